Background: an optimization exercise with open tools, aiming at small area. Do not read the settings as production practice. Where RTL was checked, it was by simulation tests only, not by an equivalence proof against the original. Runs are listed by start time; runs that overlapped did not see each other's results, and the first one shown may already differ from the original design. Not every run is shown, and edits may drop behaviour that the tests do not exercise. No functional check of the RTL was part of runs 1 and 9. The flow treats the clock pin as an ideal source, which a real chip does not have. Power figures rest on the tool's default switching activity, not on a simulated workload.

## flow/run.sh

```bash
#!/bin/bash
# synth_recipe.tcl (not shown) runs the flow's synth.tcl, then flattens the netlist and writes it again
# the make line also repeats each setting of config.mk as NAME=value (left out here)
make -C /OpenROAD-flow-scripts/flow DESIGN_CONFIG=/design/flow/config.mk WORK_HOME=/design/flow/orfs CLKGATE_MAP_FILE= SYNTH_SCRIPT=/design/flow/synth_recipe.tcl finish
```

## flow/config.mk

```make
export PLATFORM = sky130hd
export DESIGN_NAME = keyscan
export DESIGN_NICKNAME = keyscan
export VERILOG_FILES = /design/flow/design.v
export SDC_FILE = /design/flow/constraint.sdc
export NUM_CORES = 4
export LEC_CHECK = 0
export CAP_MARGIN = 20
export CORE_MARGIN = 2
export CORE_UTILIZATION = 40
export SLEW_MARGIN = 20
```

## flow/constraint.sdc

```tcl
create_clock -name core_clock -period 10.0 [get_ports {clk}]
set_input_delay 2.0000 -clock core_clock [delete_from_list [all_inputs] [get_ports {clk}]]
set_output_delay 2.0000 -clock core_clock [all_outputs]
set_load 0.01 [all_outputs]
```

## flow/design.v

```verilog
module Hssync(
  input        io_global_pclk,
  input        io_global_presetn,
  input        io_global_sclk,
  input        io_global_sresetn,
  input  [7:0] io_master_key_curinfo,
  input        io_master_key_vld,
  output       io_master_key_ack,
  output [7:0] io_slave_key_curinfo,
  output       io_slave_key_vld,
  input        io_slave_key_ack
);
  reg  _T;  
  reg  _T_1;  
  wire  _T_2;  
  reg [1:0] _T_3;  
  wire  _T_4;  
  wire  _T_5;  
  wire  _T_7;  
  wire  _T_8;  
  wire  _T_10;  
  wire  _T_11;  
  wire  _T_13;  
  wire  _T_14;  
  wire  _T_16;  
  reg [1:0] _T_21;  
  reg  _T_22;  
  reg  _T_23;  
  wire  _T_24;  
  wire  _T_25;  
  wire  _T_27;  
  wire  _T_29;  
  wire  _T_30;  
  wire  _T_31;  
  wire  _T_32;  
  wire  _T_34;  
  wire  _T_36;  
  assign _T_2 = _T_1 == 1'h0;  
  assign _T_4 = 2'h0 == _T_3;  
  assign _T_5 = 2'h1 == _T_3;  
  assign _T_7 = 2'h2 == _T_3;  
  assign _T_8 = io_master_key_vld == 1'h0;  
  assign _T_10 = 2'h3 == _T_3;  
  assign _T_11 = _T_3 == 2'h1;  
  assign _T_13 = _T_11 & io_master_key_vld;  
  assign _T_14 = _T_3 == 2'h2;  
  assign _T_16 = _T_14 & _T_2;  
  assign _T_24 = 2'h0 == _T_21;  
  assign _T_25 = 2'h1 == _T_21;  
  assign _T_27 = 2'h2 == _T_21;  
  assign _T_29 = 2'h3 == _T_21;  
  assign _T_30 = _T_23 == 1'h0;  
  assign _T_31 = _T_21 == 2'h2;  
  assign _T_32 = _T_21 == 2'h1;  
  assign _T_34 = _T_32 & _T_23;  
  assign _T_36 = _T_21 == 2'h3;  
  assign io_master_key_ack = _T_14 & _T_1;  
  assign io_slave_key_curinfo = io_master_key_curinfo;  
  assign io_slave_key_vld = _T_31 | _T_34;  
  always @(posedge io_global_sclk) begin
    _T <= _T_36 & _T_23;
    _T_1 <= _T;
  end
  always @(posedge io_global_pclk) begin
    _T_22 <= _T_13 | _T_16;
    _T_23 <= _T_22;
  end
  always @(posedge io_global_sclk or posedge io_global_sresetn) begin
    if (io_global_sresetn) begin
      _T_3 <= 2'h0;
    end else if (_T_4) begin
      _T_3 <= 2'h1;
    end else if (_T_5) begin
      if (io_master_key_vld) begin
        _T_3 <= 2'h2;
      end
    end else if (_T_7) begin
      if (_T_8) begin
        _T_3 <= 2'h1;
      end else if (_T_1) begin
        _T_3 <= 2'h3;
      end
    end else if (_T_10) begin
      if (_T_2) begin
        _T_3 <= 2'h1;
      end
    end
  end
  always @(posedge io_global_pclk or posedge io_global_presetn) begin
    if (io_global_presetn) begin
      _T_21 <= 2'h0;
    end else if (_T_24) begin
      _T_21 <= 2'h1;
    end else if (_T_25) begin
      if (_T_23) begin
        _T_21 <= 2'h2;
      end
    end else if (_T_27) begin
      if (io_slave_key_ack) begin
        _T_21 <= 2'h3;
      end
    end else if (_T_29) begin
      if (_T_30) begin
        _T_21 <= 2'h1;
      end
    end
  end
endmodule
module Regfile(
  input         clock,
  input         reset,
  input         io_apb_psel,
  input         io_apb_pwrite,
  input         io_apb_penable,
  input  [5:0]  io_apb_paddr,
  input  [31:0] io_apb_pwdata,
  output [31:0] io_apb_prdata,
  output        io_apb_irq,
  input  [7:0]  io_hs_key_curinfo,
  input         io_hs_key_vld,
  output        io_hs_key_ack,
  output        io_ctl_ksen,
  output        io_ctl_wken,
  output [7:0]  io_ctl_key_preinfo,
  output [25:0] io_ctl_ioen,
  output        io_ctl_pol,
  output [3:0]  io_ctl_deb_value,
  output [3:0]  io_ctl_rintval_value,
  output [3:0]  io_ctl_sintval_value,
  input  [4:0]  io_ctl_cyc_value,
  input         io_ctl_ctl_int
);
  reg  key_vld_d;  
  reg  key_vld_dd;  
  reg  key_ack;  
  wire  _T;  
  wire  key_vld_r;  
  reg  ctl_int_d;  
  reg  ctl_int_dd;  
  reg  ctl_int_ddd;  
  reg  ctl_int_r;  
  wire  _T_2;  
  wire  _T_5;  
  wire  wr_en;  
  wire  _T_6;  
  wire  _T_7;  
  wire  _T_8;  
  wire  rd_en;  
  wire  _T_9;  
  wire  ks_en_wr;  
  reg  ks_en;  
  reg  wk_en;  
  wire  _T_11;  
  wire  _T_12;  
  wire  _T_14;  
  wire  _T_15;  
  wire [31:0] ks_en_bus;  
  wire  _T_17;  
  wire  io_cfg_wr;  
  reg [17:0] ksoe;  
  reg [7:0] ksie;  
  wire [17:0] _T_19;  
  wire [7:0] _T_20;  
  wire [31:0] io_cfg_bus;  
  wire  _T_22;  
  wire  int_cfg_wr;  
  reg  int_en;  
  reg  ksf;  
  reg  ksif;  
  wire  _T_27;  
  wire  _T_29;  
  wire  _GEN_7;  
  wire  _T_32;  
  wire  _T_33;  
  wire  _T_35;  
  wire [31:0] int_cfg_bus;  
  wire  _T_39;  
  wire  ks_cfg_wr;  
  reg  pol;  
  reg  clr_key;  
  reg [3:0] sintval_value;  
  reg [3:0] rintval_value;  
  reg [3:0] deb_value;  
  wire  _T_41;  
  wire  _T_42;  
  wire [3:0] _T_43;  
  wire [3:0] _T_44;  
  wire [3:0] _T_45;  
  wire [31:0] ks_cfg_bus;  
  reg [7:0] rows_0;  
  wire  _T_51;  
  wire  _T_53;  
  reg [7:0] rows_1;  
  wire  _T_55;  
  wire  _T_57;  
  reg [7:0] rows_2;  
  wire  _T_59;  
  wire  _T_61;  
  reg [7:0] rows_3;  
  wire  _T_63;  
  wire  _T_65;  
  reg [7:0] rows_4;  
  wire  _T_67;  
  wire  _T_69;  
  reg [7:0] rows_5;  
  wire  _T_71;  
  wire  _T_73;  
  reg [7:0] rows_6;  
  wire  _T_75;  
  wire  _T_77;  
  reg [7:0] rows_7;  
  wire  _T_79;  
  wire  _T_81;  
  reg [7:0] rows_8;  
  wire  _T_83;  
  wire  _T_85;  
  reg [7:0] rows_9;  
  wire  _T_87;  
  wire  _T_89;  
  reg [7:0] rows_10;  
  wire  _T_91;  
  wire  _T_93;  
  reg [7:0] rows_11;  
  wire  _T_95;  
  wire  _T_97;  
  reg [7:0] rows_12;  
  wire  _T_99;  
  wire  _T_101;  
  reg [7:0] rows_13;  
  wire  _T_103;  
  wire  _T_105;  
  reg [7:0] rows_14;  
  wire  _T_107;  
  wire  _T_109;  
  reg [7:0] rows_15;  
  wire  _T_111;  
  wire  _T_113;  
  reg [7:0] rows_16;  
  wire  _T_115;  
  wire  _T_117;  
  reg [7:0] rows_17;  
  wire  _T_119;  
  wire  _T_121;  
  wire [31:0] ks_info0_bus;  
  wire [31:0] ks_info1_bus;  
  wire [31:0] ks_info2_bus;  
  wire [31:0] ks_info3_bus;  
  wire [31:0] ks_info4_bus;  
  wire  _T_135;  
  wire  _T_136;  
  wire  _T_137;  
  wire  _T_138;  
  wire  _T_139;  
  reg [31:0] prdata_d;  
  wire  _T_149;  
  wire [7:0] sel_rows_0;  
  wire  _T_150;  
  wire [7:0] sel_rows_1;  
  wire  _T_151;  
  wire [7:0] sel_rows_2;  
  wire  _T_152;  
  wire [7:0] sel_rows_3;  
  wire  _T_153;  
  wire [7:0] sel_rows_4;  
  wire  _T_154;  
  wire [7:0] sel_rows_5;  
  wire  _T_155;  
  wire [7:0] sel_rows_6;  
  wire  _T_156;  
  wire [7:0] sel_rows_7;  
  wire  _T_157;  
  wire [7:0] sel_rows_8;  
  wire  _T_158;  
  wire [7:0] sel_rows_9;  
  wire  _T_159;  
  wire [7:0] sel_rows_10;  
  wire  _T_160;  
  wire [7:0] sel_rows_11;  
  wire  _T_161;  
  wire [7:0] sel_rows_12;  
  wire  _T_162;  
  wire [7:0] sel_rows_13;  
  wire  _T_163;  
  wire [7:0] sel_rows_14;  
  wire  _T_164;  
  wire [7:0] sel_rows_15;  
  wire  _T_165;  
  wire [7:0] sel_rows_16;  
  wire  _T_166;  
  wire [7:0] sel_rows_17;  
  wire [7:0] _T_167;  
  wire [7:0] _T_168;  
  wire [7:0] _T_169;  
  wire [7:0] _T_170;  
  wire [7:0] _T_171;  
  wire [7:0] _T_172;  
  wire [7:0] _T_173;  
  wire [7:0] _T_174;  
  wire [7:0] _T_175;  
  wire [7:0] _T_176;  
  wire [7:0] _T_177;  
  wire [7:0] _T_178;  
  wire [7:0] _T_179;  
  wire [7:0] _T_180;  
  wire [7:0] _T_181;  
  wire [7:0] _T_182;  
  wire [7:0] _T_183;  
  wire [7:0] key_info;  
  assign _T = key_vld_dd == 1'h0;  
  assign key_vld_r = _T & key_vld_d;  
  assign _T_2 = ctl_int_ddd == 1'h0;  
  assign _T_5 = io_apb_psel & io_apb_penable;  
  assign wr_en = _T_5 & io_apb_pwrite;  
  assign _T_6 = io_apb_penable == 1'h0;  
  assign _T_7 = io_apb_psel & _T_6;  
  assign _T_8 = io_apb_pwrite == 1'h0;  
  assign rd_en = _T_7 & _T_8;  
  assign _T_9 = io_apb_paddr == 6'h0;  
  assign ks_en_wr = _T_9 & wr_en;  
  assign _T_11 = io_apb_pwdata[0];  
  assign _T_12 = io_apb_pwdata[1];  
  assign _T_14 = wk_en == 1'h0;  
  assign _T_15 = ctl_int_r & _T_14;  
  assign ks_en_bus = {30'h0,wk_en,ks_en};  
  assign _T_17 = io_apb_paddr == 6'h1;  
  assign io_cfg_wr = _T_17 & wr_en;  
  assign _T_19 = io_apb_pwdata[25:8];  
  assign _T_20 = io_apb_pwdata[7:0];  
  assign io_cfg_bus = {6'h0,ksoe,ksie};  
  assign _T_22 = io_apb_paddr == 6'h2;  
  assign int_cfg_wr = _T_22 & wr_en;  
  assign _T_27 = int_cfg_wr & _T_12;  
  assign _T_29 = ~ _T_12;  
  assign _GEN_7 = ctl_int_r | ksf;  
  assign _T_32 = io_apb_pwdata[2];  
  assign _T_33 = int_cfg_wr & _T_32;  
  assign _T_35 = ~ _T_32;  
  assign int_cfg_bus = {29'h0,ksif,ksf,int_en};  
  assign _T_39 = io_apb_paddr == 6'h3;  
  assign ks_cfg_wr = _T_39 & wr_en;  
  assign _T_41 = io_apb_pwdata[13];  
  assign _T_42 = io_apb_pwdata[12];  
  assign _T_43 = io_apb_pwdata[11:8];  
  assign _T_44 = io_apb_pwdata[7:4];  
  assign _T_45 = io_apb_pwdata[3:0];  
  assign ks_cfg_bus = {18'h0,pol,clr_key,sintval_value,rintval_value,deb_value};  
  assign _T_51 = io_ctl_cyc_value == 5'h0;  
  assign _T_53 = _T_51 & key_vld_r;  
  assign _T_55 = io_ctl_cyc_value == 5'h1;  
  assign _T_57 = _T_55 & key_vld_r;  
  assign _T_59 = io_ctl_cyc_value == 5'h2;  
  assign _T_61 = _T_59 & key_vld_r;  
  assign _T_63 = io_ctl_cyc_value == 5'h3;  
  assign _T_65 = _T_63 & key_vld_r;  
  assign _T_67 = io_ctl_cyc_value == 5'h4;  
  assign _T_69 = _T_67 & key_vld_r;  
  assign _T_71 = io_ctl_cyc_value == 5'h5;  
  assign _T_73 = _T_71 & key_vld_r;  
  assign _T_75 = io_ctl_cyc_value == 5'h6;  
  assign _T_77 = _T_75 & key_vld_r;  
  assign _T_79 = io_ctl_cyc_value == 5'h7;  
  assign _T_81 = _T_79 & key_vld_r;  
  assign _T_83 = io_ctl_cyc_value == 5'h8;  
  assign _T_85 = _T_83 & key_vld_r;  
  assign _T_87 = io_ctl_cyc_value == 5'h9;  
  assign _T_89 = _T_87 & key_vld_r;  
  assign _T_91 = io_ctl_cyc_value == 5'ha;  
  assign _T_93 = _T_91 & key_vld_r;  
  assign _T_95 = io_ctl_cyc_value == 5'hb;  
  assign _T_97 = _T_95 & key_vld_r;  
  assign _T_99 = io_ctl_cyc_value == 5'hc;  
  assign _T_101 = _T_99 & key_vld_r;  
  assign _T_103 = io_ctl_cyc_value == 5'hd;  
  assign _T_105 = _T_103 & key_vld_r;  
  assign _T_107 = io_ctl_cyc_value == 5'he;  
  assign _T_109 = _T_107 & key_vld_r;  
  assign _T_111 = io_ctl_cyc_value == 5'hf;  
  assign _T_113 = _T_111 & key_vld_r;  
  assign _T_115 = io_ctl_cyc_value == 5'h10;  
  assign _T_117 = _T_115 & key_vld_r;  
  assign _T_119 = io_ctl_cyc_value == 5'h11;  
  assign _T_121 = _T_119 & key_vld_r;  
  assign ks_info0_bus = {rows_3,rows_2,rows_1,rows_0};  
  assign ks_info1_bus = {rows_7,rows_6,rows_5,rows_4};  
  assign ks_info2_bus = {rows_11,rows_10,rows_9,rows_8};  
  assign ks_info3_bus = {rows_15,rows_14,rows_13,rows_12};  
  assign ks_info4_bus = {16'h0,rows_17,rows_16};  
  assign _T_135 = io_apb_paddr == 6'h4;  
  assign _T_136 = io_apb_paddr == 6'h5;  
  assign _T_137 = io_apb_paddr == 6'h6;  
  assign _T_138 = io_apb_paddr == 6'h7;  
  assign _T_139 = io_apb_paddr == 6'h8;  
  assign _T_149 = ksoe[0];  
  assign sel_rows_0 = _T_149 ? rows_0 : 8'h0;  
  assign _T_150 = ksoe[1];  
  assign sel_rows_1 = _T_150 ? rows_1 : 8'h0;  
  assign _T_151 = ksoe[2];  
  assign sel_rows_2 = _T_151 ? rows_2 : 8'h0;  
  assign _T_152 = ksoe[3];  
  assign sel_rows_3 = _T_152 ? rows_3 : 8'h0;  
  assign _T_153 = ksoe[4];  
  assign sel_rows_4 = _T_153 ? rows_4 : 8'h0;  
  assign _T_154 = ksoe[5];  
  assign sel_rows_5 = _T_154 ? rows_5 : 8'h0;  
  assign _T_155 = ksoe[6];  
  assign sel_rows_6 = _T_155 ? rows_6 : 8'h0;  
  assign _T_156 = ksoe[7];  
  assign sel_rows_7 = _T_156 ? rows_7 : 8'h0;  
  assign _T_157 = ksoe[8];  
  assign sel_rows_8 = _T_157 ? rows_8 : 8'h0;  
  assign _T_158 = ksoe[9];  
  assign sel_rows_9 = _T_158 ? rows_9 : 8'h0;  
  assign _T_159 = ksoe[10];  
  assign sel_rows_10 = _T_159 ? rows_10 : 8'h0;  
  assign _T_160 = ksoe[11];  
  assign sel_rows_11 = _T_160 ? rows_11 : 8'h0;  
  assign _T_161 = ksoe[12];  
  assign sel_rows_12 = _T_161 ? rows_12 : 8'h0;  
  assign _T_162 = ksoe[13];  
  assign sel_rows_13 = _T_162 ? rows_13 : 8'h0;  
  assign _T_163 = ksoe[14];  
  assign sel_rows_14 = _T_163 ? rows_14 : 8'h0;  
  assign _T_164 = ksoe[15];  
  assign sel_rows_15 = _T_164 ? rows_15 : 8'h0;  
  assign _T_165 = ksoe[16];  
  assign sel_rows_16 = _T_165 ? rows_16 : 8'h0;  
  assign _T_166 = ksoe[17];  
  assign sel_rows_17 = _T_166 ? rows_17 : 8'h0;  
  assign _T_167 = _T_119 ? sel_rows_17 : 8'h0;  
  assign _T_168 = _T_115 ? sel_rows_16 : _T_167;  
  assign _T_169 = _T_111 ? sel_rows_15 : _T_168;  
  assign _T_170 = _T_107 ? sel_rows_14 : _T_169;  
  assign _T_171 = _T_103 ? sel_rows_13 : _T_170;  
  assign _T_172 = _T_99 ? sel_rows_12 : _T_171;  
  assign _T_173 = _T_95 ? sel_rows_11 : _T_172;  
  assign _T_174 = _T_91 ? sel_rows_10 : _T_173;  
  assign _T_175 = _T_87 ? sel_rows_9 : _T_174;  
  assign _T_176 = _T_83 ? sel_rows_8 : _T_175;  
  assign _T_177 = _T_79 ? sel_rows_7 : _T_176;  
  assign _T_178 = _T_75 ? sel_rows_6 : _T_177;  
  assign _T_179 = _T_71 ? sel_rows_5 : _T_178;  
  assign _T_180 = _T_67 ? sel_rows_4 : _T_179;  
  assign _T_181 = _T_63 ? sel_rows_3 : _T_180;  
  assign _T_182 = _T_59 ? sel_rows_2 : _T_181;  
  assign _T_183 = _T_55 ? sel_rows_1 : _T_182;  
  assign key_info = _T_51 ? sel_rows_0 : _T_183;  
  assign io_apb_prdata = prdata_d;  
  assign io_apb_irq = ctl_int_r;  
  assign io_hs_key_ack = key_ack;  
  assign io_ctl_ksen = ks_en;  
  assign io_ctl_wken = wk_en;  
  assign io_ctl_key_preinfo = key_info & ksie;  
  assign io_ctl_ioen = {ksoe,ksie};  
  assign io_ctl_pol = pol;  
  assign io_ctl_deb_value = deb_value;  
  assign io_ctl_rintval_value = rintval_value;  
  assign io_ctl_sintval_value = sintval_value;  
  always @(posedge clock) begin
    key_vld_d <= io_hs_key_vld;
    key_vld_dd <= key_vld_d;
    ctl_int_d <= io_ctl_ctl_int;
    ctl_int_dd <= ctl_int_d;
    ctl_int_ddd <= ctl_int_dd;
  end
  always @(posedge clock or posedge reset) begin
    if (reset) begin
      key_ack <= 1'h0;
    end else begin
      key_ack <= _T & key_vld_d;
    end
  end
  always @(posedge clock or posedge reset) begin
    if (reset) begin
      ctl_int_r <= 1'h0;
    end else begin
      ctl_int_r <= _T_2 & ctl_int_dd;
    end
  end
  always @(posedge clock or posedge reset) begin
    if (reset) begin
      ks_en <= 1'h0;
    end else if (ks_en_wr) begin
      ks_en <= _T_11;
    end else if (_T_15) begin
      ks_en <= 1'h0;
    end
  end
  always @(posedge clock or posedge reset) begin
    if (reset) begin
      wk_en <= 1'h0;
    end else if (ks_en_wr) begin
      wk_en <= _T_12;
    end
  end
  always @(posedge clock or posedge reset) begin
    if (reset) begin
      ksoe <= 18'h0;
    end else if (io_cfg_wr) begin
      ksoe <= _T_19;
    end
  end
  always @(posedge clock or posedge reset) begin
    if (reset) begin
      ksie <= 8'h0;
    end else if (io_cfg_wr) begin
      ksie <= _T_20;
    end
  end
  always @(posedge clock or posedge reset) begin
    if (reset) begin
      int_en <= 1'h0;
    end else if (int_cfg_wr) begin
      int_en <= _T_11;
    end
  end
  always @(posedge clock or posedge reset) begin
    if (reset) begin
      ksf <= 1'h0;
    end else if (_T_27) begin
      ksf <= _T_29;
    end else begin
      ksf <= _GEN_7;
    end
  end
  always @(posedge clock or posedge reset) begin
    if (reset) begin
      ksif <= 1'h0;
    end else if (_T_33) begin
      ksif <= _T_35;
    end else if (ctl_int_r) begin
      ksif <= int_en;
    end
  end
  always @(posedge clock or posedge reset) begin
    if (reset) begin
      pol <= 1'h0;
    end else if (ks_cfg_wr) begin
      pol <= _T_41;
    end
  end
  always @(posedge clock or posedge reset) begin
    if (reset) begin
      clr_key <= 1'h0;
    end else begin
      clr_key <= ks_cfg_wr & _T_42;
    end
  end
  always @(posedge clock or posedge reset) begin
    if (reset) begin
      sintval_value <= 4'h8;
    end else if (ks_cfg_wr) begin
      sintval_value <= _T_43;
    end
  end
  always @(posedge clock or posedge reset) begin
    if (reset) begin
      rintval_value <= 4'h0;
    end else if (ks_cfg_wr) begin
      rintval_value <= _T_44;
    end
  end
  always @(posedge clock or posedge reset) begin
    if (reset) begin
      deb_value <= 4'h4;
    end else if (ks_cfg_wr) begin
      deb_value <= _T_45;
    end
  end
  always @(posedge clock or posedge reset) begin
    if (reset) begin
      rows_0 <= 8'h0;
    end else if (clr_key) begin
      rows_0 <= 8'h0;
    end else if (_T_53) begin
      rows_0 <= io_hs_key_curinfo;
    end
  end
  always @(posedge clock or posedge reset) begin
    if (reset) begin
      rows_1 <= 8'h0;
    end else if (clr_key) begin
      rows_1 <= 8'h0;
    end else if (_T_57) begin
      rows_1 <= io_hs_key_curinfo;
    end
  end
  always @(posedge clock or posedge reset) begin
    if (reset) begin
      rows_2 <= 8'h0;
    end else if (clr_key) begin
      rows_2 <= 8'h0;
    end else if (_T_61) begin
      rows_2 <= io_hs_key_curinfo;
    end
  end
  always @(posedge clock or posedge reset) begin
    if (reset) begin
      rows_3 <= 8'h0;
    end else if (clr_key) begin
      rows_3 <= 8'h0;
    end else if (_T_65) begin
      rows_3 <= io_hs_key_curinfo;
    end
  end
  always @(posedge clock or posedge reset) begin
    if (reset) begin
      rows_4 <= 8'h0;
    end else if (clr_key) begin
      rows_4 <= 8'h0;
    end else if (_T_69) begin
      rows_4 <= io_hs_key_curinfo;
    end
  end
  always @(posedge clock or posedge reset) begin
    if (reset) begin
      rows_5 <= 8'h0;
    end else if (clr_key) begin
      rows_5 <= 8'h0;
    end else if (_T_73) begin
      rows_5 <= io_hs_key_curinfo;
    end
  end
  always @(posedge clock or posedge reset) begin
    if (reset) begin
      rows_6 <= 8'h0;
    end else if (clr_key) begin
      rows_6 <= 8'h0;
    end else if (_T_77) begin
      rows_6 <= io_hs_key_curinfo;
    end
  end
  always @(posedge clock or posedge reset) begin
    if (reset) begin
      rows_7 <= 8'h0;
    end else if (clr_key) begin
      rows_7 <= 8'h0;
    end else if (_T_81) begin
      rows_7 <= io_hs_key_curinfo;
    end
  end
  always @(posedge clock or posedge reset) begin
    if (reset) begin
      rows_8 <= 8'h0;
    end else if (clr_key) begin
      rows_8 <= 8'h0;
    end else if (_T_85) begin
      rows_8 <= io_hs_key_curinfo;
    end
  end
  always @(posedge clock or posedge reset) begin
    if (reset) begin
      rows_9 <= 8'h0;
    end else if (clr_key) begin
      rows_9 <= 8'h0;
    end else if (_T_89) begin
      rows_9 <= io_hs_key_curinfo;
    end
  end
  always @(posedge clock or posedge reset) begin
    if (reset) begin
      rows_10 <= 8'h0;
    end else if (clr_key) begin
      rows_10 <= 8'h0;
    end else if (_T_93) begin
      rows_10 <= io_hs_key_curinfo;
    end
  end
  always @(posedge clock or posedge reset) begin
    if (reset) begin
      rows_11 <= 8'h0;
    end else if (clr_key) begin
      rows_11 <= 8'h0;
    end else if (_T_97) begin
      rows_11 <= io_hs_key_curinfo;
    end
  end
  always @(posedge clock or posedge reset) begin
    if (reset) begin
      rows_12 <= 8'h0;
    end else if (clr_key) begin
      rows_12 <= 8'h0;
    end else if (_T_101) begin
      rows_12 <= io_hs_key_curinfo;
    end
  end
  always @(posedge clock or posedge reset) begin
    if (reset) begin
      rows_13 <= 8'h0;
    end else if (clr_key) begin
      rows_13 <= 8'h0;
    end else if (_T_105) begin
      rows_13 <= io_hs_key_curinfo;
    end
  end
  always @(posedge clock or posedge reset) begin
    if (reset) begin
      rows_14 <= 8'h0;
    end else if (clr_key) begin
      rows_14 <= 8'h0;
    end else if (_T_109) begin
      rows_14 <= io_hs_key_curinfo;
    end
  end
  always @(posedge clock or posedge reset) begin
    if (reset) begin
      rows_15 <= 8'h0;
    end else if (clr_key) begin
      rows_15 <= 8'h0;
    end else if (_T_113) begin
      rows_15 <= io_hs_key_curinfo;
    end
  end
  always @(posedge clock or posedge reset) begin
    if (reset) begin
      rows_16 <= 8'h0;
    end else if (clr_key) begin
      rows_16 <= 8'h0;
    end else if (_T_117) begin
      rows_16 <= io_hs_key_curinfo;
    end
  end
  always @(posedge clock or posedge reset) begin
    if (reset) begin
      rows_17 <= 8'h0;
    end else if (clr_key) begin
      rows_17 <= 8'h0;
    end else if (_T_121) begin
      rows_17 <= io_hs_key_curinfo;
    end
  end
  always @(posedge clock or posedge reset) begin
    if (reset) begin
      prdata_d <= 32'h0;
    end else if (rd_en) begin
      if (_T_9) begin
        prdata_d <= ks_en_bus;
      end else if (_T_17) begin
        prdata_d <= io_cfg_bus;
      end else if (_T_22) begin
        prdata_d <= int_cfg_bus;
      end else if (_T_39) begin
        prdata_d <= ks_cfg_bus;
      end else if (_T_135) begin
        prdata_d <= ks_info0_bus;
      end else if (_T_136) begin
        prdata_d <= ks_info1_bus;
      end else if (_T_137) begin
        prdata_d <= ks_info2_bus;
      end else if (_T_138) begin
        prdata_d <= ks_info3_bus;
      end else if (_T_139) begin
        prdata_d <= ks_info4_bus;
      end else begin
        prdata_d <= 32'h0;
      end
    end
  end
endmodule
module Ctl(
  input         clock,
  input         reset,
  output [7:0]  io_hs_key_curinfo,
  output        io_hs_key_vld,
  input         io_hs_key_ack,
  input         io_regfile_ksen,
  input         io_regfile_wken,
  input  [7:0]  io_regfile_key_preinfo,
  input  [25:0] io_regfile_ioen,
  input         io_regfile_pol,
  input  [3:0]  io_regfile_deb_value,
  input  [3:0]  io_regfile_rintval_value,
  input  [3:0]  io_regfile_sintval_value,
  output [4:0]  io_regfile_cyc_value,
  output        io_regfile_ctl_int,
  input  [7:0]  io_gpio_ks_in,
  output [17:0] io_gpio_ks_out,
  output [17:0] io_gpio_ks_oe
);
  reg [2:0] ks_state;  
  reg  key_vld;  
  reg [7:0] ks_in_d;  
  reg [7:0] ks_in_dd;  
  wire [17:0] out_en;  
  wire [7:0] in_en;  
  wire [7:0] _T;  
  wire [7:0] _T_1;  
  wire [7:0] ks_in_mask;  
  reg [17:0] cyc_cnt;  
  wire  _T_264;  
  wire [1:0] _T_265;  
  wire  _T_267;  
  wire [15:0] _T_266;  
  wire [15:0] _GEN_42;  
  wire [15:0] _T_268;  
  wire [7:0] _T_269;  
  wire  _T_271;  
  wire [7:0] _T_270;  
  wire [7:0] _T_272;  
  wire [3:0] _T_273;  
  wire  _T_275;  
  wire [3:0] _T_274;  
  wire [3:0] _T_276;  
  wire [1:0] _T_277;  
  wire  _T_279;  
  wire [1:0] _T_278;  
  wire [1:0] _T_280;  
  wire  _T_281;  
  wire [4:0] _T_285;  
  wire [4:0] cyc_value;  
  wire  sel_cyc_value_0;  
  wire  sel_cyc_value_1;  
  wire  sel_cyc_value_2;  
  wire  sel_cyc_value_3;  
  wire  sel_cyc_value_4;  
  wire  sel_cyc_value_5;  
  wire  sel_cyc_value_6;  
  wire  sel_cyc_value_7;  
  wire  sel_cyc_value_8;  
  wire  sel_cyc_value_9;  
  wire  sel_cyc_value_10;  
  wire  sel_cyc_value_11;  
  wire  sel_cyc_value_12;  
  wire  sel_cyc_value_13;  
  wire  sel_cyc_value_14;  
  wire  sel_cyc_value_15;  
  wire  sel_cyc_value_16;  
  wire  sel_cyc_value_17;  
  wire  _T_2;  
  wire [7:0] sel_ks_in_mask_0;  
  wire  _T_3;  
  wire [7:0] sel_ks_in_mask_1;  
  wire  _T_4;  
  wire [7:0] sel_ks_in_mask_2;  
  wire  _T_5;  
  wire [7:0] sel_ks_in_mask_3;  
  wire  _T_6;  
  wire [7:0] sel_ks_in_mask_4;  
  wire  _T_7;  
  wire [7:0] sel_ks_in_mask_5;  
  wire  _T_8;  
  wire [7:0] sel_ks_in_mask_6;  
  wire  _T_9;  
  wire [7:0] sel_ks_in_mask_7;  
  wire  _T_10;  
  wire [7:0] sel_ks_in_mask_8;  
  wire  _T_11;  
  wire [7:0] sel_ks_in_mask_9;  
  wire  _T_12;  
  wire [7:0] sel_ks_in_mask_10;  
  wire  _T_13;  
  wire [7:0] sel_ks_in_mask_11;  
  wire  _T_14;  
  wire [7:0] sel_ks_in_mask_12;  
  wire  _T_15;  
  wire [7:0] sel_ks_in_mask_13;  
  wire  _T_16;  
  wire [7:0] sel_ks_in_mask_14;  
  wire  _T_17;  
  wire [7:0] sel_ks_in_mask_15;  
  wire  _T_18;  
  wire [7:0] sel_ks_in_mask_16;  
  wire  _T_19;  
  wire [7:0] sel_ks_in_mask_17;  
  wire [7:0] _T_20;  
  wire [7:0] _T_21;  
  wire [7:0] _T_22;  
  wire [7:0] _T_23;  
  wire [7:0] _T_24;  
  wire [7:0] _T_25;  
  wire [7:0] _T_26;  
  wire [7:0] _T_27;  
  wire [7:0] _T_28;  
  wire [7:0] _T_29;  
  wire [7:0] _T_30;  
  wire [7:0] _T_31;  
  wire [7:0] _T_32;  
  wire [7:0] _T_33;  
  wire [7:0] _T_34;  
  wire [7:0] _T_35;  
  wire [7:0] _T_36;  
  wire [7:0] key_cur_st;  
  wire  _T_37;  
  reg [1:0] step_cnt;  
  wire  step_cnt_max;  
  wire  _T_38;  
  wire  _T_39;  
  wire  _T_40;  
  wire  key_change;  
  reg [7:0] key_cur_st_d;  
  wire  _T_41;  
  wire  _T_42;  
  wire  _T_43;  
  wire  key_pulse;  
  reg [17:0] f_ks_oe;  
  wire [16:0] _T_253;  
  wire  _T_254;  
  wire [17:0] cyc_cnt_shift;  
  wire [17:0] m_ks_oe;  
  wire  _T_44;  
  wire  _T_45;  
  wire  _T_46;  
  wire  _T_236;  
  wire [2:0] _GEN_11;  
  wire  _T_238;  
  wire  _T_239;  
  reg [15:0] sintval_cnt;  
  wire [15:0] sintval_cnt_max;  
  wire  sintval_finish;  
  wire [2:0] _GEN_12;  
  wire [2:0] _GEN_13;  
  wire  _T_240;  
  wire [2:0] _GEN_14;  
  wire [2:0] _GEN_15;  
  wire [2:0] _GEN_16;  
  wire  _T_243;  
  reg [15:0] deb_cnt;  
  wire [15:0] deb_cnt_max;  
  wire  _T_212;  
  wire  _T_213;  
  wire  _T_214;  
  wire  _T_215;  
  wire  _T_216;  
  wire  valid_change;  
  wire  _T_245;  
  wire [2:0] _GEN_17;  
  wire [2:0] _GEN_18;  
  wire  _T_247;  
  wire  cnt_complt;  
  wire  _T_249;  
  wire  _T_250;  
  reg [3:0] rintval_cnt;  
  wire  rintval_finish;  
  wire  _T_252;  
  wire [2:0] _GEN_19;  
  wire [2:0] _GEN_20;  
  wire [2:0] _GEN_21;  
  wire [2:0] _GEN_22;  
  wire [2:0] _GEN_23;  
  wire [2:0] _GEN_24;  
  wire [2:0] _GEN_25;  
  wire [2:0] n_ks_state;  
  wire  _T_47;  
  wire  _T_48;  
  wire  _T_49;  
  wire  _T_50;  
  wire  _T_51;  
  wire  _T_52;  
  wire  _T_53;  
  reg [17:0] f_ks_out;  
  wire  _T_55;  
  wire  _T_57;  
  wire  _T_58;  
  wire  _T_59;  
  wire  m_ks_out_0;  
  wire  _T_62;  
  wire  _T_64;  
  wire  _T_65;  
  wire  m_ks_out_1;  
  wire  _T_69;  
  wire  _T_71;  
  wire  _T_72;  
  wire  m_ks_out_2;  
  wire  _T_76;  
  wire  _T_78;  
  wire  _T_79;  
  wire  m_ks_out_3;  
  wire  _T_83;  
  wire  _T_85;  
  wire  _T_86;  
  wire  m_ks_out_4;  
  wire  _T_90;  
  wire  _T_92;  
  wire  _T_93;  
  wire  m_ks_out_5;  
  wire  _T_97;  
  wire  _T_99;  
  wire  _T_100;  
  wire  m_ks_out_6;  
  wire  _T_104;  
  wire  _T_106;  
  wire  _T_107;  
  wire  m_ks_out_7;  
  wire  _T_111;  
  wire  _T_113;  
  wire  _T_114;  
  wire  m_ks_out_8;  
  wire  _T_118;  
  wire  _T_120;  
  wire  _T_121;  
  wire  m_ks_out_9;  
  wire  _T_125;  
  wire  _T_127;  
  wire  _T_128;  
  wire  m_ks_out_10;  
  wire  _T_132;  
  wire  _T_134;  
  wire  _T_135;  
  wire  m_ks_out_11;  
  wire  _T_139;  
  wire  _T_141;  
  wire  _T_142;  
  wire  m_ks_out_12;  
  wire  _T_146;  
  wire  _T_148;  
  wire  _T_149;  
  wire  m_ks_out_13;  
  wire  _T_153;  
  wire  _T_155;  
  wire  _T_156;  
  wire  m_ks_out_14;  
  wire  _T_160;  
  wire  _T_162;  
  wire  _T_163;  
  wire  m_ks_out_15;  
  wire  _T_167;  
  wire  _T_169;  
  wire  _T_170;  
  wire  m_ks_out_16;  
  wire  _T_174;  
  wire  _T_176;  
  wire  _T_177;  
  wire  m_ks_out_17;  
  wire [8:0] _T_192;  
  wire [17:0] _T_201;  
  wire  _T_208;  
  wire  _T_209;  
  wire [15:0] _T_211;  
  wire  _T_220;  
  wire  _T_221;  
  wire [15:0] _T_223;  
  wire  _T_227;  
  wire  _T_228;  
  wire [3:0] _T_230;  
  wire [1:0] _T_234;  
  wire  _T_286;  
  wire  _T_287;  
  wire  _GEN_35;  
  reg [7:0] key_curinfo;  
  reg  int_trig;  
  wire  _T_291;  
  wire  _T_292;  
  wire  _T_294;  
  wire  _GEN_39;  
  reg  ctl_int;  
  assign out_en = io_regfile_ioen[25:8];  
  assign in_en = io_regfile_ioen[7:0];  
  assign _T = ~ ks_in_dd;  
  assign _T_1 = io_regfile_pol ? ks_in_dd : _T;  
  assign ks_in_mask = in_en & _T_1;  
  assign _T_264 = cyc_cnt == 18'h0;  
  assign _T_265 = cyc_cnt[17:16];  
  assign _T_267 = _T_265 != 2'h0;  
  assign _T_266 = cyc_cnt[15:0];  
  assign _GEN_42 = {{14'd0}, _T_265};  
  assign _T_268 = _GEN_42 | _T_266;  
  assign _T_269 = _T_268[15:8];  
  assign _T_271 = _T_269 != 8'h0;  
  assign _T_270 = _T_268[7:0];  
  assign _T_272 = _T_269 | _T_270;  
  assign _T_273 = _T_272[7:4];  
  assign _T_275 = _T_273 != 4'h0;  
  assign _T_274 = _T_272[3:0];  
  assign _T_276 = _T_273 | _T_274;  
  assign _T_277 = _T_276[3:2];  
  assign _T_279 = _T_277 != 2'h0;  
  assign _T_278 = _T_276[1:0];  
  assign _T_280 = _T_277 | _T_278;  
  assign _T_281 = _T_280[1];  
  assign _T_285 = {_T_267,_T_271,_T_275,_T_279,_T_281};  
  assign cyc_value = _T_264 ? 5'h0 : _T_285;  
  assign sel_cyc_value_0 = cyc_value == 5'h0;  
  assign sel_cyc_value_1 = cyc_value == 5'h1;  
  assign sel_cyc_value_2 = cyc_value == 5'h2;  
  assign sel_cyc_value_3 = cyc_value == 5'h3;  
  assign sel_cyc_value_4 = cyc_value == 5'h4;  
  assign sel_cyc_value_5 = cyc_value == 5'h5;  
  assign sel_cyc_value_6 = cyc_value == 5'h6;  
  assign sel_cyc_value_7 = cyc_value == 5'h7;  
  assign sel_cyc_value_8 = cyc_value == 5'h8;  
  assign sel_cyc_value_9 = cyc_value == 5'h9;  
  assign sel_cyc_value_10 = cyc_value == 5'ha;  
  assign sel_cyc_value_11 = cyc_value == 5'hb;  
  assign sel_cyc_value_12 = cyc_value == 5'hc;  
  assign sel_cyc_value_13 = cyc_value == 5'hd;  
  assign sel_cyc_value_14 = cyc_value == 5'he;  
  assign sel_cyc_value_15 = cyc_value == 5'hf;  
  assign sel_cyc_value_16 = cyc_value == 5'h10;  
  assign sel_cyc_value_17 = cyc_value == 5'h11;  
  assign _T_2 = out_en[0];  
  assign sel_ks_in_mask_0 = _T_2 ? ks_in_mask : 8'h0;  
  assign _T_3 = out_en[1];  
  assign sel_ks_in_mask_1 = _T_3 ? ks_in_mask : 8'h0;  
  assign _T_4 = out_en[2];  
  assign sel_ks_in_mask_2 = _T_4 ? ks_in_mask : 8'h0;  
  assign _T_5 = out_en[3];  
  assign sel_ks_in_mask_3 = _T_5 ? ks_in_mask : 8'h0;  
  assign _T_6 = out_en[4];  
  assign sel_ks_in_mask_4 = _T_6 ? ks_in_mask : 8'h0;  
  assign _T_7 = out_en[5];  
  assign sel_ks_in_mask_5 = _T_7 ? ks_in_mask : 8'h0;  
  assign _T_8 = out_en[6];  
  assign sel_ks_in_mask_6 = _T_8 ? ks_in_mask : 8'h0;  
  assign _T_9 = out_en[7];  
  assign sel_ks_in_mask_7 = _T_9 ? ks_in_mask : 8'h0;  
  assign _T_10 = out_en[8];  
  assign sel_ks_in_mask_8 = _T_10 ? ks_in_mask : 8'h0;  
  assign _T_11 = out_en[9];  
  assign sel_ks_in_mask_9 = _T_11 ? ks_in_mask : 8'h0;  
  assign _T_12 = out_en[10];  
  assign sel_ks_in_mask_10 = _T_12 ? ks_in_mask : 8'h0;  
  assign _T_13 = out_en[11];  
  assign sel_ks_in_mask_11 = _T_13 ? ks_in_mask : 8'h0;  
  assign _T_14 = out_en[12];  
  assign sel_ks_in_mask_12 = _T_14 ? ks_in_mask : 8'h0;  
  assign _T_15 = out_en[13];  
  assign sel_ks_in_mask_13 = _T_15 ? ks_in_mask : 8'h0;  
  assign _T_16 = out_en[14];  
  assign sel_ks_in_mask_14 = _T_16 ? ks_in_mask : 8'h0;  
  assign _T_17 = out_en[15];  
  assign sel_ks_in_mask_15 = _T_17 ? ks_in_mask : 8'h0;  
  assign _T_18 = out_en[16];  
  assign sel_ks_in_mask_16 = _T_18 ? ks_in_mask : 8'h0;  
  assign _T_19 = out_en[17];  
  assign sel_ks_in_mask_17 = _T_19 ? ks_in_mask : 8'h0;  
  assign _T_20 = sel_cyc_value_17 ? sel_ks_in_mask_17 : 8'h0;  
  assign _T_21 = sel_cyc_value_16 ? sel_ks_in_mask_16 : _T_20;  
  assign _T_22 = sel_cyc_value_15 ? sel_ks_in_mask_15 : _T_21;  
  assign _T_23 = sel_cyc_value_14 ? sel_ks_in_mask_14 : _T_22;  
  assign _T_24 = sel_cyc_value_13 ? sel_ks_in_mask_13 : _T_23;  
  assign _T_25 = sel_cyc_value_12 ? sel_ks_in_mask_12 : _T_24;  
  assign _T_26 = sel_cyc_value_11 ? sel_ks_in_mask_11 : _T_25;  
  assign _T_27 = sel_cyc_value_10 ? sel_ks_in_mask_10 : _T_26;  
  assign _T_28 = sel_cyc_value_9 ? sel_ks_in_mask_9 : _T_27;  
  assign _T_29 = sel_cyc_value_8 ? sel_ks_in_mask_8 : _T_28;  
  assign _T_30 = sel_cyc_value_7 ? sel_ks_in_mask_7 : _T_29;  
  assign _T_31 = sel_cyc_value_6 ? sel_ks_in_mask_6 : _T_30;  
  assign _T_32 = sel_cyc_value_5 ? sel_ks_in_mask_5 : _T_31;  
  assign _T_33 = sel_cyc_value_4 ? sel_ks_in_mask_4 : _T_32;  
  assign _T_34 = sel_cyc_value_3 ? sel_ks_in_mask_3 : _T_33;  
  assign _T_35 = sel_cyc_value_2 ? sel_ks_in_mask_2 : _T_34;  
  assign _T_36 = sel_cyc_value_1 ? sel_ks_in_mask_1 : _T_35;  
  assign key_cur_st = sel_cyc_value_0 ? sel_ks_in_mask_0 : _T_36;  
  assign _T_37 = ks_state == 3'h2;  
  assign step_cnt_max = step_cnt == 2'h3;  
  assign _T_38 = _T_37 & step_cnt_max;  
  assign _T_39 = io_regfile_key_preinfo == key_cur_st;  
  assign _T_40 = _T_39 == 1'h0;  
  assign key_change = _T_38 & _T_40;  
  assign _T_41 = ks_state == 3'h3;  
  assign _T_42 = key_cur_st == key_cur_st_d;  
  assign _T_43 = _T_42 == 1'h0;  
  assign key_pulse = _T_41 & _T_43;  
  assign _T_253 = cyc_cnt[16:0];  
  assign _T_254 = cyc_cnt[17];  
  assign cyc_cnt_shift = {_T_253,_T_254};  
  assign m_ks_oe = cyc_cnt_shift & out_en;  
  assign _T_44 = ks_state == 3'h1;  
  assign _T_45 = ks_state == 3'h4;  
  assign _T_46 = _T_44 | _T_45;  
  assign _T_236 = 3'h0 == ks_state;  
  assign _GEN_11 = io_regfile_ksen ? 3'h1 : ks_state;  
  assign _T_238 = 3'h1 == ks_state;  
  assign _T_239 = io_regfile_ksen == 1'h0;  
  assign sintval_cnt_max = 16'h1 << io_regfile_sintval_value;  
  assign sintval_finish = sintval_cnt == sintval_cnt_max;  
  assign _GEN_12 = sintval_finish ? 3'h2 : ks_state;  
  assign _GEN_13 = _T_239 ? 3'h0 : _GEN_12;  
  assign _T_240 = 3'h2 == ks_state;  
  assign _GEN_14 = key_change ? 3'h3 : 3'h4;  
  assign _GEN_15 = step_cnt_max ? _GEN_14 : ks_state;  
  assign _GEN_16 = _T_239 ? 3'h0 : _GEN_15;  
  assign _T_243 = 3'h3 == ks_state;  
  assign deb_cnt_max = 16'h1 << io_regfile_deb_value;  
  assign _T_212 = deb_cnt == deb_cnt_max;  
  assign _T_213 = key_pulse == 1'h0;  
  assign _T_214 = _T_212 & _T_213;  
  assign _T_215 = key_cur_st == io_regfile_key_preinfo;  
  assign _T_216 = _T_215 == 1'h0;  
  assign valid_change = _T_214 & _T_216;  
  assign _T_245 = key_pulse | valid_change;  
  assign _GEN_17 = _T_245 ? 3'h4 : ks_state;  
  assign _GEN_18 = _T_239 ? 3'h0 : _GEN_17;  
  assign _T_247 = 3'h4 == ks_state;  
  assign cnt_complt = cyc_cnt == 18'h20000;  
  assign _T_249 = key_vld == 1'h0;  
  assign _T_250 = cnt_complt & _T_249;  
  assign rintval_finish = rintval_cnt == io_regfile_rintval_value;  
  assign _T_252 = rintval_finish & _T_249;  
  assign _GEN_19 = _T_252 ? 3'h2 : ks_state;  
  assign _GEN_20 = _T_250 ? 3'h1 : _GEN_19;  
  assign _GEN_21 = _T_239 ? 3'h0 : _GEN_20;  
  assign _GEN_22 = _T_247 ? _GEN_21 : 3'h0;  
  assign _GEN_23 = _T_243 ? _GEN_18 : _GEN_22;  
  assign _GEN_24 = _T_240 ? _GEN_16 : _GEN_23;  
  assign _GEN_25 = _T_238 ? _GEN_13 : _GEN_24;  
  assign n_ks_state = _T_236 ? _GEN_11 : _GEN_25;  
  assign _T_47 = n_ks_state == 3'h2;  
  assign _T_48 = _T_46 & _T_47;  
  assign _T_49 = n_ks_state == 3'h1;  
  assign _T_50 = n_ks_state == 3'h0;  
  assign _T_51 = _T_49 | _T_50;  
  assign _T_52 = n_ks_state == 3'h4;  
  assign _T_53 = _T_51 | _T_52;  
  assign _T_55 = cyc_cnt_shift[0];  
  assign _T_57 = ~ _T_55;  
  assign _T_58 = io_regfile_pol ? _T_55 : _T_57;  
  assign _T_59 = ~ io_regfile_pol;  
  assign m_ks_out_0 = _T_2 ? _T_58 : _T_59;  
  assign _T_62 = cyc_cnt_shift[1];  
  assign _T_64 = ~ _T_62;  
  assign _T_65 = io_regfile_pol ? _T_62 : _T_64;  
  assign m_ks_out_1 = _T_3 ? _T_65 : _T_59;  
  assign _T_69 = cyc_cnt_shift[2];  
  assign _T_71 = ~ _T_69;  
  assign _T_72 = io_regfile_pol ? _T_69 : _T_71;  
  assign m_ks_out_2 = _T_4 ? _T_72 : _T_59;  
  assign _T_76 = cyc_cnt_shift[3];  
  assign _T_78 = ~ _T_76;  
  assign _T_79 = io_regfile_pol ? _T_76 : _T_78;  
  assign m_ks_out_3 = _T_5 ? _T_79 : _T_59;  
  assign _T_83 = cyc_cnt_shift[4];  
  assign _T_85 = ~ _T_83;  
  assign _T_86 = io_regfile_pol ? _T_83 : _T_85;  
  assign m_ks_out_4 = _T_6 ? _T_86 : _T_59;  
  assign _T_90 = cyc_cnt_shift[5];  
  assign _T_92 = ~ _T_90;  
  assign _T_93 = io_regfile_pol ? _T_90 : _T_92;  
  assign m_ks_out_5 = _T_7 ? _T_93 : _T_59;  
  assign _T_97 = cyc_cnt_shift[6];  
  assign _T_99 = ~ _T_97;  
  assign _T_100 = io_regfile_pol ? _T_97 : _T_99;  
  assign m_ks_out_6 = _T_8 ? _T_100 : _T_59;  
  assign _T_104 = cyc_cnt_shift[7];  
  assign _T_106 = ~ _T_104;  
  assign _T_107 = io_regfile_pol ? _T_104 : _T_106;  
  assign m_ks_out_7 = _T_9 ? _T_107 : _T_59;  
  assign _T_111 = cyc_cnt_shift[8];  
  assign _T_113 = ~ _T_111;  
  assign _T_114 = io_regfile_pol ? _T_111 : _T_113;  
  assign m_ks_out_8 = _T_10 ? _T_114 : _T_59;  
  assign _T_118 = cyc_cnt_shift[9];  
  assign _T_120 = ~ _T_118;  
  assign _T_121 = io_regfile_pol ? _T_118 : _T_120;  
  assign m_ks_out_9 = _T_11 ? _T_121 : _T_59;  
  assign _T_125 = cyc_cnt_shift[10];  
  assign _T_127 = ~ _T_125;  
  assign _T_128 = io_regfile_pol ? _T_125 : _T_127;  
  assign m_ks_out_10 = _T_12 ? _T_128 : _T_59;  
  assign _T_132 = cyc_cnt_shift[11];  
  assign _T_134 = ~ _T_132;  
  assign _T_135 = io_regfile_pol ? _T_132 : _T_134;  
  assign m_ks_out_11 = _T_13 ? _T_135 : _T_59;  
  assign _T_139 = cyc_cnt_shift[12];  
  assign _T_141 = ~ _T_139;  
  assign _T_142 = io_regfile_pol ? _T_139 : _T_141;  
  assign m_ks_out_12 = _T_14 ? _T_142 : _T_59;  
  assign _T_146 = cyc_cnt_shift[13];  
  assign _T_148 = ~ _T_146;  
  assign _T_149 = io_regfile_pol ? _T_146 : _T_148;  
  assign m_ks_out_13 = _T_15 ? _T_149 : _T_59;  
  assign _T_153 = cyc_cnt_shift[14];  
  assign _T_155 = ~ _T_153;  
  assign _T_156 = io_regfile_pol ? _T_153 : _T_155;  
  assign m_ks_out_14 = _T_16 ? _T_156 : _T_59;  
  assign _T_160 = cyc_cnt_shift[15];  
  assign _T_162 = ~ _T_160;  
  assign _T_163 = io_regfile_pol ? _T_160 : _T_162;  
  assign m_ks_out_15 = _T_17 ? _T_163 : _T_59;  
  assign _T_167 = cyc_cnt_shift[16];  
  assign _T_169 = ~ _T_167;  
  assign _T_170 = io_regfile_pol ? _T_167 : _T_169;  
  assign m_ks_out_16 = _T_18 ? _T_170 : _T_59;  
  assign _T_174 = cyc_cnt_shift[17];  
  assign _T_176 = ~ _T_174;  
  assign _T_177 = io_regfile_pol ? _T_174 : _T_176;  
  assign m_ks_out_17 = _T_19 ? _T_177 : _T_59;  
  assign _T_192 = {m_ks_out_8,m_ks_out_7,m_ks_out_6,m_ks_out_5,m_ks_out_4,m_ks_out_3,m_ks_out_2,m_ks_out_1,m_ks_out_0};  
  assign _T_201 = {m_ks_out_17,m_ks_out_16,m_ks_out_15,m_ks_out_14,m_ks_out_13,m_ks_out_12,m_ks_out_11,m_ks_out_10,m_ks_out_9,_T_192};  
  assign _T_208 = valid_change == 1'h0;  
  assign _T_209 = _T_41 & _T_208;  
  assign _T_211 = deb_cnt + 16'h1;  
  assign _T_220 = sintval_finish == 1'h0;  
  assign _T_221 = _T_44 & _T_220;  
  assign _T_223 = sintval_cnt + 16'h1;  
  assign _T_227 = rintval_finish == 1'h0;  
  assign _T_228 = _T_45 & _T_227;  
  assign _T_230 = rintval_cnt + 4'h1;  
  assign _T_234 = step_cnt + 2'h1;  
  assign _T_286 = io_regfile_wken == 1'h0;  
  assign _T_287 = valid_change & _T_286;  
  assign _GEN_35 = io_hs_key_ack ? 1'h0 : key_vld;  
  assign _T_291 = _T_41 & valid_change;  
  assign _T_292 = ks_state == 3'h0;  
  assign _T_294 = _T_292 | _T_44;  
  assign _GEN_39 = _T_294 ? 1'h0 : int_trig;  
  assign io_hs_key_curinfo = key_curinfo;  
  assign io_hs_key_vld = key_vld;  
  assign io_regfile_cyc_value = _T_264 ? 5'h0 : _T_285;  
  assign io_regfile_ctl_int = ctl_int;  
  assign io_gpio_ks_out = f_ks_out;  
  assign io_gpio_ks_oe = f_ks_oe;  
  always @(posedge clock) begin
    if (_T_236) begin
      if (io_regfile_ksen) begin
        ks_state <= 3'h1;
      end
    end else if (_T_238) begin
      if (_T_239) begin
        ks_state <= 3'h0;
      end else if (sintval_finish) begin
        ks_state <= 3'h2;
      end
    end else if (_T_240) begin
      if (_T_239) begin
        ks_state <= 3'h0;
      end else if (step_cnt_max) begin
        if (key_change) begin
          ks_state <= 3'h3;
        end else begin
          ks_state <= 3'h4;
        end
      end
    end else if (_T_243) begin
      if (_T_239) begin
        ks_state <= 3'h0;
      end else if (_T_245) begin
        ks_state <= 3'h4;
      end
    end else if (_T_247) begin
      if (_T_239) begin
        ks_state <= 3'h0;
      end else if (_T_250) begin
        ks_state <= 3'h1;
      end else if (_T_252) begin
        ks_state <= 3'h2;
      end
    end else begin
      ks_state <= 3'h0;
    end
    ks_in_d <= io_gpio_ks_in;
    ks_in_dd <= ks_in_d;
    if (sel_cyc_value_0) begin
      if (_T_2) begin
        key_cur_st_d <= ks_in_mask;
      end else begin
        key_cur_st_d <= 8'h0;
      end
    end else if (sel_cyc_value_1) begin
      if (_T_3) begin
        key_cur_st_d <= ks_in_mask;
      end else begin
        key_cur_st_d <= 8'h0;
      end
    end else if (sel_cyc_value_2) begin
      if (_T_4) begin
        key_cur_st_d <= ks_in_mask;
      end else begin
        key_cur_st_d <= 8'h0;
      end
    end else if (sel_cyc_value_3) begin
      if (_T_5) begin
        key_cur_st_d <= ks_in_mask;
      end else begin
        key_cur_st_d <= 8'h0;
      end
    end else if (sel_cyc_value_4) begin
      if (_T_6) begin
        key_cur_st_d <= ks_in_mask;
      end else begin
        key_cur_st_d <= 8'h0;
      end
    end else if (sel_cyc_value_5) begin
      if (_T_7) begin
        key_cur_st_d <= ks_in_mask;
      end else begin
        key_cur_st_d <= 8'h0;
      end
    end else if (sel_cyc_value_6) begin
      if (_T_8) begin
        key_cur_st_d <= ks_in_mask;
      end else begin
        key_cur_st_d <= 8'h0;
      end
    end else if (sel_cyc_value_7) begin
      if (_T_9) begin
        key_cur_st_d <= ks_in_mask;
      end else begin
        key_cur_st_d <= 8'h0;
      end
    end else if (sel_cyc_value_8) begin
      if (_T_10) begin
        key_cur_st_d <= ks_in_mask;
      end else begin
        key_cur_st_d <= 8'h0;
      end
    end else if (sel_cyc_value_9) begin
      if (_T_11) begin
        key_cur_st_d <= ks_in_mask;
      end else begin
        key_cur_st_d <= 8'h0;
      end
    end else if (sel_cyc_value_10) begin
      if (_T_12) begin
        key_cur_st_d <= ks_in_mask;
      end else begin
        key_cur_st_d <= 8'h0;
      end
    end else if (sel_cyc_value_11) begin
      if (_T_13) begin
        key_cur_st_d <= ks_in_mask;
      end else begin
        key_cur_st_d <= 8'h0;
      end
    end else if (sel_cyc_value_12) begin
      if (_T_14) begin
        key_cur_st_d <= ks_in_mask;
      end else begin
        key_cur_st_d <= 8'h0;
      end
    end else if (sel_cyc_value_13) begin
      if (_T_15) begin
        key_cur_st_d <= ks_in_mask;
      end else begin
        key_cur_st_d <= 8'h0;
      end
    end else if (sel_cyc_value_14) begin
      if (_T_16) begin
        key_cur_st_d <= ks_in_mask;
      end else begin
        key_cur_st_d <= 8'h0;
      end
    end else if (sel_cyc_value_15) begin
      if (_T_17) begin
        key_cur_st_d <= ks_in_mask;
      end else begin
        key_cur_st_d <= 8'h0;
      end
    end else if (sel_cyc_value_16) begin
      if (_T_18) begin
        key_cur_st_d <= ks_in_mask;
      end else begin
        key_cur_st_d <= 8'h0;
      end
    end else if (sel_cyc_value_17) begin
      if (_T_19) begin
        key_cur_st_d <= ks_in_mask;
      end else begin
        key_cur_st_d <= 8'h0;
      end
    end else begin
      key_cur_st_d <= 8'h0;
    end
  end
  always @(posedge clock or posedge reset) begin
    if (reset) begin
      key_vld <= 1'h0;
    end else begin
      key_vld <= _T_287 | _GEN_35;
    end
  end
  always @(posedge clock or posedge reset) begin
    if (reset) begin
      cyc_cnt <= 18'h0;
    end else if (_T_236) begin
      cyc_cnt <= 18'h0;
    end else if (_T_238) begin
      if (_T_50) begin
        cyc_cnt <= 18'h0;
      end else if (_T_47) begin
        cyc_cnt <= cyc_cnt_shift;
      end else begin
        cyc_cnt <= 18'h20000;
      end
    end else if (_T_247) begin
      if (_T_47) begin
        cyc_cnt <= cyc_cnt_shift;
      end else if (_T_49) begin
        cyc_cnt <= 18'h20000;
      end
    end
  end
  always @(posedge clock or posedge reset) begin
    if (reset) begin
      step_cnt <= 2'h0;
    end else if (_T_47) begin
      step_cnt <= _T_234;
    end else begin
      step_cnt <= 2'h0;
    end
  end
  always @(posedge clock or posedge reset) begin
    if (reset) begin
      f_ks_oe <= 18'h0;
    end else if (_T_48) begin
      f_ks_oe <= m_ks_oe;
    end else if (_T_53) begin
      f_ks_oe <= 18'h0;
    end
  end
  always @(posedge clock or posedge reset) begin
    if (reset) begin
      sintval_cnt <= 16'h0;
    end else if (_T_239) begin
      sintval_cnt <= 16'h0;
    end else if (_T_221) begin
      sintval_cnt <= _T_223;
    end else begin
      sintval_cnt <= 16'h0;
    end
  end
  always @(posedge clock or posedge reset) begin
    if (reset) begin
      deb_cnt <= 16'h0;
    end else if (_T_239) begin
      deb_cnt <= 16'h0;
    end else if (_T_209) begin
      deb_cnt <= _T_211;
    end else begin
      deb_cnt <= 16'h0;
    end
  end
  always @(posedge clock or posedge reset) begin
    if (reset) begin
      rintval_cnt <= 4'h0;
    end else if (_T_239) begin
      rintval_cnt <= 4'h0;
    end else if (_T_228) begin
      rintval_cnt <= _T_230;
    end else begin
      rintval_cnt <= 4'h0;
    end
  end
  always @(posedge clock or posedge reset) begin
    if (reset) begin
      f_ks_out <= 18'h0;
    end else if (_T_48) begin
      f_ks_out <= _T_201;
    end else if (_T_51) begin
      if (io_regfile_pol) begin
        f_ks_out <= 18'h0;
      end else begin
        f_ks_out <= 18'h3ffff;
      end
    end
  end
  always @(posedge clock or posedge reset) begin
    if (reset) begin
      key_curinfo <= 8'h0;
    end else if (valid_change) begin
      if (sel_cyc_value_0) begin
        if (_T_2) begin
          key_curinfo <= ks_in_mask;
        end else begin
          key_curinfo <= 8'h0;
        end
      end else if (sel_cyc_value_1) begin
        if (_T_3) begin
          key_curinfo <= ks_in_mask;
        end else begin
          key_curinfo <= 8'h0;
        end
      end else if (sel_cyc_value_2) begin
        if (_T_4) begin
          key_curinfo <= ks_in_mask;
        end else begin
          key_curinfo <= 8'h0;
        end
      end else if (sel_cyc_value_3) begin
        if (_T_5) begin
          key_curinfo <= ks_in_mask;
        end else begin
          key_curinfo <= 8'h0;
        end
      end else if (sel_cyc_value_4) begin
        if (_T_6) begin
          key_curinfo <= ks_in_mask;
        end else begin
          key_curinfo <= 8'h0;
        end
      end else if (sel_cyc_value_5) begin
        if (_T_7) begin
          key_curinfo <= ks_in_mask;
        end else begin
          key_curinfo <= 8'h0;
        end
      end else if (sel_cyc_value_6) begin
        if (_T_8) begin
          key_curinfo <= ks_in_mask;
        end else begin
          key_curinfo <= 8'h0;
        end
      end else if (sel_cyc_value_7) begin
        if (_T_9) begin
          key_curinfo <= ks_in_mask;
        end else begin
          key_curinfo <= 8'h0;
        end
      end else if (sel_cyc_value_8) begin
        if (_T_10) begin
          key_curinfo <= ks_in_mask;
        end else begin
          key_curinfo <= 8'h0;
        end
      end else if (sel_cyc_value_9) begin
        if (_T_11) begin
          key_curinfo <= ks_in_mask;
        end else begin
          key_curinfo <= 8'h0;
        end
      end else if (sel_cyc_value_10) begin
        if (_T_12) begin
          key_curinfo <= ks_in_mask;
        end else begin
          key_curinfo <= 8'h0;
        end
      end else if (sel_cyc_value_11) begin
        if (_T_13) begin
          key_curinfo <= ks_in_mask;
        end else begin
          key_curinfo <= 8'h0;
        end
      end else if (sel_cyc_value_12) begin
        if (_T_14) begin
          key_curinfo <= ks_in_mask;
        end else begin
          key_curinfo <= 8'h0;
        end
      end else if (sel_cyc_value_13) begin
        if (_T_15) begin
          key_curinfo <= ks_in_mask;
        end else begin
          key_curinfo <= 8'h0;
        end
      end else if (sel_cyc_value_14) begin
        if (_T_16) begin
          key_curinfo <= ks_in_mask;
        end else begin
          key_curinfo <= 8'h0;
        end
      end else if (sel_cyc_value_15) begin
        if (_T_17) begin
          key_curinfo <= ks_in_mask;
        end else begin
          key_curinfo <= 8'h0;
        end
      end else if (sel_cyc_value_16) begin
        if (_T_18) begin
          key_curinfo <= ks_in_mask;
        end else begin
          key_curinfo <= 8'h0;
        end
      end else if (sel_cyc_value_17) begin
        if (_T_19) begin
          key_curinfo <= ks_in_mask;
        end else begin
          key_curinfo <= 8'h0;
        end
      end else begin
        key_curinfo <= 8'h0;
      end
    end else if (io_hs_key_ack) begin
      key_curinfo <= 8'h0;
    end
  end
  always @(posedge clock or posedge reset) begin
    if (reset) begin
      int_trig <= 1'h0;
    end else begin
      int_trig <= _T_291 | _GEN_39;
    end
  end
  always @(posedge clock or posedge reset) begin
    if (reset) begin
      ctl_int <= 1'h0;
    end else begin
      ctl_int <= _T_44 & int_trig;
    end
  end
endmodule
module KeyscanTop(
  input         io_global_pclk,
  input         io_global_presetn,
  input         io_global_sclk,
  input         io_global_sresetn,
  input         io_apb_psel,
  input         io_apb_pwrite,
  input         io_apb_penable,
  input  [5:0]  io_apb_paddr,
  input  [31:0] io_apb_pwdata,
  output [31:0] io_apb_prdata,
  output        io_apb_irq,
  input  [7:0]  io_gpio_ks_in,
  output [17:0] io_gpio_ks_out,
  output [17:0] io_gpio_ks_oe
);
  wire  hssync_io_global_pclk;  
  wire  hssync_io_global_presetn;  
  wire  hssync_io_global_sclk;  
  wire  hssync_io_global_sresetn;  
  wire [7:0] hssync_io_master_key_curinfo;  
  wire  hssync_io_master_key_vld;  
  wire  hssync_io_master_key_ack;  
  wire [7:0] hssync_io_slave_key_curinfo;  
  wire  hssync_io_slave_key_vld;  
  wire  hssync_io_slave_key_ack;  
  wire  regfile_clock;  
  wire  regfile_reset;  
  wire  regfile_io_apb_psel;  
  wire  regfile_io_apb_pwrite;  
  wire  regfile_io_apb_penable;  
  wire [5:0] regfile_io_apb_paddr;  
  wire [31:0] regfile_io_apb_pwdata;  
  wire [31:0] regfile_io_apb_prdata;  
  wire  regfile_io_apb_irq;  
  wire [7:0] regfile_io_hs_key_curinfo;  
  wire  regfile_io_hs_key_vld;  
  wire  regfile_io_hs_key_ack;  
  wire  regfile_io_ctl_ksen;  
  wire  regfile_io_ctl_wken;  
  wire [7:0] regfile_io_ctl_key_preinfo;  
  wire [25:0] regfile_io_ctl_ioen;  
  wire  regfile_io_ctl_pol;  
  wire [3:0] regfile_io_ctl_deb_value;  
  wire [3:0] regfile_io_ctl_rintval_value;  
  wire [3:0] regfile_io_ctl_sintval_value;  
  wire [4:0] regfile_io_ctl_cyc_value;  
  wire  regfile_io_ctl_ctl_int;  
  wire  ctl_clock;  
  wire  ctl_reset;  
  wire [7:0] ctl_io_hs_key_curinfo;  
  wire  ctl_io_hs_key_vld;  
  wire  ctl_io_hs_key_ack;  
  wire  ctl_io_regfile_ksen;  
  wire  ctl_io_regfile_wken;  
  wire [7:0] ctl_io_regfile_key_preinfo;  
  wire [25:0] ctl_io_regfile_ioen;  
  wire  ctl_io_regfile_pol;  
  wire [3:0] ctl_io_regfile_deb_value;  
  wire [3:0] ctl_io_regfile_rintval_value;  
  wire [3:0] ctl_io_regfile_sintval_value;  
  wire [4:0] ctl_io_regfile_cyc_value;  
  wire  ctl_io_regfile_ctl_int;  
  wire [7:0] ctl_io_gpio_ks_in;  
  wire [17:0] ctl_io_gpio_ks_out;  
  wire [17:0] ctl_io_gpio_ks_oe;  
  Hssync hssync (  
    .io_global_pclk(hssync_io_global_pclk),
    .io_global_presetn(hssync_io_global_presetn),
    .io_global_sclk(hssync_io_global_sclk),
    .io_global_sresetn(hssync_io_global_sresetn),
    .io_master_key_curinfo(hssync_io_master_key_curinfo),
    .io_master_key_vld(hssync_io_master_key_vld),
    .io_master_key_ack(hssync_io_master_key_ack),
    .io_slave_key_curinfo(hssync_io_slave_key_curinfo),
    .io_slave_key_vld(hssync_io_slave_key_vld),
    .io_slave_key_ack(hssync_io_slave_key_ack)
  );
  Regfile regfile (  
    .clock(regfile_clock),
    .reset(regfile_reset),
    .io_apb_psel(regfile_io_apb_psel),
    .io_apb_pwrite(regfile_io_apb_pwrite),
    .io_apb_penable(regfile_io_apb_penable),
    .io_apb_paddr(regfile_io_apb_paddr),
    .io_apb_pwdata(regfile_io_apb_pwdata),
    .io_apb_prdata(regfile_io_apb_prdata),
    .io_apb_irq(regfile_io_apb_irq),
    .io_hs_key_curinfo(regfile_io_hs_key_curinfo),
    .io_hs_key_vld(regfile_io_hs_key_vld),
    .io_hs_key_ack(regfile_io_hs_key_ack),
    .io_ctl_ksen(regfile_io_ctl_ksen),
    .io_ctl_wken(regfile_io_ctl_wken),
    .io_ctl_key_preinfo(regfile_io_ctl_key_preinfo),
    .io_ctl_ioen(regfile_io_ctl_ioen),
    .io_ctl_pol(regfile_io_ctl_pol),
    .io_ctl_deb_value(regfile_io_ctl_deb_value),
    .io_ctl_rintval_value(regfile_io_ctl_rintval_value),
    .io_ctl_sintval_value(regfile_io_ctl_sintval_value),
    .io_ctl_cyc_value(regfile_io_ctl_cyc_value),
    .io_ctl_ctl_int(regfile_io_ctl_ctl_int)
  );
  Ctl ctl (  
    .clock(ctl_clock),
    .reset(ctl_reset),
    .io_hs_key_curinfo(ctl_io_hs_key_curinfo),
    .io_hs_key_vld(ctl_io_hs_key_vld),
    .io_hs_key_ack(ctl_io_hs_key_ack),
    .io_regfile_ksen(ctl_io_regfile_ksen),
    .io_regfile_wken(ctl_io_regfile_wken),
    .io_regfile_key_preinfo(ctl_io_regfile_key_preinfo),
    .io_regfile_ioen(ctl_io_regfile_ioen),
    .io_regfile_pol(ctl_io_regfile_pol),
    .io_regfile_deb_value(ctl_io_regfile_deb_value),
    .io_regfile_rintval_value(ctl_io_regfile_rintval_value),
    .io_regfile_sintval_value(ctl_io_regfile_sintval_value),
    .io_regfile_cyc_value(ctl_io_regfile_cyc_value),
    .io_regfile_ctl_int(ctl_io_regfile_ctl_int),
    .io_gpio_ks_in(ctl_io_gpio_ks_in),
    .io_gpio_ks_out(ctl_io_gpio_ks_out),
    .io_gpio_ks_oe(ctl_io_gpio_ks_oe)
  );
  assign io_apb_prdata = regfile_io_apb_prdata;  
  assign io_apb_irq = regfile_io_apb_irq;  
  assign io_gpio_ks_out = ctl_io_gpio_ks_out;  
  assign io_gpio_ks_oe = ctl_io_gpio_ks_oe;  
  assign hssync_io_global_pclk = io_global_pclk;  
  assign hssync_io_global_presetn = io_global_presetn;  
  assign hssync_io_global_sclk = io_global_sclk;  
  assign hssync_io_global_sresetn = io_global_sresetn;  
  assign hssync_io_master_key_curinfo = ctl_io_hs_key_curinfo;  
  assign hssync_io_master_key_vld = ctl_io_hs_key_vld;  
  assign hssync_io_slave_key_ack = regfile_io_hs_key_ack;  
  assign regfile_clock = io_global_pclk;
  assign regfile_reset = io_global_presetn;
  assign regfile_io_apb_psel = io_apb_psel;  
  assign regfile_io_apb_pwrite = io_apb_pwrite;  
  assign regfile_io_apb_penable = io_apb_penable;  
  assign regfile_io_apb_paddr = io_apb_paddr;  
  assign regfile_io_apb_pwdata = io_apb_pwdata;  
  assign regfile_io_hs_key_curinfo = hssync_io_slave_key_curinfo;  
  assign regfile_io_hs_key_vld = hssync_io_slave_key_vld;  
  assign regfile_io_ctl_cyc_value = ctl_io_regfile_cyc_value;  
  assign regfile_io_ctl_ctl_int = ctl_io_regfile_ctl_int;  
  assign ctl_clock = io_global_sclk;
  assign ctl_reset = io_global_sresetn;
  assign ctl_io_hs_key_ack = hssync_io_master_key_ack;  
  assign ctl_io_regfile_ksen = regfile_io_ctl_ksen;  
  assign ctl_io_regfile_wken = regfile_io_ctl_wken;  
  assign ctl_io_regfile_key_preinfo = regfile_io_ctl_key_preinfo;  
  assign ctl_io_regfile_ioen = regfile_io_ctl_ioen;  
  assign ctl_io_regfile_pol = regfile_io_ctl_pol;  
  assign ctl_io_regfile_deb_value = regfile_io_ctl_deb_value;  
  assign ctl_io_regfile_rintval_value = regfile_io_ctl_rintval_value;  
  assign ctl_io_regfile_sintval_value = regfile_io_ctl_sintval_value;  
  assign ctl_io_gpio_ks_in = io_gpio_ks_in;  
endmodule
module keyscan(
  input         clk,
  input         rst,
  input         psel,
  input         pwrite,
  input         penable,
  input  [5:0]  paddr,
  input  [31:0] pwdata,
  output [31:0] prdata,
  output        irq,
  input  [7:0]  ks_in,
  output [17:0] ks_out,
  output [17:0] ks_oe
);
  KeyscanTop u_keyscan (
    .io_global_pclk(clk),
    .io_global_presetn(rst),
    .io_global_sclk(clk),
    .io_global_sresetn(rst),
    .io_apb_psel(psel),
    .io_apb_pwrite(pwrite),
    .io_apb_penable(penable),
    .io_apb_paddr(paddr),
    .io_apb_pwdata(pwdata),
    .io_apb_prdata(prdata),
    .io_apb_irq(irq),
    .io_gpio_ks_in(ks_in),
    .io_gpio_ks_out(ks_out),
    .io_gpio_ks_oe(ks_oe)
  );
endmodule
```

==> results.cfg, run 1 <==
[yosys]
post_synth_instance_area_mm2 = 0.0212
yosys.area_share.xor_xnor_pct = 2.89
synth.largest_area_cell = sky130_fd_sc_hd__dfrtp_1
dominant_combinational_cell_family_by_area_after_synthesis = simple AND/OR/NAND/NOR gates
avgSynthCellArea_um2 = 8.65
synth-seq-area-share_pct = 42.4
ys_seq_elements = 366
mappedNetlistNets = 2517
synth_enable_flop_cells = 0
synth.yosys.warnings = 3
most_used_flip_flop_cell_after_synthesis = sky130_fd_sc_hd__dfrtp_1
synth-async-reset-ratio_pct = 90.2
post_synth_inst_count = 2451
ys_top_cells_by_area = sky130_fd_sc_hd__dfrtp_1 (39%), sky130_fd_sc_hd__nand2_1 (7.9%), sky130_fd_sc_hd__a21oi_1 (5.6%)
synth_mux_area_share_pct = 7.06
synth_adder_area_share_pct = 0.885
ys_types = 99
synth_compound_gate_area_share_pct = 19.9
synth_top_cell_area_share_pct = 38.7
synth_simple_gate_area_share_pct = 22.8

[final_layout]
drive_gt1_share_pct = 10.7
fin_area_mm2 = 0.0244
final_cell_mix = sky130_fd_sc_hd__nand2_1 (444), sky130_fd_sc_hd__dfrtp_1 (326), sky130_fd_sc_hd__a21oi_1 (236), sky130_fd_sc_hd__nor2_1 (209), sky130_fd_sc_hd__clkdlybuf4s50_1 (111)
final_common_cell = sky130_fd_sc_hd__nand2_1
final_net_count = 2546
syn_to_final_growth_pct = 15.1
number_of_antenna_cells_inserted = 0

[cts]
cts-htree-levels = 2
cts_resized = 0
clkLatencyLatePin_ns = 0.58
tritoncts.num_buffers = 42
post_cts.repair.setup_buffers = 0
clk_transition_reported_paths_ns = 0.06
tritoncts_clock_tree = done
clockBufferDepth = 3
clock_root_cell = sky130_fd_sc_hd__clkbuf_16
cts_sinks = 366
cts_hold_buf = 0

[die]
full_die_area_mm2 = 0.0549
io-pin-count = 120
chipHeight_um = 234
floorplan.rows = 84
die_width_um = 234
area_of_the_core_mm2 = 0.0524
floorplan.initialDensity_pct = 40.4

[sta]
drv_slew = 0
timing.setup.tns_ns = 0
worst_pin_slew_ns = 1.21
setup_repair_after_global_routing_missed_its_margin = no
final-setup-viol-count = 0
max_slew_headroom_pct = 19.0
period_share_pct = 63.1
clock_period_minus_worst_slack_ns = 6.31
max_freq_mhz = 159
timing.clock.skew_ns = 0.0319
finalHoldViolCount = 0

[worst_setup_path]
worst-endpoint-arrival_ns = 6.80
worstPathMaxFanout = 35
crit_slowest_cell = sky130_fd_sc_hd__a2111oi_2
critPathCaptureType = register
worst-endpoint-required_ns = 10.49
r2r_setup_slack_ns = 3.69
critPathBufInv = 1
critPathTopFamily = compound AO/OA/AOI/OAI gates
crit_chain = nor4_4 > buf_4 > nand2_1 > a2111oi_2 > a2111oi_0 > a211oi_1 > o211ai_1 > nand3_1 > nor4b_4 > nand3_2 > nor3_2 > o41a_4 > nand2_1 > o21ai_2
critPathMostFrequentCell = sky130_fd_sc_hd__nand2_1
slowest_delay_ns = 1.17
timing.critical_path.from_type = register
type_of_the_worst_setup_path = reg -> reg

[drt]
drc = 0
num_vias = 20400
wirelength_mm = 92.1
initialDrtViolationCount = 2195
drt-vias-per-instance = 6.36
post_drt_wl_per_cell_um = 28.8
first_drt_pass_iteration_count = 6
number_of_nets_still_failing_antenna_checks_after_routing = 0

[status]
status = timing/DRC/antenna clean

[min_path]
hold_path.class = reg -> reg

[placement]
io_buffers = 113
place_congestion = 1.05
hpwl_mm = 67.7
postPlaceCellArea_mm2 = 0.0229

[power]
power.static_leakage_nw = 10.2
max-vdd-ir-drop_mv = 0.110
power.density_mw_per_mm2 = 186

[global_route]
vias_in_the_first_global_route = 19500
maximum_number_of_pins_on_one_net_before_global_route_repair = 152
grt_antenna_before_repair = 1
global_router_s_overall_resource_usage_pct = 33.4
grt_pass1_wl_mm = 134
grt_remaining_overflow = 0

[run]
max_cap_viol_count = 0
==> cell families after synthesis <==
group / after synthesis
DFF: 366
muxes: 131
adders and majority gates: 15
buffers and inverters: 202
xor gates and xnor gates: 70
AOI/OAI and AO/OA: 648
and+or+nand+nor: 1019
==> final timing paths <==
path | from | end | depth (start not counted)
worst max register to register | u_keyscan.ctl.cyc_cnt[5] | u_keyscan.ctl.cyc_cnt[10] | 14
max in group asynchronous | rst | u_keyscan.ctl.key_curinfo[1] | 3
worst max-delay path | u_keyscan.ctl.cyc_cnt[5] | u_keyscan.ctl.cyc_cnt[10] | 14
min in group asynchronous | rst | u_keyscan.regfile.pol | 2
worst min-delay path | u_keyscan.ctl.ks_in_d[7] | u_keyscan.ctl.ks_in_dd[7] | 0
worst min register to register | u_keyscan.ctl.ks_in_d[7] | u_keyscan.ctl.ks_in_dd[7] | 0
==> layer usage <==
metal	track usage, %	share of wire, %	up-vias
met5	0	0	-
met4	16.7	5.5	0
met3	7.09	8.8	261
met2	51.3	45	1056
met1	44.6	41	10100
li1	-	-	8911
==> area by class of cell <==
type | count | area (µm²)
Sequential cell | 366 | 8990
Tap cell | 688 | 861
Inverter | 28 | 109
Fill cell | 5066 | 28000
Clock inverter | 15 | 260
Multi-Input combinational cell | 1883 | 11500
Clock buffer | 61 | 1220
Timing Repair Buffer | 159 | 1490
==> Yosys cell counts (8+ instances only) <==
library cell               number
sky130_fd_sc_hd__nand2_1      444
sky130_fd_sc_hd__dfrtp_1      328
sky130_fd_sc_hd__a21oi_1      236
sky130_fd_sc_hd__nor2_1       210
sky130_fd_sc_hd__clkbuf_1     122
sky130_fd_sc_hd__nand3_1      110
sky130_fd_sc_hd__o21ai_0       85
sky130_fd_sc_hd__mux2i_1       63
sky130_fd_sc_hd__nor3_1        60
sky130_fd_sc_hd__mux2_2        58
sky130_fd_sc_hd__o21ai_1       39
sky130_fd_sc_hd__xor2_1        39
sky130_fd_sc_hd__dfxtp_1       36
sky130_fd_sc_hd__xnor2_1       31
sky130_fd_sc_hd__a31oi_1       27
sky130_fd_sc_hd__a21o_1        26
sky130_fd_sc_hd__buf_2         26
sky130_fd_sc_hd__inv_1         26
sky130_fd_sc_hd__a221oi_1      25
sky130_fd_sc_hd__nand4_1       25
sky130_fd_sc_hd__nor4_1        25
sky130_fd_sc_hd__and3_1        24
sky130_fd_sc_hd__a22oi_1       21
sky130_fd_sc_hd__o211ai_1      19
sky130_fd_sc_hd__ha_1          15
sky130_fd_sc_hd__nand2b_1      15
sky130_fd_sc_hd__a22o_1        12
sky130_fd_sc_hd__buf_1         12
sky130_fd_sc_hd__o22ai_1       12
sky130_fd_sc_hd__o21ai_2       11
sky130_fd_sc_hd__or4_1         11
sky130_fd_sc_hd__a211o_1       10
sky130_fd_sc_hd__a211oi_1      10
sky130_fd_sc_hd__a222oi_1      10
sky130_fd_sc_hd__nor2b_1       10
sky130_fd_sc_hd__and2_1         9
sky130_fd_sc_hd__mux4_2         9
sky130_fd_sc_hd__nor3b_1        9
sky130_fd_sc_hd__buf_4          8
sky130_fd_sc_hd__o21a_1         8
==> state kept, by name, summed over array words and instances, names as in the netlist, 16 cells and up <==
signal and cells:
u_keyscan.ctl.cyc_cnt 18, u_keyscan.ctl.deb_cnt 16, u_keyscan.ctl.sintval_cnt 16, u_keyscan.regfile.prdata_d 32
u_keyscan.ctl.f_ks_out 18, u_keyscan.regfile.ksoe 18, u_keyscan.ctl.f_ks_oe 18
==> power breakdown <==
group / internal (mW) / switching [mW]
Clock: 1.03 / 0.639
Combinational: 0.379 / 0.803
Sequential: 1.57 / 0.113
==> through the flow <==
step | instances | hold WS (ns) | power (mW) | utilization (%) | worst slack, ns
after floorplan | 2451 | 0.310 | 2.45 | - | 3.59
after global placement | 3124 | 0.311 | 2.85 | 43.7 | 3.84
after detailed placement | 3124 | 0.312 | 2.88 | 43.7 | 3.98
after CTS | 3200 | 0.319 | 4.55 | 46.5 | 3.93
after global routing | 3200 | 0.325 | 4.74 | 46.5 | 3.54
final | 3200 | 0.322 | 4.54 | 46.5 | 3.69
==> worst register-to-register path: stages, from the launching register on <==
cell and delay [ns]:
sky130_fd_sc_hd__dfrtp_1 0.51, sky130_fd_sc_hd__nor4_4 0.29, sky130_fd_sc_hd__buf_4 0.46, sky130_fd_sc_hd__nand2_1 0.70, sky130_fd_sc_hd__a2111oi_2 1.17, sky130_fd_sc_hd__a2111oi_0 0.34
sky130_fd_sc_hd__a211oi_1 0.62, sky130_fd_sc_hd__o211ai_1 0.31, sky130_fd_sc_hd__nand3_1 0.15, sky130_fd_sc_hd__nor4b_4 0.24, sky130_fd_sc_hd__nand3_2 0.21, sky130_fd_sc_hd__nor3_2 0.51
sky130_fd_sc_hd__o41a_4 0.47, sky130_fd_sc_hd__nand2_1 0.16, sky130_fd_sc_hd__o21ai_2 0.09
==> inputs of run 2 (changes only) <==
==> flow/design.v (replaced) <==
module keyscan(
  input         clk,
  input         rst,
  input         psel,
  input         pwrite,
  input         penable,
  input  [5:0]  paddr,
  input  [31:0] pwdata,
  output [31:0] prdata,
  output        irq,
  input  [7:0]  ks_in,
  output [17:0] ks_out,
  output [17:0] ks_oe
);
  localparam [2:0] S_IDLE = 3'd0, S_SINT = 3'd1, S_ROW = 3'd2, S_DEB = 3'd3, S_WAIT = 3'd4;
  wire wr_en = psel & penable & pwrite;
  wire rd_en = psel & ~penable & ~pwrite;
  wire a0 = paddr == 6'd0;
  wire a1 = paddr == 6'd1;
  wire a2 = paddr == 6'd2;
  wire a3 = paddr == 6'd3;
  wire a4 = paddr == 6'd4;
  wire a5 = paddr == 6'd5;
  wire a6 = paddr == 6'd6;
  wire a7 = paddr == 6'd7;
  wire a8 = paddr == 6'd8;
  wire wr0 = wr_en & a0;
  wire wr1 = wr_en & a1;
  wire wr2 = wr_en & a2;
  wire wr3 = wr_en & a3;
  reg        ks_en, wk_en, int_en, ksf, ksif, pol, clr_key;
  reg [17:0] ksoe;
  reg [7:0]  ksie;
  reg [3:0]  sint_v, rint_v, deb_v;
  reg        irq_r;
  always @(posedge clk) begin
    if (rst) begin
      ks_en <= 1'b0;
      wk_en <= 1'b0;
      ksoe <= 18'h0;
      ksie <= 8'h0;
      int_en <= 1'b0;
      ksf <= 1'b0;
      ksif <= 1'b0;
      pol <= 1'b0;
      clr_key <= 1'b0;
      sint_v <= 4'h8;
      rint_v <= 4'h0;
      deb_v <= 4'h4;
    end else begin
      if (wr0) begin
        ks_en <= pwdata[0];
        wk_en <= pwdata[1];
      end else if (irq_r & ~wk_en)
        ks_en <= 1'b0;
      if (wr1) begin
        ksoe <= pwdata[25:8];
        ksie <= pwdata[7:0];
      end
      if (wr2) int_en <= pwdata[0];
      if (wr2 & pwdata[1]) ksf <= 1'b0;
      else ksf <= ksf | irq_r;
      if (wr2 & pwdata[2]) ksif <= 1'b0;
      else if (irq_r) ksif <= int_en;
      if (wr3) begin
        pol <= pwdata[13];
        sint_v <= pwdata[11:8];
        rint_v <= pwdata[7:4];
        deb_v <= pwdata[3:0];
      end
      clr_key <= wr3 & pwdata[12];
    end
  end
  reg  [2:0]  st;
  reg  [4:0]  idx;         
  reg  [15:0] cnt;         
  reg         from_deb;    
  reg  [7:0]  ks_in_d, ks_in_dd;
  reg  [7:0]  cur_d;
  reg  [7:0]  key_curinfo;
  reg         key_vld;
  reg         int_trig;
  reg  [1:0]  int_dly;
  reg         oe_hot, out_hot, out_bg;
  reg  [143:0] rows;      
  reg [1:0] m_st, s_st;
  reg       m_ack_s, m_ack_ss, req_s, req_ss;
  reg       vld_d, vld_dd, key_ack;
  wire      m_ack = (m_st == 2'd2) & m_ack_ss;
  wire      s_vld = (s_st == 2'd2) | ((s_st == 2'd1) & req_ss);
  wire      kvr = vld_d & ~vld_dd;
  wire s0 = st == S_IDLE;
  wire s1 = st == S_SINT;
  wire s2 = st == S_ROW;
  wire s3 = st == S_DEB;
  wire s4 = st == S_WAIT;
  wire [7:0] inp = pol ? ks_in_dd : ~ks_in_dd;
  wire [17:0] hit;
  genvar gi;
  generate
    for (gi = 0; gi < 16; gi = gi + 1) begin : g_hit
      assign hit[gi] = ~idx[4] & (idx[3:0] == gi);
    end
  endgenerate
  assign hit[16] = idx[4] & ~idx[0];
  assign hit[17] = idx[4] & idx[0];
  wire       oe_sel = idx[4] ? (idx[0] ? ksoe[17] : ksoe[16]) : ksoe[idx[3:0]];
  wire [7:0] key_cur_st = oe_sel ? (ksie & inp) : 8'h0;
  wire [7:0] row_sel = idx[4] ? (idx[0] ? rows[143:136] : rows[135:128]) : rows[idx[3:0]*8 +: 8];
  wire       neq_pre = oe_sel & |((row_sel ^ inp) & ksie);
  wire [15:0] smax = 16'h1 << sint_v;
  wire [15:0] dmax = 16'h1 << deb_v;
  wire        s_fin = cnt == smax;
  wire        step_max = cnt[1];
  wire        deb_act = s3 | (s4 & from_deb);
  wire        key_pulse = s3 & (key_cur_st != cur_d);
  wire        valid_change = deb_act & (cnt == dmax) & ~key_pulse & neq_pre;
  wire [3:0]  rcnt = (s4 & from_deb) ? 4'h0 : cnt[3:0];
  wire        r_fin = rcnt == rint_v;
  wire        cnt_complt = idx == 5'd17;
  reg [2:0] n;
  always @(*) begin
    n = S_IDLE;
    if (ks_en) begin
      case (st)
        S_IDLE: n = S_SINT;
        S_SINT: n = s_fin ? S_ROW : S_SINT;
        S_ROW:  n = step_max ? (neq_pre ? S_DEB : S_WAIT) : S_ROW;
        S_DEB:  n = (key_pulse | valid_change) ? S_WAIT : S_DEB;
        S_WAIT: n = key_vld ? S_WAIT : cnt_complt ? S_SINT : r_fin ? S_ROW : S_WAIT;
        default: n = S_IDLE;
      endcase
    end
  end
  wire go_sint = n == S_SINT;
  wire go_row = n == S_ROW;
  wire load = (s1 | s4) & go_row;
  wire cnt_run = ks_en & ((s1 & ~s_fin) | (s2 & ~step_max) | (s3 & ~valid_change) |
                          (s4 & ~r_fin & ~go_sint));
  wire [15:0] cnt_in = {cnt[15:4], rcnt};
  always @(posedge clk) begin
    if (rst) begin
      st <= S_IDLE;
      idx <= 5'd0;
      cnt <= 16'h0;
      from_deb <= 1'b0;
      key_vld <= 1'b0;
      int_trig <= 1'b0;
      int_dly <= 2'd0;
    end else begin
      st <= n;
      if (s0 | (s1 & ~go_sint)) idx <= 5'd0;
      else if (s1) idx <= 5'd17;
      else if (s4 & go_row) idx <= idx + 5'd1;
      cnt <= cnt_run ? cnt_in + 16'h1 : 16'h0;
      from_deb <= s3;
      key_vld <= (valid_change & ~wk_en) | (key_vld & ~m_ack);
      int_trig <= (s3 & valid_change) | (int_trig & ~(s0 | s1));
      if (s1 & int_trig) int_dly <= 2'd1;
      else if (int_dly != 2'd0) int_dly <= int_dly + 2'd1;
    end
  end
  always @(posedge clk) begin
    ks_in_d <= ks_in;
    ks_in_dd <= ks_in_d;
    cur_d <= key_cur_st;
    if (valid_change) key_curinfo <= key_cur_st;
  end
  wire [17:0] ksoe_next = {ksoe[0], ksoe[17:1]};
  wire        oe_new = s1 ? ksoe[0] :
                          idx[4] ? (idx[0] ? ksoe_next[17] : ksoe_next[16]) : ksoe_next[idx[3:0]];
  always @(posedge clk or posedge rst) begin
    if (rst) begin
      oe_hot <= 1'b0;
      out_hot <= 1'b0;
      out_bg <= 1'b0;
      irq_r <= 1'b0;
    end else begin
      irq_r <= int_dly == 2'd3;
      if (load) begin
        oe_hot <= oe_new;
        out_hot <= oe_new;
        out_bg <= ~pol;
      end else if (go_sint | n == S_IDLE) begin
        oe_hot <= 1'b0;
        out_hot <= 1'b0;
        out_bg <= ~pol;
      end else if (n == S_WAIT)
        oe_hot <= 1'b0;
    end
  end
  assign ks_oe = {18{oe_hot}} & hit;
  assign ks_out = {18{out_bg}} ^ ({18{out_hot}} & hit);
  always @(posedge clk) begin
    m_ack_s <= (s_st == 2'd3) & req_ss;
    m_ack_ss <= m_ack_s;
    req_s <= ((m_st == 2'd1) & key_vld) | ((m_st == 2'd2) & ~m_ack_ss);
    req_ss <= req_s;
    vld_d <= s_vld;
    vld_dd <= vld_d;
  end
  always @(posedge clk) begin
    if (rst) begin
      m_st <= 2'd0;
      s_st <= 2'd0;
      key_ack <= 1'b0;
    end else begin
      case (m_st)
        2'd0: m_st <= 2'd1;
        2'd1: if (key_vld) m_st <= 2'd2;
        2'd2: if (~key_vld) m_st <= 2'd1; else if (m_ack_ss) m_st <= 2'd3;
        default: if (~m_ack_ss) m_st <= 2'd1;
      endcase
      case (s_st)
        2'd0: s_st <= 2'd1;
        2'd1: if (req_ss) s_st <= 2'd2;
        2'd2: if (key_ack) s_st <= 2'd3;
        default: if (~req_ss) s_st <= 2'd1;
      endcase
      key_ack <= kvr;
    end
  end
  wire       clr = clr_key | rst;
  wire [7:0] wdat = clr ? 8'h0 : key_curinfo;
  integer ri;
  always @(posedge clk) begin
    for (ri = 0; ri < 18; ri = ri + 1)
      if (clr | (kvr & hit[ri])) rows[ri*8 +: 8] <= wdat;
  end
  reg [31:0] rsel;
  always @(*) begin
    rsel = 32'h0;
    if (a0) rsel = {30'h0, wk_en, ks_en};
    if (a1) rsel = {6'h0, ksoe, ksie};
    if (a2) rsel = {29'h0, ksif, ksf, int_en};
    if (a3) rsel = {18'h0, pol, clr_key, sint_v, rint_v, deb_v};
    if (a4) rsel = {rows[31:24], rows[23:16], rows[15:8], rows[7:0]};
    if (a5) rsel = {rows[63:56], rows[55:48], rows[47:40], rows[39:32]};
    if (a6) rsel = {rows[95:88], rows[87:80], rows[79:72], rows[71:64]};
    if (a7) rsel = {rows[127:120], rows[119:112], rows[111:104], rows[103:96]};
    if (a8) rsel = {16'h0, rows[143:136], rows[135:128]};
  end
  reg [31:0] prdata_r;
  always @(posedge clk or posedge rst) begin
    if (rst) prdata_r <= 32'h0;
    else if (rd_en) prdata_r <= rsel;
  end
  assign prdata = prdata_r;
  assign irq = irq_r;
endmodule
==> results.cfg, run 2 <==
[placement]
preCtsSetupSlack_ns = 4.27
hpwl_mm = 32.6
io_buffers = 113
place_congestion = 0.892

[final_layout]
final_common_cell = sky130_fd_sc_hd__nand2_1
final_cell_mix = sky130_fd_sc_hd__nand2_1 (206), sky130_fd_sc_hd__edfxtp_1 (152), sky130_fd_sc_hd__clkdlybuf4s50_1 (111), sky130_fd_sc_hd__dfxtp_1 (108), sky130_fd_sc_hd__a21oi_1 (94)
largest_register_ff_count = 144
syn_to_final_growth_pct = 16.6
sequential_cell_area_mm2 = 0.00765
number_of_antenna_cells_inserted = 0
fillers = 3439
drive_gt1_share_pct = 10.5
final_net_count = 1550
largest_registers = rows: 144 flops, prdata_r: 32 flops, ksoe: 18 flops
final_core_util_pct = 47.1
largest_register = rows
area_of_combinational_cells_with_multiple_inputs_mm2 = 0.00689

[die]
chipHeight_um = 198
io-pin-count = 120
die_width_um = 198
floorplan.initialDensity_pct = 40.4
floorplan.rows = 71
area_of_the_core_mm2 = 0.0374
full_die_area_mm2 = 0.0393

[yosys]
yosys.cell_count.top_type = sky130_fd_sc_hd__nand2_1
post_synth_instance_area_mm2 = 0.0151
synth_enable_flop_cells = 152
synth_top_cell_area_share_pct = 30.2
synth-seq-area-share_pct = 50.7
yosys-top-cells-count = sky130_fd_sc_hd__nand2_1 (206), sky130_fd_sc_hd__edfxtp_1 (152), sky130_fd_sc_hd__dfxtp_1 (109), sky130_fd_sc_hd__nor2_1 (95), sky130_fd_sc_hd__a21oi_1 (94)
ys_top_cells_by_area = sky130_fd_sc_hd__edfxtp_1 (30%), sky130_fd_sc_hd__dfxtp_1 (14%), sky130_fd_sc_hd__dfrtp_1 (6.0%)
synth-async-reset-ratio_pct = 12.1
most_used_flip_flop_cell_after_synthesis = sky130_fd_sc_hd__edfxtp_1
post_synth_inst_count = 1423
synth.largest_area_cell = sky130_fd_sc_hd__edfxtp_1
ys_seq_elements = 297
synth.yosys.warnings = 1
avgSynthCellArea_um2 = 10.6
ys_types = 85
mappedNetlistNets = 1491

[sta]
clock_period_minus_worst_slack_ns = 5.94
timing.setup.tns_ns = 0
period_share_pct = 59.4
setup_repair_after_global_routing_missed_its_margin = no
timing.clock.skew_ns = 0.0193
drv_slew = 0
finalHoldViolCount = 0
max_slew_headroom_pct = 21.3
final-setup-viol-count = 0
worst_pin_slew_ns = 1.17
final.setup.worst_slack_ns = 4.06
hold_slack_ns = 0.325
max_freq_mhz = 168

[cts]
cts_resized = 0
cts_sinks = 297
cts-htree-levels = 2
cts_hold_buf = 0
clock_root_cell = sky130_fd_sc_hd__clkbuf_16
clkLatencyLatePin_ns = 0.55
tritoncts_clock_tree = done
clockBufferDepth = 3
post_cts.repair.setup_buffers = 0
tritoncts.num_buffers = 35
clk_transition_reported_paths_ns = 0.06

[global_route]
met3_usage_pct = 3.32
grt_pass1_wl_mm = 69.0
grt.busiest_layer = met2
vias_in_the_first_global_route = 11000
grt_util_met2_pct = 37.5
global_router_s_overall_resource_usage_pct = 23.5
maximum_number_of_pins_on_one_net_before_global_route_repair = 57
use_met1_pct = 32.6
grt_antenna_before_repair = 0
grt_remaining_overflow = 0

[power]
finalPower_mw = 2.79
power.combinational.fraction_pct = 7.9
power.density_mw_per_mm2 = 158
net-switching-power_mw = 0.676
power.static_leakage_nw = 6.10
netSwitchingFraction_pct = 24.3
power_frac_seq_pct = 48.8
max-vdd-ir-drop_mv = 0.0935
clkPwrFrac_pct = 43.2
internal-power_mw = 2.11

[worst_setup_path]
type_of_the_worst_setup_path = reg -> out
worst-endpoint-arrival_ns = 3.94
worst-endpoint-required_ns = 8.00
worstPathMaxFanout = 41
timing.critical_path.from_type = register
critPathCaptureType = primary output
r2r_setup_slack_ns = 4.57

[min_path]
hold_path.class = reg -> reg

[drt]
wirelength_mm = 46.2
num_vias = 11700
drc = 0
post_drt_wl_per_cell_um = 22.9
initialDrtViolationCount = 1162
number_of_nets_still_failing_antenna_checks_after_routing = 0
first_drt_pass_iteration_count = 5
drt-vias-per-instance = 5.81

[run]
max_cap_viol_count = 0

[status]
status = timing/DRC/antenna clean
[run 2: cell count changes after synthesis, moves of 40 or more]
cell,before,now
sky130_fd_sc_hd__nor2_1,210,95
sky130_fd_sc_hd__clkbuf_1,122,82
sky130_fd_sc_hd__nor3_1,60,14
sky130_fd_sc_hd__nand3_1,110,29
sky130_fd_sc_hd__edfxtp_1,0,152
sky130_fd_sc_hd__a21oi_1,236,94
sky130_fd_sc_hd__dfrtp_1,328,36
sky130_fd_sc_hd__nand2_1,444,206
sky130_fd_sc_hd__dfxtp_1,36,109
[run 2: path summary, 6_finish.rpt]
| kind | end | cells after the start | start |
|---|---|---|---|
| min reg2reg | ks_in_dd[1] | 0 | ks_in_d[1] |
| max in group asynchronous | prdata_r[27] | 4 | rst |
| max | ks_out[15] | 7 | idx[0] |
| max reg2reg | key_curinfo[5] | 9 | idx[0] |
| min | ks_in_dd[1] | 0 | ks_in_d[1] |
| min in group asynchronous | out_bg | 4 | rst |
[run 2: layout make-up]
type                       count  share of cell area [%]
clock inverter                16                   0.618
sequential                   297                    43.5
inverter                      32                   0.682
tap                          511                    3.63
multi-input combinational    988                    39.1
timing repair buffer         128                    7.01
clock buffer                  48                    5.48
[run 2: routing by layer]
| metal | vias up | part of all wire [%] |
|---|---|---|
| met3 | 77 | 6.6 |
| li1 | 5341 | - |
| met5 | - | 0 |
| met1 | 5849 | 43 |
| met2 | 466 | 47 |
| met4 | 0 | 3.3 |
[run 2: critical path, cell delays in order, from the launching register on]
cell                              delay (ns)
sky130_fd_sc_hd__dfxtp_4                0.75
sky130_fd_sc_hd__buf_4                  0.71
sky130_fd_sc_hd__ha_1                   0.62
sky130_fd_sc_hd__and3_1                 0.23
sky130_fd_sc_hd__ha_1                   0.25
sky130_fd_sc_hd__nand2_1                0.09
sky130_fd_sc_hd__xnor2_1                0.14
sky130_fd_sc_hd__clkdlybuf4s50_1        0.58
[run 2: logic make-up after synthesis]
group,after synthesis,share of synthesized area (%)
adders and majority gates,17,1.41
xor gates and xnor gates,54,3.13
muxes,116,11.3
buffers and inverters,138,3.94
and+or+nand+nor,500,16.3
AOI/OAI and AO/OA,301,13.3
DFF,297,50.7
[run 2: power by group through the flow]
stage	sequential (mW)	clock [mW]	combinational (mW)
finish	1.36	1.20	0.220
global route	1.36	1.27	0.239
CTS	1.36	1.22	0.219
detailed placement	1.39	0	0.218
global placement	1.38	0	0.214
floorplan	1.38	0	0.117
[run 2: stage by stage]
stage / std cells / cell area [µm²]
floorplan: 1423 / 15100
global placement: 1955 / 16500
detailed placement: 1955 / 16500
CTS: 2019 / 17600
global route: 2020 / 17600
finish: 2020 / 17600
==> inputs of run 3 (changes only) <==
--- a/flow/config.mk
+++ b/flow/config.mk
@@ -5,7 +5,9 @@
 export SDC_FILE = /design/flow/constraint.sdc
 export NUM_CORES = 4
 export LEC_CHECK = 0
+export ABC_AREA = 1
 export CAP_MARGIN = 20
 export CORE_MARGIN = 2
-export CORE_UTILIZATION = 40
+export CORE_UTILIZATION = 60
+export CTS_BUF_LIST = sky130_fd_sc_hd__clkbuf_4
 export SLEW_MARGIN = 20
==> results.cfg, run 3 <==
[power]
finalPower_mw = 2.72
power.combinational.fraction_pct = 9.5
net-switching-power_mw = 0.718
power.density_mw_per_mm2 = 156
power_frac_seq_pct = 50.5
internal-power_mw = 2.01
max-vdd-ir-drop_mv = 0.125
netSwitchingFraction_pct = 26.3
clkPwrFrac_pct = 40.0
power.static_leakage_nw = 7.46

[yosys]
avgSynthCellArea_um2 = 8.12
synth_top_cell_area_share_pct = 30.3
yosys.cell_count.top_type = sky130_fd_sc_hd__nand2_1
synth_enable_flop_cells = 152
synth-seq-area-share_pct = 50.8
most_used_flip_flop_cell_after_synthesis = sky130_fd_sc_hd__edfxtp_1
post_synth_instance_area_mm2 = 0.0150
synth.yosys.warnings = 1
ys_top_cells_by_area = sky130_fd_sc_hd__edfxtp_1 (30%), sky130_fd_sc_hd__dfxtp_1 (15%), sky130_fd_sc_hd__nand2_1 (10%)
post_synth_inst_count = 1852
ys_seq_elements = 297
synth.largest_area_cell = sky130_fd_sc_hd__edfxtp_1
yosys-top-cells-count = sky130_fd_sc_hd__nand2_1 (417), sky130_fd_sc_hd__inv_1 (265), sky130_fd_sc_hd__nor2_1 (191), sky130_fd_sc_hd__edfxtp_1 (152), sky130_fd_sc_hd__o21ai_0 (143)
mappedNetlistNets = 1920
ys_types = 47
synth-async-reset-ratio_pct = 12.1

[sta]
timing.setup.tns_ns = 0
max_freq_mhz = 181
final-setup-viol-count = 0
setup_repair_after_global_routing_missed_its_margin = no
hold_slack_ns = 0.326
clock_period_minus_worst_slack_ns = 5.52
finalHoldViolCount = 0
period_share_pct = 55.2
max_slew_headroom_pct = 22.9
timing.clock.skew_ns = 0.0457
final.setup.worst_slack_ns = 4.48
worst_pin_slew_ns = 1.15
drv_slew = 0

[final_layout]
fin_area_mm2 = 0.0175
stdcell_count = 2389
largest_register = rows
largest_registers = rows: 144 flops, prdata_r: 32 flops, ksoe: 18 flops
drive_gt1_share_pct = 9.11
final_core_util_pct = 71.5
final_common_cell = sky130_fd_sc_hd__nand2_1
final_cell_mix = sky130_fd_sc_hd__nand2_1 (417), sky130_fd_sc_hd__inv_1 (264), sky130_fd_sc_hd__nor2_1 (189), sky130_fd_sc_hd__edfxtp_1 (152), sky130_fd_sc_hd__o21ai_0 (135)
largest_register_ff_count = 144
syn_to_final_growth_pct = 16.2
final_net_count = 2067

[drt]
drt-vias-per-instance = 5.69
drc = 0
num_vias = 13600
wirelength_mm = 46.3
post_drt_wl_per_cell_um = 19.4
number_of_nets_still_failing_antenna_checks_after_routing = 0
initialDrtViolationCount = 1718
first_drt_pass_iteration_count = 9

[cts]
clock_root_cell = sky130_fd_sc_hd__clkbuf_4
post_cts.repair.setup_buffers = 0
tritoncts.num_buffers = 79
cts_sinks = 297
clkLatencyLatePin_ns = 0.70
cts-htree-levels = 3
cts_hold_buf = 0
clk_transition_reported_paths_ns = 0.06
clockBufferDepth = 3
tritoncts_clock_tree = done
cts_resized = 0

[min_path]
hold_path.class = reg -> reg
min_from = m_ack_s
hold-path-cell-count = 0

[worst_setup_path]
worst-endpoint-arrival_ns = 3.52
timing.critical_path.from_type = register
slowest_delay_ns = 0.80
type_of_the_worst_setup_path = reg -> out
reg2reg_depth = 24
worstPathMaxFanout = 96
critical_path.reg2reg.startpoint = idx[0]
critical_path.startpoint = idx[0]
worst-endpoint-required_ns = 8.00
crit_slowest_cell = sky130_fd_sc_hd__buf_4
crit_chain = buf_4 > ha_1 > inv_1 > nor2_1 > inv_1 > nor2_1 > nand2_1 > xor2_1 > clkdlybuf4s50_1
critPathCaptureType = primary output

[global_route]
grt_pass1_wl_mm = 71.1
maximum_number_of_pins_on_one_net_before_global_route_repair = 97
grt_antenna_before_repair = 4
grt_remaining_overflow = 0
vias_in_the_first_global_route = 13200
global_router_s_overall_resource_usage_pct = 35.5

[die]
chipHeight_um = 162
floorplan.initialDensity_pct = 61.5
full_die_area_mm2 = 0.0264
io-pin-count = 120
die_width_um = 162
floorplan.rows = 57
area_of_the_core_mm2 = 0.0245

[placement]
postPlaceCellArea_mm2 = 0.0164
preCtsSetupSlack_ns = 4.17
io_buffers = 113
hpwl_mm = 33.0
place_congestion = 0.952
dpl.cell_count = 2242

[status]
status = timing/DRC/antenna clean

[run]
max_cap_viol_count = 0
==> run 3: changes by cell type after synthesis, moves of 28 or more <==
cell and change:
sky130_fd_sc_hd__and2_1 -28, sky130_fd_sc_hd__clkbuf_1 -40, sky130_fd_sc_hd__inv_1 +235, sky130_fd_sc_hd__mux2i_1 -56, sky130_fd_sc_hd__mux4_2 -39, sky130_fd_sc_hd__nand2_1 +211, sky130_fd_sc_hd__nand3_1 +82, sky130_fd_sc_hd__nor2_1 +96
sky130_fd_sc_hd__o21ai_0 +90, sky130_fd_sc_hd__xnor2_1 -36, sky130_fd_sc_hd__xor2_1 +52
==> run 3: kinds of logic (layout without fill, tap and decap cells) <==
group | count (synthesis) | count (layout) | share of synthesized area [%]
and+or+nand+nor | 792 | 792 | 21.8
buffers and inverters | 355 | 566 | 9.42
AOI/OAI and AO/OA | 321 | 321 | 12.4
DFF | 297 | 297 | 50.8
xor gates and xnor gates | 70 | 70 | 4.08
adders and majority gates | 17 | 17 | 1.41
other | 0 | 2 | 0
==> run 3: cell type report <==
cell class,count,area (µm²)
clock buffers,109,818
inverters,280,1050
clock inverters,36,215
fillers,1969,6980
repair buffers,141,1340
multi-input cells,1200,6000
flip-flops and latches,297,7650
diodes,2,5.00
well taps,324,405
==> run 3: power groups by stage <==
stage	sequential [mW]	combinational [mW]	clock, mW
2_1_floorplan	1.40	0.134	0
3_3_place_gp	1.40	0.243	0
3_5_place_dp	1.40	0.254	0
4_1_cts	1.38	0.255	1.10
5_1_grt	1.38	0.284	1.17
6_report	1.38	0.258	1.09
==> run 3: worst paths after layout <==
| path | end | slack, ns |
|---|---|---|
| hold / removal | m_ack_ss | 0.33 |
| min in group asynchronous | irq_r | 2.46 |
| setup / recovery | ks_out[11] | 4.48 |
| hold reg to reg | m_ack_ss | 0.33 |
| setup reg to reg | out_bg | 5.53 |
| max in group asynchronous | prdata_r[26] | 6.95 |
==> run 3: worst max-delay path, delay by kind of cell, from the launching register on <==
family / cells / cell delay [ns]
adders and majority gates: 1 / 0.33
buffers and inverters: 4 / 1.53
xor gates and xnor gates: 1 / 0.18
and+or+nand+nor: 3 / 0.40
DFF: 1 / 0.39
==> run 3: layer usage <==
layer | GRT usage (%) | wire length (µm)
met1 | 47.2 | 18600
met4 | 19.2 | 2510
met5 | 0 | 14
met2 | 52.4 | 19600
met3 | 10.8 | 5570
==> inputs of run 4 (changes only) <==
--- a/flow/design.v
+++ b/flow/design.v
@@ -83,12 +83,9 @@
   reg  [1:0]  int_dly;
   reg         oe_hot, out_hot, out_bg;
   reg  [143:0] rows;      
-  reg [1:0] m_st, s_st;
-  reg       m_ack_s, m_ack_ss, req_s, req_ss;
-  reg       vld_d, vld_dd, key_ack;
-  wire      m_ack = (m_st == 2'd2) & m_ack_ss;
-  wire      s_vld = (s_st == 2'd2) | ((s_st == 2'd1) & req_ss);
-  wire      kvr = vld_d & ~vld_dd;
+  reg  [3:0]  hs_ph;
+  wire        m_ack = hs_ph == 4'd8;
+  wire        kvr = hs_ph == 4'd4;
   wire s0 = st == S_IDLE;
   wire s1 = st == S_SINT;
   wire s2 = st == S_ROW;
@@ -104,17 +101,23 @@
   endgenerate
   assign hit[16] = idx[4] & ~idx[0];
   assign hit[17] = idx[4] & idx[0];
-  wire       oe_sel = idx[4] ? (idx[0] ? ksoe[17] : ksoe[16]) : ksoe[idx[3:0]];
+  wire       oe_sel = |(hit & ksoe);
   wire [7:0] key_cur_st = oe_sel ? (ksie & inp) : 8'h0;
-  wire [7:0] row_sel = idx[4] ? (idx[0] ? rows[143:136] : rows[135:128]) : rows[idx[3:0]*8 +: 8];
+  reg  [7:0] row_sel;
+  integer si;
+  always @(*) begin
+    row_sel = 8'h0;
+    for (si = 0; si < 18; si = si + 1)
+      row_sel = row_sel | ({8{hit[si]}} & rows[si*8 +: 8]);
+  end
   wire       neq_pre = oe_sel & |((row_sel ^ inp) & ksie);
-  wire [15:0] smax = 16'h1 << sint_v;
-  wire [15:0] dmax = 16'h1 << deb_v;
-  wire        s_fin = cnt == smax;
+  wire [3:0]  lim_v = s1 ? sint_v : deb_v;
+  wire        at_lim = cnt == (16'h1 << lim_v);
+  wire        s_fin = at_lim;
   wire        step_max = cnt[1];
   wire        deb_act = s3 | (s4 & from_deb);
   wire        key_pulse = s3 & (key_cur_st != cur_d);
-  wire        valid_change = deb_act & (cnt == dmax) & ~key_pulse & neq_pre;
+  wire        valid_change = deb_act & at_lim & ~key_pulse & neq_pre;
   wire [3:0]  rcnt = (s4 & from_deb) ? 4'h0 : cnt[3:0];
   wire        r_fin = rcnt == rint_v;
   wire        cnt_complt = idx == 5'd17;
@@ -154,7 +157,7 @@
       else if (s4 & go_row) idx <= idx + 5'd1;
       cnt <= cnt_run ? cnt_in + 16'h1 : 16'h0;
       from_deb <= s3;
-      key_vld <= (valid_change & ~wk_en) | (key_vld & ~m_ack);
+      key_vld <= key_vld_nx;
       int_trig <= (s3 & valid_change) | (int_trig & ~(s0 | s1));
       if (s1 & int_trig) int_dly <= 2'd1;
       else if (int_dly != 2'd0) int_dly <= int_dly + 2'd1;
@@ -167,8 +170,7 @@
     if (valid_change) key_curinfo <= key_cur_st;
   end
   wire [17:0] ksoe_next = {ksoe[0], ksoe[17:1]};
-  wire        oe_new = s1 ? ksoe[0] :
-                          idx[4] ? (idx[0] ? ksoe_next[17] : ksoe_next[16]) : ksoe_next[idx[3:0]];
+  wire        oe_new = s1 ? ksoe[0] : |(hit & ksoe_next);
   always @(posedge clk or posedge rst) begin
     if (rst) begin
       oe_hot <= 1'b0;
@@ -191,34 +193,13 @@
   end
   assign ks_oe = {18{oe_hot}} & hit;
   assign ks_out = {18{out_bg}} ^ ({18{out_hot}} & hit);
-  always @(posedge clk) begin
-    m_ack_s <= (s_st == 2'd3) & req_ss;
-    m_ack_ss <= m_ack_s;
-    req_s <= ((m_st == 2'd1) & key_vld) | ((m_st == 2'd2) & ~m_ack_ss);
-    req_ss <= req_s;
-    vld_d <= s_vld;
-    vld_dd <= vld_d;
-  end
-  always @(posedge clk) begin
-    if (rst) begin
-      m_st <= 2'd0;
-      s_st <= 2'd0;
-      key_ack <= 1'b0;
-    end else begin
-      case (m_st)
-        2'd0: m_st <= 2'd1;
-        2'd1: if (key_vld) m_st <= 2'd2;
-        2'd2: if (~key_vld) m_st <= 2'd1; else if (m_ack_ss) m_st <= 2'd3;
-        default: if (~m_ack_ss) m_st <= 2'd1;
-      endcase
-      case (s_st)
-        2'd0: s_st <= 2'd1;
-        2'd1: if (req_ss) s_st <= 2'd2;
-        2'd2: if (key_ack) s_st <= 2'd3;
-        default: if (~req_ss) s_st <= 2'd1;
-      endcase
-      key_ack <= kvr;
-    end
+  wire key_vld_nx = (valid_change & ~wk_en) | (key_vld & ~m_ack);
+  always @(posedge clk) begin
+    if (rst) hs_ph <= 4'd0;
+    else if (hs_ph == 4'd0) hs_ph <= {3'd0, key_vld_nx};
+    else if (hs_ph == 4'd11) hs_ph <= key_vld_nx ? 4'd12 : 4'd0;
+    else if (hs_ph == 4'd12) hs_ph <= 4'd1;
+    else hs_ph <= hs_ph + 4'd1;
   end
   wire       clr = clr_key | rst;
   wire [7:0] wdat = clr ? 8'h0 : key_curinfo;
@@ -227,19 +208,16 @@
     for (ri = 0; ri < 18; ri = ri + 1)
       if (clr | (kvr & hit[ri])) rows[ri*8 +: 8] <= wdat;
   end
-  reg [31:0] rsel;
-  always @(*) begin
-    rsel = 32'h0;
-    if (a0) rsel = {30'h0, wk_en, ks_en};
-    if (a1) rsel = {6'h0, ksoe, ksie};
-    if (a2) rsel = {29'h0, ksif, ksf, int_en};
-    if (a3) rsel = {18'h0, pol, clr_key, sint_v, rint_v, deb_v};
-    if (a4) rsel = {rows[31:24], rows[23:16], rows[15:8], rows[7:0]};
-    if (a5) rsel = {rows[63:56], rows[55:48], rows[47:40], rows[39:32]};
-    if (a6) rsel = {rows[95:88], rows[87:80], rows[79:72], rows[71:64]};
-    if (a7) rsel = {rows[127:120], rows[119:112], rows[111:104], rows[103:96]};
-    if (a8) rsel = {16'h0, rows[143:136], rows[135:128]};
-  end
+  wire [31:0] rsel =
+    ({32{a0}} & {30'h0, wk_en, ks_en}) |
+    ({32{a1}} & {6'h0, ksoe, ksie}) |
+    ({32{a2}} & {29'h0, ksif, ksf, int_en}) |
+    ({32{a3}} & {18'h0, pol, clr_key, sint_v, rint_v, deb_v}) |
+    ({32{a4}} & rows[31:0]) |
+    ({32{a5}} & rows[63:32]) |
+    ({32{a6}} & rows[95:64]) |
+    ({32{a7}} & rows[127:96]) |
+    ({32{a8}} & {16'h0, rows[143:128]});
   reg [31:0] prdata_r;
   always @(posedge clk or posedge rst) begin
     if (rst) prdata_r <= 32'h0;
==> flow/flow/run.sh (new file) <==
#!/bin/bash
# The standard layout (standard.sh) with three changes:
#  - synthesis maps the logic with an area-oriented ABC script,
#  - the port buffers use the smallest buffer cell,
#  - the clock tree uses clkbuf_8 buffers on clusters of at most 16 sinks.
set -euo pipefail
W=$PWD
export AREA_ABC_SCRIPT=$W/flow/area.abc
export BUFFER_PORTS_ARGS="-buffer_cell sky130_fd_sc_hd__buf_1"
export CTS_ARGS="-sink_clustering_enable -repair_clock_nets -sink_clustering_size 16 -sink_clustering_max_diameter 60 -buf_list sky130_fd_sc_hd__clkbuf_8 -root_buf sky130_fd_sc_hd__clkbuf_8 -dont_use_dummy_load"
sed "s#SYNTH_SCRIPT=[^ ]*#SYNTH_SCRIPT=$W/flow/synth.tcl#" standard.sh > flow_standard.sh
grep -q "SYNTH_SCRIPT=$W/flow/synth.tcl" flow_standard.sh
bash flow_standard.sh > standard.log 2>&1
==> flow/flow/area.abc (new file) <==
strash
balance
rewrite
refactor
balance
rewrite
rewrite -z
balance
refactor -z
rewrite -z
balance
balance
rewrite
refactor
balance
rewrite
rewrite -z
balance
refactor -z
rewrite -z
balance
dch -f
map -a
strash
dch -f
map -a
topo
dnsize -c
==> flow/flow/synth.tcl (new file) <==
# synth_recipe.tcl with one change: Yosys's abc pass maps the logic with an
# area-oriented ABC script (flow/area.abc) instead of ORFS's own script.
proc synth {args} { yosys synth -nofsm -noshare {*}$args }
proc abc {args} {
  set i [lsearch -exact $args -script]
  if { $i >= 0 } { lset args [expr {$i + 1}] $::env(AREA_ABC_SCRIPT) }
  yosys abc {*}$args
}
source $::env(SCRIPTS_DIR)/synth.tcl
# left out here: clear keep_hierarchy, flatten, clean up, hide names made inside functions, write 1_2_yosys.v
==> flow/standard.sh (new file) <==
#!/bin/bash
# synth_recipe.tcl (not shown) runs the flow's synth.tcl, then flattens the netlist and writes it again
# the make line also repeats each setting of config.mk as NAME=value (left out here)
make -C /OpenROAD-flow-scripts/flow DESIGN_CONFIG=/design/flow/config.mk WORK_HOME=/design/flow/orfs CLKGATE_MAP_FILE= SYNTH_SCRIPT=/design/flow/synth_recipe.tcl "${@:-finish}"
==> flow/config.mk (replaced) <==
export PLATFORM = sky130hd
export DESIGN_NAME = keyscan
export DESIGN_NICKNAME = keyscan
export VERILOG_FILES = /design/flow/design.v
export SDC_FILE = /design/flow/constraint.sdc
export NUM_CORES = 4
export LEC_CHECK = 0
export CAP_MARGIN = 20
export CORE_MARGIN = 2
export CORE_UTILIZATION = 60
export SLEW_MARGIN = 20
removed: flow/run.sh
==> results.cfg, run 4 <==
[yosys]
synth_enable_flop_cells = 152
ys_types = 37
post_synth_instance_area_mm2 = 0.0127
synth-seq-area-share_pct = 59.1
synth-async-reset-ratio_pct = 12.4
synth_top_cell_area_share_pct = 35.9
most_used_flip_flop_cell_after_synthesis = sky130_fd_sc_hd__edfxtp_1
post_synth_inst_count = 1269
avgSynthCellArea_um2 = 10.0
synth.yosys.warnings = 1
yosys.cell_count.top_type = sky130_fd_sc_hd__nor2_1
synth.largest_area_cell = sky130_fd_sc_hd__edfxtp_1
ys_seq_elements = 290
yosys-top-cells-count = sky130_fd_sc_hd__nor2_1 (175), sky130_fd_sc_hd__clkinv_1 (158), sky130_fd_sc_hd__edfxtp_1 (152), sky130_fd_sc_hd__nand2_1 (115), sky130_fd_sc_hd__a22oi_1 (106)
ys_top_cells_by_area = sky130_fd_sc_hd__edfxtp_1 (36%), sky130_fd_sc_hd__dfxtp_1 (16%), sky130_fd_sc_hd__dfrtp_1 (7.1%)
mappedNetlistNets = 1330

[drt]
wirelength_mm = 42.3
num_vias = 11100
drc = 0
post_drt_wl_per_cell_um = 24.6
first_drt_pass_iteration_count = 6
initialDrtViolationCount = 1345
number_of_nets_still_failing_antenna_checks_after_routing = 0
drt-vias-per-instance = 6.46

[final_layout]
final_common_cell = sky130_fd_sc_hd__nor2_1
final_cell_mix = sky130_fd_sc_hd__nor2_1 (169), sky130_fd_sc_hd__clkinv_1 (157), sky130_fd_sc_hd__edfxtp_1 (152), sky130_fd_sc_hd__nand2_1 (115), sky130_fd_sc_hd__buf_1 (113)
syn_to_final_growth_pct = 11.4
final_net_count = 1508
drive_gt1_share_pct = 5.67
largest_register = rows
largest_registers = rows: 144 flops, prdata_r: 32 flops, ksoe: 18 flops
number_of_antenna_cells_inserted = 0
fin_area_mm2 = 0.0142
final_core_util_pct = 67.8
largest_register_ff_count = 144

[cts]
clk_transition_reported_paths_ns = 0.09
tritoncts.num_buffers = 23
cts-htree-levels = 1
cts_hold_buf = 0
clockBufferDepth = 3
post_cts.repair.setup_buffers = 0
tritoncts_clock_tree = done
cts_sinks = 290
clkLatencyLatePin_ns = 0.57
cts_resized = 0
clock_root_cell = sky130_fd_sc_hd__clkbuf_8

[worst_setup_path]
timing.critical_path.from_type = register
worst-endpoint-arrival_ns = 6.66
type_of_the_worst_setup_path = reg -> reg
critical_path.reg2reg.startpoint = idx[3]
critical_path.startpoint = idx[3]
worstPathMaxFanout = 16
worst-endpoint-required_ns = 10.40
critPathCaptureType = register

[die]
floorplan.initialDensity_pct = 60.9
die_width_um = 150
full_die_area_mm2 = 0.0224
area_of_the_core_mm2 = 0.0209
chipHeight_um = 150
io-pin-count = 120
floorplan.rows = 53

[sta]
worst_pin_slew_ns = 1.18
timing.clock.skew_ns = 0.0420
clock_period_minus_worst_slack_ns = 6.26
drv_slew = 0
max_freq_mhz = 160
timing.setup.tns_ns = 0
period_share_pct = 62.6
max_slew_headroom_pct = 20.7
final-setup-viol-count = 0
hold_slack_ns = 0.335
finalHoldViolCount = 0
setup_repair_after_global_routing_missed_its_margin = no

[global_route]
grt_antenna_before_repair = 0
grt_remaining_overflow = 0
vias_in_the_first_global_route = 10300
maximum_number_of_pins_on_one_net_before_global_route_repair = 79
global_router_s_overall_resource_usage_pct = 37.7
grt_pass1_wl_mm = 61.7

[placement]
postPlaceCellArea_mm2 = 0.0138
place_congestion = 0.985
io_buffers = 113
hpwl_mm = 29.3

[min_path]
hold_path.class = reg -> reg
min_from = ks_in_d[6]

[status]
status = timing/DRC/antenna clean

[power]
max-vdd-ir-drop_mv = 0.163
power.density_mw_per_mm2 = 148
power.static_leakage_nw = 4.71

[run]
max_cap_viol_count = 0
==> run 4: changes by cell type in the layout (fill, tap and decap cells not counted), sizes merged, moves of 29 or more <==
cell	change
nand2	-306
clkinv	+119
buf	+125
clkdlybuf4s50	-113
nand3	-75
clkbuf	-86
inv	-273
a22oi	+96
nor2	-29
o21ai	-78
==> run 4: power by group <==
group          switching, mW  internal, mW  total (mW)
combinational          0.105        0.0490       0.154
clock                  0.363         0.206       0.569
sequential            0.0430          1.33        1.37
total                  0.511          1.58        2.09
==> run 4: cell type report <==
cell class	instances	area, µm²
Inverter	158	593
Clock buffer	23	317
Tap cell	275	344
Sequential cell	290	7510
Fill cell	1753	6720
Timing Repair Buffer	153	724
Multi-Input combinational cell	821	4680
==> run 4: per-stage QoR <==
stage          std cells  worst slack (ns)  power [mW]
2_1_floorplan       1269              4.13        1.46
3_3_place_gp        1695              3.87        1.54
3_5_place_dp        1695              3.81        1.54
4_1_cts             1718              3.77        2.09
5_1_grt             1720              3.32        2.16
6_report            1720              3.74        2.09
==> run 4: cell families after synthesis <==
family | synth area share (%)
AND/OR/NAND/NOR | 12.7
AO/OA/AOI/OAI | 18.9
flip-flops | 59.1
adder cells (fa/ha/maj) | 0.984
XOR/XNOR | 3.72
buffers and inverters | 4.67
==> run 4: final timing paths <==
path                       slack, ns           end  cells past startpoint
max                             3.74       cnt[11]                     18
min                             0.33   ks_in_dd[6]                      0
max reg2reg                     3.74       cnt[11]                     18
min reg2reg                     0.33   ks_in_dd[6]                      0
max in group asynchronous       7.42   prdata_r[3]                      4
min in group asynchronous       1.95  prdata_r[23]                      4
==> run 4: per-layer routing <==
metal | share of wire (%) | track usage (%)
met1 | 37 | 51.2
met2 | 44 | 56.6
met3 | 13 | 9.24
met4 | 5.9 | 19.4
met5 | 0 | 0
==> run 4: critical path: stages (launching register included) <==
cell	delay, ns
sky130_fd_sc_hd__dfxtp_1	0.43
sky130_fd_sc_hd__clkinv_1	0.11
sky130_fd_sc_hd__nor2_1	0.14
sky130_fd_sc_hd__clkinv_1	0.12
sky130_fd_sc_hd__nor2_1	0.87
sky130_fd_sc_hd__clkinv_1	0.55
sky130_fd_sc_hd__o22ai_1	0.29
sky130_fd_sc_hd__a221oi_1	0.07
sky130_fd_sc_hd__nand3_1	0.39
sky130_fd_sc_hd__clkinv_1	0.16
sky130_fd_sc_hd__nor3_1	0.36
sky130_fd_sc_hd__xnor2_1	0.17
sky130_fd_sc_hd__nand3_1	0.08
sky130_fd_sc_hd__nor3_1	0.47
sky130_fd_sc_hd__nor2_1	0.08
sky130_fd_sc_hd__nor2_1	0.84
sky130_fd_sc_hd__nor2_1	0.19
sky130_fd_sc_hd__o311ai_4	0.70
sky130_fd_sc_hd__nor3_1	0.10
==> inputs of run 5 (changes only) <==
==> flow/flow/run.sh (replaced) <==
#!/bin/bash
# The standard layout (standard.sh) with three changes:
#  - synthesis maps the logic with an area-oriented ABC script,
#  - the port buffers use the smallest buffer cell,
#  - the clock tree uses clkbuf_8 buffers on clusters of at most 20 sinks.
set -euo pipefail
W=$PWD
export AREA_ABC_SCRIPT=$W/flow/area.abc
export BUFFER_PORTS_ARGS="-buffer_cell sky130_fd_sc_hd__buf_1"
export CTS_ARGS="-sink_clustering_enable -repair_clock_nets -sink_clustering_size 20 -sink_clustering_max_diameter 60 -buf_list sky130_fd_sc_hd__clkbuf_8 -root_buf sky130_fd_sc_hd__clkbuf_8 -dont_use_dummy_load"
sed "s#SYNTH_SCRIPT=[^ ]*#SYNTH_SCRIPT=$W/flow/synth.tcl#" standard.sh > flow_standard.sh
grep -q "SYNTH_SCRIPT=$W/flow/synth.tcl" flow_standard.sh
bash flow_standard.sh > standard.log 2>&1
--- a/flow/config.mk
+++ b/flow/config.mk
@@ -7,5 +7,5 @@
 export LEC_CHECK = 0
 export CAP_MARGIN = 20
 export CORE_MARGIN = 2
-export CORE_UTILIZATION = 60
+export CORE_UTILIZATION = 80
 export SLEW_MARGIN = 20
==> results.cfg, run 5 <==
[drt]
first_drt_pass_iteration_count = 11
met2_length_mm = 18.4
wirelength_mm = 43.0
highest_layer = met4
num_vias = 12000
drt-vias-per-instance = 7.28
route.layer.met1.wl_mm = 13.1
met3RoutedLength_mm = 7.84
initialDrtViolationCount = 2359
drc = 0
number_of_nets_still_failing_antenna_checks_after_routing = 0
post_drt_wl_per_cell_um = 26.2

[final_layout]
largest_register = rows
drive_gt1_share_pct = 4.91
final_core_util_pct = 88.7
largest_registers = rows: 144 flops, prdata_r: 32 flops, ksoe: 18 flops
number_of_antenna_cells_inserted = 0
final_common_cell = sky130_fd_sc_hd__nor2_1
final_net_count = 1489
final_cell_mix = sky130_fd_sc_hd__nor2_1 (167), sky130_fd_sc_hd__clkinv_1 (157), sky130_fd_sc_hd__edfxtp_1 (152), sky130_fd_sc_hd__nand2_1 (115), sky130_fd_sc_hd__buf_1 (113)
largest_register_ff_count = 144
fin_area_mm2 = 0.0139
syn_to_final_growth_pct = 9.66

[die]
io-pin-count = 120
floorplan.initialDensity_pct = 80.9
area_of_the_core_mm2 = 0.0157
floorplan.rows = 46
die_width_um = 130
full_die_area_mm2 = 0.0169
chipHeight_um = 130

[power]
power.static_leakage_nw = 4.62
power.density_mw_per_mm2 = 147
finalPower_mw = 2.05
max-vdd-ir-drop_mv = 0.199

[yosys]
ys_seq_elements = 290
mappedNetlistNets = 1330
yosys-top-cells-count = sky130_fd_sc_hd__nor2_1 (175), sky130_fd_sc_hd__clkinv_1 (158), sky130_fd_sc_hd__edfxtp_1 (152), sky130_fd_sc_hd__nand2_1 (115), sky130_fd_sc_hd__a22oi_1 (106)
synth-async-reset-ratio_pct = 12.4
synth-seq-area-share_pct = 59.1
avgSynthCellArea_um2 = 10.0
ys_top_cells_by_area = sky130_fd_sc_hd__edfxtp_1 (36%), sky130_fd_sc_hd__dfxtp_1 (16%), sky130_fd_sc_hd__dfrtp_1 (7.1%)
synth.yosys.warnings = 1
synth_enable_flop_cells = 152
ys_types = 37
post_synth_instance_area_mm2 = 0.0127
post_synth_inst_count = 1269
most_used_flip_flop_cell_after_synthesis = sky130_fd_sc_hd__edfxtp_1
yosys.cell_count.top_type = sky130_fd_sc_hd__nor2_1
synth_top_cell_area_share_pct = 35.9
synth.largest_area_cell = sky130_fd_sc_hd__edfxtp_1

[cts]
clk_transition_reported_paths_ns = 0.11
clockBufferDepth = 3
cts_resized = 0
cts_sinks = 290
post_cts.repair.setup_buffers = 0
clock_root_cell = sky130_fd_sc_hd__clkbuf_8
cts_hold_buf = 0
cts-htree-levels = 1
tritoncts_clock_tree = done
clkLatencyLatePin_ns = 0.57
tritoncts.num_buffers = 19

[sta]
timing.setup.tns_ns = 0
finalHoldViolCount = 0
timing.clock.skew_ns = 0.0681
setup_repair_after_global_routing_missed_its_margin = no
final.setup.worst_slack_ns = 3.65
max_slew_headroom_pct = 13.4
final-setup-viol-count = 0
clock_period_minus_worst_slack_ns = 6.35
max_freq_mhz = 158
worst_pin_slew_ns = 1.29
period_share_pct = 63.5
drv_slew = 0

[placement]
preCtsSetupSlack_ns = 4.12
io_buffers = 113
place_congestion = 1.05
postPlaceCellArea_mm2 = 0.0136
hpwl_mm = 28.5

[min_path]
hold-path-cell-count = 0
hold_path.class = reg -> reg
worstHoldEndpoint = ks_in_dd[5]
min_from = ks_in_d[5]

[global_route]
grt_pass1_wl_mm = 61.9
global_router_s_overall_resource_usage_pct = 50.5
vias_in_the_first_global_route = 11100
grt_antenna_before_repair = 0
grt_remaining_overflow = 0
maximum_number_of_pins_on_one_net_before_global_route_repair = 79

[worst_setup_path]
critical_path.reg2reg.startpoint = idx[2]
critPathCaptureType = register
r2r_setup_slack_ns = 3.65
worstPathMaxFanout = 10
worst-endpoint-arrival_ns = 6.79
timing.critical_path.from_type = register
worst-endpoint-required_ns = 10.44
type_of_the_worst_setup_path = reg -> reg
regToRegEndpoint = idx[3]
reg2reg_depth = 25

[run]
max_cap_viol_count = 0

[status]
status = timing/DRC/antenna clean
run 5: worst max-delay path: stages, from the launching register on:
cell and delay (ns):
sky130_fd_sc_hd__dfxtp_1 0.41, sky130_fd_sc_hd__clkinv_1 0.17, sky130_fd_sc_hd__nor2_1 0.22, sky130_fd_sc_hd__clkinv_1 0.18, sky130_fd_sc_hd__nor2_1 0.96, sky130_fd_sc_hd__clkinv_1 0.44, sky130_fd_sc_hd__o22ai_1 0.22, sky130_fd_sc_hd__a2111oi_0 0.10
sky130_fd_sc_hd__nand3_1 0.37, sky130_fd_sc_hd__clkinv_1 0.16, sky130_fd_sc_hd__nor3_1 0.36, sky130_fd_sc_hd__xnor2_1 0.18, sky130_fd_sc_hd__nand3_1 0.09, sky130_fd_sc_hd__nor3_1 0.45, sky130_fd_sc_hd__nand2_1 0.11, sky130_fd_sc_hd__nand2_1 0.08
sky130_fd_sc_hd__o2111ai_1 0.17, sky130_fd_sc_hd__nor2_1 0.19, sky130_fd_sc_hd__a21oi_1 0.09, sky130_fd_sc_hd__a21oi_1 0.24, sky130_fd_sc_hd__nand2_1 0.11, sky130_fd_sc_hd__nor2_1 0.21, sky130_fd_sc_hd__clkinv_1 0.21, sky130_fd_sc_hd__nor4_1 0.29
sky130_fd_sc_hd__o21ai_0 0.13, sky130_fd_sc_hd__a21oi_1 0.12
run 5: layout make-up:
| class | count | area [µm²] |
|---|---|---|
| well taps | 216 | 270 |
| fillers | 751 | 1770 |
| repair buffers | 138 | 612 |
| multi-input cells | 821 | 4690 |
| clock buffers | 19 | 262 |
| inverters | 158 | 593 |
| flip-flops and latches | 290 | 7510 |
run 5: kinds of logic after synthesis:
kind of cell | after synthesis | synth area share [%]
adders and majority gates | 10 | 0.984
buffers and inverters | 158 | 4.67
and+or+nand+nor | 386 | 12.7
DFF | 290 | 59.1
AOI/OAI and AO/OA | 371 | 18.9
xor gates and xnor gates | 54 | 3.72
run 5: how the worst max path moves through the flow:
stage / from / end
detailed placement: idx[0] / idx[3]
CTS: idx[1] / idx[3]
global route: idx[2] / idx[3]
finish: idx[2] / idx[3]
global placement: idx[2] / idx[3]
floorplan: pwrite / prdata_r[2]
run 5: layer usage:
metal  track usage (%)  up-vias
met5                 0        -
met4              33.8        0
met3              19.2      353
met2              73.7     1322
met1              63.1     5362
li1                  -     4924
run 5: through the flow:
step           hold WS, ns  cells
3_3_place_gp         0.310   1622
5_1_grt              0.342   1642
6_report             0.342   1642
2_1_floorplan        0.310   1269
3_5_place_dp         0.315   1623
4_1_cts              0.342   1642
run 5: where the power goes:
group | leakage [nW] | total, mW | internal (mW) | switching [mW]
clock network | 0.137 | 0.522 | 0.173 | 0.349
logic | 1.75 | 0.156 | 0.0463 | 0.110
registers | 2.73 | 1.38 | 1.33 | 0.0485
total | 4.62 | 2.05 | 1.55 | 0.507
==> inputs of run 6 (changes only) <==
==> flow/flow/run.sh (replaced) <==
#!/bin/bash
# The standard layout (standard.sh) with three changes:
#  - synthesis maps the logic with an area-oriented ABC script,
#  - the port buffers use the smallest buffer cell,
#  - the clock tree uses clkbuf_8 buffers on clusters of at most 16 sinks.
set -euo pipefail
W=$PWD
export AREA_ABC_SCRIPT=$W/flow/area.abc
export BUFFER_PORTS_ARGS="-buffer_cell sky130_fd_sc_hd__buf_1"
export CTS_ARGS="-sink_clustering_enable -repair_clock_nets -sink_clustering_size 16 -sink_clustering_max_diameter 60 -buf_list sky130_fd_sc_hd__clkbuf_8 -root_buf sky130_fd_sc_hd__clkbuf_8 -dont_use_dummy_load"
sed "s#SYNTH_SCRIPT=[^ ]*#SYNTH_SCRIPT=$W/flow/synth.tcl#" standard.sh > flow_standard.sh
grep -q "SYNTH_SCRIPT=$W/flow/synth.tcl" flow_standard.sh
bash flow_standard.sh > standard.log 2>&1
--- a/flow/flow/area.abc
+++ b/flow/flow/area.abc
@@ -19,10 +19,10 @@
 refactor -z
 rewrite -z
 balance
-dch -f
-map -a
-strash
-dch -f
-map -a
+&get -n
+&st
+&dch -f
+&nf -a
+&put
 topo
 dnsize -c
--- a/flow/config.mk
+++ b/flow/config.mk
@@ -7,5 +7,5 @@
 export LEC_CHECK = 0
 export CAP_MARGIN = 20
 export CORE_MARGIN = 2
-export CORE_UTILIZATION = 80
+export CORE_UTILIZATION = 70
 export SLEW_MARGIN = 20
==> results.cfg, run 6 <==
[status]
status = timing/DRC/antenna clean

[yosys]
synth.largest_area_cell = sky130_fd_sc_hd__edfxtp_1
ys_seq_elements = 290
synth_top_cell_area_share_pct = 35.6
ys_top_cells_by_area = sky130_fd_sc_hd__edfxtp_1 (36%), sky130_fd_sc_hd__dfxtp_1 (16%), sky130_fd_sc_hd__dfrtp_1 (7.0%)
yosys-top-cells-count = sky130_fd_sc_hd__edfxtp_1 (152), sky130_fd_sc_hd__nand2_1 (148), sky130_fd_sc_hd__dfxtp_1 (102), sky130_fd_sc_hd__a21oi_1 (89), sky130_fd_sc_hd__a22oi_1 (82)
yosys.cell_count.top_type = sky130_fd_sc_hd__edfxtp_1
synth_enable_flop_cells = 152
avgSynthCellArea_um2 = 11.2
ys_types = 56
synth-async-reset-ratio_pct = 12.4
post_synth_instance_area_mm2 = 0.0128
synth.yosys.warnings = 1
mappedNetlistNets = 1209
post_synth_inst_count = 1148
synth-seq-area-share_pct = 58.6
most_used_flip_flop_cell_after_synthesis = sky130_fd_sc_hd__edfxtp_1

[die]
floorplan.initialDensity_pct = 71.3
floorplan.rows = 49
io-pin-count = 120
die_width_um = 139
area_of_the_core_mm2 = 0.0180
full_die_area_mm2 = 0.0194
chipHeight_um = 139

[sta]
max_freq_mhz = 164
finalHoldViolCount = 0
timing.clock.skew_ns = 0.0613
worst_pin_slew_ns = 1.19
period_share_pct = 61.0
setup_repair_after_global_routing_missed_its_margin = no
drv_slew = 0
final-setup-viol-count = 0
final.setup.worst_slack_ns = 3.90
clock_period_minus_worst_slack_ns = 6.10
timing.setup.tns_ns = 0
hold_slack_ns = 0.330
max_slew_headroom_pct = 19.9

[run]
max_cap_viol_count = 0

[drt]
num_vias = 11300
first_drt_pass_iteration_count = 9
post_drt_wl_per_cell_um = 26.8
initialDrtViolationCount = 2233
wirelength_mm = 41.4
number_of_nets_still_failing_antenna_checks_after_routing = 0
drt-vias-per-instance = 7.34
drc = 0

[cts]
cts-htree-levels = 1
tritoncts.num_buffers = 23
clkLatencyLatePin_ns = 0.58
clk_transition_reported_paths_ns = 0.10
clockBufferDepth = 3
tritoncts_clock_tree = done
cts_resized = 0
post_cts.repair.setup_buffers = 0
clock_root_cell = sky130_fd_sc_hd__clkbuf_8
cts_hold_buf = 0
cts_sinks = 290

[worst_setup_path]
timing.critical_path.from_type = register
r2r_setup_slack_ns = 3.90
critical_path.reg2reg.startpoint = idx[4]
critical_path.startpoint = idx[4]
critPathCaptureType = register
regToRegEndpoint = cnt[7]
worstPathMaxFanout = 20
worst-endpoint-arrival_ns = 6.49
type_of_the_worst_setup_path = reg -> reg
setup.worst_path.end = cnt[7]
worst-endpoint-required_ns = 10.39
reg2reg_depth = 13

[global_route]
grt_remaining_overflow = 0
grt_antenna_before_repair = 0
vias_in_the_first_global_route = 10600
grt_pass1_wl_mm = 62.2
maximum_number_of_pins_on_one_net_before_global_route_repair = 56
global_router_s_overall_resource_usage_pct = 42.0

[power]
power.combinational.fraction_pct = 6.0
clkPwrFrac_pct = 28.0
net-switching-power_mw = 0.466
netSwitchingFraction_pct = 23.3
power.density_mw_per_mm2 = 141
internal-power_mw = 1.54
finalPower_mw = 2.00
max-vdd-ir-drop_mv = 0.160
power_frac_seq_pct = 66.0
power.static_leakage_nw = 4.96

[min_path]
hold_path.class = reg -> reg

[final_layout]
syn_to_final_growth_pct = 11.0
final_net_count = 1380
fillers = 1121
final_cell_mix = sky130_fd_sc_hd__edfxtp_1 (152), sky130_fd_sc_hd__nand2_1 (148), sky130_fd_sc_hd__buf_1 (112), sky130_fd_sc_hd__dfxtp_1 (102), sky130_fd_sc_hd__a21oi_1 (89)
area_of_combinational_cells_with_multiple_inputs_mm2 = 0.00531
largest_register_ff_count = 144
largest_registers = rows: 144 flops, prdata_r: 32 flops, ksoe: 18 flops
drive_gt1_share_pct = 6.07
final_common_cell = sky130_fd_sc_hd__edfxtp_1
number_of_antenna_cells_inserted = 0
final_core_util_pct = 79.2
largest_register = rows
sequential_cell_area_mm2 = 0.00751

[placement]
hpwl_mm = 28.6
place_congestion = 1.01
io_buffers = 113
preCtsSetupSlack_ns = 4.04
run 6: worst max-delay path, stage by stage, from the launching register on:
cell and delay (ns):
sky130_fd_sc_hd__dfxtp_1 0.88, sky130_fd_sc_hd__clkinv_1 0.44, sky130_fd_sc_hd__ha_1 0.65, sky130_fd_sc_hd__a222oi_1 0.46
sky130_fd_sc_hd__nand3_1 0.15, sky130_fd_sc_hd__or3_1 0.62, sky130_fd_sc_hd__and3_1 0.34, sky130_fd_sc_hd__xor2_1 0.17
sky130_fd_sc_hd__nor4_1 0.54, sky130_fd_sc_hd__nor3b_1 0.44, sky130_fd_sc_hd__a21boi_0 0.26, sky130_fd_sc_hd__o31ai_1 0.27
sky130_fd_sc_hd__a41o_1 0.59, sky130_fd_sc_hd__nor3_1 0.12
run 6: final cells by class:
cell class / count / share of cell area (%)
flip-flops and latches: 290 / 52.8
well taps: 229 / 2.01
clock buffers: 23 / 2.23
inverters: 36 / 0.950
repair buffers: 146 / 4.73
multi-input cells: 822 / 37.3
run 6: power groups by stage:
stage	Sequential (mW)	Combinational (mW)	Clock, mW
floorplan	1.34	0.0562	0
global placement	1.34	0.113	0
detailed placement	1.35	0.117	0
CTS	1.32	0.118	0.558
global route	1.33	0.131	0.587
finish	1.32	0.120	0.561
run 6: worst min path at each step:
stage	to	cells past startpoint	slack [ns]	start
finish	ks_in_dd[7]	0	0.33	ks_in_d[7]
global placement	ks_in_dd[6]	0	0.31	ks_in_d[6]
CTS	ks_in_dd[7]	0	0.33	ks_in_d[7]
floorplan	ks_in_dd[0]	0	0.31	ks_in_d[0]
global route	ks_in_dd[7]	0	0.33	ks_in_d[7]
detailed placement	ks_in_dd[2]	0	0.31	ks_in_d[2]
run 6: per-stage QoR:
stage	cells	cell area, µm²
5_1_grt	1546	14200
6_report	1546	14200
2_1_floorplan	1148	12800
4_1_cts	1546	14200
3_5_place_dp	1523	13900
3_3_place_gp	1523	13900
run 6: logic make-up (layout without fill, tap and decap cells):
family	Yosys count	after routing	synth area share, %
buf+inv	36	205	1.05
fa+ha+maj	10	10	0.976
flops	290	290	58.6
compound gates	347	347	19.1
xor+xnor	58	58	3.96
simple gates	395	395	15.3
mux	12	12	0.986
run 6: layer usage:
layer,share of wire [%],global-route usage [%],up-vias
met4,6.5,18.9,0
met1,34,57.1,5266
met3,15,9.46,198
met2,45,65.5,1043
met5,0,0,-
li1,-,-,4835
==> inputs of run 7 (changes only) <==
==> flow/flow/run.sh (replaced) <==
#!/bin/bash
# The standard layout (standard.sh) with three changes:
#  - synthesis maps the logic with an area-oriented ABC script,
#  - the port buffers use the smallest buffer cell,
#  - the clock tree uses clkbuf_8 buffers on clusters of at most 16 sinks.
set -euo pipefail
W=$PWD
export AREA_ABC_SCRIPT=$W/flow/area.abc
export BUFFER_PORTS_ARGS="-buffer_cell sky130_fd_sc_hd__buf_1"
export CTS_ARGS="-sink_clustering_enable -repair_clock_nets -buf_list {sky130_fd_sc_hd__clkbuf_4 sky130_fd_sc_hd__clkbuf_8 sky130_fd_sc_hd__clkbuf_16} -dont_use_dummy_load"
sed "s#SYNTH_SCRIPT=[^ ]*#SYNTH_SCRIPT=$W/flow/synth.tcl#" standard.sh > flow_standard.sh
grep -q "SYNTH_SCRIPT=$W/flow/synth.tcl" flow_standard.sh
bash flow_standard.sh > standard.log 2>&1
--- a/flow/flow/area.abc
+++ b/flow/flow/area.abc
@@ -19,10 +19,10 @@
 refactor -z
 rewrite -z
 balance
-&get -n
-&st
-&dch -f
-&nf -a
-&put
+dch -f
+map -a
+strash
+dch -f
+map -a
 topo
 dnsize -c
==> results.cfg, run 7 <==
[status]
status = timing/DRC/antenna clean

[final_layout]
largest_registers = rows: 144 flops, prdata_r: 32 flops, ksoe: 18 flops
final_net_count = 1501
final_cell_mix = sky130_fd_sc_hd__nor2_1 (169), sky130_fd_sc_hd__clkinv_1 (157), sky130_fd_sc_hd__edfxtp_1 (152), sky130_fd_sc_hd__nand2_1 (115), sky130_fd_sc_hd__buf_1 (113)
fillers = 1157
syn_to_final_growth_pct = 13.7
largest_register_ff_count = 144
number_of_antenna_cells_inserted = 0
largest_register = rows
final_common_cell = sky130_fd_sc_hd__nor2_1
drive_gt1_share_pct = 5.56

[die]
floorplan.rows = 49
io-pin-count = 120
floorplan.initialDensity_pct = 71.0
die_width_um = 139
full_die_area_mm2 = 0.0193
chipHeight_um = 139
area_of_the_core_mm2 = 0.0179

[sta]
timing.setup.tns_ns = 0
drv_slew = 0
worst_pin_slew_ns = 1.28
final.setup.worst_slack_ns = 3.80
clock_period_minus_worst_slack_ns = 6.20
finalHoldViolCount = 0
timing.clock.skew_ns = 0.0692
max_freq_mhz = 161
period_share_pct = 62.0
final-setup-viol-count = 0
setup_repair_after_global_routing_missed_its_margin = no
max_slew_headroom_pct = 13.8

[global_route]
global_router_s_overall_resource_usage_pct = 43.6
maximum_number_of_pins_on_one_net_before_global_route_repair = 79
grt_remaining_overflow = 0
grt_antenna_before_repair = 0
vias_in_the_first_global_route = 11200
grt_pass1_wl_mm = 63.6

[placement]
hpwl_mm = 28.9
preCtsSetupSlack_ns = 4.13
place_congestion = 1.03
io_buffers = 113

[cts]
clk_transition_reported_paths_ns = 0.06
cts_resized = 0
post_cts.repair.setup_buffers = 0
clockBufferDepth = 3
clock_root_cell = sky130_fd_sc_hd__clkbuf_16
cts-htree-levels = 1
cts_hold_buf = 0
tritoncts.num_buffers = 30
clkLatencyLatePin_ns = 0.58
cts_sinks = 290
tritoncts_clock_tree = done

[yosys]
synth-seq-area-share_pct = 59.1
post_synth_inst_count = 1269
synth_enable_flop_cells = 152
yosys.cell_count.top_type = sky130_fd_sc_hd__nor2_1
synth_top_cell_area_share_pct = 35.9
synth.yosys.warnings = 1
synth.largest_area_cell = sky130_fd_sc_hd__edfxtp_1
synth-async-reset-ratio_pct = 12.4
avgSynthCellArea_um2 = 10.0
most_used_flip_flop_cell_after_synthesis = sky130_fd_sc_hd__edfxtp_1
post_synth_instance_area_mm2 = 0.0127
ys_seq_elements = 290
mappedNetlistNets = 1330
ys_top_cells_by_area = sky130_fd_sc_hd__edfxtp_1 (36%), sky130_fd_sc_hd__dfxtp_1 (16%), sky130_fd_sc_hd__dfrtp_1 (7.1%)
yosys-top-cells-count = sky130_fd_sc_hd__nor2_1 (175), sky130_fd_sc_hd__clkinv_1 (158), sky130_fd_sc_hd__edfxtp_1 (152), sky130_fd_sc_hd__nand2_1 (115), sky130_fd_sc_hd__a22oi_1 (106)
ys_types = 37

[power]
power.combinational.fraction_pct = 6.3
clkPwrFrac_pct = 37.9
net-switching-power_mw = 0.566
power.static_leakage_nw = 4.85
power.density_mw_per_mm2 = 170
internal-power_mw = 1.90
max-vdd-ir-drop_mv = 0.187
netSwitchingFraction_pct = 23.0
power_frac_seq_pct = 55.8

[drt]
wirelength_mm = 42.9
initialDrtViolationCount = 1738
number_of_nets_still_failing_antenna_checks_after_routing = 0
drt-vias-per-instance = 6.98
drc = 0
num_vias = 11600
first_drt_pass_iteration_count = 7
post_drt_wl_per_cell_um = 25.7

[worst_setup_path]
type_of_the_worst_setup_path = reg -> reg
worst-endpoint-arrival_ns = 6.60
critPathCaptureType = register
timing.critical_path.from_type = register
worst-endpoint-required_ns = 10.40
worstPathMaxFanout = 12

[run]
max_cap_viol_count = 0

[min_path]
hold_path.class = reg -> reg
run 7: cell types whose count changed in the layout (fill, tap and decap cells not counted), sizes merged, moves of 17 or more:
cell | previous run | this run
a222oi | 51 | 0
xnor2 | 42 | 4
a22oi | 82 | 106
nor2 | 65 | 175
and2 | 33 | 1
a221oi | 6 | 23
xor2 | 16 | 50
nand2 | 148 | 115
o21ai | 28 | 82
and3 | 23 | 1
clkinv | 35 | 157
run 7: cell type report:
type / instances / area [µm²] / area share (%)
repair buffers: 139 / 619 / 4.29
inverters: 158 / 593 / 4.10
flip-flops and latches: 290 / 7510 / 52.0
clock buffers: 30 / 751 / 5.20
multi-input cells: 821 / 4690 / 32.5
well taps: 229 / 287 / 1.98
run 7: worst paths after layout:
path                            start      endpoint  slack [ns]  cells after the start
hold / removal             ks_in_d[4]   ks_in_dd[4]        0.33                      0
min in group asynchronous         rst   prdata_r[9]        1.90                      4
hold reg to reg            ks_in_d[4]   ks_in_dd[4]        0.33                      0
max in group asynchronous         rst  prdata_r[16]        7.42                      4
setup / recovery               idx[0]        cnt[6]        3.80                     18
setup reg to reg               idx[0]        cnt[6]        3.80                     18
run 7: logic make-up (layout without fill, tap and decap cells):
| family | after synthesis | in the layout | synth area share (%) |
|---|---|---|---|
| flops | 290 | 290 | 59.1 |
| fa+ha+maj | 10 | 10 | 0.984 |
| simple gates | 386 | 386 | 12.7 |
| buf+inv | 158 | 327 | 4.67 |
| xor+xnor | 54 | 54 | 3.72 |
| compound gates | 371 | 371 | 18.9 |
run 7: power groups by stage:
stage	sequential [mW]	combinational (mW)	clock, mW
floorplan	1.39	0.0719	0
global placement	1.39	0.142	0
detailed placement	1.39	0.147	0
CTS	1.37	0.149	0.931
global route	1.38	0.165	0.973
finish	1.37	0.154	0.934
run 7: through the flow:
step / area, µm² / power (mW) / std cells / utilization (%) / hold slack [ns]
4_1_cts: 14400 / 2.45 / 1666 / 80.5 / 0.330
6_report: 14500 / 2.46 / 1667 / 80.7 / 0.328
3_3_place_gp: 13600 / 1.53 / 1635 / 76.2 / 0.310
5_1_grt: 14500 / 2.52 / 1667 / 80.7 / 0.331
3_5_place_dp: 13700 / 1.54 / 1636 / 76.3 / 0.314
2_1_floorplan: 12700 / 1.46 / 1269 / - / 0.310
run 7: worst max-delay path, cell delays in order (launching register included):
cell                        delay (ns)
sky130_fd_sc_hd__dfxtp_1          0.36
sky130_fd_sc_hd__clkinv_1         0.13
sky130_fd_sc_hd__ha_1             0.16
sky130_fd_sc_hd__nand2_1          0.11
sky130_fd_sc_hd__nor2_1           0.89
sky130_fd_sc_hd__clkinv_1         0.47
sky130_fd_sc_hd__o22ai_1          0.31
sky130_fd_sc_hd__a2111oi_0        0.10
sky130_fd_sc_hd__nand3_1          0.37
sky130_fd_sc_hd__nand3_1          0.29
sky130_fd_sc_hd__xor2_1           0.23
sky130_fd_sc_hd__nand4_1          0.19
sky130_fd_sc_hd__nor3_1           0.53
sky130_fd_sc_hd__nor2_1           0.08
sky130_fd_sc_hd__nor2_1           0.84
sky130_fd_sc_hd__nor2_1           0.11
sky130_fd_sc_hd__o311ai_2         0.52
sky130_fd_sc_hd__buf_4            0.28
sky130_fd_sc_hd__nor3b_1          0.07
run 7: metal layers:
metal / vias up / GRT usage [%] / part of all wire, %
met4: 0 / 25.0 / 7.5
met2: 1017 / 66.1 / 43
met1: 5395 / 57.2 / 34
li1: 4962 / - / -
met5: - / 0 / 0
met3: 255 / 12.1 / 15
==> inputs of run 8 (changes only) <==
--- a/flow/flow/run.sh
+++ b/flow/flow/run.sh
@@ -7,7 +7,7 @@
 W=$PWD
 export AREA_ABC_SCRIPT=$W/flow/area.abc
 export BUFFER_PORTS_ARGS="-buffer_cell sky130_fd_sc_hd__buf_1"
-export CTS_ARGS="-sink_clustering_enable -repair_clock_nets -buf_list {sky130_fd_sc_hd__clkbuf_4 sky130_fd_sc_hd__clkbuf_8 sky130_fd_sc_hd__clkbuf_16} -dont_use_dummy_load"
+export CTS_ARGS="-sink_clustering_enable -repair_clock_nets -sink_clustering_size 26 -sink_clustering_max_diameter 60 -buf_list sky130_fd_sc_hd__clkbuf_16 -root_buf sky130_fd_sc_hd__clkbuf_16 -dont_use_dummy_load"
 sed "s#SYNTH_SCRIPT=[^ ]*#SYNTH_SCRIPT=$W/flow/synth.tcl#" standard.sh > flow_standard.sh
 grep -q "SYNTH_SCRIPT=$W/flow/synth.tcl" flow_standard.sh
 bash flow_standard.sh > standard.log 2>&1
==> results.cfg, run 8 <==
[status]
status = timing/DRC/antenna clean

[yosys]
avgSynthCellArea_um2 = 10.0
synth_enable_flop_cells = 152
synth-seq-area-share_pct = 59.1
post_synth_inst_count = 1269
ys_types = 37
mappedNetlistNets = 1330
synth-async-reset-ratio_pct = 12.4
yosys-top-cells-count = sky130_fd_sc_hd__nor2_1 (175), sky130_fd_sc_hd__clkinv_1 (158), sky130_fd_sc_hd__edfxtp_1 (152), sky130_fd_sc_hd__nand2_1 (115), sky130_fd_sc_hd__a22oi_1 (106)
synth_top_cell_area_share_pct = 35.9
most_used_flip_flop_cell_after_synthesis = sky130_fd_sc_hd__edfxtp_1
yosys.cell_count.top_type = sky130_fd_sc_hd__nor2_1
post_synth_instance_area_mm2 = 0.0127
ys_seq_elements = 290
ys_top_cells_by_area = sky130_fd_sc_hd__edfxtp_1 (36%), sky130_fd_sc_hd__dfxtp_1 (16%), sky130_fd_sc_hd__dfrtp_1 (7.1%)
synth.yosys.warnings = 1
synth.largest_area_cell = sky130_fd_sc_hd__edfxtp_1

[worst_setup_path]
setup.worst_path.end = cnt[2]
r2r_setup_slack_ns = 3.75
reg2reg_depth = 19
type_of_the_worst_setup_path = reg -> reg
critical_path.reg2reg.startpoint = idx[0]
worst-endpoint-arrival_ns = 6.62
timing.critical_path.from_type = register
critical_path.startpoint = idx[0]
regToRegEndpoint = cnt[2]
worstPathMaxFanout = 12
worst-endpoint-required_ns = 10.37
critPathCaptureType = register

[global_route]
use_met1_pct = 57.6
maximum_number_of_pins_on_one_net_before_global_route_repair = 79
vias_in_the_first_global_route = 11000
grt_antenna_before_repair = 0
grt_util_met2_pct = 65.5
global_router_s_overall_resource_usage_pct = 43.2
met3_usage_pct = 10.8
grt_pass1_wl_mm = 62.9
grt_remaining_overflow = 0
grt.busiest_layer = met2

[die]
die_width_um = 139
area_of_the_core_mm2 = 0.0179
io-pin-count = 120
chipHeight_um = 139
full_die_area_mm2 = 0.0193
floorplan.initialDensity_pct = 71.0
floorplan.rows = 49

[final_layout]
final_net_count = 1488
final_common_cell = sky130_fd_sc_hd__nor2_1
fillers = 1196
final_cell_mix = sky130_fd_sc_hd__nor2_1 (169), sky130_fd_sc_hd__clkinv_1 (157), sky130_fd_sc_hd__edfxtp_1 (152), sky130_fd_sc_hd__nand2_1 (115), sky130_fd_sc_hd__buf_1 (113)
largest_register = rows
number_of_antenna_cells_inserted = 0
drive_gt1_share_pct = 4.70
syn_to_final_growth_pct = 11.3
final_core_util_pct = 79.0
largest_register_ff_count = 144
largest_registers = rows: 144 flops, prdata_r: 32 flops, ksoe: 18 flops

[cts]
tritoncts.num_buffers = 18
cts_sinks = 290
clk_transition_reported_paths_ns = 0.09
cts_resized = 0
clkLatencyLatePin_ns = 0.53
post_cts.repair.setup_buffers = 0
cts-htree-levels = 1
cts_hold_buf = 0
clock_root_cell = sky130_fd_sc_hd__clkbuf_16
clockBufferDepth = 3
tritoncts_clock_tree = done

[drt]
first_drt_pass_iteration_count = 6
drc = 0
post_drt_wl_per_cell_um = 25.5
initialDrtViolationCount = 1962
wirelength_mm = 42.2
drt-vias-per-instance = 6.98
number_of_nets_still_failing_antenna_checks_after_routing = 0
num_vias = 11500

[sta]
setup_repair_after_global_routing_missed_its_margin = no
drv_slew = 0
timing.setup.tns_ns = 0
max_slew_headroom_pct = 15.5
max_freq_mhz = 160
clock_period_minus_worst_slack_ns = 6.25
timing.clock.skew_ns = 0.0535
final-setup-viol-count = 0
worst_pin_slew_ns = 1.26
period_share_pct = 62.5
finalHoldViolCount = 0

[power]
power.static_leakage_nw = 4.70
max-vdd-ir-drop_mv = 0.182
power.density_mw_per_mm2 = 156

[placement]
io_buffers = 113
place_congestion = 1.03
hpwl_mm = 28.9

[min_path]
hold_path.class = reg -> reg

[run]
max_cap_viol_count = 0
-- run 8: cell counts after synthesis --
No cell type changed its count.
-- run 8: cells by family (layout without fill, tap and decap cells) --
group                    Yosys count  in the layout  share of synthesized area, %
AND/OR/NAND/NOR                  386            386                          12.7
AO/OA/AOI/OAI                    371            371                          18.9
flip-flops                       290            290                          59.1
buffers and inverters            158            314                          4.67
XOR/XNOR                          54             54                          3.72
adder cells (fa/ha/maj)           10             10                         0.984
-- run 8: routing by layer --
layer  routed length (µm)  up-vias
met2                18400     1002
met3                 6170      268
met5                    0        -
met4                 3200        0
li1                     -     4932
met1                14400     5339
-- run 8: cell type report --
class | instances | area [µm²] | share of cell area (%)
Timing Repair Buffer | 138 | 612 | 4.33
Clock buffer | 18 | 450 | 3.18
Inverter | 158 | 593 | 4.19
Sequential cell | 290 | 7510 | 53.1
Multi-Input combinational cell | 821 | 4690 | 33.2
Tap cell | 229 | 287 | 2.03
-- run 8: how the worst min path moves through the flow --
stage               start           to  slack (ns)  depth (start not counted)
4_1_cts        ks_in_d[0]  ks_in_dd[0]        0.31                          0
3_5_place_dp   ks_in_d[7]  ks_in_dd[7]        0.31                          0
5_1_grt        ks_in_d[0]  ks_in_dd[0]        0.33                          0
6_report       ks_in_d[0]  ks_in_dd[0]        0.32                          0
2_1_floorplan  ks_in_d[0]  ks_in_dd[0]        0.31                          0
3_3_place_gp   ks_in_d[4]  ks_in_dd[4]        0.31                          0
-- run 8: stage by stage --
stage | cell area [µm²] | std cells | worst slack (ns) | total power, mW | hold slack [ns]
floorplan | 12700 | 1269 | 4.13 | 1.46 | 0.310
global placement | 13600 | 1635 | 4.01 | 1.53 | 0.310
detailed placement | 13700 | 1636 | 4.13 | 1.54 | 0.314
CTS | 14100 | 1654 | 4.05 | 2.20 | 0.314
global route | 14100 | 1654 | 3.46 | 2.26 | 0.328
finish | 14100 | 1654 | 3.75 | 2.21 | 0.320
-- run 8: worst max-delay path: stages (launching register included) --
cell and delay [ns]:
sky130_fd_sc_hd__dfxtp_1 0.37, sky130_fd_sc_hd__clkinv_1 0.13, sky130_fd_sc_hd__ha_1 0.16, sky130_fd_sc_hd__nand2_1 0.12, sky130_fd_sc_hd__nor2_1 0.90, sky130_fd_sc_hd__clkinv_1 0.48, sky130_fd_sc_hd__o22ai_1 0.32, sky130_fd_sc_hd__a2111oi_0 0.11
sky130_fd_sc_hd__nand3_1 0.38, sky130_fd_sc_hd__clkinv_1 0.17, sky130_fd_sc_hd__nor3_1 0.34, sky130_fd_sc_hd__xnor2_1 0.17, sky130_fd_sc_hd__nand3_1 0.08, sky130_fd_sc_hd__nor3_1 0.46, sky130_fd_sc_hd__nor2_1 0.08, sky130_fd_sc_hd__nor2_1 0.82
sky130_fd_sc_hd__nor2_1 0.11, sky130_fd_sc_hd__o311ai_2 0.53, sky130_fd_sc_hd__buf_4 0.29, sky130_fd_sc_hd__nor3b_1 0.07
-- run 8: where the power goes --
group	switching, mW	leakage, nW	internal (mW)
combinational	0.108	1.75	0.0462
clock	0.364	0.222	0.321
sequential	0.0453	2.73	1.33
==> inputs of run 9 (changes only) <==
--- a/flow/design.v
+++ b/flow/design.v
@@ -77,7 +77,7 @@
   reg         from_deb;    
   reg  [7:0]  ks_in_d, ks_in_dd;
   reg  [7:0]  cur_d;
-  reg  [7:0]  key_curinfo;
+  reg  [7:0]  key_curinfo_n;   
   reg         key_vld;
   reg         int_trig;
   reg  [1:0]  int_dly;
@@ -167,7 +167,7 @@
     ks_in_d <= ks_in;
     ks_in_dd <= ks_in_d;
     cur_d <= key_cur_st;
-    if (valid_change) key_curinfo <= key_cur_st;
+    if (valid_change) key_curinfo_n <= ~key_cur_st;
   end
   wire [17:0] ksoe_next = {ksoe[0], ksoe[17:1]};
   wire        oe_new = s1 ? ksoe[0] : |(hit & ksoe_next);
@@ -202,7 +202,7 @@
     else hs_ph <= hs_ph + 4'd1;
   end
   wire       clr = clr_key | rst;
-  wire [7:0] wdat = clr ? 8'h0 : key_curinfo;
+  wire [7:0] wdat = ~({8{clr}} | key_curinfo_n);
   integer ri;
   always @(posedge clk) begin
     for (ri = 0; ri < 18; ri = ri + 1)
==> flow/flow/run.sh (replaced) <==
#!/bin/bash
# The standard layout (standard.sh) with three changes:
#  - synthesis maps the logic with an area-oriented ABC script,
#  - the port buffers use the smallest buffer cell,
#  - the clock tree uses clkbuf_8 buffers on clusters of at most 16 sinks.
set -euo pipefail
W=$PWD
export AREA_ABC_SCRIPT=$W/flow/area.abc
export BUFFER_PORTS_ARGS="-buffer_cell sky130_fd_sc_hd__buf_1"
export CTS_ARGS="-sink_clustering_enable -repair_clock_nets -sink_clustering_size 16 -sink_clustering_max_diameter 60 -buf_list sky130_fd_sc_hd__clkbuf_8 -root_buf sky130_fd_sc_hd__clkbuf_8 -dont_use_dummy_load"
sed "s#SYNTH_SCRIPT=[^ ]*#SYNTH_SCRIPT=$W/flow/synth.tcl#" standard.sh > flow_standard.sh
grep -q "SYNTH_SCRIPT=$W/flow/synth.tcl" flow_standard.sh
bash flow_standard.sh > standard.log 2>&1
==> results.cfg, run 9 <==
[status]
status = timing/DRC/antenna clean

[drt]
post_drt_wl_per_cell_um = 24.2
drc = 0
first_drt_pass_iteration_count = 6
number_of_nets_still_failing_antenna_checks_after_routing = 0
num_vias = 11400
initialDrtViolationCount = 1950
wirelength_mm = 40.2
drt-vias-per-instance = 6.89

[cts]
tritoncts.num_buffers = 23
clkLatencyLatePin_ns = 0.57
post_cts.repair.setup_buffers = 0
clockBufferDepth = 3
cts_resized = 0
cts_hold_buf = 0
clock_root_cell = sky130_fd_sc_hd__clkbuf_8
cts-htree-levels = 1
clk_transition_reported_paths_ns = 0.10
cts_sinks = 290
tritoncts_clock_tree = done

[final_layout]
final_cell_mix = sky130_fd_sc_hd__nor2_1 (160), sky130_fd_sc_hd__edfxtp_1 (152), sky130_fd_sc_hd__clkinv_1 (147), sky130_fd_sc_hd__nand2_1 (117), sky130_fd_sc_hd__buf_1 (113)
number_of_antenna_cells_inserted = 0
largest_registers = rows: 144 flops, prdata_r: 32 flops, ksoe: 18 flops
fillers = 1236
final_net_count = 1495
drive_gt1_share_pct = 5.38
largest_register_ff_count = 144
final_common_cell = sky130_fd_sc_hd__nor2_1
stdcell_count = 1661
largest_register = rows
syn_to_final_growth_pct = 10.5

[worst_setup_path]
worst-endpoint-required_ns = 10.43
worst-endpoint-arrival_ns = 7.32
critPathCaptureType = register
slowest_delay_ns = 0.75
type_of_the_worst_setup_path = reg -> reg
crit_slowest_cell = sky130_fd_sc_hd__nor2_1
timing.critical_path.from_type = register
crit_chain = ha_1 > clkinv_1 > nor2_1 > clkinv_1 > nor2_1 > clkinv_1 > o22ai_1 > a2111oi_0 > nand3_1 > clkinv_1 > nor3_1 > xnor2_1 > nand4_1 > a2111oi_2 > nand3_1 > a21oi_1 > clkinv_1 > nand2_1 > nor2_1 > o221ai_1 > nand3_1 > nor3b_1
critPathMostFrequentCell = sky130_fd_sc_hd__clkinv_1
worstPathMaxFanout = 16

[global_route]
grt_antenna_before_repair = 2
vias_in_the_first_global_route = 10500
grt_remaining_overflow = 0
grt_pass1_wl_mm = 59.9
global_router_s_overall_resource_usage_pct = 40.7
maximum_number_of_pins_on_one_net_before_global_route_repair = 58

[die]
floorplan.rows = 49
floorplan.initialDensity_pct = 70.9
die_width_um = 139
full_die_area_mm2 = 0.0192
chipHeight_um = 139
io-pin-count = 120
area_of_the_core_mm2 = 0.0179

[yosys]
post_synth_instance_area_mm2 = 0.0127
synth.yosys.warnings = 1
synth_top_cell_area_share_pct = 36.0
synth-seq-area-share_pct = 59.1
yosys.cell_count.top_type = sky130_fd_sc_hd__nor2_1
post_synth_inst_count = 1263
ys_seq_elements = 290
synth-async-reset-ratio_pct = 12.4
most_used_flip_flop_cell_after_synthesis = sky130_fd_sc_hd__edfxtp_1
ys_top_cells_by_area = sky130_fd_sc_hd__edfxtp_1 (36%), sky130_fd_sc_hd__dfxtp_1 (16%), sky130_fd_sc_hd__dfrtp_1 (7.1%)
mappedNetlistNets = 1324
yosys-top-cells-count = sky130_fd_sc_hd__nor2_1 (165), sky130_fd_sc_hd__edfxtp_1 (152), sky130_fd_sc_hd__clkinv_1 (148), sky130_fd_sc_hd__nand2_1 (117)
ys_types = 38
synth_enable_flop_cells = 152
synth.largest_area_cell = sky130_fd_sc_hd__edfxtp_1
avgSynthCellArea_um2 = 10.1

[sta]
period_share_pct = 68.9
timing.setup.tns_ns = 0
setup_repair_after_global_routing_missed_its_margin = no
worst_pin_slew_ns = 1.24
max_freq_mhz = 145
drv_slew = 0
timing.clock.skew_ns = 0.0580
finalHoldViolCount = 0
max_slew_headroom_pct = 17.1
clock_period_minus_worst_slack_ns = 6.89
final-setup-viol-count = 0

[placement]
hpwl_mm = 28.6
place_congestion = 1.02
dpl.cell_count = 1636
io_buffers = 113

[min_path]
hold_path.class = reg -> reg

[power]
power.static_leakage_nw = 4.68
finalPower_mw = 2.07
max-vdd-ir-drop_mv = 0.183
power.density_mw_per_mm2 = 147

[run]
max_cap_viol_count = 0
[run 9: cell types whose count changed after synthesis, sizes merged, moves of 5 or more]
cell / before / now
xor2: 50 / 36
o21ai: 82 / 94
clkinv: 158 / 148
nor2: 175 / 165
a21oi: 85 / 92
xnor2: 4 / 9
[run 9: kinds of logic (layout without fill, tap and decap cells)]
family | count (synthesis) | count (layout) | share of synthesized area [%]
AOI/OAI and AO/OA | 393 | 393 | 20.0
xor gates and xnor gates | 45 | 45 | 3.10
adders and majority gates | 10 | 10 | 0.986
buffers and inverters | 148 | 317 | 4.38
DFF | 290 | 290 | 59.1
and+or+nand+nor | 377 | 377 | 12.4
[run 9: worst paths after layout]
kind,from,end,slack (ns),depth (start not counted)
max in group asynchronous,rst,prdata_r[30],7.23,4
worst max-delay path,idx[0],cnt[11],3.11,22
min in group asynchronous,rst,prdata_r[25],1.66,3
worst max register to register,idx[0],cnt[11],3.11,22
worst min-delay path,ks_in_d[3],ks_in_dd[3],0.33,0
worst min register to register,ks_in_d[3],ks_in_dd[3],0.33,0
[run 9: cell type report]
class / count / area (µm²) / area share (%)
well taps: 229 / 287 / 2.04
inverters: 148 / 556 / 3.96
repair buffers: 146 / 669 / 4.77
flip-flops and latches: 290 / 7510 / 53.5
clock buffers: 23 / 317 / 2.26
multi-input cells: 825 / 4690 / 33.4
[run 9: through the flow]
step                      hold WS, ns  instance area [µm²]  setup slack, ns  util, %
after floorplan                 0.310                12700             4.15        -
final                           0.328                14000             3.11     78.3
after global placement          0.310                13700             3.27     76.4
after global routing            0.335                14000             2.56     78.3
after detailed placement        0.314                13700             3.11     76.4
after CTS                       0.331                14000             3.05     78.2
[run 9: metal layers]
| layer | wire length [µm] | share of wire [%] | track usage [%] |
|---|---|---|---|
| met2 | 17700 | 44 | 62.4 |
| met4 | 2310 | 5.7 | 18.6 |
| met1 | 14100 | 35 | 55.9 |
| met5 | 29 | 0.072 | 0 |
| met3 | 6060 | 15 | 10.1 |
[run 9: critical path, delay by kind of cell, from the launching register on]
| family | cells | cell delay [ns] |
|---|---|---|
| simple gates | 10 | 3.55 |
| flops | 1 | 0.42 |
| compound gates | 5 | 1.36 |
| xor+xnor | 1 | 0.18 |
| fa+ha+maj | 1 | 0.18 |
| buf+inv | 5 | 1.10 |
[run 9: power by group]
group	internal, mW	leakage, nW	switching, mW
clock	0.206	0.165	0.353
sequential	1.32	2.77	0.0435
combinational	0.0458	1.74	0.101
total	1.57	4.68	0.497
==> inputs of run 10 (changes only) <==
--- a/flow/design.v
+++ b/flow/design.v
@@ -77,7 +77,7 @@
   reg         from_deb;    
   reg  [7:0]  ks_in_d, ks_in_dd;
   reg  [7:0]  cur_d;
-  reg  [7:0]  key_curinfo_n;   
+  reg  [7:0]  key_curinfo;
   reg         key_vld;
   reg         int_trig;
   reg  [1:0]  int_dly;
@@ -167,7 +167,7 @@
     ks_in_d <= ks_in;
     ks_in_dd <= ks_in_d;
     cur_d <= key_cur_st;
-    if (valid_change) key_curinfo_n <= ~key_cur_st;
+    if (valid_change) key_curinfo <= key_cur_st;
   end
   wire [17:0] ksoe_next = {ksoe[0], ksoe[17:1]};
   wire        oe_new = s1 ? ksoe[0] : |(hit & ksoe_next);
@@ -202,7 +202,7 @@
     else hs_ph <= hs_ph + 4'd1;
   end
   wire       clr = clr_key | rst;
-  wire [7:0] wdat = ~({8{clr}} | key_curinfo_n);
+  wire [7:0] wdat = clr ? 8'h0 : key_curinfo;
   integer ri;
   always @(posedge clk) begin
     for (ri = 0; ri < 18; ri = ri + 1)
--- a/flow/config.mk
+++ b/flow/config.mk
@@ -8,4 +8,5 @@
 export CAP_MARGIN = 20
 export CORE_MARGIN = 2
 export CORE_UTILIZATION = 70
+export GPL_TIMING_DRIVEN = 0
 export SLEW_MARGIN = 20
==> results.cfg, run 10 <==
[status]
status = timing/DRC/antenna clean

[final_layout]
largest_register_ff_count = 144
stdcell_count = 1665
final_common_cell = sky130_fd_sc_hd__nor2_1
largest_registers = rows: 144 flops, prdata_r: 32 flops, ksoe: 18 flops
number_of_antenna_cells_inserted = 0
largest_register = rows
syn_to_final_growth_pct = 11.4
final_cell_mix = sky130_fd_sc_hd__nor2_1 (160), sky130_fd_sc_hd__clkinv_1 (156), sky130_fd_sc_hd__edfxtp_1 (152), sky130_fd_sc_hd__nand2_1 (115), sky130_fd_sc_hd__buf_1 (113)
final_net_count = 1499
drive_gt1_share_pct = 6.34

[placement]
hpwl_mm = 30.0
preCtsSetupSlack_ns = 3.41
dpl.cell_count = 1643
io_buffers = 113
place_congestion = 0.998

[global_route]
grt_antenna_before_repair = 0
met3_usage_pct = 11.1
global_router_s_overall_resource_usage_pct = 42.5
use_met1_pct = 57.4
maximum_number_of_pins_on_one_net_before_global_route_repair = 79
grt_pass1_wl_mm = 61.9
grt.busiest_layer = met2
grt_util_met2_pct = 63.8
vias_in_the_first_global_route = 10600
grt_remaining_overflow = 0

[worst_setup_path]
crit_slowest_cell = sky130_fd_sc_hd__nor2_1
crit_chain = ha_1 > clkinv_1 > nor2_1 > clkinv_1 > nor2_2 > clkinv_1 > o22ai_1 > a2111oi_0 > nand3_1 > clkinv_1 > nor3_1 > xnor2_1 > nand3_1 > nor3_1 > nor2_1 > nor2_1 > nor2_1 > o311ai_2 > buf_4 > nor3b_1
critPathCaptureType = register
worstPathMaxFanout = 12
worst-endpoint-required_ns = 10.40
critPathBufInv = 5
type_of_the_worst_setup_path = reg -> reg
reg2reg_depth = 20
timing.critical_path.from_type = register
worst-endpoint-arrival_ns = 6.87
r2r_setup_slack_ns = 3.54
critical_path.reg2reg.startpoint = idx[0]
slowest_delay_ns = 0.84
regToRegEndpoint = cnt[8]
critPathTopFamily = simple AND/OR/NAND/NOR gates
critical_path.startpoint = idx[0]

[yosys]
synth-async-reset-ratio_pct = 12.4
synth.yosys.warnings = 1
post_synth_inst_count = 1269
yosys.cell_count.top_type = sky130_fd_sc_hd__nor2_1
synth_top_cell_area_share_pct = 35.9
post_synth_instance_area_mm2 = 0.0127
ys_top_cells_by_area = sky130_fd_sc_hd__edfxtp_1 (36%), sky130_fd_sc_hd__dfxtp_1 (16%), sky130_fd_sc_hd__dfrtp_1 (7.1%)
most_used_flip_flop_cell_after_synthesis = sky130_fd_sc_hd__edfxtp_1
synth.largest_area_cell = sky130_fd_sc_hd__edfxtp_1
ys_types = 37
ys_seq_elements = 290
synth_enable_flop_cells = 152
yosys-top-cells-count = sky130_fd_sc_hd__nor2_1 (175), sky130_fd_sc_hd__clkinv_1 (158), sky130_fd_sc_hd__edfxtp_1 (152), sky130_fd_sc_hd__nand2_1 (115), sky130_fd_sc_hd__a22oi_1 (106)
mappedNetlistNets = 1330
synth-seq-area-share_pct = 59.1
avgSynthCellArea_um2 = 10.0

[sta]
drv_slew = 0
timing.setup.tns_ns = 0
setup_repair_after_global_routing_missed_its_margin = no
worst_pin_slew_ns = 1.26
final.setup.worst_slack_ns = 3.54
max_slew_headroom_pct = 15.5
period_share_pct = 64.6
final-setup-viol-count = 0
max_freq_mhz = 155
finalHoldViolCount = 0
hold_slack_ns = 0.337
timing.clock.skew_ns = 0.0817
clock_period_minus_worst_slack_ns = 6.46

[cts]
clockBufferDepth = 3
post_cts.repair.setup_buffers = 0
cts_hold_buf = 0
tritoncts.num_buffers = 22
clkLatencyLatePin_ns = 0.59
tritoncts_clock_tree = done
clock_root_cell = sky130_fd_sc_hd__clkbuf_8
cts_resized = 0
clk_transition_reported_paths_ns = 0.10
cts-htree-levels = 1
cts_sinks = 290

[drt]
drc = 0
wirelength_mm = 41.8
num_vias = 11600
drt-vias-per-instance = 6.95
first_drt_pass_iteration_count = 7
initialDrtViolationCount = 2031
number_of_nets_still_failing_antenna_checks_after_routing = 0
post_drt_wl_per_cell_um = 25.1

[die]
floorplan.rows = 49
die_width_um = 139
full_die_area_mm2 = 0.0193
area_of_the_core_mm2 = 0.0179
chipHeight_um = 139
io-pin-count = 120
floorplan.initialDensity_pct = 71.0

[run]
max_cap_viol_count = 0

[min_path]
worstHoldEndpoint = ks_in_dd[3]
hold_path.class = reg -> reg
hold-path-cell-count = 0
min_from = ks_in_d[3]

[power]
internal-power_mw = 1.57
power.density_mw_per_mm2 = 147
power_frac_seq_pct = 65.8
netSwitchingFraction_pct = 24.5
max-vdd-ir-drop_mv = 0.148
net-switching-power_mw = 0.511
power.static_leakage_nw = 4.70
power.combinational.fraction_pct = 7.5
clkPwrFrac_pct = 26.7
-- run 10: cells by family (layout without fill, tap and decap cells) --
kind of cell	count (synthesis)	count (layout)	synth area share (%)
xor gates and xnor gates	54	54	3.72
DFF	290	290	59.1
buffers and inverters	158	325	4.67
and+or+nand+nor	386	386	12.7
AOI/OAI and AO/OA	371	371	18.9
adders and majority gates	10	10	0.984
-- run 10: cell type report --
cell class	count	area, µm²
sequential	290	7510
multi-input combinational	821	4730
fill	1202	3740
timing repair buffer	145	734
inverter	158	599
clock buffer	22	303
tap	229	287
-- run 10: per-layer routing --
| layer | vias to the layer above | wire (µm) |
|---|---|---|
| li1 | 4961 | - |
| met1 | 5345 | 14500 |
| met2 | 1035 | 18100 |
| met3 | 233 | 6210 |
| met4 | 0 | 2940 |
| met5 | - | 0 |
-- run 10: how the worst max path moves through the flow --
stage             endpoint  slack [ns]  cells past startpoint
2_1_floorplan  prdata_r[2]        4.13                      4
6_report            cnt[8]        3.54                     20
3_3_place_gp   prdata_r[2]       -0.02                      6
4_1_cts             cnt[7]        3.40                     20
3_5_place_dp        cnt[6]        3.41                     20
5_1_grt             idx[3]        3.28                     26
-- run 10: metrics by stage --
step	util [%]	instance area (µm²)	power, mW
floorplan	-	12700	1.46
global placement	75.0	13400	1.53
detailed placement	77.3	13800	1.55
CTS	78.9	14100	2.07
global route	79.1	14200	2.13
finish	79.1	14200	2.08
-- run 10: power groups by stage --
stage	Combinational, mW	Clock [mW]	Sequential, mW
2_1_floorplan	0.0719	0	1.39
3_3_place_gp	0.139	0	1.39
3_5_place_dp	0.151	0	1.39
4_1_cts	0.152	0.552	1.37
5_1_grt	0.167	0.590	1.38
6_report	0.156	0.556	1.37
==> inputs of run 11 (changes only) <==
--- a/flow/config.mk
+++ b/flow/config.mk
@@ -8,5 +8,4 @@
 export CAP_MARGIN = 20
 export CORE_MARGIN = 2
 export CORE_UTILIZATION = 70
-export GPL_TIMING_DRIVEN = 0
 export SLEW_MARGIN = 20
==> results.cfg, run 11 <==
[die]
area_of_the_core_mm2 = 0.0179
io-pin-count = 120
floorplan.rows = 49
full_die_area_mm2 = 0.0193
chipHeight_um = 139
floorplan.initialDensity_pct = 71.0
die_width_um = 139

[global_route]
grt_antenna_before_repair = 0
vias_in_the_first_global_route = 10900
global_router_s_overall_resource_usage_pct = 42.4
grt_pass1_wl_mm = 61.8
grt_remaining_overflow = 0
maximum_number_of_pins_on_one_net_before_global_route_repair = 79

[yosys]
synth_top_cell_area_share_pct = 35.9
post_synth_inst_count = 1269
synth.yosys.warnings = 1
avgSynthCellArea_um2 = 10.0
ys_top_cells_by_area = sky130_fd_sc_hd__edfxtp_1 (36%), sky130_fd_sc_hd__dfxtp_1 (16%), sky130_fd_sc_hd__dfrtp_1 (7.1%)
synth_enable_flop_cells = 152
synth-async-reset-ratio_pct = 12.4
synth.largest_area_cell = sky130_fd_sc_hd__edfxtp_1
most_used_flip_flop_cell_after_synthesis = sky130_fd_sc_hd__edfxtp_1
ys_seq_elements = 290
ys_types = 37
mappedNetlistNets = 1330
yosys.cell_count.top_type = sky130_fd_sc_hd__nor2_1
synth-seq-area-share_pct = 59.1
post_synth_instance_area_mm2 = 0.0127
yosys-top-cells-count = sky130_fd_sc_hd__nor2_1 (175), sky130_fd_sc_hd__clkinv_1 (158), sky130_fd_sc_hd__edfxtp_1 (152), sky130_fd_sc_hd__nand2_1 (115), sky130_fd_sc_hd__a22oi_1 (106)

[power]
net-switching-power_mw = 0.506
power.static_leakage_nw = 4.64
clkPwrFrac_pct = 26.6
power.density_mw_per_mm2 = 148
finalPower_mw = 2.08
netSwitchingFraction_pct = 24.4
power_frac_seq_pct = 66.0
internal-power_mw = 1.57
power.combinational.fraction_pct = 7.4
max-vdd-ir-drop_mv = 0.175

[cts]
clockBufferDepth = 3
clkLatencyLatePin_ns = 0.60
cts_resized = 0
tritoncts.num_buffers = 22
tritoncts_clock_tree = done
cts_hold_buf = 0
clk_transition_reported_paths_ns = 0.09
cts_sinks = 290
clock_root_cell = sky130_fd_sc_hd__clkbuf_8
cts-htree-levels = 1
post_cts.repair.setup_buffers = 0

[sta]
hold_slack_ns = 0.326
drv_slew = 0
timing.clock.skew_ns = 0.0952
finalHoldViolCount = 0
max_slew_headroom_pct = 15.0
max_freq_mhz = 161
period_share_pct = 62.2
setup_repair_after_global_routing_missed_its_margin = no
worst_pin_slew_ns = 1.27
clock_period_minus_worst_slack_ns = 6.22
final-setup-viol-count = 0
timing.setup.tns_ns = 0

[worst_setup_path]
type_of_the_worst_setup_path = reg -> reg
timing.critical_path.from_type = register
critPathCaptureType = register
worstPathMaxFanout = 12
worst-endpoint-required_ns = 10.40
worst-endpoint-arrival_ns = 6.62

[final_layout]
final_cell_mix = sky130_fd_sc_hd__nor2_1 (169), sky130_fd_sc_hd__clkinv_1 (157), sky130_fd_sc_hd__edfxtp_1 (152), sky130_fd_sc_hd__nand2_1 (115), sky130_fd_sc_hd__buf_1 (113)
largest_register_ff_count = 144
syn_to_final_growth_pct = 10.1
largest_register = rows
number_of_antenna_cells_inserted = 0
final_common_cell = sky130_fd_sc_hd__nor2_1
largest_registers = rows: 144 flops, prdata_r: 32 flops, ksoe: 18 flops
drive_gt1_share_pct = 4.97
final_net_count = 1492

[placement]
io_buffers = 113
hpwl_mm = 28.9
place_congestion = 1.03

[drt]
number_of_nets_still_failing_antenna_checks_after_routing = 0
first_drt_pass_iteration_count = 6
post_drt_wl_per_cell_um = 25.1
num_vias = 11500
initialDrtViolationCount = 1800
drc = 0
drt-vias-per-instance = 6.95
wirelength_mm = 41.6

[status]
status = timing/DRC/antenna clean

[run]
max_cap_viol_count = 0

[min_path]
hold_path.class = reg -> reg
-- run 11: logic make-up (layout without fill, tap and decap cells) --
logic type / Yosys count / in the layout / synth area share (%)
AO/OA/AOI/OAI: 371 / 371 / 18.9
XOR/XNOR: 54 / 54 / 3.72
adder cells (fa/ha/maj): 10 / 10 / 0.984
buffers and inverters: 158 / 318 / 4.67
flip-flops: 290 / 290 / 59.1
AND/OR/NAND/NOR: 386 / 386 / 12.7
-- run 11: through the flow --
step | worst slack [ns] | cell area (µm²) | utilization [%] | std cells
finish | 3.78 | 14000 | 78.2 | 1658
global route | 3.48 | 14000 | 78.2 | 1658
CTS | 4.10 | 14000 | 78.0 | 1658
detailed placement | 4.13 | 13700 | 76.3 | 1636
global placement | 4.01 | 13600 | 76.2 | 1635
floorplan | 4.13 | 12700 | - | 1269
-- run 11: layout make-up --
cell class	count	area, µm²
Sequential cell	290	7510
Clock buffer	22	303
Multi-Input combinational cell	821	4690
Fill cell	1234	3910
Inverter	158	593
Timing Repair Buffer	138	612
Tap cell	229	287
-- run 11: path summary, 6_finish.rpt --
| kind | slack (ns) | end | startpoint | depth (start not counted) |
|---|---|---|---|---|
| min | 0.33 | ks_in_dd[6] | ks_in_d[6] | 0 |
| min reg2reg | 0.33 | ks_in_dd[6] | ks_in_d[6] | 0 |
| max in group asynchronous | 7.39 | prdata_r[24] | rst | 4 |
| max | 3.78 | cnt[6] | idx[3] | 18 |
| max reg2reg | 3.78 | cnt[6] | idx[3] | 18 |
| min in group asynchronous | 1.89 | prdata_r[1] | rst | 4 |
-- run 11: routing by layer --
| metal | vias to the layer above | part of all wire [%] | global-route usage (%) |
|---|---|---|---|
| li1 | 4945 | - | - |
| met1 | 5333 | 34 | 56.7 |
| met2 | 1014 | 44 | 64.7 |
| met3 | 232 | 15 | 10.8 |
| met4 | 0 | 6.8 | 22.6 |
| met5 | - | 0 | 0 |
-- run 11: power groups by stage --
stage               clock network (mW)  registers [mW]  logic (mW)
CTS                              0.546            1.37       0.149
global route                     0.584            1.38       0.164
floorplan                            0            1.39      0.0719
global placement                     0            1.39       0.142
detailed placement                   0            1.39       0.147
finish                           0.551            1.37       0.155
-- run 11: critical path, stage by stage (launching register included) --
cell and delay [ns]:
sky130_fd_sc_hd__dfxtp_1 0.37, sky130_fd_sc_hd__nor2_1 0.25, sky130_fd_sc_hd__clkinv_1 0.19, sky130_fd_sc_hd__nor2_1 0.89
sky130_fd_sc_hd__clkinv_1 0.50, sky130_fd_sc_hd__o22ai_1 0.32, sky130_fd_sc_hd__a2111oi_0 0.11, sky130_fd_sc_hd__nand3_1 0.37
sky130_fd_sc_hd__clkinv_1 0.17, sky130_fd_sc_hd__nor3_1 0.36, sky130_fd_sc_hd__xnor2_1 0.17, sky130_fd_sc_hd__nand3_1 0.08
sky130_fd_sc_hd__nor3_1 0.44, sky130_fd_sc_hd__nor2_1 0.08, sky130_fd_sc_hd__nor2_1 0.82, sky130_fd_sc_hd__nor2_1 0.11
sky130_fd_sc_hd__o311ai_2 0.53, sky130_fd_sc_hd__buf_4 0.28, sky130_fd_sc_hd__nor3b_1 0.07
==> inputs of run 12 (changes only) <==
==> flow/flow/run.sh (replaced) <==
#!/bin/bash
# The standard layout (standard.sh) with three changes:
#  - synthesis maps the logic with an area-oriented ABC script,
#  - the port buffers use the smallest buffer cell,
#  - the clock tree uses clkbuf_8 buffers on clusters of at most 16 sinks,
#  - after global routing, gates off the critical paths are downsized (RECOVER_POWER).
set -euo pipefail
W=$PWD
export AREA_ABC_SCRIPT=$W/flow/area.abc
export RECOVER_POWER=100
export BUFFER_PORTS_ARGS="-buffer_cell sky130_fd_sc_hd__buf_1"
export CTS_ARGS="-sink_clustering_enable -repair_clock_nets -sink_clustering_size 16 -sink_clustering_max_diameter 60 -buf_list sky130_fd_sc_hd__clkbuf_8 -root_buf sky130_fd_sc_hd__clkbuf_8 -dont_use_dummy_load"
sed "s#SYNTH_SCRIPT=[^ ]*#SYNTH_SCRIPT=$W/flow/synth.tcl#" standard.sh > flow_standard.sh
grep -q "SYNTH_SCRIPT=$W/flow/synth.tcl" flow_standard.sh
bash flow_standard.sh > standard.log 2>&1
==> results.cfg, run 12 <==
[final_layout]
largest_register_ff_count = 144
final_cell_mix = sky130_fd_sc_hd__nor2_1 (175), sky130_fd_sc_hd__clkinv_1 (158), sky130_fd_sc_hd__edfxtp_1 (152), sky130_fd_sc_hd__nand2_1 (115), sky130_fd_sc_hd__buf_1 (113)
drive_gt1_share_pct = 2.38
final_core_util_pct = 77.4
final_net_count = 1492
largest_registers = rows: 144 flops, prdata_r: 32 flops, ksoe: 18 flops
final_common_cell = sky130_fd_sc_hd__nor2_1
syn_to_final_growth_pct = 9.02
largest_register = rows
number_of_antenna_cells_inserted = 0

[status]
check.faults = capacitance limit, slew limit
status = failed layout checks

[sta]
max_freq_mhz = 143
hold_slack_ns = 0.328
finalHoldViolCount = 0
timing.clock.skew_ns = 0.0960
worst_pin_slew_ns = 3.88
period_share_pct = 69.7
setup_repair_after_global_routing_missed_its_margin = no
timing.setup.tns_ns = 0
final-setup-viol-count = 0
max_slew_headroom_pct = -159
drv_slew = 311
clock_period_minus_worst_slack_ns = 6.97

[run]
max_cap_viol_count = 19

[yosys]
mappedNetlistNets = 1330
post_synth_inst_count = 1269
ys_seq_elements = 290
synth_top_cell_area_share_pct = 35.9
ys_types = 37
synth.yosys.warnings = 1
most_used_flip_flop_cell_after_synthesis = sky130_fd_sc_hd__edfxtp_1
synth.largest_area_cell = sky130_fd_sc_hd__edfxtp_1
ys_top_cells_by_area = sky130_fd_sc_hd__edfxtp_1 (36%), sky130_fd_sc_hd__dfxtp_1 (16%), sky130_fd_sc_hd__dfrtp_1 (7.1%)
yosys-top-cells-count = sky130_fd_sc_hd__nor2_1 (175), sky130_fd_sc_hd__clkinv_1 (158), sky130_fd_sc_hd__edfxtp_1 (152), sky130_fd_sc_hd__nand2_1 (115), sky130_fd_sc_hd__a22oi_1 (106)
synth-seq-area-share_pct = 59.1
post_synth_instance_area_mm2 = 0.0127
synth_enable_flop_cells = 152
synth-async-reset-ratio_pct = 12.4
avgSynthCellArea_um2 = 10.0
yosys.cell_count.top_type = sky130_fd_sc_hd__nor2_1

[die]
area_of_the_core_mm2 = 0.0179
floorplan.rows = 49
floorplan.initialDensity_pct = 71.0
chipHeight_um = 139
die_width_um = 139
full_die_area_mm2 = 0.0193
io-pin-count = 120

[worst_setup_path]
crit_slowest_cell = sky130_fd_sc_hd__clkbuf_1
worst-endpoint-required_ns = 10.43
slowest_delay_ns = 2.71
timing.critical_path.from_type = primary input
worstPathMaxFanout = 78
crit_chain = buf_1 > clkbuf_1 > clkinv_1 > clkbuf_1 > o311ai_0 > clkbuf_1 > nor3b_1
type_of_the_worst_setup_path = in -> reg
critPathCaptureType = register
critPathMostFrequentCell = sky130_fd_sc_hd__clkbuf_1
worst-endpoint-arrival_ns = 7.40
r2r_setup_slack_ns = 3.13

[cts]
cts-htree-levels = 1
cts_sinks = 290
clk_transition_reported_paths_ns = 0.09
post_cts.repair.setup_buffers = 0
cts_resized = 0
clock_root_cell = sky130_fd_sc_hd__clkbuf_8
tritoncts_clock_tree = done
clockBufferDepth = 3
tritoncts.num_buffers = 22
cts_hold_buf = 0
clkLatencyLatePin_ns = 0.59

[global_route]
grt_antenna_before_repair = 0
grt_remaining_overflow = 0
maximum_number_of_pins_on_one_net_before_global_route_repair = 79
global_router_s_overall_resource_usage_pct = 42.4
vias_in_the_first_global_route = 10900
grt_pass1_wl_mm = 61.8

[power]
power.static_leakage_nw = 4.55
max-vdd-ir-drop_mv = 0.175
finalPower_mw = 2.08
power.density_mw_per_mm2 = 150

[placement]
io_buffers = 113
place_congestion = 1.03
hpwl_mm = 28.9

[drt]
wirelength_mm = 41.8
num_vias = 11400
drc = 0
drt-vias-per-instance = 6.89
number_of_nets_still_failing_antenna_checks_after_routing = 0
first_drt_pass_iteration_count = 8
initialDrtViolationCount = 1959
post_drt_wl_per_cell_um = 25.2

[min_path]
hold_path.class = reg -> reg
==> run 12: cells by family after synthesis <==
logic type      Yosys count  share of synthesized area [%]
compound gates          371                           18.9
xor+xnor                 54                           3.72
fa+ha+maj                10                          0.984
buf+inv                 158                           4.67
flops                   290                           59.1
simple gates            386                           12.7
==> run 12: layout make-up <==
| type | count | area [µm²] |
|---|---|---|
| Timing Repair Buffer | 138 | 537 |
| Multi-Input combinational cell | 821 | 4630 |
| Fill cell | 1268 | 4050 |
| Sequential cell | 290 | 7510 |
| Inverter | 158 | 593 |
| Tap cell | 229 | 287 |
| Clock buffer | 22 | 303 |
==> run 12: worst max-delay path, delay by kind of cell <==
| kind | cells | cell delay, ns |
|---|---|---|
| buf+inv | 5 | 3.78 |
| simple gates | 1 | 0.24 |
| compound gates | 1 | 1.33 |
==> run 12: worst paths after layout <==
| path | depth (start not counted) | startpoint | to |
|---|---|---|---|
| max in group asynchronous | 4 | rst | prdata_r[24] |
| max | 7 | rst | cnt[6] |
| min | 0 | ks_in_d[6] | ks_in_dd[6] |
| min in group asynchronous | 4 | rst | prdata_r[1] |
| max reg2reg | 23 | idx[2] | cnt[6] |
| min reg2reg | 0 | ks_in_d[6] | ks_in_dd[6] |
==> run 12: metal layers <==
layer,global-route usage (%),share of wire [%],up-vias
li1,-,-,4940
met1,56.7,35,5227
met2,64.7,44,1019
met3,10.8,14,230
met4,22.6,6.9,0
met5,0,0,-
==> run 12: metrics by stage <==
step | cells | area (µm²) | setup WS (ns)
final | 1658 | 13900 | 3.03
after floorplan | 1269 | 12700 | 4.13
after global routing | 1658 | 13900 | 2.20
after CTS | 1658 | 14000 | 4.10
after detailed placement | 1636 | 13700 | 4.13
after global placement | 1635 | 13600 | 4.01
==> run 12: power by group <==
group | internal [mW] | switching [mW] | total, mW
combinational | 0.0449 | 0.107 | 0.152
clock | 0.198 | 0.354 | 0.552
sequential | 1.33 | 0.0449 | 1.37
total | 1.57 | 0.506 | 2.08
==> inputs of run 13 (changes only) <==
==> flow/flow/run.sh (replaced) <==
#!/bin/bash
# The standard layout (standard.sh) with four changes:
#  - synthesis maps the logic with an area-oriented ABC script,
#  - the port buffers use the smallest buffer cell,
#  - the clock tree uses clkbuf_8 buffers on clusters of at most 16 sinks,
#  - after clock tree synthesis, gates off the critical paths are downsized
#    (flow/post_cts.tcl).
set -euo pipefail
W=$PWD
export AREA_ABC_SCRIPT=$W/flow/area.abc
export POST_CTS_TCL=$W/flow/post_cts.tcl
export BUFFER_PORTS_ARGS="-buffer_cell sky130_fd_sc_hd__buf_1"
export CTS_ARGS="-sink_clustering_enable -repair_clock_nets -sink_clustering_size 16 -sink_clustering_max_diameter 60 -buf_list sky130_fd_sc_hd__clkbuf_8 -root_buf sky130_fd_sc_hd__clkbuf_8 -dont_use_dummy_load"
sed "s#SYNTH_SCRIPT=[^ ]*#SYNTH_SCRIPT=$W/flow/synth.tcl#" standard.sh > flow_standard.sh
grep -q "SYNTH_SCRIPT=$W/flow/synth.tcl" flow_standard.sh
bash flow_standard.sh > standard.log 2>&1
==> flow/flow/post_cts.tcl (new file) <==
# Area recovery after clock tree synthesis: downsize gates off the critical
# paths, then repair any slew or capacitance violations this leaves and
# legalise the placement again. Global routing repairs the design once more
# with routed parasitics.
log_cmd estimate_parasitics -placement
log_cmd repair_timing -recover_power 100 -verbose
log_cmd repair_design -slew_margin 20 -cap_margin 20 -verbose
log_cmd detailed_placement
check_placement -verbose
==> results.cfg, run 13 <==
[final_layout]
fillers = 1225
area_of_combinational_cells_with_multiple_inputs_mm2 = 0.00466
largest_register_ff_count = 144
final_common_cell = sky130_fd_sc_hd__nor2_1
sequential_cell_area_mm2 = 0.00751
drive_gt1_share_pct = 4.22
largest_register = rows
final_net_count = 1507
syn_to_final_growth_pct = 10.6
fin_area_mm2 = 0.0141
number_of_antenna_cells_inserted = 0
final_cell_mix = sky130_fd_sc_hd__nor2_1 (169), sky130_fd_sc_hd__clkinv_1 (158), sky130_fd_sc_hd__edfxtp_1 (152), sky130_fd_sc_hd__nand2_1 (115), sky130_fd_sc_hd__buf_1 (113)
largest_registers = rows: 144 flops, prdata_r: 32 flops, ksoe: 18 flops

[placement]
hpwl_mm = 28.9
io_buffers = 113
place_congestion = 1.03
postPlaceCellArea_mm2 = 0.0137

[die]
full_die_area_mm2 = 0.0193
area_of_the_core_mm2 = 0.0179
io-pin-count = 120
die_width_um = 139
floorplan.initialDensity_pct = 71.0
chipHeight_um = 139
floorplan.rows = 49

[drt]
first_drt_pass_iteration_count = 11
wirelength_mm = 42.2
num_vias = 11600
drc = 0
number_of_nets_still_failing_antenna_checks_after_routing = 0
post_drt_wl_per_cell_um = 25.2
drt-vias-per-instance = 6.91
initialDrtViolationCount = 1855

[global_route]
maximum_number_of_pins_on_one_net_before_global_route_repair = 43
grt_remaining_overflow = 0
vias_in_the_first_global_route = 11000
grt_pass1_wl_mm = 62.1
grt_antenna_before_repair = 0
global_router_s_overall_resource_usage_pct = 42.7

[sta]
timing.clock.skew_ns = 0.104
worst_pin_slew_ns = 1.25
drv_slew = 0
clock_period_minus_worst_slack_ns = 6.69
timing.setup.tns_ns = 0
max_slew_headroom_pct = 16.4
final-setup-viol-count = 0
max_freq_mhz = 149
finalHoldViolCount = 0
setup_repair_after_global_routing_missed_its_margin = no
period_share_pct = 66.9

[cts]
tritoncts_clock_tree = done
cts_sinks = 290
clk_transition_reported_paths_ns = 0.09
clkLatencyLatePin_ns = 0.60

[yosys]
synth.yosys.warnings = 1
yosys-top-cells-count = sky130_fd_sc_hd__nor2_1 (175), sky130_fd_sc_hd__clkinv_1 (158), sky130_fd_sc_hd__edfxtp_1 (152), sky130_fd_sc_hd__nand2_1 (115), sky130_fd_sc_hd__a22oi_1 (106)
post_synth_instance_area_mm2 = 0.0127
synth_top_cell_area_share_pct = 35.9
synth_enable_flop_cells = 152
post_synth_inst_count = 1269
mappedNetlistNets = 1330
synth-async-reset-ratio_pct = 12.4
most_used_flip_flop_cell_after_synthesis = sky130_fd_sc_hd__edfxtp_1
synth-seq-area-share_pct = 59.1
synth.largest_area_cell = sky130_fd_sc_hd__edfxtp_1
ys_seq_elements = 290
ys_types = 37
yosys.cell_count.top_type = sky130_fd_sc_hd__nor2_1
ys_top_cells_by_area = sky130_fd_sc_hd__edfxtp_1 (36%), sky130_fd_sc_hd__dfxtp_1 (16%), sky130_fd_sc_hd__dfrtp_1 (7.1%)
avgSynthCellArea_um2 = 10.0

[power]
power.density_mw_per_mm2 = 148
max-vdd-ir-drop_mv = 0.173
power.static_leakage_nw = 4.65

[worst_setup_path]
critPathCaptureType = register
slowest_delay_ns = 0.95
timing.critical_path.from_type = register
crit_chain = clkinv_1 > nor2_1 > clkinv_1 > nor2_1 > clkinv_1 > o22ai_1 > a2111oi_0 > nand3_1 > clkinv_1 > nor3_1 > xnor2_1 > nand3_1 > nor3_1 > nor2_1 > nor2_1 > nor2_1 > o311ai_1 > clkbuf_1 > nor3b_1
type_of_the_worst_setup_path = reg -> reg
critPathMostFrequentCell = sky130_fd_sc_hd__nor2_1
worst-endpoint-required_ns = 10.37
crit_slowest_cell = sky130_fd_sc_hd__nor2_1
critPathBufInv = 5
worstPathMaxFanout = 12
critPathTopFamily = simple AND/OR/NAND/NOR gates
worst-endpoint-arrival_ns = 7.06

[min_path]
hold_path.class = reg -> reg

[status]
status = timing/DRC/antenna clean

[run]
max_cap_viol_count = 0
-- run 13: cell counts after synthesis --
Identical to the previous run, type by type.
-- run 13: power by group --
part	total, mW	switching [mW]	internal, mW
Sequential	1.37	0.0453	1.33
Combinational	0.159	0.109	0.0493
Clock	0.552	0.354	0.198
Total	2.08	0.509	1.57
-- run 13: stage by stage --
stage | setup slack (ns) | hold WS (ns) | cells | total power, mW | util (%)
final | 3.31 | 0.330 | 1673 | 2.08 | 78.5
after global routing | 2.95 | 0.338 | 1673 | 2.13 | 78.5
after detailed placement | 4.13 | 0.314 | 1636 | 1.54 | 76.3
after global placement | 4.01 | 0.310 | 1635 | 1.53 | 76.2
after floorplan | 4.13 | 0.310 | 1269 | 1.46 | -
-- run 13: kinds of logic (layout without fill, tap and decap cells) --
| kind of cell | Yosys count | after routing | synth area share, % |
|---|---|---|---|
| xor gates and xnor gates | 54 | 54 | 3.72 |
| AOI/OAI and AO/OA | 371 | 371 | 18.9 |
| and+or+nand+nor | 386 | 386 | 12.7 |
| DFF | 290 | 290 | 59.1 |
| adders and majority gates | 10 | 10 | 0.984 |
| buffers and inverters | 158 | 333 | 4.67 |
-- run 13: worst reg2reg max path, stage by stage, from the launching register on --
cell and delay (ns):
sky130_fd_sc_hd__dfxtp_1 0.40, sky130_fd_sc_hd__clkinv_1 0.16, sky130_fd_sc_hd__nor2_1 0.17, sky130_fd_sc_hd__clkinv_1 0.13
sky130_fd_sc_hd__nor2_1 0.95, sky130_fd_sc_hd__clkinv_1 0.40, sky130_fd_sc_hd__o22ai_1 0.25, sky130_fd_sc_hd__a2111oi_0 0.09
sky130_fd_sc_hd__nand3_1 0.38, sky130_fd_sc_hd__clkinv_1 0.17, sky130_fd_sc_hd__nor3_1 0.40, sky130_fd_sc_hd__xnor2_1 0.18
sky130_fd_sc_hd__nand3_1 0.08, sky130_fd_sc_hd__nor3_1 0.44, sky130_fd_sc_hd__nor2_1 0.08, sky130_fd_sc_hd__nor2_1 0.87
sky130_fd_sc_hd__nor2_1 0.08, sky130_fd_sc_hd__o311ai_1 0.71, sky130_fd_sc_hd__clkbuf_1 0.52, sky130_fd_sc_hd__nor3b_1 0.10
-- run 13: path summary, 6_finish.rpt --
| check | start | endpoint | slack [ns] | cells after the start |
|---|---|---|---|---|
| min in group asynchronous | rst | prdata_r[9] | 2.01 | 4 |
| max in group asynchronous | rst | prdata_r[24] | 7.30 | 5 |
| setup / recovery | idx[2] | cnt[6] | 3.31 | 19 |
| hold / removal | ks_in_d[6] | ks_in_dd[6] | 0.33 | 0 |
| setup reg to reg | idx[2] | cnt[6] | 3.31 | 19 |
| hold reg to reg | ks_in_d[6] | ks_in_dd[6] | 0.33 | 0 |
-- run 13: per-layer routing --
layer	share of wire, %	vias up	wire length, µm	GRT usage, %
met5	0	-	0	0
met4	7.0	0	2960	22.9
met3	15	258	6500	11.6
met2	44	1055	18400	65.5
met1	34	5279	14300	56.1
li1	-	4976	-	-
-- run 13: area by class of cell --
| class | count | area share [%] |
|---|---|---|
| tap | 229 | 2.04 |
| inverter | 158 | 4.22 |
| sequential | 290 | 53.4 |
| clock buffer | 22 | 2.15 |
| timing repair buffer | 153 | 5.04 |
| multi-input combinational | 821 | 33.2 |
==> inputs of run 14 (changes only) <==
==> flow/flow/run.sh (replaced) <==
#!/bin/bash
# The standard layout (standard.sh) with three changes:
#  - synthesis maps the logic with an area-oriented ABC script,
#  - the port buffers use the smallest buffer cell,
#  - the clock tree uses clkbuf_8 buffers on clusters of at most 16 sinks.
set -euo pipefail
W=$PWD
export AREA_ABC_SCRIPT=$W/flow/area.abc
export BUFFER_PORTS_ARGS="-buffer_cell sky130_fd_sc_hd__buf_1"
export CTS_ARGS="-sink_clustering_enable -repair_clock_nets -sink_clustering_size 16 -sink_clustering_max_diameter 60 -buf_list sky130_fd_sc_hd__clkbuf_8 -root_buf sky130_fd_sc_hd__clkbuf_8 -dont_use_dummy_load"
sed "s#SYNTH_SCRIPT=[^ ]*#SYNTH_SCRIPT=$W/flow/synth.tcl#" standard.sh > flow_standard.sh
grep -q "SYNTH_SCRIPT=$W/flow/synth.tcl" flow_standard.sh
bash flow_standard.sh > standard.log 2>&1
--- a/flow/flow/area.abc
+++ b/flow/flow/area.abc
@@ -24,5 +24,6 @@
 strash
 dch -f
 map -a
+buffer -c
 topo
 dnsize -c
removed: flow/flow/post_cts.tcl
==> results.cfg, run 14 <==
[die]
floorplan.initialDensity_pct = 71.7
floorplan.rows = 49
area_of_the_core_mm2 = 0.0180
full_die_area_mm2 = 0.0196
die_width_um = 140
io-pin-count = 120
chipHeight_um = 140

[yosys]
ys_seq_elements = 290
avgSynthCellArea_um2 = 9.77
ys_top_cells_by_area = sky130_fd_sc_hd__edfxtp_1 (35%), sky130_fd_sc_hd__dfxtp_1 (16%), sky130_fd_sc_hd__dfrtp_1 (7.0%)
post_synth_instance_area_mm2 = 0.0129
mappedNetlistNets = 1384
yosys.cell_count.top_type = sky130_fd_sc_hd__nor2_1
synth.largest_area_cell = sky130_fd_sc_hd__edfxtp_1
synth_top_cell_area_share_pct = 35.3
synth-async-reset-ratio_pct = 12.4
most_used_flip_flop_cell_after_synthesis = sky130_fd_sc_hd__edfxtp_1
synth_enable_flop_cells = 152
post_synth_inst_count = 1323
yosys-top-cells-count = sky130_fd_sc_hd__nor2_1 (171), sky130_fd_sc_hd__inv_1 (156), sky130_fd_sc_hd__edfxtp_1 (152), sky130_fd_sc_hd__nand2_1 (115), sky130_fd_sc_hd__a22oi_1 (106)
synth.yosys.warnings = 1
ys_types = 42
synth-seq-area-share_pct = 58.1

[sta]
final-setup-viol-count = 0
worst_pin_slew_ns = 1.25
setup_repair_after_global_routing_missed_its_margin = no
drv_slew = 0
timing.clock.skew_ns = 0.0818
timing.setup.tns_ns = 0
finalHoldViolCount = 0
final.setup.worst_slack_ns = 3.76
hold_slack_ns = 0.333
period_share_pct = 62.4
max_slew_headroom_pct = 16.4
clock_period_minus_worst_slack_ns = 6.24
max_freq_mhz = 160

[drt]
post_drt_wl_per_cell_um = 24.6
drc = 0
wirelength_mm = 40.9
first_drt_pass_iteration_count = 8
initialDrtViolationCount = 1706
drt-vias-per-instance = 6.77
number_of_nets_still_failing_antenna_checks_after_routing = 0
num_vias = 11200

[global_route]
global_router_s_overall_resource_usage_pct = 41.3
grt_remaining_overflow = 0
grt_pass1_wl_mm = 61.4
vias_in_the_first_global_route = 10700
maximum_number_of_pins_on_one_net_before_global_route_repair = 78
grt_antenna_before_repair = 0

[worst_setup_path]
worstPathMaxFanout = 16
slowest_delay_ns = 0.89
worst-endpoint-required_ns = 10.38
reg2reg_depth = 22
timing.critical_path.from_type = register
critPathCaptureType = register
worst-endpoint-arrival_ns = 6.62
type_of_the_worst_setup_path = reg -> reg
crit_slowest_cell = sky130_fd_sc_hd__nor2_1
crit_chain = inv_1 > ha_1 > nand2_1 > nor2_1 > inv_1 > o22ai_1 > a221oi_1 > nand3_1 > inv_1 > nor3_1 > xnor2_1 > nand3_1 > nor3_1 > nand3_1 > o2111ai_1 > nor2_1 > a21oi_1 > a21oi_1 > nor2_1 > a31oi_1 > o311ai_4 > nor3b_1

[cts]
tritoncts_clock_tree = done
cts_hold_buf = 0
cts-htree-levels = 1
cts_sinks = 290
clockBufferDepth = 3
cts_resized = 0
post_cts.repair.setup_buffers = 0
clkLatencyLatePin_ns = 0.59
clk_transition_reported_paths_ns = 0.09
tritoncts.num_buffers = 24
clock_root_cell = sky130_fd_sc_hd__clkbuf_8

[final_layout]
final_common_cell = sky130_fd_sc_hd__nor2_1
largest_register = rows
drive_gt1_share_pct = 4.76
final_cell_mix = sky130_fd_sc_hd__nor2_1 (167), sky130_fd_sc_hd__inv_1 (154), sky130_fd_sc_hd__edfxtp_1 (152), sky130_fd_sc_hd__nand2_1 (115), sky130_fd_sc_hd__buf_1 (113)
final_net_count = 1493
largest_registers = rows: 144 flops, prdata_r: 32 flops, ksoe: 18 flops
number_of_antenna_cells_inserted = 0
syn_to_final_growth_pct = 8.30
fillers = 1268
largest_register_ff_count = 144

[placement]
place_congestion = 0.988
io_buffers = 113
preCtsSetupSlack_ns = 3.94
hpwl_mm = 28.8

[power]
power_frac_seq_pct = 65.6
clkPwrFrac_pct = 27.5
internal-power_mw = 1.59
max-vdd-ir-drop_mv = 0.165
net-switching-power_mw = 0.507
netSwitchingFraction_pct = 24.2
power.density_mw_per_mm2 = 150
power.static_leakage_nw = 4.93
power.combinational.fraction_pct = 7.0

[status]
status = timing/DRC/antenna clean

[min_path]
hold_path.class = reg -> reg
hold-path-cell-count = 0

[run]
max_cap_viol_count = 0
run 14: changes by cell type in the layout (fill, tap and decap cells not counted), moves of 3 or more:
cell,previous run,this run
sky130_fd_sc_hd__buf_4,14,23
sky130_fd_sc_hd__nor2_2,5,8
sky130_fd_sc_hd__clkinv_1,158,2
sky130_fd_sc_hd__clkbuf_1,17,0
sky130_fd_sc_hd__inv_1,0,154
run 14: path summary, 6_finish.rpt:
kind                            start          end  slack [ns]
hold / removal             ks_in_d[5]  ks_in_dd[5]        0.33
max in group asynchronous         rst  prdata_r[8]        7.21
setup / recovery               idx[0]       cnt[6]        3.76
min in group asynchronous         rst  prdata_r[9]        2.15
setup reg to reg               idx[0]       cnt[6]        3.76
hold reg to reg            ks_in_d[5]  ks_in_dd[5]        0.33
run 14: per-stage QoR:
stage               area [µm²]  util (%)  total power, mW  std cells
detailed placement       13700      75.7             1.54       1635
CTS                      14000      77.6             2.09       1659
global placement         13600      75.6             1.53       1633
finish                   14000      77.7             2.09       1659
floorplan                12900         -             1.46       1323
global route             14000      77.7             2.14       1659
run 14: area by class of cell:
| type | instances | area [µm²] | area share (%) |
|---|---|---|---|
| Sequential cell | 290 | 7510 | 53.6 |
| Multi-Input combinational cell | 821 | 4680 | 33.4 |
| Timing Repair Buffer | 137 | 608 | 4.34 |
| Inverter | 158 | 593 | 4.24 |
| Clock buffer | 24 | 330 | 2.36 |
| Tap cell | 229 | 287 | 2.05 |
run 14: metal layers:
| layer | vias up | GRT usage [%] | share of wire, % | wire (µm) |
|---|---|---|---|---|
| met1 | 5268 | 56.5 | 36 | 14900 |
| li1 | 4894 | - | - | - |
| met2 | 908 | 63.9 | 45 | 18200 |
| met3 | 159 | 10.1 | 14 | 5720 |
| met4 | 0 | 18.1 | 5.0 | 2030 |
| met5 | - | 0 | 0 | 0 |
run 14: critical path: cells and delay by family (launching register included):
kind	cells	cell delay (ns)
compound gates	7	1.60
xor+xnor	1	0.17
fa+ha+maj	1	0.16
buf+inv	3	0.71
flops	1	0.37
simple gates	10	3.06
run 14: kinds of logic after synthesis:
| kind of cell | after synthesis | share of synthesized area [%] |
|---|---|---|
| adders and majority gates | 10 | 0.968 |
| and+or+nand+nor | 386 | 12.5 |
| DFF | 290 | 58.1 |
| buffers and inverters | 212 | 6.19 |
| AOI/OAI and AO/OA | 371 | 18.6 |
| xor gates and xnor gates | 54 | 3.66 |
run 14: power by group through the flow:
| stage | Clock, mW | Sequential, mW | Combinational (mW) |
|---|---|---|---|
| floorplan | 0 | 1.39 | 0.0735 |
| global placement | 0 | 1.39 | 0.139 |
| detailed placement | 0 | 1.40 | 0.143 |
| CTS | 0.573 | 1.37 | 0.145 |
| global route | 0.605 | 1.38 | 0.160 |
| finish | 0.575 | 1.37 | 0.146 |

-- port drivers added, routing unchanged --
No port has a modelled driver above. Below, the same layouts with a new extraction and two added sets of constraints.
Step 1 (the two cells are an assumption about what drives the block):
set clk [get_ports {clk}]
set_driving_cell -lib_cell sky130_fd_sc_hd__clkbuf_16 $clk
set_driving_cell -lib_cell sky130_fd_sc_hd__buf_2 [delete_from_list [all_inputs] $clk]
Step 2, shift: input delay + t, output delay - t, t = (earliest + latest rising clock arrival at the registers) / 2. This alone moves slack from input paths to output paths.
Three values: ideal ports, drivers, drivers and shift; two values: the first two.
| run | t, ns | setup WS [ns] | worst setup path at the end |
|---|---|---|---|
| run 1 | 0.630 | 3.692 / 3.692 / 3.692 | register to register |
| run 2 | 0.589 | 4.064 / 4.011 / 4.217 | input to register |
| run 3 | 0.724 | 4.482 / 4.438 / 4.425 | input to register |
| run 4 | 0.591 | 3.736 / 3.736 / 3.736 | register to register |
| run 5 | 0.574 | 3.652 / 3.652 / 3.652 | register to register |
| run 6 | 0.592 | 3.902 / 3.902 / 3.902 | register to register |
| run 7 | 0.593 | 3.804 / 3.804 / 3.804 | register to register |
| run 8 | 0.547 | 3.749 / 3.749 / 3.749 | register to register |
| run 9 | 0.581 | 3.105 / 3.105 / 3.105 | register to register |
| run 10 | 0.592 | 3.538 / 3.538 / 3.538 | register to register |
| run 11 | 0.595 | 3.783 / 3.783 / 3.783 | register to register |
| run 12 | 0.590 | 3.030 / 3.053 / 2.463 | input to register |
| run 13 | 0.585 | 3.306 / 3.306 / 3.306 | register to register |
| run 14 | 0.594 | 3.757 / 3.757 / 3.757 | register to register |
The setup slack of run 12, which loses most, moves by +0.023 ns with the drivers and by -0.567 ns with both steps.
